This design comes from an exercise in tuning for small area on the open sky130 flow, not from production work.
In this exercise RTL edits were held to simulation tests only and were not proved equivalent to the original.
Order is by start time. A run may have started before the one above it ended, and the first run may already hold edits.
The series may have gaps, and a smaller design here may also do less where the tests do not look.
Power is estimated from default activity; no workload was simulated.

<file path="flow/run.sh">
#!/bin/bash
# synth_recipe.tcl (not shown) runs the flow's synth.tcl, then flattens the netlist and writes it again
# the make line also repeats each setting of config.mk as NAME=value (left out here)
make -C /OpenROAD-flow-scripts/flow DESIGN_CONFIG=/design/flow/config.mk WORK_HOME=/design/flow/orfs CLKGATE_MAP_FILE= SYNTH_SCRIPT=/design/flow/synth_recipe.tcl finish
</file>
<file path="flow/config.mk">
export PLATFORM = sky130hd
export DESIGN_NAME = tms9900
export DESIGN_NICKNAME = tms9900
export VERILOG_FILES = /design/flow/design.v
export SDC_FILE = /design/flow/constraint.sdc
export NUM_CORES = 4
export LEC_CHECK = 0
export CAP_MARGIN = 20
export CORE_MARGIN = 2
export CORE_UTILIZATION = 40
export PLACE_DENSITY = 0.6
export SLEW_MARGIN = 20
</file>
<file path="flow/constraint.sdc">
create_clock -name core_clock -period 10.0 [get_ports {clk}]
set_input_delay 2.0000 -clock core_clock [delete_from_list [all_inputs] [get_ports {clk}]]
set_output_delay 2.0000 -clock core_clock [all_outputs]
set_load 0.01 [all_outputs]
</file>
<file path="flow/design.v">
module alu9900(
	input [16:0] arg1, 	 
	input [15:0] arg2, 
	input [3:0] ope, 
	input compare,	 
	output [15:0] alu_result,
	output alu_logical_gt,
	output alu_arithmetic_gt,
	output alu_flag_zero,
	output alu_flag_carry,
	output alu_flag_overflow,
	output alu_flag_parity,
	output alu_flag_parity_source
	);
	localparam load1=4'h0, load2=4'h1, add =4'h2, sub =4'h3, 
				  abs  =4'h4, aor  =4'h5, aand=4'h6, axor=4'h7,
				  andn =4'h8, coc  =4'h9, czc =4'ha, swpb=4'hb,
				  sla  =4'hc, sra  =4'hd, src =4'he, srl =4'hf;
	wire [16:0] alu_out;
	assign alu_out = 
		(ope == load1) ? arg1 :
		(ope == load2) ? { 1'b0, arg2 } :
		(ope == add)   ? arg1 + { 1'b0, arg2 } :
		(ope == sub)   ? arg1 - { 1'b0, arg2 } :
		(ope == aor)   ? arg1 | { 1'b0, arg2 } :
		(ope == aand)  ? arg1 & { 1'b0, arg2 } :
		(ope == axor)  ? arg1 ^ { 1'b0, arg2 } :
		(ope == andn)  ? arg1 & { 1'b0, ~arg2 } :
		(ope == coc)   ? (arg1 ^ { 1'b0, arg2 }) & arg1 :  
		(ope == czc)   ? (arg1 ^ { 1'b0, ~arg2 }) & arg1 :  
		(ope == swpb)  ? { 1'b0, arg2[7:0], arg2[15:8] }:  
		(ope == abs)   ? (arg2[15] ? arg1 - { 1'b0, arg2 } : { 1'b0, arg2 }) :
		(ope == sla)   ? { arg2, 1'b0 } :
		(ope == sra)   ? { arg2[0], arg2[15], arg2[15:1] } :
		(ope == src)   ? { arg2[0], arg2[0],  arg2[15:1] } :
		{ arg2[0], 1'b0,     arg2[15:1] };  
	assign alu_result = alu_out[15:0];
	assign alu_logical_gt = compare ? (arg2[15] && !arg1[15]) || (arg1[15]==arg2[15] && alu_result[15]) 
											  : alu_result != 16'd0;
	assign alu_arithmetic_gt = compare ? (!arg2[15] && arg1[15]) || (arg1[15]==arg2[15] && alu_result[15])
											  : (ope == abs) ? arg2[15] == 1'b0 && arg2 != 16'd0
											  : alu_result[15]==1'b0 && alu_result != 16'd0;
	assign alu_flag_zero = !(|alu_result);
	assign alu_flag_carry = (ope == sub) ? !alu_out[16] : alu_out[16];  
	assign alu_flag_overflow = (ope == sla) ? alu_result[15] != arg2[15] :  
										(compare || ope==sub || ope==abs) ? (arg1[15] != arg2[15] && alu_result[15] != arg1[15]) : 
																					   (arg1[15] == arg2[15] && alu_result[15] != arg1[15]);
	assign alu_flag_parity = ^alu_result[15:8];
	assign alu_flag_parity_source = ^arg2[15:8];
endmodule
module tms9900(
    input clk, 
    input reset,
    output [15:0] addr_out,
    input  [15:0] data_in,
    output [15:0] data_out,
    output reg rd,
    output reg wr,
    output reg rd_now,
    input  cache_hit,
    input  use_ready,
    input  ready,
    output reg iaq,
    output reg as,
    input  int_req,
    input [3:0] ic03,
    output reg int_ack,
    input  cruin,
    output reg cruout,
    output cruclk,
    input  hold,
    output reg holda,
    input [7:0] waits,
    output reg stuck,
    output [15:0] ir_out,
    output [15:0] pc_ir_out,
    output [15:0] pc_ir_out2     
);
localparam 	
    do_pc_read=7'd0, 		    do_alu_read=7'd1,
    do_fetch=7'd2,              do_fetch0=7'd3, 
    do_decode=7'd4,             do_branch=7'd5,
    do_stuck=7'd6,              do_read0=7'd7, 
    do_read1=7'd8,              do_read2=7'd9, 
    do_read3=7'd10,             do_write=7'd11,
    do_write0=7'd12,            do_write1=7'd13, 
    do_write2=7'd14,            do_write3=7'd15, 
    do_ir_imm=7'd16,            do_lwpi_limi=7'd17,
    do_load_imm=7'd18,          do_load_imm5=7'd19,
    do_read_operand0=7'd20,     do_read_operand1=7'd21, 
    do_read_operand2=7'd22,     do_read_operand3=7'd23, 
    do_read_operand4=7'd24,     do_read_operand5=7'd25,
    do_alu_write=7'd26,         do_dual_op=7'd27, 
    do_dual_op1=7'd28,          do_dual_op2=7'd29, 
    do_dual_op3=7'd30,          do_source_address0=7'd31, 
    do_source_address1=7'd32,   do_source_address2=7'd33, 
    do_source_address3=7'd34,   do_source_address4=7'd35, 
    do_source_address5=7'd36,   do_source_address6=7'd37,
    do_branch_b_bl=7'd38,       do_x_instruction=7'd39, 
    do_x_write0=7'd40,          do_x_fetch=7'd41,
    do_single_op_writeback=7'd42, do_rtwp0=7'd43, 
    do_rtwp1=7'd44,             do_rtwp2=7'd45, 
    do_rtwp3=7'd46,             do_shifts0=7'd47, 
    do_shifts1=7'd48,           do_shifts2=7'd49, 
    do_shifts3=7'd50,           do_shifts4=7'd51,
    do_blwp00=7'd52,            do_blwp0=7'd53, 
    do_blwp_xop=7'd54,          do_blwp1=7'd55, 
    do_blwp2=7'd56,             do_blwp3=7'd57,
    do_single_bit_cru0=7'd58,   do_single_bit_cru1=7'd59, 
    do_single_bit_cru2=7'd60,   do_ext_instructions=7'd61, 
    do_store_instructions=7'd62, do_coc_czc_etc0=7'd63, 
    do_coc_czc_etc1=7'd64,      do_coc_czc_etc2=7'd65, 
    do_coc_czc_etc3=7'd66,      do_xop=7'd67,
	do_ldcr0=7'd68,             do_ldcr00=7'd69, 
    do_ldcr1=7'd70,             do_ldcr2=7'd71, 
    do_ldcr3=7'd72,             do_ldcr4=7'd73, 
    do_ldcr5=7'd74,             do_stcr0=7'd75, 
    do_stcr6=7'd76,             do_stcr7=7'd77,
	do_stcr_delay0=7'd78,       do_stcr_delay1=7'd79,
	do_idle_wait=7'd80,         do_mul_store0=7'd81, 
    do_mul_store1=7'd82,        do_mul_store2=7'd83,
	do_div0=7'd84,              do_div1=7'd85, 
    do_div2=7'd86,              do_div3=7'd87, 
    do_div4=7'd88,              do_div5=7'd89,
    do_process_branch=7'd90,    do_mul0=7'd91,
    do_mul1=7'd92,              do_mul2=7'd93,
    do_mul3=7'd94,              do_mul4=7'd95 ;
localparam fetch_sub1=2'd1, fetch_sub2=2'd2, fetch_sub3=3'd3;
localparam 
        alu_load1=4'h0, alu_load2=4'h1, alu_add =4'h2, alu_sub =4'h3, 
        alu_abs  =4'h4, alu_aor  =4'h5, alu_aand=4'h6, alu_axor=4'h7,
        alu_andn =4'h8, alu_coc  =4'h9, alu_czc =4'ha, alu_swpb=4'hb,
        alu_sla  =4'hc, alu_sra  =4'hd, alu_src =4'he, alu_srl =4'hf;
reg  [16:0] arg1;    
reg  [15:0] arg2;
reg  [3:0]  ope;
wire [15:0] alu_result;
wire alu_logical_gt, alu_arithmetic_gt;
wire alu_flag_zero, alu_flag_carry, alu_flag_overflow;
wire alu_flag_parity, alu_flag_parity_source;
reg alu_compare;
reg [15:0] addr;     
assign addr_out = addr;
assign data_out = wr_dat;
alu9900 alu(
    .arg1(arg1), .arg2(arg2), .ope(ope), .alu_result(alu_result),
    .compare(alu_compare),
    .alu_logical_gt(alu_logical_gt), .alu_arithmetic_gt(alu_arithmetic_gt),
    .alu_flag_zero(alu_flag_zero), .alu_flag_carry(alu_flag_carry),
    .alu_flag_overflow(alu_flag_overflow), 
    .alu_flag_parity(alu_flag_parity), .alu_flag_parity_source(alu_flag_parity_source)
    );
reg operand_word;
reg  [15:0] read_byte_aligner;
reg  [15:0] ea, rd_dat;
reg  [15:0] st, pc, w;
reg cruclk_internal;
reg i_am_xop;
reg [6:0] cpu_state, cpu_state_next, cpu_state_operand_return;
reg read_to_arg2, set_ea_from_alu, set_dual_op_flags;
reg [15:0] wr_dat;
reg set_int_priority;
reg [15:0] reg_t, reg_t2, reg_stcr;
reg [7:0] delay_count;
reg [15:0] pc_offset;
reg [1:0] fetch_substate;
reg add_to_pc;
reg [15:0] ir;
reg [4:0] shift_count;
reg [15:0] pc_ir, pc_ir2;   
reg executing_x;
assign ir_out = ir;
assign pc_ir_out = pc_ir;
assign pc_ir_out2 = pc_ir2;
localparam [7:0] cru_delay_spec = 8'h02;
reg mult_top_bit;
reg mul_carry;
reg [31:0] dividend;    
reg [16:0] divider_sub;
assign cruclk = cruclk_internal;
always @(operand_word, rd_dat, ea)
begin
    if (operand_word)
        read_byte_aligner <= rd_dat;
    else begin
        if(ea[0] == 1'b0 )
            read_byte_aligner <= { rd_dat[15:8], 8'h00 };
        else    
            read_byte_aligner <= { rd_dat[7:0], 8'h00 };
    end
end
reg [15:0] dest_reg_addr;
reg [5:0] operand_mode;
reg mpy_div_done;
reg mpy_div_start;
reg mpy_op;   
reg [3:0] md_count;
reg md_step;
reg md_carry;
always @(posedge clk)
begin : mpy_div
    if (mpy_div_start == 1'b1) begin
        mpy_div_done <= 1'b0;
        md_count <= 4'b0000;
        dividend <= mpy_op ? { rd_dat, 16'h0000 } : { reg_t2, rd_dat };
        md_step <= 1'b1;
    end else if (!mpy_div_done) begin
        if (md_step) begin
            dividend <= { dividend[30:0], 1'b0 };
            md_carry <= dividend[31];
            divider_sub <= dividend[31 : 15] - { 1'b0, reg_t };
            md_count <= md_count - 4'h1;
        end else begin
            if(mpy_op) begin
                if(md_carry)
                    dividend <= dividend + { 16'h0000, reg_t };
            end else if (divider_sub[16] == 1'b0) begin 
                dividend[31 : 16] <= divider_sub[15 : 0];
                dividend[0] <= 1;
            end
            if (md_count == 4'b0000)
                mpy_div_done <= 1'b1;
        end
        md_step <= !md_step;
    end
end
always @(posedge clk)
begin
    if (reset == 1'b1) begin
        st <= 16'h0000;   
        pc <= 16'h1234;   
        w <= 16'h0000;    
        stuck <= 1'b0;
        rd <= 1'b0;
        wr <= 1'b0;
        cruclk_internal <= 1'b0;
        cruout <= 1'b0;
        i_am_xop <= 1'b0;
        arg2 <= 16'h0000;
        ope <= alu_load2;
        cpu_state <= do_blwp00;
        delay_count = 0;
        holda <= hold;    
        set_int_priority <= 1'b0;
        int_ack <= 1'b0;
        iaq <= 1'b0;
        rd_now <= 1'b0;
        as <= 1'b0;
        read_to_arg2 <= 1'b0;
        set_ea_from_alu <= 1'b0;
        set_dual_op_flags <= 1'b0;
        add_to_pc = 1'b0;
    end else begin
        add_to_pc = 0;
        if (set_ea_from_alu) begin
            ea <= alu_result;
            set_ea_from_alu <= 0;
        end
        if (set_dual_op_flags)  
        begin
            set_dual_op_flags <= 0;
            st[15] <= alu_logical_gt;
            st[14] <= alu_arithmetic_gt;
            st[13] <= alu_flag_zero;
            if (ir[15:13] == 3'b101 || ir[15:13] == 3'b011) begin
                st[12] <= alu_flag_carry;
                st[11] <= alu_flag_overflow;
            end 	
            if (!operand_word) begin
                if (ir[15:13] == 3'b100 || ir[15:13] == 3'b110)
                    st[10] <= alu_flag_parity_source;	 
                else
                    st[10] <= alu_flag_parity;
            end 
        end    
        case(cpu_state)
			do_pc_read: begin
				    addr <= pc;
					add_to_pc = 1'b1;
					pc_offset = 16'h0002;
					as <= 1'b1;
					rd <= 1'b1;
					cpu_state <= do_read0;
                end
            do_alu_read: begin
                    addr <= alu_result;
                    as <= 1'b1;
                    rd <= 1'b1;
                    cpu_state <= do_read0;
                end
			do_read0: begin
					cpu_state <= do_read1;
					delay_count = waits;	 
					as <= 1'b0;
                end
			do_read1: begin
					if (cache_hit == 1'b1) begin
                        delay_count = 0;
                        cpu_state <= cpu_state_next;
                        rd <= 1'b0;
                        rd_dat <= data_in;
                        if (read_to_arg2) begin
                            arg2 <= data_in;
                            read_to_arg2 <= 1'b0;
                        end
                    end else begin
                        if ((use_ready==1'b0 && delay_count == 8'd0) || (ready == 1'b1)) begin
                            delay_count = 8'd0;
                            cpu_state <= do_read3;   
                            rd_now <= 1'b1;                            
                        end
                    end
                end
			do_read2: begin
					cpu_state <= do_read3;
					rd_now <= 1'b1;	 
                end
			do_read3: begin
                    cpu_state <= cpu_state_next;
                    rd <= 1'b0;
                    rd_dat <= data_in;
                    rd_now <= 1'b0;
                    if (read_to_arg2) begin
                        arg2 <= data_in;
                        read_to_arg2 <= 1'b0;
                    end
                end
            do_write:
                begin
                    addr <= ea;
                    as <= 1'b1;
                    wr <= 1'b1;
                    cpu_state <= do_write0;
                end
            do_alu_write: begin
                addr <= alu_result;						
                as <= 1'b1;
                wr <= 1'b1;
                cpu_state <= do_write0;
                end
            do_write0:
                begin 
                    cpu_state <= do_write1; 
                    as <= 1'b0;
                    if (waits[7:1] == 7'd0)
                        delay_count = 7'd0;  
                    else
                        delay_count = waits;
                end
            do_write1:  begin   
                    if ((use_ready == 1'b0 && delay_count == 8'd0) || ready == 1'b1) begin
                        delay_count = 8'd0;
                        cpu_state <= do_write2;
                    end
                end
            do_write2:  cpu_state <= do_write3;
            do_write3:  begin
                    cpu_state <= cpu_state_next;
                    wr <= 1'b0;
                end
            do_fetch: begin
                    if (hold == 1'b1)
                        holda <= 1'b1;
                    else begin
                        holda <= 1'b0;
                        i_am_xop <= 1'b0;
                        if (int_req == 1'b1 && ic03 <= st[3:0]) begin
                            set_int_priority <= 1'b1;
                            arg2 <= { 10'b00_0000_0000, ic03, 2'b00 };
                            ope <= alu_load2;
                            cpu_state <= do_blwp00;
                            int_ack <= 1'b1;
                        end else begin
                            iaq <= 1'b1;
                            addr <= pc;
                            add_to_pc = 1'b1;
                            pc_offset = 16'h0002;
                            as <= 1'b1;
                            rd <= 1'b1;
                            cpu_state <= do_fetch0;
                            fetch_substate <= fetch_sub1;
                        end
                    end
                end
            do_fetch0: begin
                    cpu_state <= do_decode;
                    as <= 1'b0;
                    delay_count = waits;
                    executing_x <= 1'b0;
                end
            do_decode: begin
                    if ((fetch_substate == fetch_sub1 && cache_hit==1) || fetch_substate==fetch_sub3) begin
                        if (!executing_x)
                            ir = data_in;						 
                        delay_count = 8'd0;
                        rd_now <= 0;
                        rd <= 0;
                        pc_ir2 <= pc_ir;                     
                        pc_ir <= pc;						 
                        operand_word <= 1;			 
                        iaq <= 0;
                        arg1 <= { 1'b0, w };
                        arg2 <= { 11'b0000_0000_000, ir[3:0], 1'b0 };
                        ope <= alu_add;	 
                        dest_reg_addr <= w + { 11'b0000_0000_000, ir[9:6], 1'b0 };;
                        operand_mode <= ir[5:0]; 
                        alu_compare <= 0;
                        if (ir[15:13] == 3'b101 ||  
                            ir[15:13] == 3'b100 ||  
                            ir[15:13] == 3'b011 ||  
                            ir[15:13] == 3'b111 ||  
                            ir[15:13] == 3'b010 ||  
                            ir[15:13] == 3'b110) begin  
                            operand_word <= !ir[12];
                            cpu_state <= do_alu_read;
                            if (ir[5:4] == 2'b00) begin 
                                cpu_state_next <= do_dual_op;	 
                                set_ea_from_alu <= 1;
                            end else begin
                                cpu_state_next <= do_read_operand1;	 
                                cpu_state_operand_return <= do_dual_op;
                            end
                        end else if (ir[15:12] == 4'b0001
                             && ir[11:8] != 4'hD && ir[11:8] != 4'hE && ir[11:8] != 4'hF)
                                cpu_state <= do_branch; 
                        else if(ir[15:10] == 6'b000010) begin  
                            shift_count <= { 1'b0, ir[7:4] };
                            cpu_state <= do_shifts0;
                        end else if (ir == 16'h0380) begin  
                            arg1 <= { 1'b0, w };
                            arg2 <= { 11'b0000_0000_000, 4'hD, 1'b0 };   
                            ope <= alu_add;	
                            cpu_state <= do_rtwp0;
                        end else if (ir[15:8] == 8'h1D  ||  
                                ir[15:8] == 8'h1E  ||  
                                ir[15:8] == 8'h1F)   
                        begin
                            arg1 <= w;
                            arg2 <= { 11'b0000_0000_000, 4'hC, 1'b0 };
                            ope <= alu_add;
                            cpu_state <= do_alu_read;	 
                            cpu_state_next <= do_single_bit_cru0;
                        end else if (ir == 16'h0340 || ir == 16'h0360 || ir == 16'h03C0 || ir == 16'h03A0 || ir == 16'h03E0)
                        begin
                            cpu_state <= do_ext_instructions;
                        end else if(ir[15:4] == 12'h02c || ir[15:4] == 12'h02a)  
                            cpu_state <= do_store_instructions;
                        else if (ir[15:13] == 3'b001 && ir[12:10] != 3'b100 && ir[12:10] != 3'b101) begin
                            if (ir[12:10] == 3'b011) begin  
                                cpu_state <= do_source_address0;
                                cpu_state_operand_return <= do_xop;
                            end else begin
                                cpu_state <= do_read_operand0;
                                cpu_state_operand_return <= do_coc_czc_etc0;
                            end
                        end else if (ir[15:11] == 5'b00110) begin  
                            if (ir[9:6] == 4'b1000 || (ir[9] == 0 && ir[8:6] != 3'b000))
                                operand_word <= 0;
                            if (ir[10] == 0) begin
                                cpu_state <= do_read_operand0;
                                cpu_state_operand_return <= do_ldcr0;	 
                            end else begin
                                cpu_state <= do_source_address0;
                                cpu_state_operand_return <= do_stcr0;	 
                            end
                        end else if (ir[15:4] == 12'h020 || ir[15:4] == 12'h022 ||  
                                     ir[15:4] == 12'h024 || ir[15:4] == 12'h026 ||  
                                    ir[15:4] == 12'h028) begin 							 
                                set_ea_from_alu <= 1;
                                cpu_state <= do_pc_read;
                                cpu_state_next <= do_load_imm;
                        end else if (ir[15:9] == 7'b000_0001 && ir[4:0] == 5'b00000)
                                cpu_state <= do_ir_imm;
                        else if (ir[15:10] == 6'b00_0001) begin 
                            operand_word <= 1;
                            if (ir[5:4] == 2'b00) 
                                cpu_state <= do_branch_b_bl;
                            else begin 
                                cpu_state <= do_source_address0;
                                cpu_state_operand_return <= do_branch_b_bl;
                            end
                        end else begin
                            cpu_state <= do_stuck;		 
                        end
                    end else begin
                        case (fetch_substate)  
                            fetch_sub1: begin 
                                if ((use_ready == 1'b0 && delay_count == 8'd0) || ready == 1'b1) 
                                    fetch_substate <= fetch_sub2; 
                            end
                            fetch_sub2: begin rd_now <= 1; fetch_substate <= fetch_sub3; end
                        endcase
                    end
                end
            do_x_instruction: begin
                    ir              = rd_dat;  
                    fetch_substate  <= fetch_sub3;
                    cpu_state       <= do_decode;
                    executing_x     <= 1'b1;
                end
            do_single_op_writeback: begin
                    if (ope != alu_swpb) begin
                        st[15] <= alu_logical_gt;
                        st[14] <= alu_arithmetic_gt;
                        st[13] <= alu_flag_zero;
                        if (ope == alu_add || ope == alu_sub || ope == alu_abs) begin
                            st[12] <= alu_flag_carry;
                            st[11] <= alu_flag_overflow;
                        end
                        if (ope == alu_abs)
                            st[12] <= 0;			 
                    end 
                    cpu_state <= do_write0; addr <= ea; wr_dat <= alu_result; as <= 1; wr <= 1;
                    cpu_state_next <= do_fetch;
                end
            do_branch_b_bl: begin
                case (ir[9:6]) 
                    4'b0001: begin  
                        pc <= alu_result;	 
                        cpu_state <= do_fetch;
                        end
                    4'b1010: begin  
                        pc <= alu_result;	 
                        wr_dat <= pc;		 
                        arg1 <= { 1'b0, w };
                        arg2 <= 16'h0016;	 
                        ope <= alu_add;
                        cpu_state <= do_alu_write;
                        cpu_state_next <= do_fetch;
                        end
                    4'b0011: begin  
                        wr_dat <= 16'h0000;
                        cpu_state <= do_alu_write;
                        cpu_state_next <= do_fetch;
                        end
                    4'b1100: begin  
                        wr_dat <= 16'hFFFF;
                        cpu_state <= do_alu_write;
                        cpu_state_next <= do_fetch;
                        end
                    4'b0101: begin  
                        ea <= alu_result;	 
                        read_to_arg2 <= 1;
                        cpu_state_next <= do_single_op_writeback;
                        cpu_state <= do_read0; addr <= alu_result; as <= 1; rd <= 1; 
                        arg1 <= 17'hFFFF;
                        ope <= alu_axor;
                        end
                    4'b0100: begin  
                        ea <= alu_result;	 
                        read_to_arg2 <= 1;
                        cpu_state_next <= do_single_op_writeback;
                        cpu_state <= do_read0; addr <= alu_result; as <= 1; rd <= 1; 
                        arg1 <= 17'h0000;
                        ope <= alu_sub;
                        end
                    4'b1101: begin  
                        ea <= alu_result;	 
                        read_to_arg2 <= 1;
                        cpu_state_next <= do_single_op_writeback;
                        cpu_state <= do_read0; addr <= alu_result; as <= 1; rd <= 1; 
                        arg1 <= 17'h0000;
                        ope <= alu_abs;
                        end
                    4'b1011: begin   
                        ea <= alu_result;	 
                        read_to_arg2 <= 1;
                        cpu_state_next <= do_single_op_writeback;
                        cpu_state <= do_read0; addr <= alu_result; as <= 1; rd <= 1; 
                        arg1 <= 17'h0000;
                        ope <= alu_swpb;
                        end
                    4'b0110: begin  
                        ea <= alu_result;	 
                        read_to_arg2 <= 1;
                        cpu_state_next <= do_single_op_writeback;
                        cpu_state <= do_read0; addr <= alu_result; as <= 1; rd <= 1; 
                        arg1 <= 17'h0001;
                        ope <= alu_add;
                        end
                    4'b0111: begin   
                        ea <= alu_result;	 
                        read_to_arg2 <= 1;
                        cpu_state_next <= do_single_op_writeback;
                        cpu_state <= do_read0; addr <= alu_result; as <= 1; rd <= 1; 
                        arg1 <= 17'h0002;
                        ope <= alu_add;
                        end
                    4'b1000: begin  
                        ea <= alu_result;	 
                        read_to_arg2 <= 1;
                        cpu_state_next <= do_single_op_writeback;
                        cpu_state <= do_read0; addr <= alu_result; as <= 1; rd <= 1; 
                        arg1 <= 17'hFFFF;	 
                        ope <= alu_add;
                        end
                    4'b1001: begin  
                        ea <= alu_result;	 
                        read_to_arg2 <= 1;
                        cpu_state_next <= do_single_op_writeback;
                        cpu_state <= do_read0; addr <= alu_result; as <= 1; rd <= 1; 
                        arg1 <= 17'hFFFE;	 
                        ope <= alu_add;
                        end
                    4'b0010: begin  
                        ea <= alu_result;
                        cpu_state_next <= do_x_instruction;
                        addr <= alu_result; as <= 1; rd <= 1; cpu_state <= do_read0;
                        end
                    4'b0000:  
                        cpu_state <= do_blwp00;
                    default: 
                        cpu_state <= do_stuck;
                    endcase
                end
            do_branch: begin
                    cpu_state <= do_process_branch;  
                    case (ir[11 : 8])
                        4'b0000: begin add_to_pc=1; end	 
                        4'b0001: begin if (st[14]==0 && st[13]==0) add_to_pc = 1; end  
                        4'b0010: begin if (st[15]==0 || st[13]==1) add_to_pc = 1; end  
                        4'b0011: begin if (             st[13]==1) add_to_pc = 1; end  
                        4'b0100: begin if (st[15]==1 || st[13]==1) add_to_pc = 1; end  
                        4'b0101: begin if (             st[14]==1) add_to_pc = 1; end  
                        4'b0110: begin if (             st[13]==0) add_to_pc = 1; end  
                        4'b0111: begin if (             st[12]==0) add_to_pc = 1; end  
                        4'b1000: begin if (             st[12]==1) add_to_pc = 1; end  
                        4'b1001: begin if (             st[11]==0) add_to_pc = 1; end  
                        4'b1010: begin if (st[15]==0 && st[13]==0) add_to_pc = 1; end  
                        4'b1011: begin if (st[15]==1 && st[13]==0) add_to_pc = 1; end  
                        4'b1100: begin if (             st[10]==1) add_to_pc = 1; end  
                        default: cpu_state <= do_stuck;
                    endcase
                    pc_offset = { ir[7] , ir[7] , ir[7] , ir[7] , ir[7] , ir[7] , ir[7] , ir[7:0] , 1'b0 };
                end
                do_process_branch: cpu_state <= do_fetch;
            do_ir_imm: begin
                    if (ir[8:5] == 4'b0111 || ir[8:5] == 4'b1000) begin	 
                        cpu_state <= do_pc_read;
                        cpu_state_next <= do_lwpi_limi;
                    end else begin
                        cpu_state <= do_stuck;
                    end
                end
            do_lwpi_limi: begin	
                    cpu_state <= do_fetch;
                    if (ir[8 : 5] == 4'b0111)
                        w <= rd_dat;	 
                    else
                        st[3 : 0] <= rd_dat[3 : 0];	 
                end
            do_load_imm: begin  
                    arg1 <= rd_dat;
                    if (ir[7:4] == 4'h0) begin
                        cpu_state <= do_load_imm5;
                        ope <= alu_load1;  
                    end else begin
                        read_to_arg2 <= 1;	 
                        addr <= ea; as <= 1; rd <= 1; cpu_state <= do_read0;	
                        case (ir[7:4] )
                            4'h0: ope <= alu_load1;  
                            4'h2: ope <= alu_add;	  
                            4'h4: ope <= alu_aand;	  
                            4'h6: ope <= alu_aor;	  
                            4'h8: begin ope <= alu_sub; alu_compare <= 1; end  
                            default:    cpu_state <= do_stuck;
                        endcase		
                        cpu_state_next <= do_load_imm5;
                    end 
                end
            do_load_imm5: begin 
                    st[15] <= alu_logical_gt;
                    st[14] <= alu_arithmetic_gt;
                    st[13] <= alu_flag_zero;
                    if (ope == alu_add ) begin
                        st[12] <= alu_flag_carry;
                        st[11] <= alu_flag_overflow;
                    end
                    if (alu_compare == 0) begin
                        wr_dat <= alu_result;	
                        cpu_state <= do_write;
                        cpu_state_next <= do_fetch;
                    end else begin
                        cpu_state <= do_fetch;
                    end
                end
            do_dual_op: begin
                    reg_t2 <= read_byte_aligner;
                    cpu_state <= do_source_address0;
                    cpu_state_operand_return <= do_dual_op1;
                    operand_mode <= ir[11:6];
                    if (ir[11:10]== 2'b00 && operand_word) begin  
                        ea <= dest_reg_addr;
                        if (ir[15:13] == 3'b110 && operand_word) begin
                            cpu_state <= do_dual_op2;
                        end else begin	 
                            addr <= dest_reg_addr; as <= 1; rd <= 1; cpu_state <= do_read0; 
                            cpu_state_next <= do_dual_op2;
                        end
                    end
                end
            do_dual_op1: begin
                    ea <= alu_result;	 
                    if (ir[15:13] == 3'b110 && operand_word) begin
                        cpu_state <= do_dual_op2;
                    end else begin
                        addr <= alu_result; as <= 1; rd <= 1; cpu_state <= do_read0; 
                        cpu_state_next <= do_dual_op2;
                    end
                end
            do_dual_op2: begin
                    if (ir[15:13] == 3'b110) begin
                        arg1 <= { 1'b0, 16'h0000 };	 
                    end else begin
                        arg1 <= { 1'b0, read_byte_aligner };
                    end
                    arg2 <= reg_t2;
                    cpu_state <= do_dual_op3;
                    alu_compare <= 0;
                    case (ir[15:13])
                        3'b101: ope <= alu_add;  
                        3'b100: begin ope <= alu_sub; alu_compare <= 1; end  
                        3'b011: ope <= alu_sub;  
                        3'b111: ope <= alu_aor;
                        3'b010: ope <= alu_andn;
                        3'b110: ope <= alu_load2;	 
                        default: cpu_state <= do_stuck;
                    endcase
                    set_dual_op_flags <= 1;	 
                end
            do_dual_op3: begin
                    if (ir[15:13] == 3'b100)
                        cpu_state <= do_fetch;	 
                    else begin
                        if (operand_word) begin
                            wr_dat <= alu_result;
                        end else begin
                            if (operand_mode[5:4] == 2'b00 || ea[0]==0) begin
                                wr_dat <= { alu_result[15:8], rd_dat[7:0] };
                            end else begin
                                wr_dat <= { rd_dat[15:8], alu_result[15:8] }; 
                            end
                        end
                        cpu_state_next <= do_fetch;
                        addr <= ea; wr <= 1; as <= 1; cpu_state <= do_write0;  
                    end
                end
            do_blwp00: begin
                    holda <= 1'b0;
                    ea <= alu_result;
                    arg1 <= { 1'b0, 16'h0002 };
                    arg2 <= alu_result;
                    ope <= alu_add;
                    addr <= alu_result;
                    as <= 1'b1;
                    rd <= 1'b1;
                    cpu_state <= do_read0;
                    cpu_state_next <= do_blwp0;
                end
            do_blwp0: begin 
                    ea <= alu_result;
                    reg_t <= rd_dat;
                    arg1  <= rd_dat;
                    if (!i_am_xop) begin
                        arg2 <= { 11'b0000_0000_000, 4'hD, 1'b0 };
                        cpu_state_next <= do_blwp1;
                    end else begin
                        arg2 <= { 11'b0000_0000_000, 4'hB, 1'b0 };
                        cpu_state_next <= do_blwp_xop;  
                    end
                    ope <= alu_add;
                    addr <= alu_result; as <= 1'b1; rd <= 1'b1; cpu_state <= do_read0;
                    int_ack <= 1'b0;  
                end
            do_blwp_xop: begin
					wr_dat <= reg_t2;				 
					ea     <= alu_result;
					arg1   <= 16'h0004;			 
					arg2   <= alu_result;		 
					cpu_state 	   <= do_write;  
					cpu_state_next <= do_blwp1;						
                end 
            do_blwp1: begin
                    wr_dat <= w;
                    ea     <= alu_result;
                    arg1   <= 16'h0002;
                    arg2   <= alu_result;		 
                    cpu_state 	    <= do_write;  
                    cpu_state_next  <= do_blwp2;
                end
            do_blwp2:    
                begin
                    wr_dat <= pc;
                    ea <= alu_result;
                    arg2 <= alu_result;
                    cpu_state      <= do_write;
                    cpu_state_next <= do_blwp3;
                end
            do_blwp3:
                begin 
                    wr_dat <= st;
                    ea <= alu_result;
                    arg2 <= alu_result;
                    cpu_state <= do_write;
                    cpu_state_next <= do_fetch;
                    if (set_int_priority) begin
                        st[3:0] <= ic03 - 4'h1;
                        set_int_priority <= 1'b0;
                    end
                    pc <= rd_dat;
                    w  <= reg_t;
                    if(i_am_xop)
                        st[9] <= 1'b1;
                end
            do_rtwp0: begin
                    ea <= alu_result;		 
                    arg1 <= { 1'b0, 16'h0002 };
                    arg2 <= alu_result;
                    ope <= alu_add;
                    addr <= alu_result; as <= 1; rd <= 1; cpu_state <= do_read0;
                    cpu_state_next <= do_rtwp1;
                end
            do_rtwp1: begin
                    w <= rd_dat;			 
                    ea <= alu_result;		 
                    arg2 <= alu_result;	 
                    addr <= alu_result; as <= 1; rd <= 1; cpu_state <= do_read0;
                    cpu_state_next <= do_rtwp2;
                end
            do_rtwp2: begin
                    pc <= rd_dat;			 
                    ea <= alu_result;		 
                    addr <= alu_result; as <= 1; rd <= 1; cpu_state <= do_read0;
                    cpu_state_next <= do_rtwp3;
                end
            do_rtwp3: begin
                    st <= rd_dat;			 
                    cpu_state <= do_fetch;
                end
            do_shifts0: begin
                    ea <= alu_result;	 
                    if (shift_count == 5'b00000) begin
                        arg1 <= { 1'b0, w };
                        arg2 <= 16'h0000;
                        ope <= alu_add;
                        cpu_state <= do_alu_read;
                        cpu_state_next <= do_shifts1;
                    end else begin
                        addr <= alu_result; as <= 1; rd <= 1; cpu_state <= do_read0;
                        cpu_state_next <= do_shifts2;
                    end
                end
            do_shifts1: begin
                    shift_count <= { rd_dat[3:0] == 4'h0 ? 1'b1 : 1'b0, rd_dat[3:0]};
                    addr <= ea; as <= 1; rd <= 1; cpu_state <= do_read0;
                    cpu_state_next <= do_shifts2;
                end
            do_shifts2: begin 
                    arg2 <= rd_dat;
                    case (ir[9 : 8]) 
                        2'b00: ope <= alu_sra;
                        2'b01: ope <= alu_srl;
                        2'b10: begin ope <= alu_sla; st[11] <= 0; end	 
                        2'b11: ope <= alu_src;
                    endcase
                    cpu_state <= do_shifts3;
                end
            do_shifts3: begin 	 
                    arg2 <= alu_result;
                    st[15] <= alu_logical_gt;
                    st[14] <= alu_arithmetic_gt;
                    st[13] <= alu_flag_zero;
                    st[12] <= alu_flag_carry;
                    if (ir[9 : 8] == 2'b10 && alu_flag_overflow==1)
                        st[11] <= 1;
                    if (shift_count == 5'b00001) begin 
                        ope <= alu_load2;				 
                        cpu_state <= do_shifts4;	 
                    end else begin
                        cpu_state <= do_shifts3;	 
                    end
                    shift_count <= shift_count - 5'b00001;
                end
            do_shifts4: begin
                    wr_dat <= alu_result;
                    cpu_state <= do_write;
                    cpu_state_next <= do_fetch;
                end
            do_ext_instructions: begin
                    if (ir == 16'h0360)
                        st[3:0] <= 16'h0000;   
                    addr[15:13] <= rd_dat[7:5];
                    delay_count = cru_delay_spec;	 
                    cpu_state <= do_single_bit_cru2;  
                    if (ir == 16'h0340)
                        cpu_state <= do_idle_wait;  
                end
            do_idle_wait: begin
                    if (delay_count != 8'b0000_0000) 
                        cruclk_internal <= 1;
                    else begin
                        cruclk_internal <= 0;
                        if (int_req == 1 && ic03 == st[3:0])	 
                            cpu_state <= do_fetch;
                    end
                end
            do_single_bit_cru0: begin
                    arg1 <= { 1'b0,  
                        ir[7], ir[7], ir[7], ir[7], ir[7], ir[7], ir[7], 
                        ir[7:0],  1'b0
                        } ;
                    arg2 <= rd_dat;
                    ope <= alu_add;
                    cpu_state <= do_single_bit_cru1;
                end
            do_single_bit_cru1: begin
                    addr <= { 3'b000, alu_result[12:1], 1'b0 };
                    cruout <= ir[8];  
                    cpu_state <= do_single_bit_cru2;
                    delay_count = cru_delay_spec;  
                end
            do_single_bit_cru2: begin
                    if (ir[15:8] != 8'h1F) begin  
                        cruclk_internal <= 1;
                    end
                    if (delay_count == 8'b0000_0000) begin
                        cpu_state <= do_fetch;
                        cruclk_internal <= 0;		 
                        if (ir[15:8] == 8'h1F)  
                            st[13] <= cruin;	 
                    end
                end                
            do_store_instructions: begin  
                    wr_dat <= (ir[6:5] == 2'b10) ? st : w;
                    cpu_state <= do_alu_write;
                    cpu_state_next <= do_fetch;
                end
            do_coc_czc_etc0: begin
                    reg_t <= rd_dat;	 
                    operand_mode <= { 2'b00 , ir[9:6]};	 
                    cpu_state <= do_source_address0;			 
                    cpu_state_operand_return <= do_coc_czc_etc1;
                end
            do_coc_czc_etc1: begin
                    ea <= alu_result;	 
                    addr <= alu_result; as <= 1; rd <= 1; cpu_state <= do_read0;
                    cpu_state_next <= do_coc_czc_etc2;
                end
            do_coc_czc_etc2: begin
                    arg1 <= { 1'b0, reg_t };		 
                    arg2 <= rd_dat;	 
                    cpu_state <= do_stuck;
                    case (ir[12 : 10])
                        3'b000: begin  
                            ope <= alu_coc;
                            cpu_state <= do_coc_czc_etc3;
                            end
                        3'b001: begin  
                            ope <= alu_czc;
                            cpu_state <= do_coc_czc_etc3;
                            end
                        3'b010: begin  
                            ope <= alu_axor;
                            cpu_state <= do_coc_czc_etc3;
                            end
                        3'b110: begin  
                                cpu_state <= do_mul0;  
                            end
                        3'b111: begin  
                            arg1 <= { 1'b0, rd_dat };
                            arg2 <= reg_t;
                            ope <= alu_sub;		 
                            cpu_state <= do_div0;
                            end
                        default:  
                            cpu_state <= do_stuck;
                    endcase
                end
            do_coc_czc_etc3: begin
                    st[13] <= alu_flag_zero;
                    if (ir[12 : 11] == 2'b00) begin
                        cpu_state <= do_fetch;			 
                    end else if (ir[12 : 11] == 2'b01) begin  
                        st[15] <= alu_logical_gt;
                        st[14] <= alu_arithmetic_gt;
                        wr_dat <= alu_result;
                        cpu_state <= do_write;
                        cpu_state_next <= do_fetch;
                    end else begin
                        cpu_state <= do_stuck;
                    end
                end
            do_mul0: begin  
                    mpy_div_start <= 1'b1;
                    mpy_op <= 1'b1;
                    cpu_state <= do_div2;     
                end
            do_div0: begin  
                    st[11] <= 0;  
                    if ((reg_t[15]==0 && rd_dat[15]==1) || (reg_t[15] == rd_dat[15] && alu_result[15]==0)) begin
                        st[11] <= 1;	  
                        cpu_state <= do_fetch;	 
                    end else begin
                        reg_t2 <= rd_dat;    
                        arg1 <= 17'h0002;
                        arg2 <= ea;
                        ope <= alu_add;
                        cpu_state <= do_alu_read;
                        cpu_state_next <= do_div1;  
                    end
                end
            do_div1: begin 
                    mpy_div_start <= 1'b1;
                    mpy_op <= 1'b0;
                    cpu_state <= do_div2;            
                end 
            do_div2: begin 
                mpy_div_start <= 1'b0; 
                if(mpy_div_done && !mpy_div_start) 
                    cpu_state <= do_div4;
            end
            do_div4: begin
                    wr_dat <= mpy_op ? dividend[31:16] : dividend[15 : 0];	
                    arg1 <= 17'h0002;
                    arg2 <= ea;
                    ope <= alu_add;
                    cpu_state <= do_write;
                    cpu_state_next <= do_div5; 
                end
            do_div5: begin
                    wr_dat <= mpy_op ? dividend[15:0] : dividend[31 : 16];	
                    ea <= alu_result;
                    cpu_state <= do_write;
                    cpu_state_next <= do_fetch;
                end
            do_xop: begin
                    reg_t2 <= alu_result;	 
                    arg1 <= 17'h0040;
                    arg2 <= { 8'h00, 2'b00, ir[9:6], 2'b00 };	 
                    ope <= alu_add;
                    cpu_state <= do_blwp00;
                    i_am_xop <= 1;
                end
            do_ldcr0: begin	
                    reg_t <= read_byte_aligner;	 
                    arg1 <= { 1'b0, read_byte_aligner };
                    ope <= alu_load1;
                    cpu_state <= do_ldcr00;
                end
            do_ldcr00: begin
                    st[15] <= alu_logical_gt;
                    st[14] <= alu_arithmetic_gt;
                    st[13] <= alu_flag_zero;
                    if (!operand_word)
                        st[10] <= alu_flag_parity;
                    operand_mode <= 6'b001100;	 
                    cpu_state <= do_read_operand0;
                    cpu_state_operand_return <= do_ldcr1;
                end
            do_stcr0: begin
                    reg_t <= operand_word ? 16'h0001 : 16'h0100;
                    reg_stcr <= 16'h0000;
                    reg_t2 <= alu_result;		 
                    operand_mode <= 6'b001100;	 
                    cpu_state <= do_read_operand0;
                    cpu_state_operand_return <= do_ldcr1;
                end
            do_ldcr1: begin
                    ea <= rd_dat;
                    shift_count <= { ir[9:6] == 4'b0000 ? 1'b1 : 1'b0, ir[9 : 6] };
                    cpu_state <= do_ldcr2;
                end
            do_ldcr2: begin
                    arg2 <= reg_t;
                    if (ir[10] == 0) begin
                        ope <= alu_srl;	 
                        cpu_state <= do_ldcr3;							
                    end else begin
                        ope <= alu_sla;	 
                        cpu_state <= do_stcr_delay0;  
                    end
                    addr <= { 3'b000, ea[12 : 1], 1'b0 };  
                end
            do_stcr_delay0: cpu_state <= do_stcr_delay1;
            do_stcr_delay1: cpu_state <= do_ldcr3;
            do_ldcr3: begin
                    if (ir[10] == 0) begin	 
                        cpu_state <= do_ldcr4;
                        if (operand_word)
                            cruout <= alu_flag_carry;
                        else
                            cruout <= alu_result[7];	 
                    end else begin
                        if (cruin == 1)
                            reg_stcr <= reg_stcr | reg_t;	
                        cpu_state <= do_ldcr5;	 
                    end
                    reg_t <= alu_result;				 
                    arg1 <= 17'h0002;
                    arg2 <= ea;
                    ope <= alu_add;
                    delay_count = cru_delay_spec;  
                end
            do_ldcr4: begin
                    cruclk_internal <= 1;
                    cpu_state <= do_ldcr5;
                end
            do_ldcr5: begin
                    if (delay_count == 8'b0000_0000) begin
                        ea <= alu_result;
                        cruclk_internal <= 0;
                        if (shift_count == 5'b00001) begin
                            if (ir[10] == 0) 
                                cpu_state <= do_fetch;		 
                            else
                                cpu_state <= do_stcr6;		 
                        end else begin
                            cpu_state <= do_ldcr2;
                        end
                        shift_count <= shift_count -  5'b00001;
                    end
                end
            do_stcr6: begin
                    st[15 : 12] <= 4'b0010;
                    if (reg_stcr != 16'h0000) 
                        st[15:13] <= { 1'b1, !reg_stcr[15], 1'b0 };
                    ea <= reg_t2;
                    addr <= reg_t2; as <= 1; rd <= 1; cpu_state <= do_read0;
                    cpu_state_next <= do_stcr7;
                end
            do_stcr7: begin
                    if (operand_word)
                        wr_dat <= reg_stcr;
                    else begin
                        if (ea[0] == 0)  
                            wr_dat <= { reg_stcr[15 : 8], rd_dat[7 : 0] };
                        else	 
                            wr_dat <= { rd_dat[15 : 8],  reg_stcr[15 : 8] }; 
                    end 
                    cpu_state_next <= do_fetch;
                    cpu_state <= do_write;
                end
            do_source_address0: begin
                    arg1 <= { 1'b0, w };
                    arg2 <= { 11'b0000_0000_000, operand_mode[3:0], 1'b0 };
                    ope <= alu_add;	 
                    case (operand_mode[5:4])
                        2'b00 : 
                            cpu_state <= cpu_state_operand_return;	 
                        2'b01 : begin  
                            cpu_state <= do_alu_read;
                            cpu_state_next <= do_source_address1;
                            end
                        2'b10 : begin  
                            cpu_state <= do_pc_read;
                            if (operand_mode[3:0] == 4'b0000)
                                cpu_state_next <= do_source_address1;	 
                            else
                                cpu_state_next <= do_source_address2;	 
                            end
                        2'b11 : begin  
                            cpu_state <= do_alu_read;
                            cpu_state_next <= do_source_address4;
                            end
                        default: cpu_state <= do_stuck;
                    endcase
                end
		    do_source_address1: begin
                arg2 <= rd_dat;
                ope  <= alu_load2;
                cpu_state <= cpu_state_operand_return;
                end
            do_source_address2: begin
                reg_t <= rd_dat;
                cpu_state <= do_alu_read;
                cpu_state_next <= do_source_address3;
                end
            do_source_address3: begin
                arg1 <= { 1'b0, rd_dat };	 
                arg2 <= reg_t;		 
                ope <= alu_add;
                cpu_state <= cpu_state_operand_return;
                end
            do_source_address4: begin	 
                reg_t <= rd_dat;	 
                arg1 <= { 1'b0, rd_dat };
                arg2 <= operand_word ? 16'h0002 : 16'h0001;
                ope <= alu_add;
                ea <= alu_result;	 
                cpu_state <= do_source_address5;
                end
            do_source_address5: begin
                wr_dat <= alu_result; addr <= ea; as <= 1; wr <= 1; cpu_state <= do_write0;
                cpu_state_next <= do_source_address6;
                end
            do_source_address6: begin
                arg2 <= reg_t;
                ope <= alu_load2;
                cpu_state <= cpu_state_operand_return;
                end
            do_read_operand0: begin
                    arg1 <= { 1'b0, w };
                    arg2 <= { 11'b0000_0000_00, operand_mode[3:0], 1'b0 };
                    ope <= alu_add;	 
                    cpu_state <= do_alu_read;	 
                    cpu_state_next <= do_read_operand1;
                end
            do_read_operand1: begin
                    case (operand_mode[5:4])
                    2'b00: begin
                        ea <= alu_result;  
                        cpu_state <= cpu_state_operand_return;
                        end
                    2'b01: begin
                        ea <= rd_dat;
                        addr <= rd_dat; as <= 1; rd <= 1; cpu_state <= do_read0;
                        cpu_state_next <= cpu_state_operand_return;
                        end
                    2'b10: begin
                        reg_t <= rd_dat;	 
                        cpu_state <= do_pc_read;
                        cpu_state_next <= do_read_operand2;
                        end
                    2'b11: begin
                        reg_t <= rd_dat;		 
                        ea <= alu_result;		 
                        arg1 <= { 1'b0, rd_dat };
                        arg2 <= operand_word ? 16'h0002 : 16'h0001;
                        ope <= alu_add;		 
                        cpu_state <= do_read_operand3;
                        end
                    default: 
                        cpu_state <= do_stuck;	 
                    endcase
                end
            do_read_operand2: begin
                    if (operand_mode[3:0] == 4'b0000) begin
                        ea <= rd_dat;
                        addr <= rd_dat; as <= 1; rd <= 1; cpu_state <= do_read0;
                        cpu_state_next <= cpu_state_operand_return;
                    end else begin
                        arg1 <= { 1'b0, rd_dat };
                        arg2 <= reg_t;
                        ope <= alu_add;
                        cpu_state <= do_read_operand5;
                    end
                end
            do_read_operand3: begin
                    wr_dat <= alu_result;
                    addr <= ea; as <= 1; wr <= 1; cpu_state <= do_write0;
                    cpu_state_next <= do_read_operand4;
                end
            do_read_operand4: begin
                    ea <= reg_t;
                    addr <= reg_t; as <= 1; rd <= 1; cpu_state <= do_read0;
                    cpu_state_next <= cpu_state_operand_return;
                end
            do_read_operand5: begin
                    ea <= alu_result;
                    addr <= alu_result; as <= 1; rd <= 1; cpu_state <= do_read0;
                    cpu_state_next <= cpu_state_operand_return; 	 
                end
            default:
                begin
                    stuck <= 1'b1;
                    holda <= hold;    
                end
        endcase
        if (delay_count)
            delay_count = delay_count -  8'd1;
        if (add_to_pc) 
            pc <= pc + pc_offset;
    end
end
endmodule
</file>
==> results.cfg, run 1 <==
[status]
outcome = finished clean

[drt]
firstDrtPassIters = 10
drt-total-wl_um = 180000
drt-vias-per-instance = 7.04
antenna_left = 0
drt-initial-drc-count = 5981
drc_errors = 0
wl_per_cell_um = 35.0
vias = 36200

[yosys]
synth_nets = 4189
avgSynthCellArea_sq_um = 8.13
synth_common_cells = 508 x nand2_1, 432 x nor2_1, 342 x a21oi_1
synthCells = 4017
synth_area_leaders = edfxtp_1 27%, dfxtp_1 6.3%, nand2_1 5.8%, a21oi_1 5.2%, ha_1 5.0%
yosysMostFrequentCell = nand2_1
yosysWarningCount = 1
synth_cell_type_count = 119
synth_area_sq_um = 32600
synth_top_area_share_pct = 26.8
ys_seq_area_share_pct = 33.1
ys_ff_latch = 394
ys_dominant_reg_cell = edfxtp_1
ys_async_sr_fraction_pct = 0
yosys.area.top_type = edfxtp_1
synth-edff-count = 291

[cells_and_area]
largest_register_ffs = 32
areaGrowthSynthToFinish_pct = 12.4
largestRegisters = dividend: 32 flops, divider_sub: 17 flops
multi_input_area_sq_um = 20000
drive_gt1_share_pct = 8.09
fin_nets = 4211
regArea_sq_um = 10800
n_fill_cell = 8071
largest-register = dividend

[worst_setup_path]
worst-path-max-fanout = 15
required_ps = 10490
cp-startpoint = ic03[0]
rrSetupSlack_ps = 4130
r2r_cells = 19
endpoint_kind = register
r2r-end = pc[15]
critPathLaunchType = primary input
crit_type = in -> reg
cp.arrival_ps = 7230
crit_end = pc[15]
r2r_start = cpu_state[2]

[place]
gp_congestion = 1.04
dp_slack_ps = 2700
dp_hpwl_um = 134000
place.port_buffers = 125

[grt]
overflow = 0
grt_pass1_wl_um = 253000
grt_max_degree = 89
grtUsageTotal_pct = 41.8
grt_pass1_vias = 33400
antenna_found_initial = 13

[clock_network]
cts.sinks = 394
ctsHoldBuffers = 0
cts_buffer_depth = 3
clkTransAtPathRegs_ps = 70
htreeDepth = 2
cts-resized-gates = 0
cts_made_buffers = 48
postCtsSetupBuffers = 0
cts_tree = built
clk_latency_ps = 650
clockRootBuffer = clkbuf_16

[timing]
worst_pin_slew_ps = 1270
tns_ps = 0
hold_violations = 0
skew_ps = 52.2
rsz0062_at_grt = false
fmax_mhz = 148
setup_viol = 0
period_needed_ps = 6740
hold_slack_ps = 445
drv_slew = 0
slew_headroom_pct = 15.3
fin_ws_ps = 3260
finalCritPeriodShare_pct = 67.4

[pwr]
peakVddDrop_mv = 0.204
p_leak_nw = 13.5
power_density_nw_per_um2 = 288

[worst_hold_path]
hold_path.class = reg -> reg

[floorplanning]
core_area_sq_um = 80700
die_area_sq_um = 83900
die_y_um = 290
io_pins = 126
initial_utilization_pct = 40.5
fp-row-count = 104
die_w_um = 290

[job]
drv_cap = 0
## layout make-up
| type | count | share of cell area [%] |
|---|---|---|
| Timing Repair Buffer | 272 | 6.41 |
| Clock inverter | 27 | 0.812 |
| Antenna cell | 5 | 0.0341 |
| Sequential cell | 394 | 29.5 |
| Multi-Input combinational cell | 3176 | 54.6 |
| Tap cell | 1060 | 3.62 |
| Clock buffer | 63 | 3.60 |
| Inverter | 147 | 1.50 |
## logic make-up (layout without fill, tap and decap cells)
group,count (synthesis),after routing,synth area share (%)
AO/OA/AOI/OAI,1347,1347,28.4
multiplexers,89,89,2.80
flip-flops,394,394,33.1
adder cells (fa/ha/maj),136,136,5.35
XOR/XNOR,113,113,3.07
other,0,5,0
buffers and inverters,447,509,5.83
AND/OR/NAND/NOR,1491,1491,21.4
## critical path: stages
cell and delay (ps):
clkdlybuf4s50_1 540, inv_1 110, ha_1 300, and3_1 180, nand3_1 100, o21ai_0 150, buf_4 220, o21a_1 220
nand2b_1 470, and2_1 370, ha_1 220, a21o_1 190, a21oi_1 240, o21bai_1 120, a31oi_1 210, o21ai_0 160
o41ai_1 500, o21ai_0 260, a31oi_1 240, xnor3_1 240, mux2i_1 140, nor2_1 50
## metal layers
metal	part of all wire [%]	track usage [%]
met3	14	13.9
met2	40	59.3
met4	6.8	23.1
met1	39	55.7
met5	0.065	0
## how the worst min path moves through the flow
stage                            start           end  slack [ps]  depth (start not counted)
final                         pc_ir[0]     pc_ir2[0]         450                          0
after global routing         pc_ir[11]    pc_ir2[11]         460                          0
after CTS                    pc_ir[11]    pc_ir2[11]         450                          0
after detailed placement     pc_ir[11]    pc_ir2[11]         440                          0
after global placement        pc_ir[5]     pc_ir2[5]         440                          0
after floorplan           read_to_arg2  read_to_arg2         430                          2
## cells in the final DEF, fill, tap and decap left out, types with 29 or more instances in the layout
cell type	count
clkdlybuf4s50_1	124
nor3_1	93
o211ai_1	59
nand2b_1	51
a211oi_1	48
ha_1	130
mux2i_1	80
a21oi_1	341
buf_4	148
nor4_1	31
xnor2_1	75
nand4_1	44
a21o_1	33
o221ai_1	39
dfxtp_1	99
nand3_1	96
a31oi_1	53
inv_1	143
o22ai_1	29
a221o_1	35
a22oi_1	50
nor2_1	424
edfxtp_1	291
xor2_1	37
o21ai_0	249
nor2b_1	48
clkbuf_16	49
nand2_1	508
a221oi_1	81
## metrics by stage
stage          std cells  util, %  area, sq um  total power, mW
2_1_floorplan       4017        -        32600             6.10
3_3_place_gp        5049     43.4        35000             8.38
3_5_place_dp        5049     43.4        35000             8.37
4_1_cts             5139     45.4        36700             10.2
5_1_grt             5139     45.5        36700             10.8
6_report            5144     45.5        36700             10.6
## power by group
part | internal [mW] | switching (mW)
Sequential | 2.16 | 0.366
Clock | 1.06 | 0.806
Combinational | 1.93 | 4.24
Total | 5.15 | 5.41
==> run 2, diff against run 1 <==
--- a/flow/design.v
+++ b/flow/design.v
@@ -1,5 +1,23 @@
+module rca9900 #(parameter N = 16) (
+	input  [N-1:0] a,
+	input  [N-1:0] b,
+	input  ci,
+	output [N-1:0] s,
+	output co
+	);
+	wire [N:0] c;
+	assign c[0] = ci;
+	genvar i;
+	generate
+		for (i = 0; i < N; i = i + 1) begin : bit_
+			assign s[i]   = a[i] ^ b[i] ^ c[i];
+			assign c[i+1] = (a[i] & b[i]) | (c[i] & (a[i] ^ b[i]));
+		end
+	endgenerate
+	assign co = c[N];
+endmodule
 module alu9900(
-	input [16:0] arg1, 	 
+	input [15:0] arg1,
 	input [15:0] arg2, 
 	input [3:0] ope, 
 	input compare,	 
@@ -16,36 +34,46 @@
 				  abs  =4'h4, aor  =4'h5, aand=4'h6, axor=4'h7,
 				  andn =4'h8, coc  =4'h9, czc =4'ha, swpb=4'hb,
 				  sla  =4'hc, sra  =4'hd, src =4'he, srl =4'hf;
-	wire [16:0] alu_out;
-	assign alu_out = 
-		(ope == load1) ? arg1 :
-		(ope == load2) ? { 1'b0, arg2 } :
-		(ope == add)   ? arg1 + { 1'b0, arg2 } :
-		(ope == sub)   ? arg1 - { 1'b0, arg2 } :
-		(ope == aor)   ? arg1 | { 1'b0, arg2 } :
-		(ope == aand)  ? arg1 & { 1'b0, arg2 } :
-		(ope == axor)  ? arg1 ^ { 1'b0, arg2 } :
-		(ope == andn)  ? arg1 & { 1'b0, ~arg2 } :
-		(ope == coc)   ? (arg1 ^ { 1'b0, arg2 }) & arg1 :  
-		(ope == czc)   ? (arg1 ^ { 1'b0, ~arg2 }) & arg1 :  
-		(ope == swpb)  ? { 1'b0, arg2[7:0], arg2[15:8] }:  
-		(ope == abs)   ? (arg2[15] ? arg1 - { 1'b0, arg2 } : { 1'b0, arg2 }) :
-		(ope == sla)   ? { arg2, 1'b0 } :
-		(ope == sra)   ? { arg2[0], arg2[15], arg2[15:1] } :
-		(ope == src)   ? { arg2[0], arg2[0],  arg2[15:1] } :
-		{ arg2[0], 1'b0,     arg2[15:1] };  
-	assign alu_result = alu_out[15:0];
-	assign alu_logical_gt = compare ? (arg2[15] && !arg1[15]) || (arg1[15]==arg2[15] && alu_result[15]) 
-											  : alu_result != 16'd0;
-	assign alu_arithmetic_gt = compare ? (!arg2[15] && arg1[15]) || (arg1[15]==arg2[15] && alu_result[15])
+	wire do_sub = (ope != add);
+	wire [15:0] sum;
+	wire sum_co;
+	rca9900 #(16) adder(.a(arg1), .b(arg2 ^ {16{do_sub}}), .ci(do_sub), .s(sum), .co(sum_co));
+	reg [15:0] r;
+	reg c16;
+	always @* begin
+		c16 = 1'b0;
+		case (ope)
+			load1: r = arg1;
+			load2: r = arg2;
+			add:   begin r = sum; c16 = sum_co; end
+			sub:   begin r = sum; c16 = !sum_co; end
+			abs:   begin r = arg2[15] ? sum : arg2; c16 = arg2[15] & !sum_co; end
+			aor:   r = arg1 | arg2;
+			aand:  r = arg1 & arg2;
+			axor:  r = arg1 ^ arg2;
+			andn:  r = arg1 & ~arg2;
+			coc:   r = (arg1 ^ arg2) & arg1;
+			czc:   r = (arg1 ^ ~arg2) & arg1;
+			swpb:  r = { arg2[7:0], arg2[15:8] };
+			sla:   begin r = { arg2[14:0], 1'b0 }; c16 = arg2[15]; end
+			sra:   begin r = { arg2[15], arg2[15:1] }; c16 = arg2[0]; end
+			src:   begin r = { arg2[0], arg2[15:1] }; c16 = arg2[0]; end
+			default: begin r = { 1'b0, arg2[15:1] }; c16 = arg2[0]; end  
+		endcase
+	end
+	assign alu_result = r;
+	wire nz = |r;
+	assign alu_logical_gt = compare ? (arg2[15] && !arg1[15]) || (arg1[15]==arg2[15] && r[15]) 
+											  : nz;
+	assign alu_arithmetic_gt = compare ? (!arg2[15] && arg1[15]) || (arg1[15]==arg2[15] && r[15])
 											  : (ope == abs) ? arg2[15] == 1'b0 && arg2 != 16'd0
-											  : alu_result[15]==1'b0 && alu_result != 16'd0;
-	assign alu_flag_zero = !(|alu_result);
-	assign alu_flag_carry = (ope == sub) ? !alu_out[16] : alu_out[16];  
-	assign alu_flag_overflow = (ope == sla) ? alu_result[15] != arg2[15] :  
-										(compare || ope==sub || ope==abs) ? (arg1[15] != arg2[15] && alu_result[15] != arg1[15]) : 
-																					   (arg1[15] == arg2[15] && alu_result[15] != arg1[15]);
-	assign alu_flag_parity = ^alu_result[15:8];
+											  : r[15]==1'b0 && nz;
+	assign alu_flag_zero = !nz;
+	assign alu_flag_carry = (ope == sub) ? !c16 : c16;
+	assign alu_flag_overflow = (ope == sla) ? r[15] != arg2[15] :
+										(compare || ope==sub || ope==abs) ? (arg1[15] != arg2[15] && r[15] != arg1[15]) : 
+																					   (arg1[15] == arg2[15] && r[15] != arg1[15]);
+	assign alu_flag_parity = ^r[15:8];
 	assign alu_flag_parity_source = ^arg2[15:8];
 endmodule
 module tms9900(
@@ -131,7 +159,7 @@
         alu_abs  =4'h4, alu_aor  =4'h5, alu_aand=4'h6, alu_axor=4'h7,
         alu_andn =4'h8, alu_coc  =4'h9, alu_czc =4'ha, alu_swpb=4'hb,
         alu_sla  =4'hc, alu_sra  =4'hd, alu_src =4'he, alu_srl =4'hf;
-reg  [16:0] arg1;    
+reg  [15:0] arg1;
 reg  [15:0] arg2;
 reg  [3:0]  ope;
 wire [15:0] alu_result;
@@ -160,9 +188,8 @@
 reg read_to_arg2, set_ea_from_alu, set_dual_op_flags;
 reg [15:0] wr_dat;
 reg set_int_priority;
-reg [15:0] reg_t, reg_t2, reg_stcr;
+reg [15:0] reg_t, reg_t2;
 reg [7:0] delay_count;
-reg [15:0] pc_offset;
 reg [1:0] fetch_substate;
 reg add_to_pc;
 reg [15:0] ir;
@@ -176,7 +203,6 @@
 reg mult_top_bit;
 reg mul_carry;
 reg [31:0] dividend;    
-reg [16:0] divider_sub;
 assign cruclk = cruclk_internal;
 always @(operand_word, rd_dat, ea)
 begin
@@ -189,7 +215,14 @@
             read_byte_aligner <= { rd_dat[7:0], 8'h00 };
     end
 end
-reg [15:0] dest_reg_addr;
+wire [15:0] dest_reg_addr;
+wire dest_c;
+wire [15:0] pc_offset = (cpu_state == do_branch) ? { {7{ir[7]}}, ir[7:0], 1'b0 } : 16'h0002;
+wire [15:0] pc_sum;
+rca9900 #(16) pc_adder(.a(pc), .b(pc_offset), .ci(1'b0), .s(pc_sum), .co());
+rca9900 #(4) dest_adder(.a(w[4:1]), .b(ir[9:6]), .ci(1'b0), .s(dest_reg_addr[4:1]), .co(dest_c));
+rca9900 #(11) dest_inc(.a(w[15:5]), .b(11'd0), .ci(dest_c), .s(dest_reg_addr[15:5]), .co());
+assign dest_reg_addr[0] = w[0];
 reg [5:0] operand_mode;
 reg mpy_div_done;
 reg mpy_div_start;
@@ -197,6 +230,13 @@
 reg [3:0] md_count;
 reg md_step;
 reg md_carry;
+wire [16:0] divider_sub;
+wire [15:0] mpy_lo;
+wire [15:0] mpy_hi;
+wire mpy_c;
+rca9900 #(17) div_sub(.a({md_carry, dividend[31:16]}), .b({1'b1, ~reg_t}), .ci(1'b1), .s(divider_sub), .co());
+rca9900 #(16) mpy_add(.a(dividend[15:0]), .b(reg_t), .ci(1'b0), .s(mpy_lo), .co(mpy_c));
+rca9900 #(16) mpy_inc(.a(dividend[31:16]), .b(16'd0), .ci(mpy_c), .s(mpy_hi), .co());
 always @(posedge clk)
 begin : mpy_div
     if (mpy_div_start == 1'b1) begin
@@ -208,12 +248,11 @@
         if (md_step) begin
             dividend <= { dividend[30:0], 1'b0 };
             md_carry <= dividend[31];
-            divider_sub <= dividend[31 : 15] - { 1'b0, reg_t };
             md_count <= md_count - 4'h1;
         end else begin
             if(mpy_op) begin
                 if(md_carry)
-                    dividend <= dividend + { 16'h0000, reg_t };
+                    dividend <= { mpy_hi, mpy_lo };
             end else if (divider_sub[16] == 1'b0) begin 
                 dividend[31 : 16] <= divider_sub[15 : 0];
                 dividend[0] <= 1;
@@ -277,7 +316,6 @@
 			do_pc_read: begin
 				    addr <= pc;
 					add_to_pc = 1'b1;
-					pc_offset = 16'h0002;
 					as <= 1'b1;
 					rd <= 1'b1;
 					cpu_state <= do_read0;
@@ -374,7 +412,6 @@
                             iaq <= 1'b1;
                             addr <= pc;
                             add_to_pc = 1'b1;
-                            pc_offset = 16'h0002;
                             as <= 1'b1;
                             rd <= 1'b1;
                             cpu_state <= do_fetch0;
@@ -402,7 +439,6 @@
                         arg1 <= { 1'b0, w };
                         arg2 <= { 11'b0000_0000_000, ir[3:0], 1'b0 };
                         ope <= alu_add;	 
-                        dest_reg_addr <= w + { 11'b0000_0000_000, ir[9:6], 1'b0 };;
                         operand_mode <= ir[5:0]; 
                         alu_compare <= 0;
                         if (ir[15:13] == 3'b101 ||  
@@ -631,7 +667,6 @@
                         4'b1100: begin if (             st[10]==1) add_to_pc = 1; end  
                         default: cpu_state <= do_stuck;
                     endcase
-                    pc_offset = { ir[7] , ir[7] , ir[7] , ir[7] , ir[7] , ir[7] , ir[7] , ir[7:0] , 1'b0 };
                 end
                 do_process_branch: cpu_state <= do_fetch;
             do_ir_imm: begin
@@ -1059,7 +1094,7 @@
                 end
             do_stcr0: begin
                     reg_t <= operand_word ? 16'h0001 : 16'h0100;
-                    reg_stcr <= 16'h0000;
+                    wr_dat <= 16'h0000;	 
                     reg_t2 <= alu_result;		 
                     operand_mode <= 6'b001100;	 
                     cpu_state <= do_read_operand0;
@@ -1092,7 +1127,7 @@
                             cruout <= alu_result[7];	 
                     end else begin
                         if (cruin == 1)
-                            reg_stcr <= reg_stcr | reg_t;	
+                            wr_dat <= wr_dat | reg_t;	
                         cpu_state <= do_ldcr5;	 
                     end
                     reg_t <= alu_result;				 
@@ -1122,20 +1157,18 @@
                 end
             do_stcr6: begin
                     st[15 : 12] <= 4'b0010;
-                    if (reg_stcr != 16'h0000) 
-                        st[15:13] <= { 1'b1, !reg_stcr[15], 1'b0 };
+                    if (wr_dat != 16'h0000) 
+                        st[15:13] <= { 1'b1, !wr_dat[15], 1'b0 };
                     ea <= reg_t2;
                     addr <= reg_t2; as <= 1; rd <= 1; cpu_state <= do_read0;
                     cpu_state_next <= do_stcr7;
                 end
             do_stcr7: begin
-                    if (operand_word)
-                        wr_dat <= reg_stcr;
-                    else begin
+                    if (!operand_word) begin
                         if (ea[0] == 0)  
-                            wr_dat <= { reg_stcr[15 : 8], rd_dat[7 : 0] };
+                            wr_dat <= { wr_dat[15 : 8], rd_dat[7 : 0] };
                         else	 
-                            wr_dat <= { rd_dat[15 : 8],  reg_stcr[15 : 8] }; 
+                            wr_dat <= { rd_dat[15 : 8],  wr_dat[15 : 8] }; 
                     end 
                     cpu_state_next <= do_fetch;
                     cpu_state <= do_write;
@@ -1269,7 +1302,7 @@
         if (delay_count)
             delay_count = delay_count -  8'd1;
         if (add_to_pc) 
-            pc <= pc + pc_offset;
+            pc <= pc_sum;
     end
 end
 endmodule
==> results.cfg, run 2 <==
[timing]
fmax_mhz = 104
setup_viol = 0
worst_pin_slew_ps = 1240
drv_slew = 0
finalCritPeriodShare_pct = 95.9
slew_headroom_pct = 15.9
period_needed_ps = 9590
hold_slack_ps = 448
hold_violations = 0
skew_ps = 35.5
rsz0062_at_grt = false
fin_ws_ps = 414
tns_ps = 0

[drt]
drt-initial-drc-count = 6276
antenna_left = 0
wl_per_cell_um = 36.2
drt-vias-per-instance = 7.37
drt-total-wl_um = 162000
drc_errors = 0
firstDrtPassIters = 10
vias = 32900

[cells_and_area]
fin_area_sq_um = 32800
drive_gt1_share_pct = 10.0
mostFrequentLayoutCells = 402 x nand2_1, 295 x nor2_1, 256 x a21oi_1, 226 x edfxtp_1, 201 x o21ai_0
fin_nets = 3642
largest_register_ffs = 32
final_util_pct = 46.1
largest-register = dividend
layout_commonest_cell = nand2_1
areaGrowthSynthToFinish_pct = 14.6
finalNonFillerCells = 4465

[place]
gp_congestion = 1.11
dp_cells = 4374
place.port_buffers = 125
dp_slack_ps = 1.25
placed_cell_area_sq_um = 31200
dp_hpwl_um = 116000

[yosys]
yosysWarningCount = 2
synth_area_sq_um = 28600
yosys.area.top_type = edfxtp_1
ys_ff_latch = 329
synth-edff-count = 226
yosysMostFrequentCell = nand2_1
synth_common_cells = 402 x nand2_1, 304 x nor2_1, 256 x a21oi_1
ys_seq_area_share_pct = 30.9
avgSynthCellArea_sq_um = 8.29
ys_dominant_reg_cell = edfxtp_1
ys_async_sr_fraction_pct = 0
synth_area_leaders = edfxtp_1 24%, dfxtp_1 7.2%, nand2_1 5.3%, a21oi_1 4.5%, fa_1 4.3%
synthCells = 3453
synth_cell_type_count = 112
synth_nets = 3622
synth_top_area_share_pct = 23.7

[worst_setup_path]
cp.arrival_ps = 9960
rrSetupSlack_ps = 410
crit_family = adder cells
endpoint_kind = register
worst-path-max-fanout = 2
required_ps = 10370
critPathLaunchType = register
crit_type = reg -> reg
crit_top_cell = ha_1
cp_num_buf_inv = 2
critPathMaxStageDelay_ps = 390
slowest_stage = fa_1

[clock_network]
clk_latency_ps = 620
cts_made_buffers = 42
cts_buffer_depth = 3
clkTransAtPathRegs_ps = 60
postCtsSetupBuffers = 0
cts.sinks = 329
cts_tree = built
htreeDepth = 2
clockRootBuffer = clkbuf_16

[grt]
antenna_found_initial = 11
grt_pass1_vias = 30000
overflow = 0
grt_pass1_wl_um = 226000
grtUsageTotal_pct = 42.3
grt_max_degree = 80

[floorplanning]
fp-row-count = 98
core_area_sq_um = 71200
die_y_um = 272
die_w_um = 272
initial_utilization_pct = 40.2
io_pins = 126
die_area_sq_um = 73800

[job]
drv_cap = 0

[pwr]
peakVddDrop_mv = 0.147
p_leak_nw = 11.8
power_density_nw_per_um2 = 289
power_mw = 9.49

[worst_hold_path]
hold_path.class = reg -> reg

[status]
outcome = finished clean
-- run 2: cell types whose count changed in the layout (fill, tap and decap cells not counted), moves of 21 or more --
| cell | before | now |
|---|---|---|
| a211oi_1 | 48 | 91 |
| a21oi_1 | 341 | 256 |
| a221oi_1 | 81 | 60 |
| edfxtp_1 | 291 | 226 |
| fa_1 | 6 | 51 |
| ha_1 | 130 | 72 |
| inv_1 | 143 | 118 |
| nand2_1 | 508 | 402 |
| nand3_1 | 96 | 62 |
| nor2_1 | 424 | 295 |
| o21ai_0 | 249 | 201 |
| xnor2_1 | 75 | 37 |
| xor2_1 | 37 | 13 |
-- run 2: final cells by class --
| class | count | area, sq um |
|---|---|---|
| Inverter | 121 | 454 |
| Timing Repair Buffer | 281 | 2420 |
| Multi-Input combinational cell | 2698 | 18300 |
| Clock inverter | 29 | 420 |
| Fill cell | 6990 | 38400 |
| Sequential cell | 329 | 8860 |
| Antenna cell | 8 | 20.0 |
| Clock buffer | 49 | 1110 |
| Tap cell | 950 | 1190 |
-- run 2: repair_timing --
item | 4_1_cts | 5_1_grt
hold endpoints to repair | 0 | 0
hold buffers | 0 | 0
endpoints found under the setup margin | 2 | 3
resized for setup | 2 | 9
-- run 2: final timing paths --
check	cells after the start	to	start
worst max-delay path	37	dividend[31]	dividend[0]
worst max register to register	37	dividend[31]	dividend[0]
worst min register to register	0	pc_ir2[11]	pc_ir[11]
worst min-delay path	0	pc_ir2[11]	pc_ir[11]
-- run 2: metal layers --
layer / GRT usage, % / wire length (um) / part of all wire [%]
met2: 58.1 / 63300 / 39
met4: 27.5 / 13500 / 8.4
met5: 0 / 183 / 0.11
met3: 19.9 / 26200 / 16
met1: 52.5 / 58700 / 36
-- run 2: worst reg2reg max path: cells and delay by family (launching register included) --
family	cells	cell delay [ps]
buffers and inverters	2	120
XOR/XNOR	1	140
adder cells (fa/ha/maj)	31	8200
flip-flops	1	380
AO/OA/AOI/OAI	3	480
-- run 2: logic make-up (layout without fill, tap and decap cells) --
group / Yosys count / after routing / share of synthesized area, %
other: 0 / 8 / 0
adder cells (fa/ha/maj): 137 / 137 / 7.55
flip-flops: 329 / 329 / 30.9
AND/OR/NAND/NOR: 1197 / 1197 / 20.6
XOR/XNOR: 51 / 51 / 1.63
multiplexers: 106 / 106 / 3.83
AO/OA/AOI/OAI: 1207 / 1207 / 29.5
buffers and inverters: 426 / 480 / 5.94
-- run 2: report_power, final --
| group | switching (mW) | internal [mW] | total (mW) |
|---|---|---|---|
| Combinational | 3.79 | 1.78 | 5.57 |
| Sequential | 0.364 | 1.85 | 2.22 |
| Clock | 0.694 | 1.01 | 1.71 |
| Total | 4.84 | 4.65 | 9.49 |
==> run 3, diff against run 2 <==
--- a/flow/design.v
+++ b/flow/design.v
@@ -105,54 +105,102 @@
     output [15:0] pc_ir_out2     
 );
 localparam 	
-    do_pc_read=7'd0, 		    do_alu_read=7'd1,
-    do_fetch=7'd2,              do_fetch0=7'd3, 
-    do_decode=7'd4,             do_branch=7'd5,
-    do_stuck=7'd6,              do_read0=7'd7, 
-    do_read1=7'd8,              do_read2=7'd9, 
-    do_read3=7'd10,             do_write=7'd11,
-    do_write0=7'd12,            do_write1=7'd13, 
-    do_write2=7'd14,            do_write3=7'd15, 
-    do_ir_imm=7'd16,            do_lwpi_limi=7'd17,
-    do_load_imm=7'd18,          do_load_imm5=7'd19,
-    do_read_operand0=7'd20,     do_read_operand1=7'd21, 
-    do_read_operand2=7'd22,     do_read_operand3=7'd23, 
-    do_read_operand4=7'd24,     do_read_operand5=7'd25,
-    do_alu_write=7'd26,         do_dual_op=7'd27, 
-    do_dual_op1=7'd28,          do_dual_op2=7'd29, 
-    do_dual_op3=7'd30,          do_source_address0=7'd31, 
-    do_source_address1=7'd32,   do_source_address2=7'd33, 
-    do_source_address3=7'd34,   do_source_address4=7'd35, 
-    do_source_address5=7'd36,   do_source_address6=7'd37,
-    do_branch_b_bl=7'd38,       do_x_instruction=7'd39, 
-    do_x_write0=7'd40,          do_x_fetch=7'd41,
-    do_single_op_writeback=7'd42, do_rtwp0=7'd43, 
-    do_rtwp1=7'd44,             do_rtwp2=7'd45, 
-    do_rtwp3=7'd46,             do_shifts0=7'd47, 
-    do_shifts1=7'd48,           do_shifts2=7'd49, 
-    do_shifts3=7'd50,           do_shifts4=7'd51,
-    do_blwp00=7'd52,            do_blwp0=7'd53, 
-    do_blwp_xop=7'd54,          do_blwp1=7'd55, 
-    do_blwp2=7'd56,             do_blwp3=7'd57,
-    do_single_bit_cru0=7'd58,   do_single_bit_cru1=7'd59, 
-    do_single_bit_cru2=7'd60,   do_ext_instructions=7'd61, 
-    do_store_instructions=7'd62, do_coc_czc_etc0=7'd63, 
-    do_coc_czc_etc1=7'd64,      do_coc_czc_etc2=7'd65, 
-    do_coc_czc_etc3=7'd66,      do_xop=7'd67,
-	do_ldcr0=7'd68,             do_ldcr00=7'd69, 
-    do_ldcr1=7'd70,             do_ldcr2=7'd71, 
-    do_ldcr3=7'd72,             do_ldcr4=7'd73, 
-    do_ldcr5=7'd74,             do_stcr0=7'd75, 
-    do_stcr6=7'd76,             do_stcr7=7'd77,
-	do_stcr_delay0=7'd78,       do_stcr_delay1=7'd79,
-	do_idle_wait=7'd80,         do_mul_store0=7'd81, 
-    do_mul_store1=7'd82,        do_mul_store2=7'd83,
-	do_div0=7'd84,              do_div1=7'd85, 
-    do_div2=7'd86,              do_div3=7'd87, 
-    do_div4=7'd88,              do_div5=7'd89,
-    do_process_branch=7'd90,    do_mul0=7'd91,
-    do_mul1=7'd92,              do_mul2=7'd93,
-    do_mul3=7'd94,              do_mul4=7'd95 ;
+    do_pc_read=7'd0,
+    do_alu_read=7'd1,
+    do_fetch=7'd73,
+    do_fetch0=7'd2,
+    do_decode=7'd3,
+    do_branch=7'd4,
+    do_stuck=7'd5,
+    do_read0=7'd6,
+    do_read1=7'd7,
+    do_read2=7'd8,
+    do_read3=7'd9,
+    do_write=7'd10,
+    do_write0=7'd11,
+    do_write1=7'd12,
+    do_write2=7'd13,
+    do_write3=7'd14,
+    do_ir_imm=7'd15,
+    do_lwpi_limi=7'd76,
+    do_load_imm=7'd74,
+    do_load_imm5=7'd75,
+    do_read_operand0=7'd16,
+    do_read_operand1=7'd77,
+    do_read_operand2=7'd78,
+    do_read_operand3=7'd17,
+    do_read_operand4=7'd79,
+    do_read_operand5=7'd18,
+    do_alu_write=7'd19,
+    do_dual_op=7'd115,
+    do_dual_op1=7'd116,
+    do_dual_op2=7'd72,
+    do_dual_op3=7'd20,
+    do_source_address0=7'd21,
+    do_source_address1=7'd87,
+    do_source_address2=7'd88,
+    do_source_address3=7'd89,
+    do_source_address4=7'd90,
+    do_source_address5=7'd22,
+    do_source_address6=7'd91,
+    do_branch_b_bl=7'd112,
+    do_x_instruction=7'd93,
+    do_x_write0=7'd23,
+    do_x_fetch=7'd24,
+    do_single_op_writeback=7'd86,
+    do_rtwp0=7'd25,
+    do_rtwp1=7'd80,
+    do_rtwp2=7'd81,
+    do_rtwp3=7'd82,
+    do_shifts0=7'd26,
+    do_shifts1=7'd83,
+    do_shifts2=7'd84,
+    do_shifts3=7'd27,
+    do_shifts4=7'd28,
+    do_blwp00=7'd29,
+    do_blwp0=7'd64,
+    do_blwp_xop=7'd68,
+    do_blwp1=7'd65,
+    do_blwp2=7'd66,
+    do_blwp3=7'd67,
+    do_single_bit_cru0=7'd85,
+    do_single_bit_cru1=7'd30,
+    do_single_bit_cru2=7'd31,
+    do_ext_instructions=7'd32,
+    do_store_instructions=7'd33,
+    do_coc_czc_etc0=7'd113,
+    do_coc_czc_etc1=7'd114,
+    do_coc_czc_etc2=7'd69,
+    do_coc_czc_etc3=7'd34,
+    do_xop=7'd120,
+    do_ldcr0=7'd117,
+    do_ldcr00=7'd35,
+    do_ldcr1=7'd118,
+    do_ldcr2=7'd36,
+    do_ldcr3=7'd37,
+    do_ldcr4=7'd38,
+    do_ldcr5=7'd39,
+    do_stcr0=7'd119,
+    do_stcr6=7'd40,
+    do_stcr7=7'd92,
+    do_stcr_delay0=7'd41,
+    do_stcr_delay1=7'd42,
+    do_idle_wait=7'd43,
+    do_mul_store0=7'd44,
+    do_mul_store1=7'd45,
+    do_mul_store2=7'd46,
+    do_div0=7'd47,
+    do_div1=7'd70,
+    do_div2=7'd48,
+    do_div3=7'd49,
+    do_div4=7'd50,
+    do_div5=7'd71,
+    do_process_branch=7'd51,
+    do_mul0=7'd52,
+    do_mul1=7'd53,
+    do_mul2=7'd54,
+    do_mul3=7'd55,
+    do_mul4=7'd56 ;
 localparam fetch_sub1=2'd1, fetch_sub2=2'd2, fetch_sub3=3'd3;
 localparam 
         alu_load1=4'h0, alu_load2=4'h1, alu_add =4'h2, alu_sub =4'h3, 
@@ -170,30 +218,42 @@
 reg [15:0] addr;     
 assign addr_out = addr;
 assign data_out = wr_dat;
-alu9900 alu(
-    .arg1(arg1), .arg2(arg2), .ope(ope), .alu_result(alu_result),
-    .compare(alu_compare),
-    .alu_logical_gt(alu_logical_gt), .alu_arithmetic_gt(alu_arithmetic_gt),
-    .alu_flag_zero(alu_flag_zero), .alu_flag_carry(alu_flag_carry),
-    .alu_flag_overflow(alu_flag_overflow), 
-    .alu_flag_parity(alu_flag_parity), .alu_flag_parity_source(alu_flag_parity_source)
-    );
 reg operand_word;
 reg  [15:0] read_byte_aligner;
 reg  [15:0] ea, rd_dat;
 reg  [15:0] st, pc, w;
 reg cruclk_internal;
 reg i_am_xop;
-reg [6:0] cpu_state, cpu_state_next, cpu_state_operand_return;
+reg [6:0] cpu_state;
+reg [5:0] cpu_state_next;            
+reg [3:0] cpu_state_operand_return;  
 reg read_to_arg2, set_ea_from_alu, set_dual_op_flags;
 reg [15:0] wr_dat;
 reg set_int_priority;
 reg [15:0] reg_t, reg_t2;
 reg [7:0] delay_count;
+function [7:0] dec8;
+    input [7:0] a;
+    integer i;
+    reg b;
+    begin
+        b = 1'b1;
+        for (i = 0; i < 8; i = i + 1) begin
+            dec8[i] = a[i] ^ b;
+            b = b & ~a[i];
+        end
+    end
+endfunction
 reg [1:0] fetch_substate;
 reg add_to_pc;
 reg [15:0] ir;
 reg [4:0] shift_count;
+wire [4:0] shift_count_dec;
+rca9900 #(5) shift_count_sub(.a(shift_count), .b(5'h1F), .ci(1'b0), .s(shift_count_dec), .co());
+wire [3:0] ic03_dec;
+rca9900 #(4) ic03_sub(.a(ic03), .b(4'hF), .ci(1'b0), .s(ic03_dec), .co());
+wire ic03_le_mask;   
+rca9900 #(4) ic03_cmp(.a(st[3:0]), .b(~ic03), .ci(1'b1), .s(), .co(ic03_le_mask));
 reg [15:0] pc_ir, pc_ir2;   
 reg executing_x;
 assign ir_out = ir;
@@ -202,7 +262,6 @@
 localparam [7:0] cru_delay_spec = 8'h02;
 reg mult_top_bit;
 reg mul_carry;
-reg [31:0] dividend;    
 assign cruclk = cruclk_internal;
 always @(operand_word, rd_dat, ea)
 begin
@@ -229,40 +288,39 @@
 reg mpy_op;   
 reg [3:0] md_count;
 reg md_step;
-reg md_carry;
-wire [16:0] divider_sub;
-wire [15:0] mpy_lo;
-wire [15:0] mpy_hi;
-wire mpy_c;
-rca9900 #(17) div_sub(.a({md_carry, dividend[31:16]}), .b({1'b1, ~reg_t}), .ci(1'b1), .s(divider_sub), .co());
-rca9900 #(16) mpy_add(.a(dividend[15:0]), .b(reg_t), .ci(1'b0), .s(mpy_lo), .co(mpy_c));
-rca9900 #(16) mpy_inc(.a(dividend[31:16]), .b(16'd0), .ci(mpy_c), .s(mpy_hi), .co());
+wire [3:0] md_count_dec;
+rca9900 #(4) md_count_sub(.a(md_count), .b(4'hF), .ci(1'b0), .s(md_count_dec), .co());
+reg md_top;      
+wire md_div_ok = md_top | alu_flag_carry;
+wire [15:0] md_rem = md_div_ok ? alu_result : arg1;
+wire md_do_step = !mpy_div_start && !mpy_div_done && md_step;
 always @(posedge clk)
 begin : mpy_div
     if (mpy_div_start == 1'b1) begin
         mpy_div_done <= 1'b0;
         md_count <= 4'b0000;
-        dividend <= mpy_op ? { rd_dat, 16'h0000 } : { reg_t2, rd_dat };
         md_step <= 1'b1;
     end else if (!mpy_div_done) begin
         if (md_step) begin
-            dividend <= { dividend[30:0], 1'b0 };
-            md_carry <= dividend[31];
-            md_count <= md_count - 4'h1;
+            md_count <= md_count_dec;
         end else begin
-            if(mpy_op) begin
-                if(md_carry)
-                    dividend <= { mpy_hi, mpy_lo };
-            end else if (divider_sub[16] == 1'b0) begin 
-                dividend[31 : 16] <= divider_sub[15 : 0];
-                dividend[0] <= 1;
-            end
             if (md_count == 4'b0000)
                 mpy_div_done <= 1'b1;
         end
         md_step <= !md_step;
     end
 end
+wire byte_to_high = !ea[0] || (cpu_state != do_stcr7 && operand_mode[5:4] == 2'b00);
+wire [15:0] byte_merge = byte_to_high ? { alu_result[15:8], rd_dat[7:0] } : { rd_dat[15:8], alu_result[15:8] };
+wire [3:0] ope_eff = (cpu_state == do_div2 && mpy_op && !wr_dat[0]) ? alu_load1 : ope;
+alu9900 alu(
+    .arg1(arg1), .arg2(arg2), .ope(ope_eff), .alu_result(alu_result),
+    .compare(alu_compare),
+    .alu_logical_gt(alu_logical_gt), .alu_arithmetic_gt(alu_arithmetic_gt),
+    .alu_flag_zero(alu_flag_zero), .alu_flag_carry(alu_flag_carry),
+    .alu_flag_overflow(alu_flag_overflow), 
+    .alu_flag_parity(alu_flag_parity), .alu_flag_parity_source(alu_flag_parity_source)
+    );
 always @(posedge clk)
 begin
     if (reset == 1'b1) begin
@@ -334,7 +392,7 @@
 			do_read1: begin
 					if (cache_hit == 1'b1) begin
                         delay_count = 0;
-                        cpu_state <= cpu_state_next;
+                        cpu_state <= { 1'b1, cpu_state_next };
                         rd <= 1'b0;
                         rd_dat <= data_in;
                         if (read_to_arg2) begin
@@ -354,7 +412,7 @@
 					rd_now <= 1'b1;	 
                 end
 			do_read3: begin
-                    cpu_state <= cpu_state_next;
+                    cpu_state <= { 1'b1, cpu_state_next };
                     rd <= 1'b0;
                     rd_dat <= data_in;
                     rd_now <= 1'b0;
@@ -393,7 +451,7 @@
                 end
             do_write2:  cpu_state <= do_write3;
             do_write3:  begin
-                    cpu_state <= cpu_state_next;
+                    cpu_state <= { 1'b1, cpu_state_next };
                     wr <= 1'b0;
                 end
             do_fetch: begin
@@ -402,7 +460,7 @@
                     else begin
                         holda <= 1'b0;
                         i_am_xop <= 1'b0;
-                        if (int_req == 1'b1 && ic03 <= st[3:0]) begin
+                        if (int_req == 1'b1 && ic03_le_mask) begin
                             set_int_priority <= 1'b1;
                             arg2 <= { 10'b00_0000_0000, ic03, 2'b00 };
                             ope <= alu_load2;
@@ -450,11 +508,11 @@
                             operand_word <= !ir[12];
                             cpu_state <= do_alu_read;
                             if (ir[5:4] == 2'b00) begin 
-                                cpu_state_next <= do_dual_op;	 
+                                cpu_state_next <= do_dual_op[5:0];	 
                                 set_ea_from_alu <= 1;
                             end else begin
-                                cpu_state_next <= do_read_operand1;	 
-                                cpu_state_operand_return <= do_dual_op;
+                                cpu_state_next <= do_read_operand1[5:0];	 
+                                cpu_state_operand_return <= do_dual_op[3:0];
                             end
                         end else if (ir[15:12] == 4'b0001
                              && ir[11:8] != 4'hD && ir[11:8] != 4'hE && ir[11:8] != 4'hF)
@@ -475,7 +533,7 @@
                             arg2 <= { 11'b0000_0000_000, 4'hC, 1'b0 };
                             ope <= alu_add;
                             cpu_state <= do_alu_read;	 
-                            cpu_state_next <= do_single_bit_cru0;
+                            cpu_state_next <= do_single_bit_cru0[5:0];
                         end else if (ir == 16'h0340 || ir == 16'h0360 || ir == 16'h03C0 || ir == 16'h03A0 || ir == 16'h03E0)
                         begin
                             cpu_state <= do_ext_instructions;
@@ -484,27 +542,27 @@
                         else if (ir[15:13] == 3'b001 && ir[12:10] != 3'b100 && ir[12:10] != 3'b101) begin
                             if (ir[12:10] == 3'b011) begin  
                                 cpu_state <= do_source_address0;
-                                cpu_state_operand_return <= do_xop;
+                                cpu_state_operand_return <= do_xop[3:0];
                             end else begin
                                 cpu_state <= do_read_operand0;
-                                cpu_state_operand_return <= do_coc_czc_etc0;
+                                cpu_state_operand_return <= do_coc_czc_etc0[3:0];
                             end
                         end else if (ir[15:11] == 5'b00110) begin  
                             if (ir[9:6] == 4'b1000 || (ir[9] == 0 && ir[8:6] != 3'b000))
                                 operand_word <= 0;
                             if (ir[10] == 0) begin
                                 cpu_state <= do_read_operand0;
-                                cpu_state_operand_return <= do_ldcr0;	 
+                                cpu_state_operand_return <= do_ldcr0[3:0];	 
                             end else begin
                                 cpu_state <= do_source_address0;
-                                cpu_state_operand_return <= do_stcr0;	 
+                                cpu_state_operand_return <= do_stcr0[3:0];	 
                             end
                         end else if (ir[15:4] == 12'h020 || ir[15:4] == 12'h022 ||  
                                      ir[15:4] == 12'h024 || ir[15:4] == 12'h026 ||  
                                     ir[15:4] == 12'h028) begin 							 
                                 set_ea_from_alu <= 1;
                                 cpu_state <= do_pc_read;
-                                cpu_state_next <= do_load_imm;
+                                cpu_state_next <= do_load_imm[5:0];
                         end else if (ir[15:9] == 7'b000_0001 && ir[4:0] == 5'b00000)
                                 cpu_state <= do_ir_imm;
                         else if (ir[15:10] == 6'b00_0001) begin 
@@ -513,7 +571,7 @@
                                 cpu_state <= do_branch_b_bl;
                             else begin 
                                 cpu_state <= do_source_address0;
-                                cpu_state_operand_return <= do_branch_b_bl;
+                                cpu_state_operand_return <= do_branch_b_bl[3:0];
                             end
                         end else begin
                             cpu_state <= do_stuck;		 
@@ -547,7 +605,7 @@
                             st[12] <= 0;			 
                     end 
                     cpu_state <= do_write0; addr <= ea; wr_dat <= alu_result; as <= 1; wr <= 1;
-                    cpu_state_next <= do_fetch;
+                    cpu_state_next <= do_fetch[5:0];
                 end
             do_branch_b_bl: begin
                 case (ir[9:6]) 
@@ -562,22 +620,22 @@
                         arg2 <= 16'h0016;	 
                         ope <= alu_add;
                         cpu_state <= do_alu_write;
-                        cpu_state_next <= do_fetch;
+                        cpu_state_next <= do_fetch[5:0];
                         end
                     4'b0011: begin  
                         wr_dat <= 16'h0000;
                         cpu_state <= do_alu_write;
-                        cpu_state_next <= do_fetch;
+                        cpu_state_next <= do_fetch[5:0];
                         end
                     4'b1100: begin  
                         wr_dat <= 16'hFFFF;
                         cpu_state <= do_alu_write;
-                        cpu_state_next <= do_fetch;
+                        cpu_state_next <= do_fetch[5:0];
                         end
                     4'b0101: begin  
                         ea <= alu_result;	 
                         read_to_arg2 <= 1;
-                        cpu_state_next <= do_single_op_writeback;
+                        cpu_state_next <= do_single_op_writeback[5:0];
                         cpu_state <= do_read0; addr <= alu_result; as <= 1; rd <= 1; 
                         arg1 <= 17'hFFFF;
                         ope <= alu_axor;
@@ -585,7 +643,7 @@
                     4'b0100: begin  
                         ea <= alu_result;	 
                         read_to_arg2 <= 1;
-                        cpu_state_next <= do_single_op_writeback;
+                        cpu_state_next <= do_single_op_writeback[5:0];
                         cpu_state <= do_read0; addr <= alu_result; as <= 1; rd <= 1; 
                         arg1 <= 17'h0000;
                         ope <= alu_sub;
@@ -593,7 +651,7 @@
                     4'b1101: begin  
                         ea <= alu_result;	 
                         read_to_arg2 <= 1;
-                        cpu_state_next <= do_single_op_writeback;
+                        cpu_state_next <= do_single_op_writeback[5:0];
                         cpu_state <= do_read0; addr <= alu_result; as <= 1; rd <= 1; 
                         arg1 <= 17'h0000;
                         ope <= alu_abs;
@@ -601,7 +659,7 @@
                     4'b1011: begin   
                         ea <= alu_result;	 
                         read_to_arg2 <= 1;
-                        cpu_state_next <= do_single_op_writeback;
+                        cpu_state_next <= do_single_op_writeback[5:0];
                         cpu_state <= do_read0; addr <= alu_result; as <= 1; rd <= 1; 
                         arg1 <= 17'h0000;
                         ope <= alu_swpb;
@@ -609,7 +667,7 @@
                     4'b0110: begin  
                         ea <= alu_result;	 
                         read_to_arg2 <= 1;
-                        cpu_state_next <= do_single_op_writeback;
+                        cpu_state_next <= do_single_op_writeback[5:0];
                         cpu_state <= do_read0; addr <= alu_result; as <= 1; rd <= 1; 
                         arg1 <= 17'h0001;
                         ope <= alu_add;
@@ -617,7 +675,7 @@
                     4'b0111: begin   
                         ea <= alu_result;	 
                         read_to_arg2 <= 1;
-                        cpu_state_next <= do_single_op_writeback;
+                        cpu_state_next <= do_single_op_writeback[5:0];
                         cpu_state <= do_read0; addr <= alu_result; as <= 1; rd <= 1; 
                         arg1 <= 17'h0002;
                         ope <= alu_add;
@@ -625,7 +683,7 @@
                     4'b1000: begin  
                         ea <= alu_result;	 
                         read_to_arg2 <= 1;
-                        cpu_state_next <= do_single_op_writeback;
+                        cpu_state_next <= do_single_op_writeback[5:0];
                         cpu_state <= do_read0; addr <= alu_result; as <= 1; rd <= 1; 
                         arg1 <= 17'hFFFF;	 
                         ope <= alu_add;
@@ -633,14 +691,14 @@
                     4'b1001: begin  
                         ea <= alu_result;	 
                         read_to_arg2 <= 1;
-                        cpu_state_next <= do_single_op_writeback;
+                        cpu_state_next <= do_single_op_writeback[5:0];
                         cpu_state <= do_read0; addr <= alu_result; as <= 1; rd <= 1; 
                         arg1 <= 17'hFFFE;	 
                         ope <= alu_add;
                         end
                     4'b0010: begin  
                         ea <= alu_result;
-                        cpu_state_next <= do_x_instruction;
+                        cpu_state_next <= do_x_instruction[5:0];
                         addr <= alu_result; as <= 1; rd <= 1; cpu_state <= do_read0;
                         end
                     4'b0000:  
@@ -672,7 +730,7 @@
             do_ir_imm: begin
                     if (ir[8:5] == 4'b0111 || ir[8:5] == 4'b1000) begin	 
                         cpu_state <= do_pc_read;
-                        cpu_state_next <= do_lwpi_limi;
+                        cpu_state_next <= do_lwpi_limi[5:0];
                     end else begin
                         cpu_state <= do_stuck;
                     end
@@ -700,7 +758,7 @@
                             4'h8: begin ope <= alu_sub; alu_compare <= 1; end  
                             default:    cpu_state <= do_stuck;
                         endcase		
-                        cpu_state_next <= do_load_imm5;
+                        cpu_state_next <= do_load_imm5[5:0];
                     end 
                 end
             do_load_imm5: begin 
@@ -714,7 +772,7 @@
                     if (alu_compare == 0) begin
                         wr_dat <= alu_result;	
                         cpu_state <= do_write;
-                        cpu_state_next <= do_fetch;
+                        cpu_state_next <= do_fetch[5:0];
                     end else begin
                         cpu_state <= do_fetch;
                     end
@@ -722,7 +780,7 @@
             do_dual_op: begin
                     reg_t2 <= read_byte_aligner;
                     cpu_state <= do_source_address0;
-                    cpu_state_operand_return <= do_dual_op1;
+                    cpu_state_operand_return <= do_dual_op1[3:0];
                     operand_mode <= ir[11:6];
                     if (ir[11:10]== 2'b00 && operand_word) begin  
                         ea <= dest_reg_addr;
@@ -730,7 +788,7 @@
                             cpu_state <= do_dual_op2;
                         end else begin	 
                             addr <= dest_reg_addr; as <= 1; rd <= 1; cpu_state <= do_read0; 
-                            cpu_state_next <= do_dual_op2;
+                            cpu_state_next <= do_dual_op2[5:0];
                         end
                     end
                 end
@@ -740,7 +798,7 @@
                         cpu_state <= do_dual_op2;
                     end else begin
                         addr <= alu_result; as <= 1; rd <= 1; cpu_state <= do_read0; 
-                        cpu_state_next <= do_dual_op2;
+                        cpu_state_next <= do_dual_op2[5:0];
                     end
                 end
             do_dual_op2: begin
@@ -770,13 +828,9 @@
                         if (operand_word) begin
                             wr_dat <= alu_result;
                         end else begin
-                            if (operand_mode[5:4] == 2'b00 || ea[0]==0) begin
-                                wr_dat <= { alu_result[15:8], rd_dat[7:0] };
-                            end else begin
-                                wr_dat <= { rd_dat[15:8], alu_result[15:8] }; 
-                            end
+                            wr_dat <= byte_merge;
                         end
-                        cpu_state_next <= do_fetch;
+                        cpu_state_next <= do_fetch[5:0];
                         addr <= ea; wr <= 1; as <= 1; cpu_state <= do_write0;  
                     end
                 end
@@ -790,7 +844,7 @@
                     as <= 1'b1;
                     rd <= 1'b1;
                     cpu_state <= do_read0;
-                    cpu_state_next <= do_blwp0;
+                    cpu_state_next <= do_blwp0[5:0];
                 end
             do_blwp0: begin 
                     ea <= alu_result;
@@ -798,10 +852,10 @@
                     arg1  <= rd_dat;
                     if (!i_am_xop) begin
                         arg2 <= { 11'b0000_0000_000, 4'hD, 1'b0 };
-                        cpu_state_next <= do_blwp1;
+                        cpu_state_next <= do_blwp1[5:0];
                     end else begin
                         arg2 <= { 11'b0000_0000_000, 4'hB, 1'b0 };
-                        cpu_state_next <= do_blwp_xop;  
+                        cpu_state_next <= do_blwp_xop[5:0];  
                     end
                     ope <= alu_add;
                     addr <= alu_result; as <= 1'b1; rd <= 1'b1; cpu_state <= do_read0;
@@ -813,7 +867,7 @@
 					arg1   <= 16'h0004;			 
 					arg2   <= alu_result;		 
 					cpu_state 	   <= do_write;  
-					cpu_state_next <= do_blwp1;						
+					cpu_state_next <= do_blwp1[5:0];						
                 end 
             do_blwp1: begin
                     wr_dat <= w;
@@ -821,7 +875,7 @@
                     arg1   <= 16'h0002;
                     arg2   <= alu_result;		 
                     cpu_state 	    <= do_write;  
-                    cpu_state_next  <= do_blwp2;
+                    cpu_state_next <= do_blwp2[5:0];
                 end
             do_blwp2:    
                 begin
@@ -829,7 +883,7 @@
                     ea <= alu_result;
                     arg2 <= alu_result;
                     cpu_state      <= do_write;
-                    cpu_state_next <= do_blwp3;
+                    cpu_state_next <= do_blwp3[5:0];
                 end
             do_blwp3:
                 begin 
@@ -837,9 +891,9 @@
                     ea <= alu_result;
                     arg2 <= alu_result;
                     cpu_state <= do_write;
-                    cpu_state_next <= do_fetch;
+                    cpu_state_next <= do_fetch[5:0];
                     if (set_int_priority) begin
-                        st[3:0] <= ic03 - 4'h1;
+                        st[3:0] <= ic03_dec;
                         set_int_priority <= 1'b0;
                     end
                     pc <= rd_dat;
@@ -853,20 +907,20 @@
                     arg2 <= alu_result;
                     ope <= alu_add;
                     addr <= alu_result; as <= 1; rd <= 1; cpu_state <= do_read0;
-                    cpu_state_next <= do_rtwp1;
+                    cpu_state_next <= do_rtwp1[5:0];
                 end
             do_rtwp1: begin
                     w <= rd_dat;			 
                     ea <= alu_result;		 
                     arg2 <= alu_result;	 
                     addr <= alu_result; as <= 1; rd <= 1; cpu_state <= do_read0;
-                    cpu_state_next <= do_rtwp2;
+                    cpu_state_next <= do_rtwp2[5:0];
                 end
             do_rtwp2: begin
                     pc <= rd_dat;			 
                     ea <= alu_result;		 
                     addr <= alu_result; as <= 1; rd <= 1; cpu_state <= do_read0;
-                    cpu_state_next <= do_rtwp3;
+                    cpu_state_next <= do_rtwp3[5:0];
                 end
             do_rtwp3: begin
                     st <= rd_dat;			 
@@ -879,16 +933,16 @@
                         arg2 <= 16'h0000;
                         ope <= alu_add;
                         cpu_state <= do_alu_read;
-                        cpu_state_next <= do_shifts1;
+                        cpu_state_next <= do_shifts1[5:0];
                     end else begin
                         addr <= alu_result; as <= 1; rd <= 1; cpu_state <= do_read0;
-                        cpu_state_next <= do_shifts2;
+                        cpu_state_next <= do_shifts2[5:0];
                     end
                 end
             do_shifts1: begin
                     shift_count <= { rd_dat[3:0] == 4'h0 ? 1'b1 : 1'b0, rd_dat[3:0]};
                     addr <= ea; as <= 1; rd <= 1; cpu_state <= do_read0;
-                    cpu_state_next <= do_shifts2;
+                    cpu_state_next <= do_shifts2[5:0];
                 end
             do_shifts2: begin 
                     arg2 <= rd_dat;
@@ -914,12 +968,12 @@
                     end else begin
                         cpu_state <= do_shifts3;	 
                     end
-                    shift_count <= shift_count - 5'b00001;
+                    shift_count <= shift_count_dec;
                 end
             do_shifts4: begin
                     wr_dat <= alu_result;
                     cpu_state <= do_write;
-                    cpu_state_next <= do_fetch;
+                    cpu_state_next <= do_fetch[5:0];
                 end
             do_ext_instructions: begin
                     if (ir == 16'h0360)
@@ -968,18 +1022,18 @@
             do_store_instructions: begin  
                     wr_dat <= (ir[6:5] == 2'b10) ? st : w;
                     cpu_state <= do_alu_write;
-                    cpu_state_next <= do_fetch;
+                    cpu_state_next <= do_fetch[5:0];
                 end
             do_coc_czc_etc0: begin
                     reg_t <= rd_dat;	 
                     operand_mode <= { 2'b00 , ir[9:6]};	 
                     cpu_state <= do_source_address0;			 
-                    cpu_state_operand_return <= do_coc_czc_etc1;
+                    cpu_state_operand_return <= do_coc_czc_etc1[3:0];
                 end
             do_coc_czc_etc1: begin
                     ea <= alu_result;	 
                     addr <= alu_result; as <= 1; rd <= 1; cpu_state <= do_read0;
-                    cpu_state_next <= do_coc_czc_etc2;
+                    cpu_state_next <= do_coc_czc_etc2[5:0];
                 end
             do_coc_czc_etc2: begin
                     arg1 <= { 1'b0, reg_t };		 
@@ -1020,7 +1074,7 @@
                         st[14] <= alu_arithmetic_gt;
                         wr_dat <= alu_result;
                         cpu_state <= do_write;
-                        cpu_state_next <= do_fetch;
+                        cpu_state_next <= do_fetch[5:0];
                     end else begin
                         cpu_state <= do_stuck;
                     end
@@ -1028,6 +1082,10 @@
             do_mul0: begin  
                     mpy_div_start <= 1'b1;
                     mpy_op <= 1'b1;
+                    arg1 <= 16'h0000;
+                    arg2 <= reg_t;
+                    ope <= alu_add;
+                    wr_dat <= rd_dat;
                     cpu_state <= do_div2;     
                 end
             do_div0: begin  
@@ -1041,32 +1099,51 @@
                         arg2 <= ea;
                         ope <= alu_add;
                         cpu_state <= do_alu_read;
-                        cpu_state_next <= do_div1;  
+                        cpu_state_next <= do_div1[5:0];  
                     end
                 end
             do_div1: begin 
                     mpy_div_start <= 1'b1;
                     mpy_op <= 1'b0;
+                    arg1 <= { reg_t2[14:0], rd_dat[15] };
+                    md_top <= reg_t2[15];
+                    arg2 <= reg_t;
+                    ope <= alu_sub;
+                    wr_dat <= rd_dat;
                     cpu_state <= do_div2;            
                 end 
             do_div2: begin 
                 mpy_div_start <= 1'b0; 
+                if (md_do_step) begin
+                    if (mpy_op) begin
+                        arg1 <= { alu_flag_carry, alu_result[15:1] };
+                        wr_dat <= { alu_result[0], wr_dat[15:1] };
+                    end else begin
+                        reg_t2 <= md_rem;
+                        arg1 <= { md_rem[14:0], wr_dat[14] };
+                        md_top <= md_rem[15];
+                        wr_dat <= { wr_dat[14:0], md_div_ok };
+                    end
+                end
                 if(mpy_div_done && !mpy_div_start) 
                     cpu_state <= do_div4;
             end
             do_div4: begin
-                    wr_dat <= mpy_op ? dividend[31:16] : dividend[15 : 0];	
+                    if (mpy_op) begin
+                        wr_dat <= arg1;      
+                        reg_t2 <= wr_dat;    
+                    end
                     arg1 <= 17'h0002;
                     arg2 <= ea;
                     ope <= alu_add;
                     cpu_state <= do_write;
-                    cpu_state_next <= do_div5; 
+                    cpu_state_next <= do_div5[5:0]; 
                 end
             do_div5: begin
-                    wr_dat <= mpy_op ? dividend[15:0] : dividend[31 : 16];	
+                    wr_dat <= reg_t2;
                     ea <= alu_result;
                     cpu_state <= do_write;
-                    cpu_state_next <= do_fetch;
+                    cpu_state_next <= do_fetch[5:0];
                 end
             do_xop: begin
                     reg_t2 <= alu_result;	 
@@ -1090,7 +1167,7 @@
                         st[10] <= alu_flag_parity;
                     operand_mode <= 6'b001100;	 
                     cpu_state <= do_read_operand0;
-                    cpu_state_operand_return <= do_ldcr1;
+                    cpu_state_operand_return <= do_ldcr1[3:0];
                 end
             do_stcr0: begin
                     reg_t <= operand_word ? 16'h0001 : 16'h0100;
@@ -1098,7 +1175,7 @@
                     reg_t2 <= alu_result;		 
                     operand_mode <= 6'b001100;	 
                     cpu_state <= do_read_operand0;
-                    cpu_state_operand_return <= do_ldcr1;
+                    cpu_state_operand_return <= do_ldcr1[3:0];
                 end
             do_ldcr1: begin
                     ea <= rd_dat;
@@ -1152,7 +1229,7 @@
                         end else begin
                             cpu_state <= do_ldcr2;
                         end
-                        shift_count <= shift_count -  5'b00001;
+                        shift_count <= shift_count_dec;
                     end
                 end
             do_stcr6: begin
@@ -1161,16 +1238,15 @@
                         st[15:13] <= { 1'b1, !wr_dat[15], 1'b0 };
                     ea <= reg_t2;
                     addr <= reg_t2; as <= 1; rd <= 1; cpu_state <= do_read0;
-                    cpu_state_next <= do_stcr7;
+                    cpu_state_next <= do_stcr7[5:0];
+                    arg2 <= wr_dat;
+                    ope <= alu_load2;
                 end
             do_stcr7: begin
                     if (!operand_word) begin
-                        if (ea[0] == 0)  
-                            wr_dat <= { wr_dat[15 : 8], rd_dat[7 : 0] };
-                        else	 
-                            wr_dat <= { rd_dat[15 : 8],  wr_dat[15 : 8] }; 
+                        wr_dat <= byte_merge;
                     end 
-                    cpu_state_next <= do_fetch;
+                    cpu_state_next <= do_fetch[5:0];
                     cpu_state <= do_write;
                 end
             do_source_address0: begin
@@ -1179,21 +1255,21 @@
                     ope <= alu_add;	 
                     case (operand_mode[5:4])
                         2'b00 : 
-                            cpu_state <= cpu_state_operand_return;	 
+                            cpu_state <= { 3'b111, cpu_state_operand_return };	 
                         2'b01 : begin  
                             cpu_state <= do_alu_read;
-                            cpu_state_next <= do_source_address1;
+                            cpu_state_next <= do_source_address1[5:0];
                             end
                         2'b10 : begin  
                             cpu_state <= do_pc_read;
                             if (operand_mode[3:0] == 4'b0000)
-                                cpu_state_next <= do_source_address1;	 
+                                cpu_state_next <= do_source_address1[5:0];	 
                             else
-                                cpu_state_next <= do_source_address2;	 
+                                cpu_state_next <= do_source_address2[5:0];	 
                             end
                         2'b11 : begin  
                             cpu_state <= do_alu_read;
-                            cpu_state_next <= do_source_address4;
+                            cpu_state_next <= do_source_address4[5:0];
                             end
                         default: cpu_state <= do_stuck;
                     endcase
@@ -1201,18 +1277,18 @@
 		    do_source_address1: begin
                 arg2 <= rd_dat;
                 ope  <= alu_load2;
-                cpu_state <= cpu_state_operand_return;
+                cpu_state <= { 3'b111, cpu_state_operand_return };
                 end
             do_source_address2: begin
                 reg_t <= rd_dat;
                 cpu_state <= do_alu_read;
-                cpu_state_next <= do_source_address3;
+                cpu_state_next <= do_source_address3[5:0];
                 end
             do_source_address3: begin
                 arg1 <= { 1'b0, rd_dat };	 
                 arg2 <= reg_t;		 
                 ope <= alu_add;
-                cpu_state <= cpu_state_operand_return;
+                cpu_state <= { 3'b111, cpu_state_operand_return };
                 end
             do_source_address4: begin	 
                 reg_t <= rd_dat;	 
@@ -1224,35 +1300,35 @@
                 end
             do_source_address5: begin
                 wr_dat <= alu_result; addr <= ea; as <= 1; wr <= 1; cpu_state <= do_write0;
-                cpu_state_next <= do_source_address6;
+                cpu_state_next <= do_source_address6[5:0];
                 end
             do_source_address6: begin
                 arg2 <= reg_t;
                 ope <= alu_load2;
-                cpu_state <= cpu_state_operand_return;
+                cpu_state <= { 3'b111, cpu_state_operand_return };
                 end
             do_read_operand0: begin
                     arg1 <= { 1'b0, w };
                     arg2 <= { 11'b0000_0000_00, operand_mode[3:0], 1'b0 };
                     ope <= alu_add;	 
                     cpu_state <= do_alu_read;	 
-                    cpu_state_next <= do_read_operand1;
+                    cpu_state_next <= do_read_operand1[5:0];
                 end
             do_read_operand1: begin
                     case (operand_mode[5:4])
                     2'b00: begin
                         ea <= alu_result;  
-                        cpu_state <= cpu_state_operand_return;
+                        cpu_state <= { 3'b111, cpu_state_operand_return };
                         end
                     2'b01: begin
                         ea <= rd_dat;
                         addr <= rd_dat; as <= 1; rd <= 1; cpu_state <= do_read0;
-                        cpu_state_next <= cpu_state_operand_return;
+                        cpu_state_next <= { 2'b11, cpu_state_operand_return };
                         end
                     2'b10: begin
                         reg_t <= rd_dat;	 
                         cpu_state <= do_pc_read;
-                        cpu_state_next <= do_read_operand2;
+                        cpu_state_next <= do_read_operand2[5:0];
                         end
                     2'b11: begin
                         reg_t <= rd_dat;		 
@@ -1270,7 +1346,7 @@
                     if (operand_mode[3:0] == 4'b0000) begin
                         ea <= rd_dat;
                         addr <= rd_dat; as <= 1; rd <= 1; cpu_state <= do_read0;
-                        cpu_state_next <= cpu_state_operand_return;
+                        cpu_state_next <= { 2'b11, cpu_state_operand_return };
                     end else begin
                         arg1 <= { 1'b0, rd_dat };
                         arg2 <= reg_t;
@@ -1281,17 +1357,17 @@
             do_read_operand3: begin
                     wr_dat <= alu_result;
                     addr <= ea; as <= 1; wr <= 1; cpu_state <= do_write0;
-                    cpu_state_next <= do_read_operand4;
+                    cpu_state_next <= do_read_operand4[5:0];
                 end
             do_read_operand4: begin
                     ea <= reg_t;
                     addr <= reg_t; as <= 1; rd <= 1; cpu_state <= do_read0;
-                    cpu_state_next <= cpu_state_operand_return;
+                    cpu_state_next <= { 2'b11, cpu_state_operand_return };
                 end
             do_read_operand5: begin
                     ea <= alu_result;
                     addr <= alu_result; as <= 1; rd <= 1; cpu_state <= do_read0;
-                    cpu_state_next <= cpu_state_operand_return; 	 
+                    cpu_state_next <= { 2'b11, cpu_state_operand_return }; 	 
                 end
             default:
                 begin
@@ -1300,7 +1376,7 @@
                 end
         endcase
         if (delay_count)
-            delay_count = delay_count -  8'd1;
+            delay_count = dec8(delay_count);
         if (add_to_pc) 
             pc <= pc_sum;
     end
==> results.cfg, run 3 <==
[drt]
antenna_left = 0
drt-vias-per-instance = 7.85
drt-initial-drc-count = 6900
vias = 32800
drt-total-wl_um = 178000
drc_errors = 0
wl_per_cell_um = 42.6
firstDrtPassIters = 10

[grt]
grt_pass1_vias = 30200
grt_max_degree = 67
grt_pass1_wl_um = 244000
overflow = 0
grtUsageTotal_pct = 51.6
antenna_found_initial = 17

[yosys]
synth_nets = 3351
yosysWarningCount = 2
yosysMostFrequentCell = nand2_1
synth_top_area_share_pct = 22.1
ys_ff_latch = 293
ys_seq_area_share_pct = 30.1
synth_common_cells = 337 x nand2_1, 312 x nor2_1, 239 x o21ai_0
yosys.area.top_type = edfxtp_1
synthCells = 3221
synth-edff-count = 190
avgSynthCellArea_sq_um = 8.02
synth_cell_type_count = 103
ys_async_sr_fraction_pct = 0
synth_area_leaders = edfxtp_1 22%, dfxtp_1 8.0%, nand2_1 4.9%, o21ai_0 4.6%, a21oi_1 4.6%
synth_area_sq_um = 25800
ys_dominant_reg_cell = edfxtp_1

[floorplanning]
core_area_sq_um = 64100
die_area_sq_um = 66700
io_pins = 126
initial_utilization_pct = 40.3
die_y_um = 258
die_w_um = 258
fp-row-count = 93

[worst_setup_path]
crit_top_cell = fa_2
r2r-end = st[10]
r2r_start = cpu_state[0]
cp-startpoint = cpu_state[0]
cp_num_buf_inv = 3
slowest_stage = or4_4
r2r_cells = 34
cp.arrival_ps = 10190
endpoint_kind = register
required_ps = 10470
crit_end = st[10]
critPathLaunchType = register
crit_type = reg -> reg
worstSetupPathDepth = 34
worst-path-max-fanout = 3
crit_family = adder cells
rrSetupSlack_ps = 290
critPathMaxStageDelay_ps = 530

[clock_network]
htreeDepth = 2
clockRootBuffer = clkbuf_16
cts_tree = built
cts.sinks = 293
clkTransAtPathRegs_ps = 60
ctsHoldBuffers = 0
cts_made_buffers = 39
cts_buffer_depth = 3
postCtsSetupBuffers = 0
clk_latency_ps = 620
cts-resized-gates = 0

[timing]
finalCritPeriodShare_pct = 97.1
drv_slew = 0
rsz0062_at_grt = false
skew_ps = 29.9
tns_ps = 0
hold_violations = 0
worst_pin_slew_ps = 1350
period_needed_ps = 9710
setup_viol = 0
hold_slack_ps = 442
fmax_mhz = 103
slew_headroom_pct = 10.1

[pwr]
power_density_nw_per_um2 = 317
peakVddDrop_mv = 0.173
p_leak_nw = 10.4

[cells_and_area]
mostFrequentLayoutCells = 337 x nand2_1, 304 x nor2_1, 239 x o21ai_0, 235 x a21oi_1, 190 x edfxtp_1
fin_area_sq_um = 29900
fin_nets = 3407
drive_gt1_share_pct = 11.0
layout_commonest_cell = nand2_1
areaGrowthSynthToFinish_pct = 15.6

[place]
place.port_buffers = 125
gp_congestion = 1.15
dp_hpwl_um = 130000
placed_cell_area_sq_um = 28500

[worst_hold_path]
hold_path.class = reg -> reg

[job]
drv_cap = 0

[status]
outcome = finished clean
==> run 3: cell count changes after synthesis, moves of 20 or more <==
cell | before | now
a211oi_1 | 93 | 49
a21oi_1 | 256 | 236
buf_1 | 40 | 17
edfxtp_1 | 226 | 190
fa_1 | 61 | 31
inv_1 | 118 | 90
mux2i_1 | 88 | 47
nand2_1 | 402 | 337
o2111ai_1 | 18 | 38
o21ai_0 | 204 | 239
==> run 3: worst min path at each step <==
| stage | startpoint | endpoint | depth (start not counted) | slack (ps) |
|---|---|---|---|---|
| after detailed placement | pc_ir[10] | pc_ir2[10] | 0 | 430 |
| after CTS | pc_ir[10] | pc_ir2[10] | 0 | 450 |
| after global routing | pc_ir[9] | pc_ir2[9] | 0 | 470 |
| final | pc_ir[10] | pc_ir2[10] | 0 | 440 |
| after global placement | pc_ir[13] | pc_ir2[13] | 0 | 430 |
| after floorplan | st[6] | st[6] | 2 | 440 |
==> run 3: layout make-up <==
class                           count  area, sq um
Antenna cell                       13         32.5
Clock buffer                       50         1060
Clock inverter                     22          195
Fill cell                        6259        34300
Inverter                           97          364
Multi-Input combinational cell   2535        16700
Sequential cell                   293         7770
Tap cell                          855         1070
Timing Repair Buffer              311         2670
==> run 3: cells by family after synthesis <==
kind of cell	synth area share [%]
compound gates	31.6
xor+xnor	1.36
fa+ha+maj	5.45
buf+inv	6.30
flops	30.1
mux	2.26
simple gates	23.0
==> run 3: routing by layer <==
| layer | GRT usage [%] | share of wire [%] | vias to the layer above |
|---|---|---|---|
| met5 | 0.285 | 0.063 | - |
| li1 | - | - | 12600 |
| met3 | 24.1 | 17 | 949 |
| met2 | 70.4 | 39 | 3530 |
| met1 | 64.6 | 36 | 15700 |
| met4 | 33.9 | 8.5 | 16 |
==> run 3: power breakdown <==
group / switching [mW] / internal [mW] / total [mW]
sequential: 0.414 / 1.66 / 2.07
combinational: 4.18 / 1.77 / 5.96
clock: 0.657 / 0.786 / 1.44
total: 5.25 / 4.22 / 9.48
==> run 3: stage by stage <==
| stage | cells | total power [mW] | util [%] | setup slack [ps] |
|---|---|---|---|---|
| global placement | 4090 | 7.51 | 44.5 | 352 |
| finish | 4176 | 9.48 | 46.6 | 287 |
| global route | 4163 | 9.56 | 46.5 | 13.7 |
| CTS | 4162 | 8.96 | 46.5 | 361 |
| detailed placement | 4090 | 7.52 | 44.5 | 416 |
| floorplan | 3221 | 5.06 | - | 14.3 |
==> run 3: worst register-to-register path, delay by kind of cell (launching register included) <==
| kind | cells | cell delay, ps |
|---|---|---|
| and+or+nand+nor | 8 | 1910 |
| DFF | 1 | 320 |
| xor gates and xnor gates | 3 | 420 |
| buffers and inverters | 3 | 230 |
| AOI/OAI and AO/OA | 4 | 960 |
| adders and majority gates | 16 | 5720 |
==> run 4, diff against run 3 <==
--- a/flow/design.v
+++ b/flow/design.v
@@ -21,6 +21,7 @@
 	input [15:0] arg2, 
 	input [3:0] ope, 
 	input compare,	 
+	input adder_sub,	 
 	output [15:0] alu_result,
 	output alu_logical_gt,
 	output alu_arithmetic_gt,
@@ -34,10 +35,16 @@
 				  abs  =4'h4, aor  =4'h5, aand=4'h6, axor=4'h7,
 				  andn =4'h8, coc  =4'h9, czc =4'ha, swpb=4'hb,
 				  sla  =4'hc, sra  =4'hd, src =4'he, srl =4'hf;
-	wire do_sub = (ope != add);
 	wire [15:0] sum;
 	wire sum_co;
-	rca9900 #(16) adder(.a(arg1), .b(arg2 ^ {16{do_sub}}), .ci(do_sub), .s(sum), .co(sum_co));
+	wire [15:0] bx = arg2 ^ {16{adder_sub}};
+	wire c8, co_h0, co_h1;
+	wire [7:0] sum_h0, sum_h1;
+	rca9900 #(8) adder_l(.a(arg1[7:0]), .b(bx[7:0]), .ci(adder_sub), .s(sum[7:0]), .co(c8));
+	rca9900 #(8) adder_h0(.a(arg1[15:8]), .b(bx[15:8]), .ci(1'b0), .s(sum_h0), .co(co_h0));
+	rca9900 #(8) adder_h1(.a(arg1[15:8]), .b(bx[15:8]), .ci(1'b1), .s(sum_h1), .co(co_h1));
+	assign sum[15:8] = c8 ? sum_h1 : sum_h0;
+	assign sum_co = c8 ? co_h1 : co_h0;
 	reg [15:0] r;
 	reg c16;
 	always @* begin
@@ -312,9 +319,10 @@
 end
 wire byte_to_high = !ea[0] || (cpu_state != do_stcr7 && operand_mode[5:4] == 2'b00);
 wire [15:0] byte_merge = byte_to_high ? { alu_result[15:8], rd_dat[7:0] } : { rd_dat[15:8], alu_result[15:8] };
-wire [3:0] ope_eff = (cpu_state == do_div2 && mpy_op && !wr_dat[0]) ? alu_load1 : ope;
+reg mpy_run;     
+wire [3:0] ope_eff = (mpy_run && !wr_dat[0]) ? alu_load1 : ope;
 alu9900 alu(
-    .arg1(arg1), .arg2(arg2), .ope(ope_eff), .alu_result(alu_result),
+    .arg1(arg1), .arg2(arg2), .ope(ope_eff), .adder_sub(ope != alu_add), .alu_result(alu_result),
     .compare(alu_compare),
     .alu_logical_gt(alu_logical_gt), .alu_arithmetic_gt(alu_arithmetic_gt),
     .alu_flag_zero(alu_flag_zero), .alu_flag_carry(alu_flag_carry),
@@ -328,6 +336,7 @@
         pc <= 16'h1234;   
         w <= 16'h0000;    
         stuck <= 1'b0;
+        mpy_run <= 1'b0;
         rd <= 1'b0;
         wr <= 1'b0;
         cruclk_internal <= 1'b0;
@@ -1082,6 +1091,7 @@
             do_mul0: begin  
                     mpy_div_start <= 1'b1;
                     mpy_op <= 1'b1;
+                    mpy_run <= 1'b1;
                     arg1 <= 16'h0000;
                     arg2 <= reg_t;
                     ope <= alu_add;
@@ -1126,7 +1136,10 @@
                     end
                 end
                 if(mpy_div_done && !mpy_div_start) 
+                begin
                     cpu_state <= do_div4;
+                    mpy_run <= 1'b0;
+                end
             end
             do_div4: begin
                     if (mpy_op) begin
==> flow/config.mk (replaced) <==
export PLATFORM = sky130hd
export DESIGN_NAME = tms9900
export DESIGN_NICKNAME = tms9900
export VERILOG_FILES = /design/flow/design.v
export SDC_FILE = /design/flow/constraint.sdc
export NUM_CORES = 4
export LEC_CHECK = 0
export CAP_MARGIN = 0
export CORE_MARGIN = 2
export CORE_UTILIZATION = 70
export CTS_BUF_LIST = sky130_fd_sc_hd__clkbuf_8
export CTS_CLUSTER_SIZE = 30
export PLACE_DENSITY = 0.85
export SLEW_MARGIN = 0
==> results.cfg, run 4 <==
[clock_network]
clockRootBuffer = clkbuf_8
cts_made_buffers = 51
cts-resized-gates = 0
cts_buffer_depth = 3
cts.sinks = 294
htreeDepth = 2
ctsHoldBuffers = 0
postCtsSetupBuffers = 0

[grt]
grt_pass1_wl_um = 204000
grt_pass1_vias = 31700
overflow = 171
grtUsageTotal_pct = 71.6
grt_max_degree = 65

[place]
place.port_buffers = 125
gp_congestion = 1.53
dp_hpwl_um = 90900
dp_cells = 3598

[yosys]
synth_area_sq_um = 25100
synth_cell_type_count = 90
synth_common_cells = 367 x nand2_1, 340 x nor2_1, 263 x o21ai_0
yosysWarningCount = 2
avgSynthCellArea_sq_um = 7.91
ys_ff_latch = 294
yosys.area.top_type = edfxtp_1
synth_top_area_share_pct = 22.7
synth_nets = 3304
synthCells = 3173
ys_dominant_reg_cell = edfxtp_1
ys_seq_area_share_pct = 31.0
synth_area_leaders = edfxtp_1 23%, dfxtp_1 8.3%, nand2_1 5.5%, o21ai_0 5.2%, nor2_1 5.1%
ys_async_sr_fraction_pct = 0
yosysMostFrequentCell = nand2_1
synth-edff-count = 190

[status]
outcome = did not finish
stop_error = [ERROR GRT-0116] Global routing finished with congestion. Check the congestion regions in the DRC Viewer.
stop_stage = 5_1_grt

[floorplanning]
fp-row-count = 69
die_w_um = 193
die_y_um = 193
io_pins = 126
initial_utilization_pct = 70.7
[run 4: cell types whose count changed after synthesis, moves of 18 or more]
| cell | previous run | this run |
|---|---|---|
| mux2i_1 | 47 | 75 |
| nand2_1 | 337 | 367 |
| a221oi_1 | 69 | 87 |
| o21ai_0 | 239 | 263 |
| nor2_1 | 312 | 340 |
[run 4: stage by stage]
step | area (sq um) | hold WS (ps) | power (mW) | worst slack, ps
2_1_floorplan | 25100 | 432 | 4.14 | 703
4_1_cts | 27800 | 451 | 6.68 | 724
3_5_place_dp | 26800 | 436 | 5.50 | 754
3_3_place_gp | 26800 | 426 | 5.37 | 1170
[run 4: how the worst max path moves through the flow]
stage                    to  slack [ps]  startpoint  depth (start not counted)
global placement    arg2[8]        1170      ope[1]                         33
floorplan           arg1[0]         700      ope[0]                         31
detailed placement  arg2[8]         750      ope[1]                         33
CTS                 arg2[8]         720      ope[1]                         33
[run 4: power by group through the flow]
stage,clock (mW),combinational [mW],sequential [mW]
floorplan,0,2.38,1.76
global placement,0,3.48,1.89
detailed placement,0,3.61,1.89
CTS,1.18,3.64,1.87
[run 4: cell families after synthesis]
group | share of synthesized area [%]
adder cells (fa/ha/maj) | 5.63
buffers and inverters | 5.94
AND/OR/NAND/NOR | 21.9
multiplexers | 3.62
AO/OA/AOI/OAI | 30.4
XOR/XNOR | 1.50
flip-flops | 31.0
[run 4: per-layer routing]
layer	GRT overflow	GRT usage, %
met1	2	77.6
met5	0	23.1
met2	87	86.3
met4	75	60.9
met3	7	56.2
==> run 5, diff against run 4 <==
--- a/flow/design.v
+++ b/flow/design.v
@@ -45,27 +45,34 @@
 	rca9900 #(8) adder_h1(.a(arg1[15:8]), .b(bx[15:8]), .ci(1'b1), .s(sum_h1), .co(co_h1));
 	assign sum[15:8] = c8 ? sum_h1 : sum_h0;
 	assign sum_co = c8 ? co_h1 : co_h0;
+	reg [3:0] tt;
+	always @* begin
+		case (ope)
+			load1:     tt = 4'b1100;	 
+			load2:     tt = 4'b1010;	 
+			aor:       tt = 4'b1110;
+			axor:      tt = 4'b0110;
+			andn, coc: tt = 4'b0100;	 
+			aand, czc: tt = 4'b1000;	 
+			default:   tt = 4'b0000;
+		endcase
+	end
+	wire [15:0] lg = (arg1 & arg2 & {16{tt[3]}}) | (arg1 & ~arg2 & {16{tt[2]}}) |
+	                 (~arg1 & arg2 & {16{tt[1]}}) | (~arg1 & ~arg2 & {16{tt[0]}});
 	reg [15:0] r;
 	reg c16;
 	always @* begin
 		c16 = 1'b0;
 		case (ope)
-			load1: r = arg1;
-			load2: r = arg2;
 			add:   begin r = sum; c16 = sum_co; end
 			sub:   begin r = sum; c16 = !sum_co; end
 			abs:   begin r = arg2[15] ? sum : arg2; c16 = arg2[15] & !sum_co; end
-			aor:   r = arg1 | arg2;
-			aand:  r = arg1 & arg2;
-			axor:  r = arg1 ^ arg2;
-			andn:  r = arg1 & ~arg2;
-			coc:   r = (arg1 ^ arg2) & arg1;
-			czc:   r = (arg1 ^ ~arg2) & arg1;
 			swpb:  r = { arg2[7:0], arg2[15:8] };
 			sla:   begin r = { arg2[14:0], 1'b0 }; c16 = arg2[15]; end
 			sra:   begin r = { arg2[15], arg2[15:1] }; c16 = arg2[0]; end
 			src:   begin r = { arg2[0], arg2[15:1] }; c16 = arg2[0]; end
-			default: begin r = { 1'b0, arg2[15:1] }; c16 = arg2[0]; end  
+			srl:   begin r = { 1'b0, arg2[15:1] }; c16 = arg2[0]; end
+			default: r = lg;
 		endcase
 	end
 	assign alu_result = r;
==> flow/flow/run.sh (new file) <==
#!/bin/bash
# The standard layout, with a small buffer (buf_1) instead of the default on every
# input and output port. Every tool's output goes to standard_flow.log here; ORFS's
# own per-step logs stay under orfs/logs/.
set -euo pipefail
export BUFFER_PORTS_ARGS="-buffer_cell sky130_fd_sc_hd__buf_1"
bash standard.sh "BUFFER_PORTS_ARGS=-buffer_cell sky130_fd_sc_hd__buf_1" finish > standard_flow.log 2>&1
==> flow/standard.sh (new file) <==
#!/bin/bash
# synth_recipe.tcl (not shown) runs the flow's synth.tcl, then flattens the netlist and writes it again
# the make line also repeats each setting of config.mk as NAME=value (left out here)
make -C /OpenROAD-flow-scripts/flow DESIGN_CONFIG=/design/flow/config.mk WORK_HOME=/design/flow/orfs CLKGATE_MAP_FILE= SYNTH_SCRIPT=/design/flow/synth_recipe.tcl "${@:-finish}"
==> flow/config.mk (replaced) <==
export PLATFORM = sky130hd
export DESIGN_NAME = tms9900
export DESIGN_NICKNAME = tms9900
export VERILOG_FILES = /design/flow/design.v
export SDC_FILE = /design/flow/constraint.sdc
export NUM_CORES = 4
export LEC_CHECK = 0
export CAP_MARGIN = 0
export CORE_MARGIN = 2
export CORE_UTILIZATION = 45
export PLACE_DENSITY = 0.65
export SLEW_MARGIN = 0
removed: flow/run.sh
==> results.cfg, run 5 <==
[cells_and_area]
finalNonFillerCells = 3886
fin_nets = 3228
layout_commonest_cell = nand2_1
mostFrequentLayoutCells = 349 x nand2_1, 290 x nor2_1, 198 x o21ai_0, 198 x a21oi_1, 190 x edfxtp_1
drive_gt1_share_pct = 10.0
n_fill_cell = 5363
areaGrowthSynthToFinish_pct = 10.5

[drt]
vias = 31300
firstDrtPassIters = 14
wl_per_cell_um = 41.9
drt-vias-per-instance = 8.05
drt-total-wl_um = 163000
antenna_left = 0
drc_errors = 0
drt-initial-drc-count = 6781

[floorplanning]
initial_utilization_pct = 45.5
io_pins = 126
die_y_um = 240
core_area_sq_um = 55100
die_w_um = 240
fp-row-count = 86
die_area_sq_um = 57600

[clock_network]
cts-resized-gates = 0
cts_made_buffers = 37
cts_buffer_depth = 3
clkTransAtPathRegs_ps = 60
cts_tree = built
cts.sinks = 294
htreeDepth = 2
clk_latency_ps = 580
postCtsSetupBuffers = 0
ctsHoldBuffers = 0
clockRootBuffer = clkbuf_16

[grt]
grt-busiest-layer = met2
antenna_found_initial = 13
grt_use_met3_pct = 31.3
use_met2_pct = 72.9
grt_pass1_wl_um = 221000
grt_max_degree = 65
grt_pass1_vias = 28100
grtUsageTotal_pct = 54.8
met1_usage_pct = 66.4
overflow = 0

[yosys]
synth-edff-count = 190
yosysWarningCount = 2
avgSynthCellArea_sq_um = 8.19
ys_seq_area_share_pct = 31.1
synth_common_cells = 349 x nand2_1, 295 x nor2_1, 199 x a21oi_1
synth_top_area_share_pct = 22.8
yosys.area.top_type = edfxtp_1
synth_area_leaders = edfxtp_1 23%, dfxtp_1 8.3%, nand2_1 5.2%, nor2_1 4.4%, a21oi_1 4.0%
yosysMostFrequentCell = nand2_1
synth_area_sq_um = 25100
ys_async_sr_fraction_pct = 0
synthCells = 3058
ys_ff_latch = 294
ys_dominant_reg_cell = edfxtp_1
synth_nets = 3181
synth_cell_type_count = 117

[worst_setup_path]
cp-startpoint = ope[2]
critPathMaxStageDelay_ps = 460
cp_num_buf_inv = 4
worst-path-max-fanout = 15
r2r_cells = 33
slowest_stage = fa_1
crit_type = reg -> reg
rrSetupSlack_ps = 1190
required_ps = 10440
endpoint_kind = register
crit_top_cell = fa_1
r2r-end = st[10]
r2r_start = ope[2]
cp.arrival_ps = 9250
critPathLaunchType = register
crit_family = adder cells

[pwr]
power_density_nw_per_um2 = 284
peakVddDrop_mv = 0.250
power_mw = 7.86
p_leak_nw = 9.86
power_frac_seq_pct = 24.1
clkPwrFrac_pct = 17.7
switching_share_pct = 53.4
netSwitchingPower_mw = 4.19
internal_power_mw = 3.67
combPwrFrac_pct = 58.2

[worst_hold_path]
holdPathEnd = pc_ir2[10]
hold_path.class = reg -> reg
worstHoldPathCells = 0
worstHoldStart = pc_ir[10]

[job]
drv_cap = 2

[status]
check.faults = max-capacitance violations, max-slew violations
outcome = complete, but fails checks

[timing]
skew_ps = 28.3
fin_ws_ps = 1190
fmax_mhz = 113
drv_slew = 1
finalCritPeriodShare_pct = 88.1
setup_viol = 0
tns_ps = 0
slew_headroom_pct = -1.35
rsz0062_at_grt = false
worst_pin_slew_ps = 1520
period_needed_ps = 8810
hold_violations = 0

[place]
dp_cells = 3814
gp_congestion = 1.18
dp_hpwl_um = 120000
place.port_buffers = 125
dp_slack_ps = 1260
==> run 5: cell count changes after synthesis, moves of 12 or more <==
cell and delta:
o21ai_0 -65, o31ai_1 +15, a21oi_1 -54, nor2_1 -45, clkbuf_1 -44, o21ai_1 +15, a22o_1 +14, buf_6 +17
a221o_1 +12, buf_4 +18, nand2_1 -18
==> run 5: area by class of cell <==
| cell class | instances | area [sq um] | share of cell area (%) |
|---|---|---|---|
| Inverter | 109 | 409 | 1.48 |
| Tap cell | 748 | 936 | 3.38 |
| Sequential cell | 294 | 7790 | 28.1 |
| Clock inverter | 12 | 130 | 0.470 |
| Clock buffer | 53 | 1070 | 3.86 |
| Timing Repair Buffer | 275 | 1600 | 5.78 |
| Antenna cell | 7 | 17.5 | 0.0633 |
| Multi-Input combinational cell | 2388 | 15700 | 56.8 |
==> run 5: cell families (layout without fill, tap and decap cells) <==
kind of cell,Yosys count,in the layout,synth area share [%]
AOI/OAI and AO/OA,1061,1061,29.9
xor gates and xnor gates,43,43,1.50
adders and majority gates,87,87,5.24
buffers and inverters,376,449,6.70
DFF,294,294,31.1
muxes,80,80,3.28
other,0,7,0
and+or+nand+nor,1117,1117,22.3
==> run 5: layer usage <==
layer	up-vias	wire, um
met5	-	588
met4	34	14700
met3	1041	30300
met2	3565	60800
met1	14800	56300
li1	11900	-
==> run 5: through the flow <==
stage          cell area, sq um  utilization, %  hold WS, ps
2_1_floorplan             25100               -          436
3_3_place_gp              26500            48.0          432
3_5_place_dp              26500            48.0          430
4_1_cts                   27700            50.2          448
5_1_grt                   27700            50.2          459
6_report                  27700            50.3          448
==> run 5: worst max-delay path by stage <==
stage,to,cells after the start,slack [ps]
after CTS,st[10],33,1210
after global routing,st[10],33,750
after floorplan,reg_t2[0],26,450
after global placement,st[10],33,1170
after detailed placement,st[10],33,1260
final,st[10],33,1190
==> run 5: power groups by stage <==
stage               Sequential (mW)  Clock [mW]  Combinational, mW
floorplan                      1.73           0               2.53
global placement               1.87           0               4.10
detailed placement             1.88           0               4.14
CTS                            1.85        1.38               4.16
global route                   1.89        1.42               4.56
finish                         1.90        1.39               4.57
==> run 6, diff against run 5 <==
--- a/flow/config.mk
+++ b/flow/config.mk
@@ -5,8 +5,8 @@
 export SDC_FILE = /design/flow/constraint.sdc
 export NUM_CORES = 4
 export LEC_CHECK = 0
-export CAP_MARGIN = 0
+export CAP_MARGIN = 20
 export CORE_MARGIN = 2
 export CORE_UTILIZATION = 45
 export PLACE_DENSITY = 0.65
-export SLEW_MARGIN = 0
+export SLEW_MARGIN = 20
==> results.cfg, run 6 <==
[clock_network]
cts_tree = built
postCtsSetupBuffers = 0
cts.sinks = 294
htreeDepth = 2
clkTransAtPathRegs_ps = 60
cts_made_buffers = 37
clk_latency_ps = 590
ctsHoldBuffers = 0
clockRootBuffer = clkbuf_16
cts-resized-gates = 0
cts_buffer_depth = 3

[timing]
tns_ps = 0
skew_ps = 24.4
hold_violations = 0
slew_headroom_pct = 5.76
setup_viol = 0
worst_pin_slew_ps = 1410
rsz0062_at_grt = false
finalCritPeriodShare_pct = 89.5
period_needed_ps = 8950
drv_slew = 0
fmax_mhz = 112

[yosys]
yosys.area.top_type = edfxtp_1
synth-edff-count = 190
ys_seq_area_share_pct = 31.1
ys_async_sr_fraction_pct = 0
ys_dominant_reg_cell = edfxtp_1
synth_cell_type_count = 117
synth_compound_area_share_pct = 29.9
yosysWarningCount = 2
yosys.area_share.adder_pct = 5.24
synth_common_cells = 349 x nand2_1, 295 x nor2_1, 199 x a21oi_1
synth_top_family_by_area = compound AO/OA/AOI/OAI gates
synth_area_sq_um = 25100
synth_top_area_share_pct = 22.8
ys_ff_latch = 294
avgSynthCellArea_sq_um = 8.19
muxShareOfSynthArea_pct = 3.28
synthCells = 3058
synth_area_leaders = edfxtp_1 23%, dfxtp_1 8.3%, nand2_1 5.2%, nor2_1 4.4%, a21oi_1 4.0%
synth_xor_area_share_pct = 1.50
yosysMostFrequentCell = nand2_1
synth-simple-area-share_pct = 22.3
synth_nets = 3181

[worst_setup_path]
crit_type = reg -> reg
crit_top_cell = fa_1
cp_num_buf_inv = 4
worst-path-max-fanout = 15
endpoint_kind = register
crit_family = adder cells
cp.arrival_ps = 9390
required_ps = 10440
critPathLaunchType = register
rrSetupSlack_ps = 1050
critPathMaxStageDelay_ps = 470
slowest_stage = fa_1

[grt]
antenna_found_initial = 11
grt_pass1_wl_um = 221000
overflow = 0
grtUsageTotal_pct = 54.7
grt_max_degree = 65
grt_pass1_vias = 28200

[status]
outcome = finished clean

[drt]
drt-initial-drc-count = 6808
drt-vias-per-instance = 8.01
wl_per_cell_um = 41.5
drt-total-wl_um = 162000
antenna_left = 0
drc_errors = 0
firstDrtPassIters = 14
vias = 31200

[floorplanning]
fp-row-count = 86
core_area_sq_um = 55100
die_area_sq_um = 57600
initial_utilization_pct = 45.5
die_w_um = 240
die_y_um = 240
io_pins = 126

[place]
dp_hpwl_um = 120000
placed_cell_area_sq_um = 26500
place.port_buffers = 125
gp_congestion = 1.18

[pwr]
power_density_nw_per_um2 = 286
peakVddDrop_mv = 0.260
power_mw = 7.97
p_leak_nw = 9.95

[cells_and_area]
final_util_pct = 50.6
mostFrequentLayoutCells = 348 x nand2_1, 289 x nor2_1, 198 x a21oi_1, 197 x o21ai_0, 190 x edfxtp_1
n_fill_cell = 5288
areaGrowthSynthToFinish_pct = 11.3
fin_nets = 3232
fin_area_sq_um = 27900
layout_commonest_cell = nand2_1
drive_gt1_share_pct = 10.3

[job]
drv_cap = 0

[worst_hold_path]
hold_path.class = reg -> reg
## run 6: cell count changes in the layout (fill, tap and decap cells not counted), moves of 2 or more
cell,before,now
clkinv_1,4,6
clkbuf_4,1,4
nor4_2,1,3
nor4_1,40,38
bufinv_16,2,7
clkinv_2,6,3
diode_2,7,10
## run 6: path summary, 6_finish.rpt
check | from | to | cells after the start
min reg2reg | pc_ir[5] | pc_ir2[5] | 0
max reg2reg | ope[2] | st[10] | 33
min | pc_ir[5] | pc_ir2[5] | 0
max | ope[2] | st[10] | 33
## run 6: metrics by stage
step / std cells / setup slack [ps] / hold slack, ps
after global placement: 3814 / 1170 / 432
after detailed placement: 3814 / 1230 / 436
final: 3896 / 1050 / 449
after floorplan: 3058 / 452 / 436
after global routing: 3886 / 689 / 459
after CTS: 3882 / 1170 / 451
## run 6: kinds of logic (layout without fill, tap and decap cells)
| group | Yosys count | in the layout |
|---|---|---|
| other | 0 | 10 |
| buffers and inverters | 376 | 456 |
| xor gates and xnor gates | 43 | 43 |
| adders and majority gates | 87 | 87 |
| muxes | 80 | 80 |
| and+or+nand+nor | 1117 | 1117 |
| AOI/OAI and AO/OA | 1061 | 1061 |
| DFF | 294 | 294 |
## run 6: power breakdown
group | switching, mW | total (mW) | internal [mW]
combinational | 3.25 | 4.55 | 1.30
clock | 0.610 | 1.53 | 0.917
sequential | 0.317 | 1.89 | 1.58
total | 4.18 | 7.97 | 3.80
## run 6: area by class of cell
class	count	area [sq um]	share of cell area [%]
sequential	294	7790	27.9
timing repair buffer	279	1640	5.87
multi-input combinational	2388	15800	56.5
tap	748	936	3.36
clock inverter	16	285	1.02
antenna	10	25.0	0.0898
inverter	109	409	1.47
clock buffer	52	1040	3.74
## run 6: layer usage
layer	global-route usage (%)	routed length [um]	part of all wire, %	vias to the layer above
met5	3.03	446	0.28	-
met4	35.2	14400	8.9	14
met3	32.0	29800	18	1016
met2	72.1	60300	37	3515
met1	66.6	56900	35	14800
li1	-	-	-	11900
==> run 7, diff against run 6 <==
==> flow/run.sh (new file) <==
#!/bin/bash
# synth_recipe.tcl (not shown) runs the flow's synth.tcl, then flattens the netlist and writes it again
# the make line also repeats each setting of config.mk as NAME=value (left out here)
make -C /OpenROAD-flow-scripts/flow DESIGN_CONFIG=/design/flow/config.mk WORK_HOME=/design/flow/orfs CLKGATE_MAP_FILE= SYNTH_SCRIPT=/design/flow/synth_recipe.tcl finish
removed: flow/flow/run.sh
removed: flow/standard.sh
==> results.cfg, run 7 <==
[status]
outcome = finished clean

[cells_and_area]
regArea_sq_um = 7790
n_fill_cell = 5306
multi_input_area_sq_um = 15700
fin_nets = 3235
areaGrowthSynthToFinish_pct = 13.9
mostFrequentLayoutCells = 348 x nand2_1, 289 x nor2_1, 199 x a21oi_1, 196 x o21ai_0, 190 x edfxtp_1
drive_gt1_share_pct = 10.5
layout_commonest_cell = nand2_1
finalNonFillerCells = 3898
final_util_pct = 51.8

[yosys]
synth_common_cells = 349 x nand2_1, 295 x nor2_1, 199 x a21oi_1
ys_async_sr_fraction_pct = 0
ys_seq_area_share_pct = 31.1
yosysMostFrequentCell = nand2_1
yosysWarningCount = 2
synthCells = 3058
ys_ff_latch = 294
synth_area_leaders = edfxtp_1 23%, dfxtp_1 8.3%, nand2_1 5.2%, nor2_1 4.4%, a21oi_1 4.0%
ys_dominant_reg_cell = edfxtp_1
synth_nets = 3181
synth_top_area_share_pct = 22.8
synth_area_sq_um = 25100
yosys.area.top_type = edfxtp_1
synth-edff-count = 190
synth_cell_type_count = 117
avgSynthCellArea_sq_um = 8.19

[clock_network]
ctsHoldBuffers = 0
clockRootBuffer = clkbuf_16
clkTransAtPathRegs_ps = 70
cts_buffer_depth = 3
postCtsSetupBuffers = 0
cts.sinks = 294
cts-resized-gates = 0
htreeDepth = 2
cts_tree = built
clk_latency_ps = 610
cts_made_buffers = 38

[drt]
drt-initial-drc-count = 6925
drt-total-wl_um = 161000
drt-vias-per-instance = 7.98
vias = 31100
wl_per_cell_um = 41.3
drc_errors = 0
firstDrtPassIters = 16
antenna_left = 0

[timing]
setup_viol = 0
worst_pin_slew_ps = 1370
drv_slew = 0
period_needed_ps = 8990
fmax_mhz = 111
finalCritPeriodShare_pct = 89.9
slew_headroom_pct = 8.74
hold_violations = 0
skew_ps = 44.2
rsz0062_at_grt = false
tns_ps = 0
hold_slack_ps = 455

[pwr]
power_density_nw_per_um2 = 276
power_mw = 7.88
p_leak_nw = 10.2
peakVddDrop_mv = 0.200

[floorplanning]
die_w_um = 240
core_area_sq_um = 55100
die_area_sq_um = 57600
die_y_um = 240
initial_utilization_pct = 45.5
io_pins = 126
fp-row-count = 86

[worst_setup_path]
r2r_cells = 33
required_ps = 10450
crit_type = reg -> reg
slowest_stage = fa_1
cp_num_buf_inv = 4
cp.arrival_ps = 9440
crit_family = adder cells
cp-startpoint = ope[2]
rrSetupSlack_ps = 1010
critPathMaxStageDelay_ps = 480
crit_top_cell = fa_1
crit_end = st[10]
r2r_start = ope[2]
endpoint_kind = register
worst-path-max-fanout = 15
critPathLaunchType = register
worstSetupPathDepth = 33
r2r-end = st[10]

[grt]
grt_max_degree = 65
antenna_found_initial = 13
grt_pass1_wl_um = 221000
grt_pass1_vias = 28600
grtUsageTotal_pct = 54.4
overflow = 0

[place]
place.port_buffers = 125
gp_congestion = 1.18
dp_hpwl_um = 117000
dp_cells = 3819

[worst_hold_path]
hold_path.class = reg -> reg

[job]
drv_cap = 0
run 7: layout make-up:
type                    instances  share of cell area [%]
clock buffers                  45                    3.57
well taps                     748                    3.28
repair buffers                281                    8.49
inverters                     109                    1.43
flip-flops and latches        294                    27.3
diodes                         10                  0.0877
clock inverters                23                   0.671
multi-input cells            2388                    55.2
run 7: stage by stage:
| stage | instance area (sq um) | setup slack, ps |
|---|---|---|
| after floorplan | 25100 | 452 |
| after global placement | 27300 | 1130 |
| after detailed placement | 27300 | 1140 |
| after CTS | 28500 | 1080 |
| after global routing | 28500 | 610 |
| final | 28500 | 1010 |
run 7: logic make-up after synthesis:
group,synth area share (%)
flops,31.1
fa+ha+maj,5.24
compound gates,29.9
mux,3.28
xor+xnor,1.50
simple gates,22.3
buf+inv,6.70
run 7: worst min-delay path by stage:
stage,to,startpoint,slack (ps),cells after the start
floorplan,st[4],st[4],440,2
global placement,pc_ir2[8],pc_ir[8],430,0
detailed placement,pc_ir2[8],pc_ir[8],440,0
CTS,pc_ir2[6],pc_ir[6],460,0
global route,pc_ir2[6],pc_ir[6],460,0
finish,pc_ir2[6],pc_ir[6],460,0
run 7: power by group:
group          leakage [nW]  internal (mW)  switching [mW]
Sequential             2.55           1.58           0.276
Clock                 0.586          0.764           0.633
Combinational          7.10           1.36            3.27
Total                  10.2           3.70            4.18
run 7: routing by layer:
metal  global-route usage [%]  wire length, um
met1                     64.7            55700
met2                     72.8            61100
met3                     31.6            29300
met4                     36.4            14400
met5                     2.94              367

## re-timing with driven ports
Ports are ideal in the flow. The routed layouts listed here were re-timed in OpenROAD. Step 1 (the two cells are an assumption about what drives the block):
set clk [get_ports {clk}]
set_driving_cell -lib_cell sky130_fd_sc_hd__clkbuf_16 $clk
set_driving_cell -lib_cell sky130_fd_sc_hd__buf_2 [delete_from_list [all_inputs] $clk]
Step 2 times the ports against the registers' clock, not the clock port: input delays grow and output delays shrink by t, the midpoint of the rising clock arrivals with the driver on. Slacks: ideal / step 1 / step 2; pairs: ideal / step 1.
run | shift t [ns] | setup WS [ns] | worst setup path after step 2 | worst register clock-pin slew, ns
run 1 | 0.697 | 3.261 / 3.306 / 2.610 | input to register | 0.08 / 0.08
run 2 | 0.672 | 0.414 / 0.414 / 0.414 | register to register | 0.07 / 0.07
run 3 | 0.671 | 0.287 / 0.287 / 0.287 | register to register | 0.07 / 0.07
run 5 | 0.639 | 1.186 / 1.186 / 1.186 | register to register | 0.07 / 0.07
run 6 | 0.639 | 1.054 / 1.054 / 1.054 | register to register | 0.07 / 0.07
run 7 | 0.648 | 1.014 / 1.014 / 1.014 | register to register | 0.08 / 0.08
The setup slack of run 1, which loses most, moves by +0.045 ns with the drivers and by -0.651 ns with both steps.
